This is an optimization exercise on Yosys and OpenROAD, whose aim is small area, a short achievable clock period and few clock cycles per item, not a production implementation. RTL that was checked went through simulation tests only; none was proved equivalent to the original. Runs are listed by start time; runs that overlapped did not see each other's results, and the first one shown may already differ from the original design. Some runs may be left out. An edit can pass the tests and still lose a function that they never use. Only the layout flow was run in runs 3, 4, 9, 10, 12 and 21; the RTL was not checked for function there. Power and IR drop assume default switching activity.

==> design.v <==
`timescale 1ns / 1ps
module mul_ctrl
#(  parameter 					r = 10163,
	parameter					G_DAT_DEP = 159,
	parameter                   G_ADDR_W = 8,
    parameter                   G_DAT_W = 64,
    parameter                   H_ADDR_W = 7,
    parameter                   H_DAT_W = 14,
    parameter					H_DAT_DEP = 71)
(
	input						clk,
	input 						rst_b,
	input 						start,
	output reg 					done,
	output reg [G_ADDR_W-1:0]	g_addra,
	output reg 					g_wea,
	output reg [G_DAT_W-1:0]	g_douta,
	input      [G_DAT_W-1:0]	g_dina, 
	output reg [G_ADDR_W-1:0]	g_addrb,
	output reg 					g_web,
	output reg [G_DAT_W-1:0]	g_doutb,
	input      [G_DAT_W-1:0]	g_dinb,
	output reg [H_ADDR_W-1:0]	h_addra,
	output reg 					h_wea,
	output reg [H_DAT_W-1:0]	h_douta,
	input      [H_DAT_W-1:0]	h_dina, 
	output reg [G_ADDR_W-1:0]	f_addra,
	output reg 					f_wea,
	output reg [G_DAT_W-1:0]	f_douta,
	input      [G_DAT_W-1:0]	f_dina
    );
wire [H_DAT_W-1:0] h_dina_inv;
wire [5:0] offset, offset2;
wire [G_DAT_W-7:0] base;
reg [3:0] cnt;
reg h_flag;
reg [5:0] offset_reg,offset_reg2;
reg [2*G_DAT_W-1:0] rotate;
reg g_rd_done;
reg ld_done;
reg rot_done;
reg [1:0] f_wr_done;
parameter 		INIT = 3'd0,  
				READ_H = 3'd1,  
				READ_G = 3'd2,  
				LOAD = 3'd3,  
				ROTATE = 3'd4,
				ADD = 3'd5,
				WRITE_F = 3'd6;
reg    [2:0]   state, next_state;
always @ (posedge clk)
	  if (!rst_b)            
			state <= INIT;        
	  else                  
			state <= next_state; 
always @(*) begin
    case (state)
        INIT: 
            if (start)
                next_state = READ_H;
            else
                next_state = INIT;  
        READ_H:
        	if (cnt == 2)
                next_state = READ_G;  
            else 
            	next_state = READ_H;          
        READ_G:
        	if (g_rd_done)
        		next_state = LOAD;
        	else 
        		next_state = READ_G;	
        LOAD:	
        	if (ld_done)
        		next_state = ROTATE;
        	else 
        		next_state = LOAD;
        ROTATE:
        	if (rot_done)
        		next_state = ADD;
        	else 
        		next_state = ROTATE;
        ADD:
        	next_state = WRITE_F;
        WRITE_F:
        	if (done)
        		next_state = INIT;
        	else if (h_flag)
        		next_state = READ_H;	
        	else 
        		next_state = ROTATE;
        default:
            next_state = INIT;        
    endcase
end
always @(posedge clk) begin
	case (state)
		INIT: begin
			done <= 0;
			g_rd_done <= 0;
			ld_done <= 0;
			rot_done <= 0;
			f_wr_done <= 0;
			h_flag <= 0;
			cnt <= 0;
			offset_reg <= 0;
			offset_reg2 <= 0;
			rotate <= {2*G_DAT_W{1'b0}};
			g_addra <= 0;
			g_wea <= 0;
			g_douta <= {G_DAT_W{1'b0}};
			g_addrb <= 0;
			g_web <= 0;
			g_doutb <= {G_DAT_W{1'b0}};	
			h_addra <= 0;
			h_wea <= 0;
			h_douta <= {H_DAT_W{1'b0}};
			f_addra <= 0;
			f_wea <= 0;
			f_douta <= {G_DAT_W{1'b0}};
		end
		READ_H: begin
			done <= 0;
			g_rd_done <= 0;
			ld_done <= 0;
			rot_done <= 0;
			f_wr_done <= 0;
			h_flag <= 0;
			if (cnt != 2)
				cnt <= cnt + 1;
			else 
				cnt <= 0;	
			offset_reg <= offset_reg;
			offset_reg2 <= offset_reg2;
			rotate <= {2*G_DAT_W{1'b0}};
			g_addra <= 0;
			g_wea <= 0;
			g_douta <= {G_DAT_W{1'b0}};
			g_addrb <= 0;
			g_web <= 0;
			g_doutb <= {G_DAT_W{1'b0}};	
			h_addra <= h_addra;
			h_wea <= 0;
			h_douta <= {H_DAT_W{1'b0}};
			f_addra <= 0;
			f_wea <= 0;
			f_douta <= {G_DAT_W{1'b0}};			
		end
		READ_G: begin
			done <= 0;
			rot_done <= 0;
			f_wr_done <= 0;
			h_flag <= 0;
			if (!g_rd_done)
				cnt <= cnt + 1'd1;
			else 
				cnt <= 0;	
			offset_reg <= offset;
			offset_reg2 <= offset;
			rotate <= {2*G_DAT_W{1'b0}};
			if (base == G_DAT_DEP - 2 && cnt == 0 && offset_reg > 50) begin  
				g_addra <= base;
				g_addrb <= base + 1'd1;
				g_rd_done <= 0;
				ld_done <= 0;
			end
			else if (base == G_DAT_DEP - 2 && cnt == 1 && offset_reg > 50) begin  
				g_addra <= base + 1'd1;
				g_addrb <= 0;
				g_rd_done <= 1;
				ld_done <= 0;
			end
			else  if (cnt == 0) begin
				g_addra <= base;
				g_addrb <= base == G_DAT_DEP - 1 ? 0 : base + 1'd1;
				g_rd_done <= 0;
				ld_done <= 0;
			end
			else begin
				g_addra <= base;
				g_addrb <= base == G_DAT_DEP - 1 ? 0 : base + 1'd1;
				g_rd_done <= 1;
				ld_done <= 0;
			end
			g_wea <= 0;
			g_douta <= {G_DAT_W{1'b0}};
			g_web <= 0;
			g_doutb <= {G_DAT_W{1'b0}};	
			h_addra <= h_addra;
			h_wea <= 0;
			h_douta <= {H_DAT_W{1'b0}};
			f_addra <= 0;
			f_wea <= 0;
			f_douta <= {G_DAT_W{1'b0}};			
		end
		LOAD: begin
			done <= 0;
			g_rd_done <= 0;
			rot_done <= 0;
			f_wr_done <= 0;
			h_flag <= 0;
			if (ld_done)
				offset_reg <= g_addra == 0 ? offset2 : offset;
			else 
				offset_reg <= offset_reg;	
			offset_reg2 <= offset_reg2;
			if (ld_done)
				cnt <= 0;
			else 
				cnt <= cnt + 1'b1;	
			if (base == G_DAT_DEP - 2 && cnt == 0 && offset_reg > 50) begin
				rotate <= {g_dina,g_dinb[G_DAT_W-1:G_DAT_W-51],13'd0};
				ld_done <= 1;
			end
			else if (base == G_DAT_DEP - 2 && cnt == 1 && offset_reg > 50) begin
				rotate <= {rotate[2*G_DAT_W-1:2*G_DAT_W-115],g_dinb[G_DAT_W-1:G_DAT_W-13]};
				ld_done <= 0;	
			end	
			else if (base == G_DAT_DEP - 1) begin
				rotate <= {g_dina[G_DAT_W-1:G_DAT_W-51],g_dinb,13'b0};
				ld_done <= 1;
			end
			else begin
				rotate <= {g_dina,g_dinb};
				ld_done <= 1;
			end
			if (cnt == 0) begin
				h_addra <= h_addra;	
				g_addra <= g_addra != G_DAT_DEP - 1 ? g_addra + 1'd1 : 0;
				g_addrb <= g_addrb != G_DAT_DEP - 1 ? g_addrb + 1'd1 : 0;
			end
			else begin
				h_addra <= h_addra;
				g_addra <= g_addra;
				g_addrb <= g_addrb;
			end
			g_wea <= 0;
			g_douta <= {G_DAT_W{1'b0}};
			g_web <= 0;
			g_doutb <= {G_DAT_W{1'b0}};	
			h_wea <= 0;
			h_douta <= {H_DAT_W{1'b0}};
			f_addra <= 0;
			f_wea <= 0;
			f_douta <= {G_DAT_W{1'b0}};
		end
		ROTATE: begin
			done <= 0;
			g_rd_done <= 0;
			ld_done <= 0;
			f_wr_done <= 0;
			h_flag <= h_flag;
			if (cnt == 5)
				cnt <= 0;
			else	
				cnt <= cnt + 1;
			if (cnt == 4)
				rot_done <= 1;
			else 
				rot_done <= 0;	
			if (cnt == 0 && offset_reg2[0])
				rotate <= {rotate[2*G_DAT_W-2:0],1'b0};
			else if (cnt == 1 && offset_reg2[1])
				rotate <= {rotate[2*G_DAT_W-3:0],2'b0};
			else if (cnt == 2 && offset_reg2[2])
				rotate <= {rotate[2*G_DAT_W-5:0],4'b0};
			else if (cnt == 3 && offset_reg2[3])
				rotate <= {rotate[2*G_DAT_W-9:0],8'b0};
			else if (cnt == 4 && offset_reg2[4])
				rotate <= {rotate[2*G_DAT_W-17:0],16'b0};
			else if (cnt == 5 && offset_reg2[5])
				rotate <= {rotate[2*G_DAT_W-33:0],32'b0};
			else 
				rotate <= rotate;	
			g_wea <= 0;
			g_douta <= {G_DAT_W{1'b0}};			
			g_web <= 0;
			g_doutb <= {G_DAT_W{1'b0}};	
			if (cnt == 2 && h_flag) begin  
				h_addra <= h_addra;
				g_addra <= base;
				g_addrb <= base + 1'd1 == G_DAT_DEP ? 0 : base + 1'd1;
				offset_reg <= offset; 
				offset_reg2 <= offset_reg2;
			end
			else if (cnt == 3 && base == G_DAT_DEP - 2 && offset_reg > 50 && h_flag) begin  
				h_addra <= h_addra;
				g_addra <= base + 1'b1;
				g_addrb <= 0;
				offset_reg <= offset_reg;
				offset_reg2 <= offset_reg2;
			end
			else if (cnt == 3 && g_addra == G_DAT_DEP - 2 && offset_reg > 50) begin  
				h_addra <= h_addra;
				g_addra <= G_DAT_DEP - 1;
				g_addrb <= 0;
				offset_reg <= offset_reg;
				offset_reg2 <= offset_reg2;
			end
			else begin
				h_addra <= h_addra;
				g_addra <= g_addra;
				g_addrb <= g_addrb;
				offset_reg <= offset_reg;
				offset_reg2 <= offset_reg2;
			end
			h_wea <= 0;
			h_douta <= {H_DAT_W{1'b0}};
			f_addra <= f_addra;
			f_wea <= 0;
			f_douta <= {G_DAT_W{1'b0}};	
		end
		ADD: begin
			if (h_addra == H_DAT_DEP-1'b1 && f_addra == G_DAT_DEP-1'b1) 
				done <= 1;
			else
				done <= 0;	
			g_rd_done <= 0;
			ld_done <= 0;
			rot_done <= 0;
			f_wr_done <= 0;	
			offset_reg <= offset_reg;
			offset_reg2 <= offset_reg2;
			cnt <= 0;
			if (g_addra == G_DAT_DEP-1 && offset_reg > 50)  
				rotate <= {g_dina,g_dinb[G_DAT_W-1:G_DAT_W-51],13'd0};
			else if (g_addra == G_DAT_DEP-1 && (offset_reg < 50 || offset_reg == 50))
				rotate <= {g_dina[G_DAT_W-1:G_DAT_W-51],g_dinb,13'd0};
			else 	
				rotate <= {g_dina,g_dinb};	
			g_addra <= g_addra;
			g_wea <= 0;
			g_douta <= {G_DAT_W{1'b0}};
			g_addrb <= g_addrb;
			g_web <= 0;
			g_doutb <= {G_DAT_W{1'b0}};	
			h_wea <= 0;
			h_douta <= {H_DAT_W{1'b0}};
			if (f_addra == G_DAT_DEP-1) begin
				h_addra <= h_addra + 1;
				h_flag <= 1;  
			end				
			else begin
				h_addra <= h_addra;	
				h_flag <= 0;
			end
			f_addra <= f_addra;
			f_wea <= 1;
			f_douta <= f_addra != G_DAT_DEP-1 ? f_dina ^ rotate[2*G_DAT_W-1:2*G_DAT_W-G_DAT_W] : {f_dina[G_DAT_W-1:G_DAT_W-51] ^ rotate[2*G_DAT_W-1:2*G_DAT_W-51],13'b0};
		end
		WRITE_F: begin	
			done <= 0;	
			g_rd_done <= 0;
			ld_done <= 0;
			rot_done <= 0;
			f_wr_done <= 0;
			if (g_addra == G_DAT_DEP-1) begin
				offset_reg <= offset2;	
				offset_reg2 <= offset_reg;			
			end
			else begin
				offset_reg <= offset_reg;
				offset_reg2 <= offset_reg;
			end	
			cnt <= 0;			
			if (g_addra == G_DAT_DEP-1 && offset_reg > 50) 
				rotate <= {rotate[2*G_DAT_W-1:2*G_DAT_W-115],g_dinb[G_DAT_W-1:G_DAT_W-13]};
			else 
				rotate <= rotate;	
			g_addra <= g_addra != G_DAT_DEP - 1 ? g_addra + 1'd1 : 0;
			g_wea <= 0;
			g_douta <= {G_DAT_W{1'b0}};
			g_addrb <= g_addrb != G_DAT_DEP - 1 ? g_addrb + 1'd1 : 0;
			g_web <= 0;
			g_doutb <= {G_DAT_W{1'b0}};	
			h_wea <= 0;
			h_addra <= h_addra;	
			h_douta <= {H_DAT_W{1'b0}};
			h_flag <= h_flag;
			if (f_addra != G_DAT_DEP-1)
				f_addra <= f_addra + 1'b1;
			else 
				f_addra <= 0;	
			f_wea <= 0;
			f_douta <= {G_DAT_W{1'b0}};	
		end
	endcase
end
assign h_dina_inv = h_dina == 0 ? 0 : r - h_dina;
assign base = h_dina_inv[H_DAT_W-1:6];
assign offset = h_dina_inv[5:0];
assign offset2 = offset > 50 ? offset-51 : offset+13; 
endmodule
`timescale 1ns / 1ps
module bike_mul
#(  parameter               G_ADDR_W = 8,
    parameter               G_DAT_W = 64,
    parameter               H_ADDR_W = 7,
    parameter               H_DAT_W = 14
    )
(
    input                   clk,
    input                   rst_b,
    input                   start,
    output reg              done,
    output reg [G_ADDR_W-1:0] g_addra,
    input      [G_DAT_W-1:0]  g_douta,
    output reg [G_ADDR_W-1:0] g_addrb,
    input      [G_DAT_W-1:0]  g_doutb,
    output reg [H_ADDR_W-1:0] h_addra,
    input      [H_DAT_W-1:0]  h_douta,
    output reg                f_wea,
    output reg [G_ADDR_W-1:0] f_addra,
    output reg [G_DAT_W-1:0]  f_dina,
    input      [G_DAT_W-1:0]  f_douta
    );
wire                    mul_done;
wire                    mul_g_wea, mul_g_web;
wire [G_ADDR_W-1:0]     mul_g_addra, mul_g_addrb;
wire [G_DAT_W-1:0]      mul_g_douta, mul_g_doutb;
wire                    mul_h_wea;
wire [H_ADDR_W-1:0]     mul_h_addra;
wire [H_DAT_W-1:0]      mul_h_douta;
wire                    mul_f_wea;
wire [G_ADDR_W-1:0]     mul_f_addra;
wire [G_DAT_W-1:0]      mul_f_douta;
mul_ctrl mul0_ctrl (
    .clk                    (clk),
    .rst_b                  (rst_b),
    .start                  (start),
    .done                   (mul_done),
    .g_addra                (mul_g_addra),
    .g_wea                  (mul_g_wea),
    .g_douta                (mul_g_douta),
    .g_dina                 (g_douta),
    .g_addrb                (mul_g_addrb),
    .g_web                  (mul_g_web),
    .g_doutb                (mul_g_doutb),
    .g_dinb                 (g_doutb),
    .h_addra                (mul_h_addra),
    .h_wea                  (mul_h_wea),
    .h_douta                (mul_h_douta),
    .h_dina                 (h_douta),
    .f_addra                (mul_f_addra),
    .f_wea                  (mul_f_wea),
    .f_douta                (mul_f_douta),
    .f_dina                 (f_douta)
    );
always @(posedge clk) begin
    if (!rst_b) begin
        done    <= 1'b0;
        g_addra <= 0;
        g_addrb <= 0;
        h_addra <= 0;
        f_wea   <= 1'b0;
        f_addra <= 0;
        f_dina  <= 0;
    end
    else begin
        done    <= mul_done;
        g_addra <= mul_g_addra;
        g_addrb <= mul_g_addrb;
        h_addra <= mul_h_addra;
        f_wea   <= mul_f_wea;
        f_addra <= mul_f_addra;
        f_dina  <= mul_f_douta;
    end
end
endmodule
==> run.sh <==
#!/bin/bash
# synth_recipe.tcl (not shown) runs the flow's synth.tcl, then flattens the netlist and writes it again
# the make line also repeats each setting of config.mk as NAME=value (left out here)
make -C /OpenROAD-flow-scripts/flow DESIGN_CONFIG=/design/flow/config.mk WORK_HOME=/design/flow/orfs CLKGATE_MAP_FILE= SYNTH_SCRIPT=/design/flow/synth_recipe.tcl finish
==> config.mk <==
export PLATFORM = sky130hd
export DESIGN_NAME = bike_mul
export DESIGN_NICKNAME = bike_mul
export VERILOG_FILES = /design/flow/design.v
export SDC_FILE = /design/flow/constraint.sdc
export NUM_CORES = 4
export LEC_CHECK = 0
export CAP_MARGIN = 20
export CORE_MARGIN = 2
export CORE_UTILIZATION = 40
export PLACE_DENSITY = 0.6
export SLEW_MARGIN = 20
==> constraint.sdc <==
create_clock -name core_clock -period 8.0 [get_ports {clk}]
set_input_delay 1.6000 -clock core_clock [delete_from_list [all_inputs] [get_ports {clk}]]
set_output_delay 1.6000 -clock core_clock [all_outputs]
set_load 0.01 [all_outputs]
==> impl_metrics.ini, run 1 <==
[synthesis]
synth_xor_area_share_pct = 4.00
yosys.area_share.adder_pct = 1.18
ys_async_sr_fraction_pct = 0
synth_top_family_by_area = compound AO/OA/AOI/OAI gates
netlist_area_sq_um = 22300
avgSynthCellArea_sq_um = 8.71
ys_ff_latch = 345
synthMuxAreaShare_pct = 5.60
synth-edff-count = 245
synthFlopType = edfxtp_1
seq_area_frac_synth_pct = 42.0
synthSimpleGateAreaFrac_pct = 14.9
syn-num-nets = 2788
synth_cells = 2558
yosysWarnings = 2
synth_compound_area_share_pct = 26.9
ys_types = 76

[power]
p_leak_nw = 10.0
pwr-share-comb_pct = 11.9
p_per_area_nw_per_um2 = 159
clock_power_share_pct = 43.0
power_frac_seq_pct = 45.0
p_sw_share_pct = 25.3
p_int_w = 0.00321
p_switching_w = 0.00109
ir_worst_vdd_uv = 120

[setup_path]
critPathCaptureType = flip-flop
worstSetupStartpointType = primary input
cp_max_fo = 36
worstPathArrival_ns = 6.40
critPathKind = in2reg
worst_ep_required_time_ns = 8.31

[global_routing]
grt_max_degree = 114
grt-ovfl-total = 0
track_usage_pct = 28.7
grt_pass1_vias = 20060
grt_pass1_wl_um = 127000
antenna_found_initial = 5

[clock_network]
holdBufCountCts = 0
cts_tree = yes
clkTransAtPathRegs_ns = 0.06
clk_path_buf_depth = 3
h-tree-depth = 2
insertion_delay_ns = 0.57
cts-root-buf = clkbuf_16
clock-sinks = 345
cts_resized = 0
cts_setup_buffers = 0
cts_made_buffers = 41

[layout]
fillCellCount = 5286
largest_reg_flops = 128
nets = 2948
final_cell_mix = clkdlybuf4s50_1 (304), nor2_1 (294), a21oi_1 (286)
syn_to_final_growth_pct = 21.3
layout_commonest_cell = clkdlybuf4s50_1
reg_top3 = mul0_ctrl.rotate x128, f_dina x64, mul0_ctrl.f_douta x64
drive_gt1_share_pct = 6.37
largest-register = mul0_ctrl.rotate

[timing]
drv_slew = 0
period_share_pct = 76.1
finalHoldViolCount = 0
setup_viol = 0
finalCriticalPeriod_ns = 6.09
relSlewSlack_pct = 26.2
tns_ns = 0
rsz0062_at_grt = false
timing.hold.ws_ns = 0.444
worstMarginPinSlew_ns = 1.11
fmax_mhz = 164
finClkSkew_ns = 0.0213

[detailed_routing]
vias = 21649
drt_pass1_iterations = 6
routed_wirelength_um = 85200
ant_nets = 0
first_iter_violations = 2992
vias_per_cell = 6.19
drc = 0
wl_per_cell_um = 24.3

[die]
core-area_sq_um = 55100
die_w_um = 240
start_util_pct = 40.4
dieArea_sq_um = 57600
placementRows = 86
fp.dieH_um = 240
ioPinCount = 306

[worst_hold_path]
hp-class = reg2reg

[place]
gp_congestion = 0.942
io_buffer_count = 305
dpl.hpwl_um = 58300

[job]
maxCapViolCount = 0

[run_status]
status = complete, no violations
[metrics by stage]
stage,setup WS (ns),total power [W],utilization [%],cell area [sq um],cells
3_3_place_gp,1.66,0.00247,46.7,25700,3423
4_1_cts,2.01,0.00432,49.0,27000,3497
6_report,1.91,0.00430,49.1,27000,3500
3_5_place_dp,1.44,0.00248,46.7,25700,3423
5_1_grt,1.51,0.00444,49.1,27000,3498
2_1_floorplan,0.773,0.00224,-,22300,2558
[cell type report]
cell class | count | area [sq um] | share of cell area [%]
flip-flops and latches | 345 | 9360 | 34.6
well taps | 748 | 936 | 3.46
inverters | 76 | 285 | 1.06
diodes | 3 | 7.51 | 0.0278
clock buffers | 62 | 1180 | 4.36
multi-input cells | 1918 | 11900 | 43.9
clock inverters | 12 | 118 | 0.435
repair buffers | 336 | 3280 | 12.2
[power by group through the flow]
stage	registers [W]	clock network, W	logic [W]
2_1_floorplan	0.00197	0	0.000271
3_3_place_gp	0.00197	0	0.000499
3_5_place_dp	0.00197	0	0.000502
4_1_cts	0.00194	0.00188	0.000505
5_1_grt	0.00194	0.00194	0.000553
6_report	0.00194	0.00185	0.000513
[path summary, 6_finish.rpt]
path | slack [ns] | end | cells after the start | from
worst min-delay path | 0.44 | f_dina[34] | 1 | mul0_ctrl.f_douta[34]
worst min register to register | 0.44 | f_dina[34] | 1 | mul0_ctrl.f_douta[34]
worst max-delay path | 1.91 | mul0_ctrl.rotate[56] | 14 | h_douta[2]
worst max register to register | 3.98 | mul0_ctrl.rotate[18] | 7 | mul0_ctrl.cnt[0]
[synth_stat cells, drive strengths merged, types with 10 or more instances]
master / number / share of area [%]
o311ai: 16 / 0.63
o22a: 19 / 0.75
a22oi: 12 / 0.40
edfxtp: 245 / 33
nand2: 107 / 1.8
xnor2: 85 / 3.4
nor4: 10 / 0.28
and2: 148 / 4.2
mux2: 46 / 2.3
mux2i: 73 / 3.3
o21ai: 281 / 6.3
a22o: 13 / 0.51
a21oi: 290 / 6.5
a221oi: 31 / 1.2
nor2: 297 / 5.0
and3: 18 / 0.51
inv: 75 / 1.3
nor3: 22 / 0.60
dfxtp: 100 / 9.0
o211ai: 52 / 1.8
xor2: 16 / 0.63
a31oi: 12 / 0.34
a21o: 13 / 0.44
ha: 21 / 1.2
o22ai: 153 / 4.3
clkbuf: 158 / 2.7
a211oi: 56 / 1.9
buf: 61 / 1.5
nand3: 42 / 0.99
[metal layers]
metal	vias up	track usage, %	routed length [um]
li1	9803	-	-
met1	10313	39.8	35900
met2	1336	44.1	37300
met3	191	4.93	8140
met4	6	11.8	3770
met5	-	0	35
[critical path, stage by stage]
cell	delay, ns
clkdlybuf4s50_1	0.59
inv_1	0.16
ha_1	0.34
nor4bb_1	0.33
and4_1	0.46
a21oi_1	0.19
inv_1	0.13
ha_1	0.17
nand3_1	0.10
nor4bb_1	0.62
nand3_2	0.78
buf_4	0.55
a21oi_1	0.24
o211ai_1	0.12
[cell families after synthesis]
| kind of cell | count (synthesis) |
|---|---|
| AOI/OAI and AO/OA | 991 |
| xor gates and xnor gates | 101 |
| adders and majority gates | 21 |
| muxes | 119 |
| buffers and inverters | 295 |
| and+or+nand+nor | 686 |
| DFF | 345 |
Testbench counts, summed over its fixed seeds: cycles 1,635,858, mults 18.
==> inputs of run 2 (changes only) <==
==> design.v (replaced) <==
`timescale 1ns / 1ps
module mul_ctrl
(
    input               clk,
    input               rst_b,
    input               start,
    output reg          done,
    output reg [7:0]    g_addra,
    input      [63:0]   g_douta,
    output reg [7:0]    g_addrb,
    input      [63:0]   g_doutb,
    output reg [6:0]    h_addra,
    input      [13:0]   h_douta,
    output reg          f_wea,
    output reg [7:0]    f_addra,
    output     [63:0]   f_dina,
    input      [63:0]   f_douta
    );
localparam [2:0] IDLE  = 3'd0,
                 FILL1 = 3'd1,
                 FILL2 = 3'd2,
                 RUN1  = 3'd3,   
                 RUN2  = 3'd4,   
                 RUN3  = 3'd5,   
                 FIN   = 3'd6;   
reg  [2:0]  state;
reg  [7:0]  w;           
reg         type_b;      
reg         nowr;        
reg  [5:0]  off1, off2, off3;
reg         um1, um2, um3;
reg         first1, first2, first3;
reg  [63:0] acc;
wire [7:0]  ph  = h_douta[13:6];
wire [5:0]  pl  = h_douta[5:0];
wire        brw = |pl;
wire [5:0]  ol  = -pl;
wire [8:0]  ah  = {1'b0, w} - {1'b0, ph} - {8'd0, brw};
wire        neg = ah[8];
wire [5:0]  o   = neg ? ol + 6'd51 : ol;
wire [7:0]  a   = neg ? ah[7:0] + 8'd158 + {7'd0, ol >= 6'd13} : ah[7:0];
wire        sp_b = (a == 8'd158);
wire        sp_a = (a == 8'd157) && (o >= 6'd52);
wire        split = sp_a | sp_b;
wire [6:0]  h_inc = (h_addra == 7'd70) ? 7'd0 : h_addra + 7'd1;
wire [6:0]  h_dec = (h_addra == 7'd0) ? 7'd70 : h_addra - 7'd1;
wire        last_term = (h_addra == 7'd1);    
wire        first_term = (h_addra == 7'd2);   
always @(posedge clk) begin
    if (!rst_b) begin
        state   <= IDLE;
        first1  <= 1'b0;
        first2  <= 1'b0;
    end
    else begin
        first2  <= first1;
        case (state)
            IDLE: begin
                first1  <= 1'b0;
                if (start) begin
                    state   <= FILL1;
                    h_addra <= 7'd0;
                    w       <= 8'd0;
                end
            end
            FILL1: begin
                first1  <= 1'b0;
                h_addra <= 7'd1;
                state   <= FILL2;
            end
            FILL2: begin
                first1  <= 1'b0;
                h_addra <= 7'd2;
                state   <= RUN1;
            end
            RUN1: begin
                g_addra <= a;
                g_addrb <= sp_b ? 8'd0 : a + 8'd1;
                off1    <= o;
                um1     <= 1'b0;
                first1  <= first_term;
                type_b  <= sp_b;
                if (split) begin
                    h_addra <= h_dec;
                    state   <= RUN2;
                end
                else begin
                    h_addra <= h_inc;
                    if (last_term) begin
                        w <= w + 8'd1;
                        if (w == 8'd158)
                            state <= FIN;
                    end
                end
            end
            RUN2: begin
                g_addrb <= 8'd0;
                off1    <= off1 + 6'd13;
                um1     <= 1'b1;
                first1  <= 1'b0;
                h_addra <= h_inc;
                state   <= RUN3;
            end
            RUN3: begin
                g_addrb <= 8'd0;
                off1    <= type_b ? off1 + 6'd51 : 6'd0;
                um1     <= 1'b1;
                first1  <= 1'b0;
                h_addra <= h_inc;
                state   <= RUN1;
                if (last_term) begin
                    w <= w + 8'd1;
                    if (w == 8'd158)
                        state <= FIN;
                end
            end
            FIN: begin
                off1    <= 6'd0;
                um1     <= 1'b1;
                first1  <= 1'b1;
                state   <= IDLE;
            end
            default: begin
                first1  <= 1'b0;
                state   <= IDLE;
            end
        endcase
    end
end
always @(posedge clk) begin
    if (!rst_b) begin
        f_wea   <= 1'b0;
        done    <= 1'b0;
    end
    else begin
        f_wea   <= first2 & ~nowr;
        done    <= first2 & ~nowr & (state == IDLE);
        if (state == IDLE && start)
            nowr <= 1'b1;
        else if (first2)
            nowr <= 1'b0;
        if (first2 & ~nowr)
            f_addra <= f_addra - 8'd1;
        else if ((state == RUN1 && first_term) || state == FIN)
            f_addra <= w;
    end
end
wire [127:0] x  = {g_douta & {64{~um3}}, g_doutb};
wire [127:0] xs = x << off3;
always @(posedge clk) begin
    off2    <= off1;
    off3    <= off2;
    um2     <= um1;
    um3     <= um2;
    first3  <= first2;
    acc     <= (first3 ? f_douta : acc) ^ xs[127:64];
end
assign f_dina = {acc[63:13], acc[12:0] & {13{f_addra != 8'd158}}};
endmodule
`timescale 1ns / 1ps
module bike_mul
#(  parameter               G_ADDR_W = 8,
    parameter               G_DAT_W = 64,
    parameter               H_ADDR_W = 7,
    parameter               H_DAT_W = 14
    )
(
    input                   clk,
    input                   rst_b,
    input                   start,
    output                  done,
    output [G_ADDR_W-1:0]   g_addra,
    input  [G_DAT_W-1:0]    g_douta,
    output [G_ADDR_W-1:0]   g_addrb,
    input  [G_DAT_W-1:0]    g_doutb,
    output [H_ADDR_W-1:0]   h_addra,
    input  [H_DAT_W-1:0]    h_douta,
    output                  f_wea,
    output [G_ADDR_W-1:0]   f_addra,
    output [G_DAT_W-1:0]    f_dina,
    input  [G_DAT_W-1:0]    f_douta
    );
mul_ctrl mul0_ctrl (
    .clk        (clk),
    .rst_b      (rst_b),
    .start      (start),
    .done       (done),
    .g_addra    (g_addra),
    .g_douta    (g_douta),
    .g_addrb    (g_addrb),
    .g_doutb    (g_doutb),
    .h_addra    (h_addra),
    .h_douta    (h_douta),
    .f_wea      (f_wea),
    .f_addra    (f_addra),
    .f_dina     (f_dina),
    .f_douta    (f_douta)
    );
endmodule
==> impl_metrics.ini, run 2 <==
[setup_path]
worstRegToRegCells = 15
regToRegSetupSlack_ns = 2.77
critPathCaptureType = flip-flop
setup.worst_path.end = mul0_ctrl.w[3]
worstPathArrival_ns = 7.27
critPathKind = in2reg
cp-startpoint = h_douta[0]
cp_max_fo = 15
worstSetupStartpointType = primary input
rr_endpoint = mul0_ctrl.w[3]
r2r_start = mul0_ctrl.w[0]
worst_ep_required_time_ns = 8.19

[timing]
drv_slew = 0
period_share_pct = 88.4
finClkSkew_ns = 0.0130
fin_ws_ns = 0.925
rsz0062_at_grt = false
fmax_mhz = 141
relSlewSlack_pct = 25.5
finalHoldViolCount = 0
setup_viol = 0
worstMarginPinSlew_ns = 1.12
finalCriticalPeriod_ns = 7.08
tns_ns = 0

[synthesis]
syn-num-nets = 1838
synthTopCellsByArea = mux2i_1 (18%), mux4_2 (16%), dfxtp_1 (11%)
synth_top_area_share_pct = 18.0
synth-edff-count = 48
yosysWarnings = 1
synth_cells = 1596
ys_ff_latch = 134
synth.largest_area_cell = mux2i_1
synthFlopType = dfxtp_1
ys_async_sr_fraction_pct = 0
netlist_area_sq_um = 15000
seq_area_frac_synth_pct = 21.1
synth.most_common_cell = mux2i_1
avgSynthCellArea_sq_um = 9.39
ys_types = 82
synth_commonest_cells = mux2i_1 (270), nor2_1 (134), mux4_2 (106), nand2_1 (99), dfxtp_1 (86)

[place]
placed_area_sq_um = 17800
dpl.hpwl_um = 39000
io_buffer_count = 304
gp_congestion = 0.927
place_ws_ns = 0.532

[layout]
syn_to_final_growth_pct = 22.7
largest_reg_flops = 64
final_cell_mix = clkdlybuf4s50_1 (304), mux2i_1 (270), nor2_1 (134)
layout_commonest_cell = clkdlybuf4s50_1
fin_area_sq_um = 18400
drive_gt1_share_pct = 13.4
nets = 1996
largest-register = mul0_ctrl.acc
antenna_cells = 0

[die]
core-area_sq_um = 36800
placementRows = 70
die_w_um = 198
dieArea_sq_um = 39000
fp.dieH_um = 198
start_util_pct = 40.7
ioPinCount = 306

[clock_network]
cts_tree = yes
cts_setup_buffers = 0
cts_made_buffers = 17
clkTransAtPathRegs_ns = 0.06
clock-sinks = 134
clk_path_buf_depth = 2
cts-root-buf = clkbuf_16
insertion_delay_ns = 0.43
holdBufCountCts = 0
cts_resized = 0
h-tree-depth = 4

[global_routing]
grt-ovfl-total = 0
grt_pass1_vias = 12484
track_usage_pct = 24.7
grt_pass1_wl_um = 73300
grt_max_degree = 138
antenna_found_initial = 1

[detailed_routing]
routed_wirelength_um = 48700
drc = 0
wl_per_cell_um = 21.8
drt_pass1_iterations = 5
ant_nets = 0
first_iter_violations = 1057
vias_per_cell = 5.73
vias = 12816

[power]
ir_worst_vdd_uv = 140
p_leak_nw = 7.09
p_per_area_nw_per_um2 = 179

[run_status]
status = complete, no violations

[worst_hold_path]
hp-class = reg2reg

[job]
maxCapViolCount = 0
[run 2: critical path, cell delays in order]
cell and delay, ns:
clkdlybuf4s50_1 0.57, inv_1 0.10, ha_1 0.37, and3b_1 0.29, fa_1 0.52, inv_1 0.05, ha_1 0.18, or2_2 0.31
fa_1 0.46, nor3b_1 0.36, or3_1 0.21, nand4_2 0.37, a2111oi_2 0.54, a2bb2oi_1 0.19, and3b_1 0.37, o211ai_2 0.23
a221oi_1 0.30, nor2b_1 0.08, buf_4 0.17
[run 2: through the flow]
| step | power [W] | instances | utilization, % | hold slack (ns) |
|---|---|---|---|---|
| finish | 0.00329 | 2235 | 50.0 | 0.322 |
| global placement | 0.00250 | 2203 | 48.4 | 0.310 |
| CTS | 0.00332 | 2235 | 50.0 | 0.322 |
| global route | 0.00349 | 2235 | 50.0 | 0.326 |
| detailed placement | 0.00253 | 2203 | 48.4 | 0.312 |
| floorplan | 0.00202 | 1596 | - | 0.310 |
[run 2: worst min-delay path by stage]
| stage | from | endpoint | slack (ns) | depth (start not counted) |
|---|---|---|---|---|
| after floorplan | mul0_ctrl.off2[0] | mul0_ctrl.off3[0] | 0.31 | 0 |
| after global placement | mul0_ctrl.off2[3] | mul0_ctrl.off3[3] | 0.31 | 0 |
| after global routing | mul0_ctrl.off2[5] | mul0_ctrl.off3[5] | 0.33 | 0 |
| final | mul0_ctrl.off2[5] | mul0_ctrl.off3[5] | 0.32 | 0 |
| after detailed placement | mul0_ctrl.off2[5] | mul0_ctrl.off3[5] | 0.31 | 0 |
| after CTS | mul0_ctrl.off2[5] | mul0_ctrl.off3[5] | 0.32 | 0 |
[run 2: kinds of logic (layout without fill, tap and decap cells)]
logic type	count (synthesis)	count (layout)	synth area share, %
buffers and inverters	219	390	7.18
and+or+nand+nor	418	418	13.5
xor gates and xnor gates	108	108	6.31
adders and majority gates	33	33	2.86
muxes	431	431	38.1
DFF	134	134	21.1
AOI/OAI and AO/OA	253	253	10.9
[run 2: layer usage]
layer	share of wire [%]	GRT usage, %
met1	44	32.6
met2	46	40.3
met3	6.6	4.39
met4	3.6	9.50
met5	0.027	0
[run 2: report_power, final]
part	switching, W	total (W)	internal (W)
clock	0.000313	0.000780	0.000466
sequential	0.000115	0.00103	0.000913
combinational	0.000704	0.00149	0.000782
[run 2: final cells by class]
cell class              count  area (sq um)
clock inverters            12           128
multi-input cells        1243         10700
inverters                  45           169
flip-flops and latches    134          3190
fillers                  3459         18400
repair buffers            313          3120
clock buffers              20           447
well taps                 468           586
Testbench counts for the RTL of run 2, summed over its fixed seeds: cycles 205,832, mults 18.
==> inputs of run 3 (changes only) <==
--- a/design.v
+++ b/design.v
@@ -25,38 +25,27 @@
                  FIN   = 3'd6;   
 reg  [2:0]  state;
 reg  [7:0]  w;           
-reg         type_b;      
-reg         nowr;        
-reg  [5:0]  off1, off2, off3;
-reg         um1, um2, um3;
-reg         first1, first2, first3;
-reg  [63:0] acc;
 wire [7:0]  ph  = h_douta[13:6];
 wire [5:0]  pl  = h_douta[5:0];
-wire        brw = |pl;
-wire [5:0]  ol  = -pl;
-wire [8:0]  ah  = {1'b0, w} - {1'b0, ph} - {8'd0, brw};
-wire        neg = ah[8];
-wire [5:0]  o   = neg ? ol + 6'd51 : ol;
-wire [7:0]  a   = neg ? ah[7:0] + 8'd158 + {7'd0, ol >= 6'd13} : ah[7:0];
-wire        sp_b = (a == 8'd158);
-wire        sp_a = (a == 8'd157) && (o >= 6'd52);
-wire        split = sp_a | sp_b;
+wire        nzl = |pl;
+wire        split = ((ph == w) & nzl) | ((w == 8'd158) & (ph == 8'd0) & (pl <= 6'd12));
 wire [6:0]  h_inc = (h_addra == 7'd70) ? 7'd0 : h_addra + 7'd1;
 wire [6:0]  h_dec = (h_addra == 7'd0) ? 7'd70 : h_addra - 7'd1;
-wire        last_term = (h_addra == 7'd1);    
+wire        last_term  = (h_addra == 7'd1);   
 wire        first_term = (h_addra == 7'd2);   
+reg  [2:0]  kind;        
+reg  [8:0]  dq;          
+reg  [5:0]  plq;
+reg         firstq;
 always @(posedge clk) begin
     if (!rst_b) begin
         state   <= IDLE;
-        first1  <= 1'b0;
-        first2  <= 1'b0;
+        kind    <= IDLE;
     end
     else begin
-        first2  <= first1;
+        kind    <= state;
         case (state)
             IDLE: begin
-                first1  <= 1'b0;
                 if (start) begin
                     state   <= FILL1;
                     h_addra <= 7'd0;
@@ -64,22 +53,14 @@
                 end
             end
             FILL1: begin
-                first1  <= 1'b0;
                 h_addra <= 7'd1;
                 state   <= FILL2;
             end
             FILL2: begin
-                first1  <= 1'b0;
                 h_addra <= 7'd2;
                 state   <= RUN1;
             end
             RUN1: begin
-                g_addra <= a;
-                g_addrb <= sp_b ? 8'd0 : a + 8'd1;
-                off1    <= o;
-                um1     <= 1'b0;
-                first1  <= first_term;
-                type_b  <= sp_b;
                 if (split) begin
                     h_addra <= h_dec;
                     state   <= RUN2;
@@ -94,18 +75,10 @@
                 end
             end
             RUN2: begin
-                g_addrb <= 8'd0;
-                off1    <= off1 + 6'd13;
-                um1     <= 1'b1;
-                first1  <= 1'b0;
                 h_addra <= h_inc;
                 state   <= RUN3;
             end
             RUN3: begin
-                g_addrb <= 8'd0;
-                off1    <= type_b ? off1 + 6'd51 : 6'd0;
-                um1     <= 1'b1;
-                first1  <= 1'b0;
                 h_addra <= h_inc;
                 state   <= RUN1;
                 if (last_term) begin
@@ -115,45 +88,111 @@
                 end
             end
             FIN: begin
+                state   <= IDLE;
+            end
+            default: begin
+                state   <= IDLE;
+            end
+        endcase
+    end
+end
+always @(posedge clk) begin
+    dq      <= {1'b0, w} - {1'b0, ph} - {8'd0, nzl};
+    plq     <= pl;
+    firstq  <= first_term;
+end
+wire        neg = dq[8];
+wire        nzq = |plq;
+wire        cc  = nzq & (plq <= 6'd51);
+wire [7:0]  a_n = dq[7:0] + 8'd158 + {7'd0, cc};
+wire [7:0]  b_n = dq[7:0] + 8'd159 + {7'd0, cc};
+wire [7:0]  a   = neg ? a_n : dq[7:0];
+wire [7:0]  b   = neg ? b_n : dq[7:0] + 8'd1;
+wire        sp_b = neg ? (dq[7:0] + {7'd0, cc} == 8'd0) : (dq[7:0] == 8'd158);
+wire [5:0]  o   = neg ? 6'd51 - plq : 6'd0 - plq;
+reg         type_b;      
+reg         nowr;        
+reg  [5:0]  off1, off2, off3;
+reg  [3:0]  off4;
+reg         um1, um2, um3;
+reg         first1, first2, first3, first4;
+always @(posedge clk) begin
+    if (!rst_b) begin
+        first1  <= 1'b0;
+    end
+    else begin
+        case (kind)
+            RUN1: begin
+                g_addra <= a;
+                g_addrb <= sp_b ? 8'd0 : b;
+                off1    <= o;
+                um1     <= 1'b0;
+                first1  <= firstq;
+                type_b  <= sp_b;
+            end
+            RUN2: begin
+                g_addrb <= 8'd0;
+                off1    <= off1 + 6'd13;
+                um1     <= 1'b1;
+                first1  <= 1'b0;
+            end
+            RUN3: begin
+                g_addrb <= 8'd0;
+                off1    <= type_b ? off1 + 6'd51 : 6'd0;
+                um1     <= 1'b1;
+                first1  <= 1'b0;
+            end
+            FIN: begin
                 off1    <= 6'd0;
                 um1     <= 1'b1;
                 first1  <= 1'b1;
-                state   <= IDLE;
             end
             default: begin
                 first1  <= 1'b0;
-                state   <= IDLE;
             end
         endcase
     end
 end
 always @(posedge clk) begin
     if (!rst_b) begin
+        first2  <= 1'b0;
+        first3  <= 1'b0;
         f_wea   <= 1'b0;
         done    <= 1'b0;
     end
     else begin
-        f_wea   <= first2 & ~nowr;
-        done    <= first2 & ~nowr & (state == IDLE);
+        first2  <= first1;
+        first3  <= first2;
+        f_wea   <= first3 & ~nowr;
+        done    <= first3 & ~nowr & (state == IDLE);
         if (state == IDLE && start)
             nowr <= 1'b1;
-        else if (first2)
+        else if (first3)
             nowr <= 1'b0;
-        if (first2 & ~nowr)
+        if (first3 & ~nowr)
             f_addra <= f_addra - 8'd1;
-        else if ((state == RUN1 && first_term) || state == FIN)
+        else if ((kind == RUN1 && firstq) || kind == FIN)
             f_addra <= w;
     end
 end
-wire [127:0] x  = {g_douta & {64{~um3}}, g_doutb};
-wire [127:0] xs = x << off3;
+wire [127:0] x = {g_douta & {64{~um3}}, g_doutb};
+wire [94:0]  y5 = off3[5] ? x[95:1]  : x[127:33];
+wire [78:0]  y4 = off3[4] ? y5[78:0] : y5[94:16];
+reg  [78:0]  ya;
+wire [70:0]  y3 = off4[3] ? ya[70:0] : ya[78:8];
+wire [66:0]  y2 = off4[2] ? y3[66:0] : y3[70:4];
+wire [64:0]  y1 = off4[1] ? y2[64:0] : y2[66:2];
+wire [63:0]  y0 = off4[0] ? y1[63:0] : y1[64:1];
+reg  [63:0]  acc;
 always @(posedge clk) begin
     off2    <= off1;
     off3    <= off2;
+    off4    <= off3[3:0];
     um2     <= um1;
     um3     <= um2;
-    first3  <= first2;
-    acc     <= (first3 ? f_douta : acc) ^ xs[127:64];
+    first4  <= first3;
+    ya      <= y4;
+    acc     <= (first4 ? f_douta : acc) ^ y0;
 end
 assign f_dina = {acc[63:13], acc[12:0] & {13{f_addra != 8'd158}}};
 endmodule
==> impl_metrics.ini, run 3 <==
[synthesis]
synth_compound_area_share_pct = 7.94
ys_types = 65
synth-edff-count = 48
synth_cells = 1357
netlist_area_sq_um = 14600
synthFlopType = dfxtp_1
synthTopCellsByArea = dfxtp_1 (26%), mux4_2 (15%), mux2i_1 (15%)
yosysWarnings = 1
syn-num-nets = 1603
synth.most_common_cell = mux2i_1
ys_async_sr_fraction_pct = 0
synthSimpleGateAreaFrac_pct = 9.42
avgSynthCellArea_sq_um = 10.8
synth.largest_area_cell = dfxtp_1
synth_top_area_share_pct = 25.9
synth_xor_area_share_pct = 6.17
synthMuxAreaShare_pct = 31.2
seq_area_frac_synth_pct = 35.7
synth_top_family_by_area = multiplexers
yosys.area_share.adder_pct = 3.27
synth_commonest_cells = mux2i_1 (213), dfxtp_1 (189), mux4_2 (99), nand2_1 (87), nor2_1 (86)
ys_ff_latch = 237

[setup_path]
cp_max_fo = 13
regToRegSetupSlack_ns = 5.11
cp-startpoint = mul0_ctrl.f_addra[0]
critPathKind = reg2out
worstSetupStartpointType = flip-flop
r2r_start = mul0_ctrl.off4[2]
worstPathArrival_ns = 2.59
setup.worst_path.end = f_dina[11]
worst_ep_required_time_ns = 6.40
critPathCaptureType = output port
worstRegToRegCells = 6
rr_endpoint = mul0_ctrl.acc[51]

[clock_network]
insertion_delay_ns = 0.55
cts_setup_buffers = 0
cts_resized = 0
h-tree-depth = 1
clkTransAtPathRegs_ns = 0.06
holdBufCountCts = 0
cts_made_buffers = 29
cts_tree = yes
clock-sinks = 237
cts-root-buf = clkbuf_16
clk_path_buf_depth = 3

[timing]
finalHoldViolCount = 0
fmax_mhz = 238
tns_ns = 0
timing.hold.ws_ns = 0.314
drv_slew = 0
rsz0062_at_grt = false
relSlewSlack_pct = 30.1
finClkSkew_ns = 0.0113
period_share_pct = 52.4
setup_viol = 0
fin_ws_ns = 3.81
finalCriticalPeriod_ns = 4.19
worstMarginPinSlew_ns = 1.05

[layout]
largest-register = mul0_ctrl.ya
multi_input_area_sq_um = 8480
largest_reg_flops = 79
syn_to_final_growth_pct = 27.0
regArea_sq_um = 5250
final_cell_mix = clkdlybuf4s50_1 (304), mux2i_1 (213), dfxtp_1 (182)
fin_area_sq_um = 18600
fin_cells = 2066
reg_top3 = mul0_ctrl.ya x79, mul0_ctrl.acc x64, mul0_ctrl.dq x9
nets = 1805
layout_commonest_cell = clkdlybuf4s50_1
fillCellCount = 3333
drive_gt1_share_pct = 11.9

[place]
place_ws_ns = 3.75
dpl.hpwl_um = 34000
gp_congestion = 0.889
io_buffer_count = 304
dp.cells = 1996
placed_area_sq_um = 17600

[run_status]
status = complete, no violations

[detailed_routing]
drt_pass1_iterations = 6
ant_nets = 0
wl_per_cell_um = 21.2
first_iter_violations = 801
vias = 11260
vias_per_cell = 5.45
drc = 0
routed_wirelength_um = 43900

[die]
die_w_um = 195
start_util_pct = 40.3
core-area_sq_um = 36300
dieArea_sq_um = 38100
placementRows = 70
fp.dieH_um = 195
ioPinCount = 306

[global_routing]
antenna_found_initial = 24
track_usage_pct = 22.4
grt_pass1_wl_um = 65800
grt_max_degree = 83
grt-ovfl-total = 0
grt_pass1_vias = 11047

[worst_hold_path]
hp-class = reg2reg

[job]
maxCapViolCount = 0

[power]
p_leak_nw = 7.02
p_per_area_nw_per_um2 = 222
ir_worst_vdd_uv = 149
-- run 3: cell types whose count changed after synthesis, moves of 12 or more --
cell and change:
clkbuf_1 -24, mux2i_1 -57, nand2_1 -12, a211oi_1 -16, nand2b_1 -55, o211ai_1 -21
xnor2_1 +36, o21ai_0 -26, a22oi_1 +32, dfxtp_1 +103, xor2_1 -41, mux2_2 -38
nor2_1 -48
-- run 3: critical path, cell delays in order, from the launching register on --
cell and delay [ns]:
edfxtp_1 0.42, inv_1 0.13, ha_1 0.15, nand3_1 0.07, nor2_1 0.64, nor2b_1 0.12, clkdlybuf4s50_1 0.51
-- run 3: report_power, final --
| part | leakage, nW | switching [W] | internal (W) |
|---|---|---|---|
| Sequential | 2.03 | 0.000175 | 0.00145 |
| Clock | 0.466 | 0.000528 | 0.000785 |
| Combinational | 4.51 | 0.000477 | 0.000694 |
-- run 3: metrics by stage --
step	total power, W	utilization, %
6_report	0.00411	51.2
5_1_grt	0.00431	51.1
4_1_cts	0.00416	51.1
3_5_place_dp	0.00283	48.4
3_3_place_gp	0.00281	48.4
2_1_floorplan	0.00240	-
-- run 3: per-layer routing --
| metal | vias to the layer above | global-route usage (%) | wire length (um) |
|---|---|---|---|
| met4 | 18 | 6.39 | 1080 |
| met3 | 70 | 6.37 | 3570 |
| met2 | 383 | 38.9 | 21400 |
| met1 | 5426 | 27.1 | 17700 |
| li1 | 5363 | - | - |
| met5 | - | 0 | 118 |
-- run 3: cell type report --
type | count | share of cell area, %
Multi-Input combinational cell | 938 | 45.7
Clock buffer | 37 | 4.19
Clock inverter | 17 | 0.937
Sequential cell | 237 | 28.3
Antenna cell | 16 | 0.216
Timing Repair Buffer | 312 | 16.7
Tap cell | 468 | 3.16
Inverter | 41 | 0.829
-- run 3: worst min path at each step --
| stage | start | endpoint | slack [ns] | depth (start not counted) |
|---|---|---|---|---|
| final | mul0_ctrl.off3[1] | mul0_ctrl.off4[1] | 0.31 | 0 |
| after floorplan | mul0_ctrl.off2[0] | mul0_ctrl.off3[0] | 0.31 | 0 |
| after CTS | mul0_ctrl.off3[1] | mul0_ctrl.off4[1] | 0.31 | 0 |
| after detailed placement | mul0_ctrl.off2[0] | mul0_ctrl.off3[0] | 0.31 | 0 |
| after global routing | mul0_ctrl.off3[1] | mul0_ctrl.off4[1] | 0.31 | 0 |
| after global placement | mul0_ctrl.off2[5] | mul0_ctrl.off3[5] | 0.31 | 0 |
-- run 3: cells by family (layout without fill, tap and decap cells) --
| group | count (synthesis) | count (layout) |
|---|---|---|
| mux | 329 | 329 |
| xor+xnor | 103 | 103 |
| fa+ha+maj | 37 | 37 |
| compound gates | 186 | 186 |
| flops | 237 | 237 |
| buf+inv | 182 | 407 |
| other cells | 0 | 16 |
| simple gates | 283 | 283 |
==> inputs of run 4 (changes only) <==
--- a/config.mk
+++ b/config.mk
@@ -5,8 +5,10 @@
 export SDC_FILE = /design/flow/constraint.sdc
 export NUM_CORES = 4
 export LEC_CHECK = 0
+export ABC_CLOCK_PERIOD_IN_PS = 2500
 export CAP_MARGIN = 20
 export CORE_MARGIN = 2
 export CORE_UTILIZATION = 40
 export PLACE_DENSITY = 0.6
+export SETUP_SLACK_MARGIN = 5
 export SLEW_MARGIN = 20
==> impl_metrics.ini, run 4 <==
[layout]
fillCellCount = 3348
drive_gt1_share_pct = 18.6
largest-register = mul0_ctrl.ya
largest_reg_flops = 79
nets = 1851
layout_commonest_cell = mux2i_1
reg_top3 = mul0_ctrl.ya x79, mul0_ctrl.acc x64, mul0_ctrl.dq x9
fin_cells = 2099
final_cell_mix = mux2i_1 (213), clkdlybuf4s50_1 (193), dfxtp_1 (182)
syn_to_final_growth_pct = 30.2
fin_area_sq_um = 19000

[global_routing]
antenna_found_initial = 11
grt-ovfl-total = 0
grt_pass1_vias = 11484
grt_pass1_wl_um = 66400
grt_max_degree = 83
track_usage_pct = 22.6

[place]
dpl.hpwl_um = 33500
gp_congestion = 0.873
io_buffer_count = 304
dp.cells = 1997
placed_area_sq_um = 17700

[timing]
relSlewSlack_pct = 32.2
rsz0062_at_grt = true
tns_ns = 0
period_share_pct = 43.6
finalCriticalPeriod_ns = 3.49
setup_viol = 0
fmax_mhz = 287
worstMarginPinSlew_ns = 1.02
drv_slew = 0
finClkSkew_ns = 0.0152
finalHoldViolCount = 0

[detailed_routing]
drt_pass1_iterations = 4
ant_nets = 0
vias_per_cell = 5.39
drc = 0
wl_per_cell_um = 20.7
vias = 11322
routed_wirelength_um = 43500
first_iter_violations = 653

[synthesis]
ys_async_sr_fraction_pct = 0
ys_types = 65
synthFlopType = dfxtp_1
yosysWarnings = 1
synth_cells = 1357
synth_top_area_share_pct = 25.9
synth-edff-count = 48
synth.most_common_cell = mux2i_1
synth.largest_area_cell = dfxtp_1
ys_ff_latch = 237
seq_area_frac_synth_pct = 35.7
synth_commonest_cells = mux2i_1 (213), dfxtp_1 (189), mux4_2 (99), nand2_1 (87), nor2_1 (86)
synthTopCellsByArea = dfxtp_1 (26%), mux4_2 (15%), mux2i_1 (15%)
avgSynthCellArea_sq_um = 10.8
netlist_area_sq_um = 14600
syn-num-nets = 1603

[setup_path]
critPathCaptureType = output port
critPathKind = reg2out
worst_ep_required_time_ns = 6.40
cp_max_fo = 7
worstSetupStartpointType = flip-flop
r2r_start = mul0_ctrl.off4[2]
worstPathArrival_ns = 1.89
cp-startpoint = mul0_ctrl.f_addra[0]

[clock_network]
cts_tree = yes
cts_made_buffers = 28
clkTransAtPathRegs_ns = 0.06
clk_path_buf_depth = 3
cts-root-buf = clkbuf_16
clock-sinks = 237
h-tree-depth = 1
insertion_delay_ns = 0.56
holdBufCountCts = 0

[power]
p_leak_nw = 7.46
total_power_w = 0.00399
p_sw_share_pct = 29.0
ir_worst_vdd_uv = 133
p_int_w = 0.00283
p_switching_w = 0.00116
p_per_area_nw_per_um2 = 210
clock_power_share_pct = 32.7
power_frac_seq_pct = 40.3
pwr-share-comb_pct = 26.9

[die]
start_util_pct = 40.3
ioPinCount = 306
placementRows = 70
fp.dieH_um = 195
dieArea_sq_um = 38100
core-area_sq_um = 36300
die_w_um = 195

[run_status]
status = complete, no violations

[job]
maxCapViolCount = 0

[worst_hold_path]
hp-class = reg2reg
min-delay-start = mul0_ctrl.off2[4]
run 4: logic make-up (layout without fill, tap and decap cells):
kind of cell             after synthesis  count (layout)  synth area share (%)
AO/OA/AOI/OAI                        186             186                  7.94
other                                  0               4                     0
AND/OR/NAND/NOR                      283             283                  9.42
adder cells (fa/ha/maj)               37              37                  3.27
buffers and inverters                182             452                  6.31
XOR/XNOR                             103             103                  6.17
multiplexers                         329             329                  31.2
flip-flops                           237             237                  35.7
run 4: metrics by stage:
| step | utilization, % | worst slack [ns] | hold slack, ns |
|---|---|---|---|
| finish | 52.5 | 4.51 | 0.324 |
| global route | 52.5 | 4.44 | 0.328 |
| CTS | 52.1 | 4.50 | 0.325 |
| detailed placement | 48.9 | 3.74 | 0.312 |
| global placement | 48.9 | 3.82 | 0.310 |
| floorplan | - | 4.61 | 0.310 |
run 4: timing repair:
action                     4_1_cts  5_1_grt
gates resized for setup        218       23
pin swaps                       24       16
setup buffers                   37        9
setup endpoints to repair      137       29
run 4: power by group through the flow:
stage                     logic, W  clock network, W  registers [W]
after floorplan           0.000847                 0        0.00157
after global placement     0.00117                 0        0.00164
after detailed placement   0.00118                 0        0.00164
after CTS                  0.00108           0.00133        0.00161
after global routing       0.00118           0.00138        0.00164
final                      0.00107           0.00130        0.00161
run 4: worst paths after layout:
| kind | to | slack, ns | cells after the start |
|---|---|---|---|
| worst max-delay path | f_dina[12] | 4.51 | 8 |
| worst min-delay path | mul0_ctrl.off3[4] | 0.32 | 0 |
| worst max register to register | mul0_ctrl.acc[46] | 5.33 | 5 |
| worst min register to register | mul0_ctrl.off3[4] | 0.32 | 0 |
run 4: metal layers:
layer	share of wire, %	GRT usage [%]	up-vias
li1	-	-	5429
met2	47	37.9	352
met4	1.8	5.06	16
met3	7.3	5.30	62
met1	43	29.7	5463
met5	0.23	0	-
run 4: worst max-delay path: stages, from the launching register on:
cell,delay (ns)
edfxtp_1,0.42
inv_2,0.10
ha_4,0.13
nand3_4,0.07
nor2_4,0.16
buf_12,0.15
buf_6,0.11
nor2b_1,0.04
buf_2,0.14
run 4: area by class of cell:
type | instances | area [sq um] | area share, %
diodes | 4 | 10.0 | 0.0526
clock buffers | 38 | 831 | 4.37
clock inverters | 14 | 123 | 0.644
inverters | 41 | 154 | 0.809
multi-input cells | 938 | 8760 | 46.0
flip-flops and latches | 237 | 5250 | 27.6
well taps | 468 | 586 | 3.08
repair buffers | 359 | 3320 | 17.5
==> inputs of run 5 (changes only) <==
--- a/design.v
+++ b/design.v
@@ -61,17 +61,16 @@
                 state   <= RUN1;
             end
             RUN1: begin
+                if (last_term)
+                    w <= w + 8'd1;
                 if (split) begin
                     h_addra <= h_dec;
                     state   <= RUN2;
                 end
                 else begin
                     h_addra <= h_inc;
-                    if (last_term) begin
-                        w <= w + 8'd1;
-                        if (w == 8'd158)
-                            state <= FIN;
-                    end
+                    if (last_term && w == 8'd158)
+                        state <= FIN;
                 end
             end
             RUN2: begin
@@ -81,11 +80,8 @@
             RUN3: begin
                 h_addra <= h_inc;
                 state   <= RUN1;
-                if (last_term) begin
-                    w <= w + 8'd1;
-                    if (w == 8'd158)
-                        state <= FIN;
-                end
+                if (last_term && w == 8'd159)
+                    state <= FIN;
             end
             FIN: begin
                 state   <= IDLE;
@@ -113,7 +109,7 @@
 reg         type_b;      
 reg         nowr;        
 reg  [5:0]  off1, off2, off3;
-reg  [3:0]  off4;
+reg  [2:0]  off4;
 reg         um1, um2, um3;
 reg         first1, first2, first3, first4;
 always @(posedge clk) begin
@@ -178,23 +174,27 @@
 wire [127:0] x = {g_douta & {64{~um3}}, g_doutb};
 wire [94:0]  y5 = off3[5] ? x[95:1]  : x[127:33];
 wire [78:0]  y4 = off3[4] ? y5[78:0] : y5[94:16];
-reg  [78:0]  ya;
-wire [70:0]  y3 = off4[3] ? ya[70:0] : ya[78:8];
-wire [66:0]  y2 = off4[2] ? y3[66:0] : y3[70:4];
+wire [70:0]  y3 = off3[3] ? y4[70:0] : y4[78:8];
+reg  [70:0]  ya;
+wire [66:0]  y2 = off4[2] ? ya[66:0] : ya[70:4];
 wire [64:0]  y1 = off4[1] ? y2[64:0] : y2[66:2];
 wire [63:0]  y0 = off4[0] ? y1[63:0] : y1[64:1];
 reg  [63:0]  acc;
+reg          m158;
+wire [63:0]  acc_nx = (first4 ? f_douta : acc) ^ y0;
 always @(posedge clk) begin
     off2    <= off1;
     off3    <= off2;
-    off4    <= off3[3:0];
+    off4    <= off3[2:0];
     um2     <= um1;
     um3     <= um2;
     first4  <= first3;
-    ya      <= y4;
-    acc     <= (first4 ? f_douta : acc) ^ y0;
-end
-assign f_dina = {acc[63:13], acc[12:0] & {13{f_addra != 8'd158}}};
+    ya      <= y3;
+    acc     <= acc_nx & {51'h7_ffff_ffff_ffff, {13{~m158}}};
+    if (first3)
+        m158 <= (f_addra == 8'd158);
+end
+assign f_dina = acc;
 endmodule
 `timescale 1ns / 1ps
 module bike_mul
--- a/config.mk
+++ b/config.mk
@@ -5,7 +5,6 @@
 export SDC_FILE = /design/flow/constraint.sdc
 export NUM_CORES = 4
 export LEC_CHECK = 0
-export ABC_CLOCK_PERIOD_IN_PS = 2500
 export CAP_MARGIN = 20
 export CORE_MARGIN = 2
 export CORE_UTILIZATION = 40
==> impl_metrics.ini, run 5 <==
[global_routing]
track_usage_pct = 23.5
grt-ovfl-total = 0
antenna_found_initial = 16
grt_pass1_vias = 11270
grt_pass1_wl_um = 65600
grt_max_degree = 89

[synthesis]
seq_area_frac_synth_pct = 36.5
ys_ff_latch = 229
synth-edff-count = 49
yosysWarnings = 1
ys_types = 65
synth.largest_area_cell = dfxtp_1
syn-num-nets = 1565
synth_top_area_share_pct = 25.9
netlist_area_sq_um = 13900
synth_cells = 1319
avgSynthCellArea_sq_um = 10.6
synth.most_common_cell = mux2i_1
ys_async_sr_fraction_pct = 0
synthFlopType = dfxtp_1
synth_commonest_cells = mux2i_1 (230), dfxtp_1 (180), nor2_1 (91), nand2_1 (79), xor2_1 (69)
synthTopCellsByArea = dfxtp_1 (26%), mux2i_1 (17%), edfxtp_1 (11%)

[clock_network]
insertion_delay_ns = 0.55
clk_path_buf_depth = 3
clkTransAtPathRegs_ns = 0.06
cts-root-buf = clkbuf_16
clock-sinks = 229
holdBufCountCts = 0
h-tree-depth = 1
cts_made_buffers = 28
cts_tree = yes

[layout]
reg_top3 = mul0_ctrl.ya x71, mul0_ctrl.acc x64, mul0_ctrl.dq x9
layout_commonest_cell = mux2i_1
fillCellCount = 3087
largest-register = mul0_ctrl.ya
largest_reg_flops = 71
drive_gt1_share_pct = 16.7
multi_input_area_sq_um = 8510
final_cell_mix = mux2i_1 (230), clkdlybuf4s50_1 (193), dfxtp_1 (173)
nets = 1857
syn_to_final_growth_pct = 33.4
regArea_sq_um = 5100

[timing]
drv_slew = 0
finalCriticalPeriod_ns = 3.35
finClkSkew_ns = 0.00910
worstMarginPinSlew_ns = 1.10
fmax_mhz = 298
rsz0062_at_grt = true
period_share_pct = 41.9
fin_ws_ns = 4.65
setup_viol = 0
finalHoldViolCount = 0
tns_ns = 0
relSlewSlack_pct = 26.6

[detailed_routing]
drc = 0
vias = 11300
routed_wirelength_um = 43500
wl_per_cell_um = 20.8
drt_pass1_iterations = 5
met3_length_um = 3060
vias_per_cell = 5.39
wl_met2_um = 21300
drt-met1-wl_um = 18000
first_iter_violations = 658
ant_nets = 0
top_layer_used = met5

[setup_path]
critPathCaptureType = flip-flop
worstSetupStartpointType = primary input
critPathKind = in2reg
worst_ep_required_time_ns = 8.48
cp_max_fo = 2
worstPathArrival_ns = 3.83
worstRegToRegCells = 12

[place]
dpl.hpwl_um = 33000
place_ws_ns = 3.57
gp_congestion = 0.884
io_buffer_count = 304

[die]
ioPinCount = 306
fp.dieH_um = 191
core-area_sq_um = 34400
dieArea_sq_um = 36300
start_util_pct = 40.5
die_w_um = 191
placementRows = 68

[job]
maxCapViolCount = 0

[worst_hold_path]
holdPathStages = 0
hp-class = reg2reg

[power]
ir_worst_vdd_uv = 180
p_leak_nw = 7.44
p_per_area_nw_per_um2 = 197

[run_status]
status = complete, no violations
## run 5: cell types whose count changed after synthesis, moves of 10 or more
cell,change
buf_4,-51
mux2_2,+41
xor2_1,+40
mux4_2,-36
xnor2_1,-34
mux2i_1,+17
nor2b_1,-12
a21oi_1,-10
## run 5: final timing paths
| kind | from | endpoint | slack [ns] |
|---|---|---|---|
| worst max register to register | mul0_ctrl.plq[2] | mul0_ctrl.g_addrb[1] | 5.27 |
| worst min-delay path | mul0_ctrl.off3[1] | mul0_ctrl.off4[1] | 0.32 |
| worst min register to register | mul0_ctrl.off3[1] | mul0_ctrl.off4[1] | 0.32 |
| worst max-delay path | h_douta[1] | mul0_ctrl.dq[7] | 4.65 |
## run 5: cell families after synthesis
group | Yosys count | synth area share, %
AOI/OAI and AO/OA | 190 | 8.88
xor gates and xnor gates | 109 | 6.86
muxes | 351 | 31.4
buffers and inverters | 135 | 3.92
and+or+nand+nor | 268 | 9.04
DFF | 229 | 36.5
adders and majority gates | 37 | 3.43
## run 5: what timing repair did
action                                 4_1_cts  5_1_grt
setup buffers                               35        2
endpoints found under the hold margin        0        0
pin swaps                                   22        7
resized for setup                          166       17
setup endpoints to repair                  139       50
## run 5: report_power, final
group	internal [W]	switching [W]	leakage, nW
Clock	0.000756	0.000518	0.447
Sequential	0.00137	0.000128	1.96
Combinational	0.000479	0.000415	5.03
## run 5: routing by layer
layer  vias up  track usage [%]
met5         -                0
met4        16             6.38
met3        68             5.67
met2       337             41.2
met1      5449             28.5
li1       5430                -
## run 5: final cells by class
cell class | count | share of cell area, %
Inverter | 47 | 0.970
Multi-Input combinational cell | 955 | 45.8
Clock buffer | 36 | 4.22
Timing Repair Buffer | 350 | 17.6
Tap cell | 455 | 3.06
Sequential cell | 229 | 27.4
Antenna cell | 7 | 0.0943
Clock inverter | 16 | 0.761
## run 5: through the flow
stage / utilization (%) / power [W] / cells / hold slack [ns] / cell area (sq um)
finish: 54.0 / 0.00366 / 2095 / 0.321 / 18600
global route: 54.0 / 0.00384 / 2091 / 0.321 / 18600
CTS: 53.7 / 0.00369 / 2086 / 0.319 / 18500
detailed placement: 50.5 / 0.00249 / 1999 / 0.312 / 17400
global placement: 50.5 / 0.00247 / 1999 / 0.310 / 17400
floorplan: - / 0.00197 / 1319 / 0.310 / 14000
## run 5: worst max-delay path: stages
cell and delay (ns):
buf_8 0.10, nor4_4 0.27, nand2_1 0.12, fa_2 0.57, inv_2 0.05, ha_4 0.15
o21ai_2 0.12, nand3b_1 0.12, a21oi_2 0.17, o21ai_2 0.10, a2111oi_2 0.33, nand3b_1 0.14
Testbench counts for the RTL of run 5, summed over its fixed seeds: cycles 205,868, mults 18.
==> inputs of run 6 (changes only) <==
==> flow/run.sh (new file) <==
#!/bin/bash
# The standard layout, with the port buffers made of buf_1 cells instead of
# the clkdlybuf4s50_1 cells buffer_ports picks by default.
set -euo pipefail
bash standard.sh "BUFFER_PORTS_ARGS=-buffer_cell sky130_fd_sc_hd__buf_1" finish > standard_flow.log 2>&1
==> standard.sh (new file) <==
#!/bin/bash
# synth_recipe.tcl (not shown) runs the flow's synth.tcl, then flattens the netlist and writes it again
# the make line also repeats each setting of config.mk as NAME=value (left out here)
make -C /OpenROAD-flow-scripts/flow DESIGN_CONFIG=/design/flow/config.mk WORK_HOME=/design/flow/orfs CLKGATE_MAP_FILE= SYNTH_SCRIPT=/design/flow/synth_recipe.tcl "${@:-finish}"
removed: run.sh
==> impl_metrics.ini, run 6 <==
[layout]
layout_commonest_cell = buf_1
drive_gt1_share_pct = 14.7
syn_to_final_growth_pct = 19.6
largest_reg_flops = 71
largest-register = mul0_ctrl.ya
nets = 1834
reg_top3 = mul0_ctrl.ya x71, mul0_ctrl.acc x64, mul0_ctrl.dq x9
fin_area_sq_um = 16700
final_cell_mix = buf_1 (296), mux2i_1 (230), dfxtp_1 (173)

[die]
die_w_um = 191
placementRows = 68
ioPinCount = 306
start_util_pct = 40.5
core-area_sq_um = 34400
fp.dieH_um = 191
dieArea_sq_um = 36300

[synthesis]
syn-num-nets = 1565
netlist_area_sq_um = 13900
synthTopCellsByArea = dfxtp_1 (26%), mux2i_1 (17%), edfxtp_1 (11%)
seq_area_frac_synth_pct = 36.5
synth-edff-count = 49
yosysWarnings = 1
ys_async_sr_fraction_pct = 0
synthFlopType = dfxtp_1
synth_cells = 1319
ys_types = 65
ys_ff_latch = 229
synth_commonest_cells = mux2i_1 (230), dfxtp_1 (180), nor2_1 (91), nand2_1 (79), xor2_1 (69)
synth.most_common_cell = mux2i_1
synth_top_area_share_pct = 25.9
avgSynthCellArea_sq_um = 10.6
synth.largest_area_cell = dfxtp_1

[timing]
setup_viol = 0
finalCriticalPeriod_ns = 3.29
rsz0062_at_grt = true
fmax_mhz = 304
worstMarginPinSlew_ns = 0.969
finalHoldViolCount = 0
period_share_pct = 41.2
tns_ns = 0
finClkSkew_ns = 0.0114
drv_slew = 0
relSlewSlack_pct = 35.4

[setup_path]
worstPathArrival_ns = 3.77
critPathKind = in2reg
regToRegSetupSlack_ns = 5.23
worstSetupStartpointType = primary input
setup.worst_path.end = mul0_ctrl.dq[7]
r2r_start = mul0_ctrl.plq[2]
cp_max_fo = 3
worst_ep_required_time_ns = 8.48
cp-startpoint = h_douta[2]
worstRegToRegCells = 12
rr_endpoint = mul0_ctrl.g_addrb[1]
critPathCaptureType = flip-flop

[power]
power_frac_seq_pct = 42.5
p_per_area_nw_per_um2 = 212
p_int_w = 0.00251
clock_power_share_pct = 36.8
p_sw_share_pct = 28.9
pwr-share-comb_pct = 20.7
p_switching_w = 0.00102
ir_worst_vdd_uv = 138
p_leak_nw = 6.34

[detailed_routing]
routed_wirelength_um = 40600
first_iter_violations = 626
vias = 11168
wl_per_cell_um = 19.6
drc = 0
vias_per_cell = 5.39
ant_nets = 0
drt_pass1_iterations = 5

[clock_network]
h-tree-depth = 1
cts_tree = yes
cts_made_buffers = 27
clk_path_buf_depth = 3
clkTransAtPathRegs_ns = 0.06
cts-root-buf = clkbuf_16
clock-sinks = 229
insertion_delay_ns = 0.54
holdBufCountCts = 0

[global_routing]
grt_pass1_vias = 10785
grt_pass1_wl_um = 60400
grt-ovfl-total = 0
antenna_found_initial = 17
track_usage_pct = 21.5
grt_max_degree = 81

[run_status]
status = complete, no violations

[place]
gp_congestion = 0.878
io_buffer_count = 304
placed_area_sq_um = 15500
dpl.hpwl_um = 31500

[job]
maxCapViolCount = 0

[worst_hold_path]
hp-class = reg2reg
-- run 6: cell counts after synthesis --
No cell type changed its count.
-- run 6: final cells by class --
| type | count | area (sq um) |
|---|---|---|
| diodes | 9 | 22.5 |
| clock buffers | 41 | 800 |
| clock inverters | 8 | 146 |
| fillers | 3262 | 17700 |
| inverters | 47 | 176 |
| multi-input cells | 955 | 8470 |
| flip-flops and latches | 229 | 5100 |
| well taps | 455 | 569 |
| repair buffers | 328 | 1380 |
-- run 6: stage by stage --
stage	std cells	hold WS (ns)	utilization [%]	worst slack, ns	power, W
2_1_floorplan	1319	0.310	-	4.29	0.00197
3_3_place_gp	2000	0.310	45.0	4.01	0.00223
3_5_place_dp	2000	0.312	45.0	3.92	0.00225
4_1_cts	2059	0.324	48.1	4.68	0.00357
5_1_grt	2068	0.329	48.4	4.62	0.00371
6_report	2072	0.324	48.4	4.71	0.00354
-- run 6: routing by layer --
metal | wire (um) | vias up | share of wire (%) | global-route usage [%]
met5 | 84 | - | 0.21 | 0
met4 | 844 | 14 | 2.1 | 5.40
met3 | 3090 | 68 | 7.6 | 5.52
met2 | 20200 | 398 | 50 | 38.3
met1 | 16400 | 5301 | 40 | 25.8
li1 | - | 5387 | - | -
-- run 6: critical path, stage by stage --
cell and delay, ns:
buf_8 0.10, nor4_4 0.27, nand2_1 0.11, fa_2 0.56, inv_2 0.05, ha_4 0.15
o21ai_2 0.10, nand3b_1 0.12, a21oi_2 0.16, o21ai_2 0.09, a2111oi_2 0.30, nand3b_1 0.16
-- run 6: worst min-delay path by stage --
stage | cells past startpoint | slack, ns | end | start
2_1_floorplan | 0 | 0.31 | mul0_ctrl.off3[0] | mul0_ctrl.off2[0]
3_3_place_gp | 0 | 0.31 | mul0_ctrl.off4[2] | mul0_ctrl.off3[2]
3_5_place_dp | 0 | 0.31 | mul0_ctrl.off4[1] | mul0_ctrl.off3[1]
4_1_cts | 0 | 0.32 | mul0_ctrl.off4[1] | mul0_ctrl.off3[1]
5_1_grt | 0 | 0.33 | mul0_ctrl.off4[1] | mul0_ctrl.off3[1]
6_report | 0 | 0.32 | mul0_ctrl.off4[1] | mul0_ctrl.off3[1]
-- run 6: cells by family after synthesis --
group                    count (synthesis)  synth area share [%]
multiplexers                           351                  31.4
AND/OR/NAND/NOR                        268                  9.04
flip-flops                             229                  36.5
AO/OA/AOI/OAI                          190                  8.88
buffers and inverters                  135                  3.92
XOR/XNOR                               109                  6.86
adder cells (fa/ha/maj)                 37                  3.43
-- run 6: power by group through the flow --
stage	Clock, W	Sequential, W	Combinational, W
2_1_floorplan	0	0.00155	0.000425
3_3_place_gp	0	0.00152	0.000708
3_5_place_dp	0	0.00153	0.000721
4_1_cts	0.00134	0.00150	0.000735
5_1_grt	0.00138	0.00152	0.000813
6_report	0.00130	0.00150	0.000732
-- run 6: what timing repair did --
action	CTS	global route
setup endpoints to repair	11	24
pin swaps	9	20
resized for setup	16	21
buffers inserted	10	4
==> inputs of run 7 (changes only) <==
--- a/design.v
+++ b/design.v
@@ -16,26 +16,35 @@
     output     [63:0]   f_dina,
     input      [63:0]   f_douta
     );
-localparam [2:0] IDLE  = 3'd0,
-                 FILL1 = 3'd1,
-                 FILL2 = 3'd2,
-                 RUN1  = 3'd3,   
-                 RUN2  = 3'd4,   
-                 RUN3  = 3'd5,   
-                 FIN   = 3'd6;   
-reg  [2:0]  state;
+localparam [3:0] IDLE  = 4'd0,
+                 FILL1 = 4'd1,
+                 FILL2 = 4'd2,
+                 FILL3 = 4'd3,
+                 RUN1  = 4'd4,   
+                 RUN2  = 4'd5,   
+                 RUN3  = 4'd6,   
+                 RUN4  = 4'd7,   
+                 FIN   = 4'd8;   
+reg  [13:0] hq;
+reg  [3:0]  state;
 reg  [7:0]  w;           
-wire [7:0]  ph  = h_douta[13:6];
-wire [5:0]  pl  = h_douta[5:0];
+wire [7:0]  ph  = hq[13:6];
+wire [5:0]  pl  = hq[5:0];
 wire        nzl = |pl;
-wire        split = ((ph == w) & nzl) | ((w == 8'd158) & (ph == 8'd0) & (pl <= 6'd12));
+wire        eqw = (ph == w);
+wire        w158 = (w == 8'd158);
+wire        p0  = (ph == 8'd0);
+wire        split = (eqw & nzl) | (w158 & p0 & (pl <= 6'd12));
+wire        sp_b  = (eqw & nzl & (pl <= 6'd51)) | (w158 & p0 & ~nzl);
 wire [6:0]  h_inc = (h_addra == 7'd70) ? 7'd0 : h_addra + 7'd1;
-wire [6:0]  h_dec = (h_addra == 7'd0) ? 7'd70 : h_addra - 7'd1;
-wire        last_term  = (h_addra == 7'd1);   
-wire        first_term = (h_addra == 7'd2);   
-reg  [2:0]  kind;        
+wire [6:0]  h_rep = (h_addra < 7'd2) ? h_addra + 7'd69 : h_addra - 7'd2;
+wire        last_term  = (h_addra == 7'd2);   
+wire        first_term = (h_addra == 7'd3);   
+reg  [3:0]  kind;        
 reg  [8:0]  dq;          
 reg  [5:0]  plq;
+reg         ccq;         
+reg         spbq;        
 reg         firstq;
 always @(posedge clk) begin
     if (!rst_b) begin
@@ -58,18 +67,22 @@
             end
             FILL2: begin
                 h_addra <= 7'd2;
+                state   <= FILL3;
+            end
+            FILL3: begin
+                h_addra <= 7'd3;
                 state   <= RUN1;
             end
             RUN1: begin
                 if (last_term)
                     w <= w + 8'd1;
                 if (split) begin
-                    h_addra <= h_dec;
+                    h_addra <= h_rep;
                     state   <= RUN2;
                 end
                 else begin
                     h_addra <= h_inc;
-                    if (last_term && w == 8'd158)
+                    if (last_term && w158)
                         state <= FIN;
                 end
             end
@@ -79,9 +92,14 @@
             end
             RUN3: begin
                 h_addra <= h_inc;
-                state   <= RUN1;
+                state   <= RUN4;
+            end
+            RUN4: begin
+                h_addra <= h_inc;
                 if (last_term && w == 8'd159)
                     state <= FIN;
+                else
+                    state <= RUN1;
             end
             FIN: begin
                 state   <= IDLE;
@@ -93,18 +111,16 @@
     end
 end
 always @(posedge clk) begin
+    hq      <= h_douta;
     dq      <= {1'b0, w} - {1'b0, ph} - {8'd0, nzl};
     plq     <= pl;
+    ccq     <= nzl & (pl <= 6'd51);
+    spbq    <= sp_b;
     firstq  <= first_term;
 end
 wire        neg = dq[8];
-wire        nzq = |plq;
-wire        cc  = nzq & (plq <= 6'd51);
-wire [7:0]  a_n = dq[7:0] + 8'd158 + {7'd0, cc};
-wire [7:0]  b_n = dq[7:0] + 8'd159 + {7'd0, cc};
-wire [7:0]  a   = neg ? a_n : dq[7:0];
-wire [7:0]  b   = neg ? b_n : dq[7:0] + 8'd1;
-wire        sp_b = neg ? (dq[7:0] + {7'd0, cc} == 8'd0) : (dq[7:0] == 8'd158);
+wire [7:0]  a   = neg ? dq[7:0] + 8'd158 + {7'd0, ccq} : dq[7:0];
+wire [7:0]  b   = neg ? dq[7:0] + 8'd159 + {7'd0, ccq} : dq[7:0] + 8'd1;
 wire [5:0]  o   = neg ? 6'd51 - plq : 6'd0 - plq;
 reg         type_b;      
 reg         nowr;        
@@ -113,18 +129,19 @@
 reg         um1, um2, um3;
 reg         first1, first2, first3, first4;
 always @(posedge clk) begin
+    g_addra <= a;
+    if (kind == RUN1)
+        type_b  <= spbq;
     if (!rst_b) begin
         first1  <= 1'b0;
     end
     else begin
         case (kind)
             RUN1: begin
-                g_addra <= a;
-                g_addrb <= sp_b ? 8'd0 : b;
+                g_addrb <= spbq ? 8'd0 : b;
                 off1    <= o;
                 um1     <= 1'b0;
                 first1  <= firstq;
-                type_b  <= sp_b;
             end
             RUN2: begin
                 g_addrb <= 8'd0;
@@ -139,11 +156,15 @@
                 first1  <= 1'b0;
             end
             FIN: begin
+                g_addrb <= 8'd0;
                 off1    <= 6'd0;
                 um1     <= 1'b1;
                 first1  <= 1'b1;
             end
             default: begin
+                g_addrb <= 8'd0;
+                off1    <= 6'd0;
+                um1     <= 1'b1;
                 first1  <= 1'b0;
             end
         endcase
--- a/config.mk
+++ b/config.mk
@@ -7,7 +7,7 @@
 export LEC_CHECK = 0
 export CAP_MARGIN = 20
 export CORE_MARGIN = 2
-export CORE_UTILIZATION = 40
-export PLACE_DENSITY = 0.6
+export CORE_UTILIZATION = 60
+export PLACE_DENSITY = 0.75
 export SETUP_SLACK_MARGIN = 5
 export SLEW_MARGIN = 20
==> impl_metrics.ini, run 7 <==
[synthesis]
netlist_area_sq_um = 14100
ys_types = 63
ys_ff_latch = 247
ys_async_sr_fraction_pct = 0
yosysWarnings = 1
synth_commonest_cells = mux2i_1 (230), dfxtp_1 (206), nor2_1 (84), nand2_1 (74), mux4_2 (64)
avgSynthCellArea_sq_um = 10.8
synth-edff-count = 41
synth_top_area_share_pct = 29.3
seq_area_frac_synth_pct = 38.1
synth.largest_area_cell = dfxtp_1
synth_cells = 1306
syn-num-nets = 1549
synth.most_common_cell = mux2i_1
synthTopCellsByArea = dfxtp_1 (29%), mux2i_1 (16%), mux4_2 (10%)
synthFlopType = dfxtp_1

[timing]
fin_ws_ns = 5.15
drv_slew = 0
fmax_mhz = 350
tns_ns = 0
finalCriticalPeriod_ns = 2.85
relSlewSlack_pct = 25.8
period_share_pct = 35.7
worstMarginPinSlew_ns = 1.11
setup_viol = 0
finalHoldViolCount = 0
finClkSkew_ns = 0.0150
rsz0062_at_grt = false

[layout]
largest_reg_flops = 71
layout_commonest_cell = buf_1
reg_top3 = mul0_ctrl.ya x71, mul0_ctrl.acc x64, mul0_ctrl.hq x14
fin_cells = 1907
final_cell_mix = buf_1 (304), mux2i_1 (230), dfxtp_1 (199)
syn_to_final_growth_pct = 15.9
fin_area_sq_um = 16300
nets = 1805
drive_gt1_share_pct = 12.5
largest-register = mul0_ctrl.ya

[clock_network]
cts_tree = yes
clock-sinks = 247
cts_setup_buffers = 0
holdBufCountCts = 0
cts_resized = 0
h-tree-depth = 1
clkTransAtPathRegs_ns = 0.06
cts_made_buffers = 26
clk_path_buf_depth = 3
cts-root-buf = clkbuf_16
insertion_delay_ns = 0.54

[global_routing]
grt_max_degree = 89
antenna_found_initial = 12
grt_pass1_vias = 10753
grt-ovfl-total = 0
track_usage_pct = 29.1
grt_pass1_wl_um = 55900

[setup_path]
worstSetupStartpointType = flip-flop
crit_chain = inv_1 -> ha_1 -> nand4_1 -> or3_4 -> o32ai_4 -> a21o_1 -> o22ai_1 -> a211o_1
timing.critical_path.depth = 8
path_delay_family = compound AO/OA/AOI/OAI gates
cp.buffers_inverters = 1
cp_max_fo = 10
critPathKind = reg2reg
cpMaxStageDelayCell = edfxtp_1
critPathCaptureType = flip-flop
worstPathArrival_ns = 3.14
worstRegToRegCells = 8
critPathMaxStageDelay_ns = 0.45
worst_ep_required_time_ns = 8.28

[die]
placementRows = 56
start_util_pct = 60.4
core-area_sq_um = 23300
dieArea_sq_um = 24700
ioPinCount = 306
die_w_um = 157
fp.dieH_um = 157

[detailed_routing]
first_iter_violations = 612
vias = 11172
vias_per_cell = 5.86
drc = 0
ant_nets = 0
wl_per_cell_um = 19.6
routed_wirelength_um = 37400
drt_pass1_iterations = 5

[place]
dp.cells = 1853
place_ws_ns = 4.67
dpl.hpwl_um = 28300
io_buffer_count = 304
placed_area_sq_um = 15300
gp_congestion = 0.925

[worst_hold_path]
hp-class = reg2reg
holdPathStages = 0

[power]
p_per_area_nw_per_um2 = 235
power_frac_seq_pct = 43.2
p_int_w = 0.00268
p_sw_share_pct = 30.0
pwr-share-comb_pct = 23.0
p_leak_nw = 5.99
p_switching_w = 0.00115
clock_power_share_pct = 33.8
ir_worst_vdd_uv = 189

[run_status]
status = complete, no violations

[job]
maxCapViolCount = 0
==> run 7: cell count changes after synthesis, sizes merged, moves of 7 or more <==
| cell | before | now |
|---|---|---|
| a21oi | 37 | 29 |
| and3 | 4 | 15 |
| dfxtp | 180 | 206 |
| edfxtp | 49 | 41 |
| nand3 | 24 | 13 |
| nor2 | 92 | 84 |
| xor2 | 69 | 62 |
==> run 7: final cells by class <==
cell class              count  area, sq um
clock inverters            15          223
multi-input cells         926         8190
inverters                  48          180
diodes                      7         17.5
flip-flops and latches    247         5380
fillers                  1831         6960
well taps                 319          399
clock buffers              32          703
repair buffers            313         1210
==> run 7: path summary, 6_finish.rpt <==
| check | startpoint | endpoint | slack [ns] |
|---|---|---|---|
| worst min register to register | mul0_ctrl.off2[5] | mul0_ctrl.off3[5] | 0.32 |
| worst min-delay path | mul0_ctrl.off2[5] | mul0_ctrl.off3[5] | 0.32 |
| worst max register to register | mul0_ctrl.w[2] | mul0_ctrl.h_addra[6] | 5.15 |
| worst max-delay path | mul0_ctrl.w[2] | mul0_ctrl.h_addra[6] | 5.15 |
==> run 7: power by group through the flow <==
stage                     Clock [W]  Combinational, W  Sequential, W
final                       0.00129          0.000881        0.00166
after global routing        0.00136          0.000968        0.00168
after CTS                   0.00132          0.000884        0.00166
after detailed placement          0          0.000876        0.00168
after global placement            0          0.000860        0.00167
after floorplan                   0          0.000548        0.00170
==> run 7: routing by layer <==
metal	GRT usage [%]	routed length, um	part of all wire [%]	vias up
li1	-	-	-	5308
met1	32.5	14100	38	5328
met2	53.3	18900	50	409
met3	6.33	2540	6.8	117
met4	12.6	1780	4.7	10
met5	0	63	0.17	-
==> run 7: logic make-up (layout without fill, tap and decap cells) <==
family | count (synthesis) | after routing | synth area share, %
AO/OA/AOI/OAI | 185 | 185 | 8.85
buffers and inverters | 133 | 408 | 3.83
adder cells (fa/ha/maj) | 34 | 34 | 3.08
multiplexers | 352 | 352 | 31.3
other | 0 | 7 | 0
XOR/XNOR | 106 | 106 | 6.60
flip-flops | 247 | 247 | 38.1
AND/OR/NAND/NOR | 249 | 249 | 8.29
==> run 7: through the flow <==
stage | hold WS (ns) | total power, W | utilization [%]
floorplan | 0.310 | 0.00225 | -
global placement | 0.310 | 0.00253 | 65.9
detailed placement | 0.314 | 0.00256 | 65.9
CTS | 0.321 | 0.00386 | 69.9
global route | 0.328 | 0.00401 | 70.0
finish | 0.320 | 0.00383 | 70.1
Testbench counts for the RTL of run 7, summed over its fixed seeds: cycles 207,147, mults 18.
==> inputs of run 8 (changes only) <==
--- a/config.mk
+++ b/config.mk
@@ -7,7 +7,7 @@
 export LEC_CHECK = 0
 export CAP_MARGIN = 20
 export CORE_MARGIN = 2
-export CORE_UTILIZATION = 60
-export PLACE_DENSITY = 0.75
+export CORE_UTILIZATION = 40
+export PLACE_DENSITY = 0.6
 export SETUP_SLACK_MARGIN = 5
 export SLEW_MARGIN = 20
==> impl_metrics.ini, run 8 <==
[run_status]
status = complete, no violations

[setup_path]
critPathMaxStageDelay_ns = 0.54
worstSetupStartpointType = flip-flop
worst_ep_required_time_ns = 6.40
regToRegSetupSlack_ns = 5.20
crit_chain = buf_1
cpMaxStageDelayCell = edfxtp_1
worstRegToRegCells = 13
worstPathArrival_ns = 1.27
cp_max_fo = 10
r2r_start = mul0_ctrl.hq[1]
rr_endpoint = mul0_ctrl.dq[8]
critPathCaptureType = output port
path_delay_family = flip-flops
critPathKind = reg2out
cp.buffers_inverters = 1

[timing]
tns_ns = 0
relSlewSlack_pct = 26.2
finalCriticalPeriod_ns = 2.87
finClkSkew_ns = 0.0186
rsz0062_at_grt = true
period_share_pct = 35.9
worstMarginPinSlew_ns = 1.11
timing.hold.ws_ns = 0.323
drv_slew = 0
finalHoldViolCount = 0
fmax_mhz = 348
setup_viol = 0

[die]
ioPinCount = 306
placementRows = 68
dieArea_sq_um = 36700
start_util_pct = 40.7
fp.dieH_um = 191
die_w_um = 191
core-area_sq_um = 34500

[synthesis]
synth.largest_area_cell = dfxtp_1
synth_top_family_by_area = multiplexers
netlist_area_sq_um = 14100
synth_commonest_cells = mux2i_1 (230), dfxtp_1 (206), nor2_1 (84), nand2_1 (74), mux4_2 (64)
ys_types = 63
synthFlopType = dfxtp_1
synth.most_common_cell = mux2i_1
ys_async_sr_fraction_pct = 0
synth_top_area_share_pct = 29.3
synthSimpleGateAreaFrac_pct = 8.29
yosysWarnings = 1
synth_cells = 1306
syn-num-nets = 1549
synth_compound_area_share_pct = 8.85
synthMuxAreaShare_pct = 31.3
ys_ff_latch = 247
yosys.area_share.adder_pct = 3.08
seq_area_frac_synth_pct = 38.1
synthTopCellsByArea = dfxtp_1 (29%), mux2i_1 (16%), mux4_2 (10%)
synth_xor_area_share_pct = 6.60
synth-edff-count = 41
avgSynthCellArea_sq_um = 10.8

[place]
dpl.hpwl_um = 31500
gp_congestion = 0.858
io_buffer_count = 304
placed_area_sq_um = 15500

[detailed_routing]
vias_per_cell = 5.36
drt_pass1_iterations = 5
first_iter_violations = 596
routed_wirelength_um = 40700
wl_per_cell_um = 19.9
vias = 10956
ant_nets = 0
drc = 0

[worst_hold_path]
hp-class = reg2reg
min_to = mul0_ctrl.off3[4]
min-delay-start = mul0_ctrl.off2[4]
holdPathStages = 0

[clock_network]
cts_tree = yes
insertion_delay_ns = 0.55
h-tree-depth = 1
clkTransAtPathRegs_ns = 0.06
holdBufCountCts = 0
clk_path_buf_depth = 3
cts_setup_buffers = 0
clock-sinks = 247
cts-root-buf = clkbuf_16
cts_made_buffers = 29
cts_resized = 0

[power]
p_per_area_nw_per_um2 = 236
ir_worst_vdd_uv = 174
p_leak_nw = 6.04

[global_routing]
antenna_found_initial = 4
grt_pass1_wl_um = 59900
track_usage_pct = 21.3
grt-ovfl-total = 0
grt_pass1_vias = 10506
grt_max_degree = 89

[layout]
largest_reg_flops = 71
largest-register = mul0_ctrl.ya
nets = 1808
syn_to_final_growth_pct = 17.4
layout_commonest_cell = buf_1
drive_gt1_share_pct = 12.6
fin_area_sq_um = 16500
final_cell_mix = buf_1 (304), mux2i_1 (230), dfxtp_1 (199)
fillCellCount = 3360
reg_top3 = mul0_ctrl.ya x71, mul0_ctrl.acc x64, mul0_ctrl.hq x14

[job]
maxCapViolCount = 0
## run 8: cell counts after synthesis
Identical to the previous run, type by type.
## run 8: power by group
part / switching, W / internal, W
registers: 0.000179 / 0.00149
clock network: 0.000526 / 0.000825
logic: 0.000480 / 0.000400
total: 0.00118 / 0.00272
## run 8: final cells by class
type	count	area [sq um]	share of cell area [%]
timing repair buffer	313	1210	7.34
inverter	48	180	1.09
clock inverter	13	143	0.864
multi-input combinational	926	8190	49.6
tap	455	569	3.45
clock buffer	40	838	5.08
sequential	247	5380	32.6
antenna	1	2.50	0.0152
## run 8: logic make-up after synthesis
logic type / Yosys count
multiplexers: 352
adder cells (fa/ha/maj): 34
flip-flops: 247
XOR/XNOR: 106
buffers and inverters: 133
AND/OR/NAND/NOR: 249
AO/OA/AOI/OAI: 185
## run 8: how the worst max path moves through the flow
| stage | endpoint | startpoint | cells after the start | slack (ns) |
|---|---|---|---|---|
| 4_1_cts | mul0_ctrl.dq[8] | mul0_ctrl.hq[1] | 13 | 5.08 |
| 6_report | h_addra[3] | mul0_ctrl.h_addra[3] | 1 | 5.13 |
| 2_1_floorplan | mul0_ctrl.h_addra[1] | start | 2 | 5.04 |
| 5_1_grt | mul0_ctrl.dq[8] | mul0_ctrl.hq[1] | 14 | 4.97 |
| 3_5_place_dp | mul0_ctrl.w[5] | rst_b | 5 | 4.61 |
| 3_3_place_gp | mul0_ctrl.w[5] | rst_b | 5 | 4.62 |
## run 8: per-layer routing
layer	vias to the layer above	GRT usage [%]	wire length [um]
li1	5304	-	-
met5	-	0	42
met1	5220	24.8	16000
met2	361	39.9	20900
met3	65	3.64	2570
met4	6	6.07	1120
## run 8: worst reg2reg max path: stages (launching register included)
cell      delay, ns
dfxtp_1        0.32
nor2_1         0.21
and3_2         0.28
xnor2_1        0.15
ha_1           0.27
ha_1           0.21
nor2_1         0.14
fa_1           0.22
nand2_1        0.06
a21oi_1        0.21
o21bai_1       0.11
a21oi_2        0.22
nor3_1         0.07
a311oi_1       0.22
## run 8: through the flow
| step | std cells | setup WS, ns | total power, W | util [%] |
|---|---|---|---|---|
| floorplan | 1306 | 5.04 | 0.00225 | - |
| global placement | 1989 | 4.62 | 0.00257 | 44.9 |
| detailed placement | 1989 | 4.61 | 0.00258 | 44.9 |
| CTS | 2042 | 5.08 | 0.00394 | 47.8 |
| global route | 2042 | 4.97 | 0.00410 | 47.8 |
| finish | 2043 | 5.13 | 0.00390 | 47.8 |
==> inputs of run 9 (changes only) <==
--- a/design.v
+++ b/design.v
@@ -55,11 +55,10 @@
         kind    <= state;
         case (state)
             IDLE: begin
-                if (start) begin
+                h_addra <= 7'd0;
+                w       <= 8'd0;
+                if (start)
                     state   <= FILL1;
-                    h_addra <= 7'd0;
-                    w       <= 8'd0;
-                end
             end
             FILL1: begin
                 h_addra <= 7'd1;
@@ -101,10 +100,8 @@
                 else
                     state <= RUN1;
             end
-            FIN: begin
-                state   <= IDLE;
-            end
             default: begin
+                h_addra <= 7'd0;
                 state   <= IDLE;
             end
         endcase
@@ -119,9 +116,9 @@
     firstq  <= first_term;
 end
 wire        neg = dq[8];
-wire [7:0]  a   = neg ? dq[7:0] + 8'd158 + {7'd0, ccq} : dq[7:0];
-wire [7:0]  b   = neg ? dq[7:0] + 8'd159 + {7'd0, ccq} : dq[7:0] + 8'd1;
-wire [5:0]  o   = neg ? 6'd51 - plq : 6'd0 - plq;
+wire [7:0]  a   = dq[7:0] + ({8{neg}} & {7'b1001111, ccq});
+wire [7:0]  b   = a + 8'd1;
+wire [5:0]  o   = ({6{neg}} & 6'd51) - plq;
 reg         type_b;      
 reg         nowr;        
 reg  [5:0]  off1, off2, off3;
@@ -132,43 +129,18 @@
     g_addra <= a;
     if (kind == RUN1)
         type_b  <= spbq;
-    if (!rst_b) begin
+    g_addrb <= (kind == RUN1 && !spbq) ? b : 8'd0;
+    um1     <= (kind != RUN1);
+    case (kind)
+        RUN1:    off1 <= o;
+        RUN2:    off1 <= off1 + 6'd13;
+        RUN3:    off1 <= type_b ? off1 + 6'd51 : 6'd0;
+        default: off1 <= 6'd0;
+    endcase
+    if (!rst_b)
         first1  <= 1'b0;
-    end
-    else begin
-        case (kind)
-            RUN1: begin
-                g_addrb <= spbq ? 8'd0 : b;
-                off1    <= o;
-                um1     <= 1'b0;
-                first1  <= firstq;
-            end
-            RUN2: begin
-                g_addrb <= 8'd0;
-                off1    <= off1 + 6'd13;
-                um1     <= 1'b1;
-                first1  <= 1'b0;
-            end
-            RUN3: begin
-                g_addrb <= 8'd0;
-                off1    <= type_b ? off1 + 6'd51 : 6'd0;
-                um1     <= 1'b1;
-                first1  <= 1'b0;
-            end
-            FIN: begin
-                g_addrb <= 8'd0;
-                off1    <= 6'd0;
-                um1     <= 1'b1;
-                first1  <= 1'b1;
-            end
-            default: begin
-                g_addrb <= 8'd0;
-                off1    <= 6'd0;
-                um1     <= 1'b1;
-                first1  <= 1'b0;
-            end
-        endcase
-    end
+    else
+        first1  <= (kind == RUN1 && firstq) || kind == FIN;
 end
 always @(posedge clk) begin
     if (!rst_b) begin
==> impl_metrics.ini, run 9 <==
[run_status]
status = complete, no violations

[timing]
worstMarginPinSlew_ns = 1.12
setup_viol = 0
drv_slew = 0
fmax_mhz = 346
finalHoldViolCount = 0
timing.hold.ws_ns = 0.324
finClkSkew_ns = 0.0161
rsz0062_at_grt = false
tns_ns = 0
relSlewSlack_pct = 25.6
finalCriticalPeriod_ns = 2.89
period_share_pct = 36.1

[synthesis]
ys_async_sr_fraction_pct = 0
netlist_area_sq_um = 13900
synth.most_common_cell = mux2i_1
seq_area_frac_synth_pct = 37.4
syn-num-nets = 1546
ys_ff_latch = 247
synthFlopType = dfxtp_1
ys_types = 64
yosysWarnings = 1
synth_top_area_share_pct = 31.8
synth_commonest_cells = mux2i_1 (229), dfxtp_1 (221), nor2_1 (82), nand2_1 (66), mux4_2 (64)
synthTopCellsByArea = dfxtp_1 (32%), mux2i_1 (16%), mux4_2 (10%)
synth-edff-count = 26
synth.largest_area_cell = dfxtp_1
synth_cells = 1299
avgSynthCellArea_sq_um = 10.7

[power]
p_switching_w = 0.00121
total_power_w = 0.00386
p_leak_nw = 5.32
pwr-share-comb_pct = 24.7
clock_power_share_pct = 33.3
power_frac_seq_pct = 42.0
p_per_area_nw_per_um2 = 236
p_sw_share_pct = 31.3
ir_worst_vdd_uv = 158
p_int_w = 0.00265

[setup_path]
critPathKind = reg2out
cp_max_fo = 10
critPathCaptureType = output port
path_delay_family = flip-flops
worstSetupStartpointType = flip-flop
worstPathArrival_ns = 1.29
crit_chain = buf_1
worst_ep_required_time_ns = 6.40
critPathMaxStageDelay_ns = 0.52
cp.buffers_inverters = 1
cpMaxStageDelayCell = edfxtp_1

[clock_network]
cts_tree = yes
clkTransAtPathRegs_ns = 0.06
holdBufCountCts = 0
clk_path_buf_depth = 3
h-tree-depth = 1
insertion_delay_ns = 0.55
clock-sinks = 247
cts-root-buf = clkbuf_16
cts_made_buffers = 29
cts_setup_buffers = 0

[global_routing]
grt-ovfl-total = 0
track_usage_pct = 20.9
antenna_found_initial = 16
grt_max_degree = 89
grt_pass1_wl_um = 58800
grt_pass1_vias = 10566

[detailed_routing]
vias = 10892
wl_met2_um = 19500
ant_nets = 0
vias_per_cell = 5.33
routed_wirelength_um = 39400
met3_length_um = 2950
first_iter_violations = 628
drt_pass1_iterations = 4
wl_per_cell_um = 19.3
top_layer_used = met5
drt-met1-wl_um = 15900
drc = 0

[layout]
layout_commonest_cell = buf_1
largest_reg_flops = 71
fin_cells = 2042
final_cell_mix = buf_1 (304), mux2i_1 (229), dfxtp_1 (213)
drive_gt1_share_pct = 12.6
nets = 1806
utilization_pct = 47.5
syn_to_final_growth_pct = 17.4
reg_top3 = mul0_ctrl.ya x71, mul0_ctrl.acc x64, mul0_ctrl.hq x14
largest-register = mul0_ctrl.ya

[die]
fp.dieH_um = 191
core-area_sq_um = 34400
placementRows = 68
start_util_pct = 40.5
die_w_um = 191
ioPinCount = 306
dieArea_sq_um = 36300

[place]
dp.cells = 1983
dpl.hpwl_um = 30600
io_buffer_count = 304
gp_congestion = 0.887

[worst_hold_path]
hp-class = reg2reg

[job]
maxCapViolCount = 0
-- run 9: timing repair --
action / CTS / global route
hold endpoints to repair: 0 / 0
setup endpoints to repair: 0 / 10
resized for setup: 0 / 3
-- run 9: path summary, 6_finish.rpt --
check	start	endpoint	slack [ns]	depth (start not counted)
min reg2reg	mul0_ctrl.off2[3]	mul0_ctrl.off3[3]	0.32	0
max	mul0_ctrl.h_addra[3]	h_addra[3]	5.11	1
max reg2reg	mul0_ctrl.hq[3]	mul0_ctrl.dq[8]	5.20	10
min	mul0_ctrl.off2[3]	mul0_ctrl.off3[3]	0.32	0
-- run 9: power by group through the flow --
stage	clock network (W)	logic [W]	registers (W)
2_1_floorplan	0	0.000654	0.00164
3_3_place_gp	0	0.000938	0.00164
3_5_place_dp	0	0.000954	0.00164
4_1_cts	0.00132	0.000960	0.00162
5_1_grt	0.00137	0.00105	0.00165
6_report	0.00129	0.000951	0.00162
-- run 9: per-stage QoR --
step / cell area (sq um) / setup WS, ns
floorplan: 13900 / 5.39
global placement: 15400 / 4.55
detailed placement: 15400 / 4.51
CTS: 16300 / 5.07
global route: 16300 / 5.01
finish: 16300 / 5.11
-- run 9: routing by layer --
metal  GRT usage (%)  vias to the layer above
met4            6.38                       16
met5               0                        -
met3            5.21                       74
met2            37.0                      335
li1                -                     5289
met1            24.7                     5178
-- run 9: final cells by class --
| cell class | count | area [sq um] |
|---|---|---|
| multi-input combinational | 923 | 8210 |
| clock inverter | 14 | 110 |
| clock buffer | 39 | 833 |
| inverter | 46 | 173 |
| fill | 3244 | 18000 |
| tap | 455 | 569 |
| timing repair buffer | 312 | 1200 |
| antenna | 6 | 15.0 |
| sequential | 247 | 5230 |
-- run 9: cells by family (layout without fill, tap and decap cells) --
| family | after synthesis | count (layout) | synth area share [%] |
|---|---|---|---|
| AND/OR/NAND/NOR | 242 | 242 | 8.22 |
| multiplexers | 351 | 351 | 31.5 |
| flip-flops | 247 | 247 | 37.4 |
| other | 0 | 6 | 0 |
| adder cells (fa/ha/maj) | 38 | 38 | 3.63 |
| XOR/XNOR | 103 | 103 | 6.48 |
| AO/OA/AOI/OAI | 189 | 189 | 9.08 |
| buffers and inverters | 129 | 411 | 3.69 |
==> inputs of run 10 (changes only) <==
==> flow/run.sh (replaced) <==
#!/bin/bash
# The standard layout, with the port buffers made of buf_1 cells instead of
# the clkdlybuf4s50_1 cells buffer_ports picks by default, and a clock tree
# without dummy loads.
set -euo pipefail
bash standard.sh "BUFFER_PORTS_ARGS=-buffer_cell sky130_fd_sc_hd__buf_1" \
  "CTS_ARGS=-sink_clustering_enable -repair_clock_nets -dont_use_dummy_load" \
  finish > standard_flow.log 2>&1
==> impl_metrics.ini, run 10 <==
[worst_hold_path]
hp-class = reg2reg

[layout]
nets = 1806
utilization_pct = 46.9
largest-register = mul0_ctrl.ya
drive_gt1_share_pct = 11.4
syn_to_final_growth_pct = 15.8
reg_top3 = mul0_ctrl.ya x71, mul0_ctrl.acc x64, mul0_ctrl.hq x14
fillCellCount = 3271
final_cell_mix = buf_1 (304), mux2i_1 (229), dfxtp_1 (213)
layout_commonest_cell = buf_1
largest_reg_flops = 71

[power]
p_switching_w = 0.00115
p_int_w = 0.00252
clock_power_share_pct = 29.8
p_sw_share_pct = 31.3
ir_worst_vdd_uv = 136
pwr-share-comb_pct = 25.9
p_per_area_nw_per_um2 = 227
power_frac_seq_pct = 44.3
p_leak_nw = 5.21

[setup_path]
path_delay_family = flip-flops
regToRegSetupSlack_ns = 5.18
cp.buffers_inverters = 1
worstSetupStartpointType = flip-flop
cpMaxStageDelayCell = edfxtp_1
crit_chain = buf_1
critPathMaxStageDelay_ns = 0.51
worst_ep_required_time_ns = 6.40
critPathCaptureType = output port
cp_max_fo = 10
worstPathArrival_ns = 1.26
critPathKind = reg2out

[clock_network]
holdBufCountCts = 0
h-tree-depth = 1
cts-root-buf = clkbuf_16
cts_tree = yes
clkTransAtPathRegs_ns = 0.05
clock-sinks = 247
cts_made_buffers = 29
clk_path_buf_depth = 3
insertion_delay_ns = 0.55
cts_setup_buffers = 0

[timing]
relSlewSlack_pct = 26.5
worstMarginPinSlew_ns = 1.10
setup_viol = 0
fmax_mhz = 350
finClkSkew_ns = 0.0328
tns_ns = 0
rsz0062_at_grt = false
finalCriticalPeriod_ns = 2.86
drv_slew = 0
finalHoldViolCount = 0
period_share_pct = 35.8

[detailed_routing]
drc = 0
wl_per_cell_um = 19.5
vias = 10806
top_layer_used = met5
met3_length_um = 2990
wl_met2_um = 19400
vias_per_cell = 5.36
ant_nets = 0
routed_wirelength_um = 39300
first_iter_violations = 574
drt-met1-wl_um = 15800
drt_pass1_iterations = 5

[global_routing]
grt_pass1_wl_um = 58600
track_usage_pct = 20.8
grt-ovfl-total = 0
antenna_found_initial = 15
grt_max_degree = 89
grt_pass1_vias = 10513

[place]
gp_congestion = 0.887
io_buffer_count = 304
dpl.hpwl_um = 30600

[die]
core-area_sq_um = 34400
die_w_um = 191
fp.dieH_um = 191
ioPinCount = 306
placementRows = 68
start_util_pct = 40.5
dieArea_sq_um = 36300

[synthesis]
netlist_area_sq_um = 13900
synthTopCellsByArea = dfxtp_1 (32%), mux2i_1 (16%), mux4_2 (10%)
avgSynthCellArea_sq_um = 10.7
synth.most_common_cell = mux2i_1
synth.largest_area_cell = dfxtp_1
ys_async_sr_fraction_pct = 0
syn-num-nets = 1546
synth_top_area_share_pct = 31.8
synthFlopType = dfxtp_1
synth_cells = 1299
synth_commonest_cells = mux2i_1 (229), dfxtp_1 (221), nor2_1 (82), nand2_1 (66), mux4_2 (64)
synth-edff-count = 26
yosysWarnings = 1
seq_area_frac_synth_pct = 37.4
ys_ff_latch = 247
ys_types = 64

[run_status]
status = complete, no violations

[job]
maxCapViolCount = 0
-- run 10: cell count changes in the layout (fill, tap and decap cells not counted), sizes merged --
cell and change:
clkinvlp -3, clkinv -8, diode -1, bufinv -1, inv -2, clkbuf -10
-- run 10: path summary, 6_finish.rpt --
| check | cells after the start | from | end |
|---|---|---|---|
| setup / recovery | 1 | mul0_ctrl.h_addra[3] | h_addra[3] |
| hold / removal | 0 | mul0_ctrl.off2[3] | mul0_ctrl.off3[3] |
| setup reg to reg | 10 | mul0_ctrl.hq[2] | mul0_ctrl.dq[8] |
| hold reg to reg | 0 | mul0_ctrl.off2[3] | mul0_ctrl.off3[3] |
-- run 10: metal layers --
metal / vias to the layer above / global-route usage [%]
met1: 5104 / 24.6
met5: - / 0
met2: 348 / 37.0
met4: 16 / 6.02
met3: 75 / 5.30
li1: 5263 / -
-- run 10: stage by stage --
stage / hold WS [ns] / setup WS (ns) / power [W] / cell area [sq um] / std cells
final: 0.323 / 5.14 / 0.00366 / 16100 / 2017
after global routing: 0.335 / 5.00 / 0.00387 / 16100 / 2014
after CTS: 0.323 / 5.09 / 0.00370 / 16100 / 2012
after detailed placement: 0.312 / 4.51 / 0.00260 / 15400 / 1983
after global placement: 0.310 / 4.55 / 0.00258 / 15400 / 1983
after floorplan: 0.310 / 5.39 / 0.00229 / 13900 / 1299
-- run 10: what timing repair did --
item	in CTS	in global routing
endpoints found under the hold margin	0	0
resized for setup	0	3
endpoints found under the setup margin	0	10
-- run 10: area by class of cell --
class                      count  area [sq um]  share of cell area, %
timing repair buffer         312          1200                   7.47
tap                          455           569                   3.53
inverter                      46           173                   1.07
multi-input combinational    923          8210                   50.9
sequential                   247          5230                   32.4
clock buffer                  29           726                   4.50
antenna                        5          12.5                 0.0776
-- run 10: power by group through the flow --
stage	clock network (W)	logic (W)	registers, W
finish	0.00109	0.000950	0.00162
global route	0.00117	0.00105	0.00165
CTS	0.00112	0.000960	0.00162
detailed placement	0	0.000954	0.00164
global placement	0	0.000938	0.00164
floorplan	0	0.000654	0.00164
-- run 10: logic make-up after synthesis --
kind of cell / count (synthesis) / synth area share [%]
compound gates: 189 / 9.08
xor+xnor: 103 / 6.48
fa+ha+maj: 38 / 3.63
buf+inv: 129 / 3.69
flops: 247 / 37.4
mux: 351 / 31.5
simple gates: 242 / 8.22
==> inputs of run 11 (changes only) <==
--- a/design.v
+++ b/design.v
@@ -32,6 +32,8 @@
 wire [5:0]  pl  = hq[5:0];
 wire        nzl = |pl;
 wire        eqw = (ph == w);
+wire [8:0]  dm1 = {1'b0, w} + {1'b1, ~ph};           
+wire [8:0]  d0  = {1'b0, w} + {1'b1, ~ph} + 9'd1;   
 wire        w158 = (w == 8'd158);
 wire        p0  = (ph == 8'd0);
 wire        split = (eqw & nzl) | (w158 & p0 & (pl <= 6'd12));
@@ -54,62 +56,52 @@
     else begin
         kind    <= state;
         case (state)
-            IDLE: begin
-                h_addra <= 7'd0;
-                w       <= 8'd0;
+            IDLE:
                 if (start)
-                    state   <= FILL1;
-            end
-            FILL1: begin
-                h_addra <= 7'd1;
-                state   <= FILL2;
-            end
-            FILL2: begin
-                h_addra <= 7'd2;
-                state   <= FILL3;
-            end
-            FILL3: begin
-                h_addra <= 7'd3;
-                state   <= RUN1;
-            end
-            RUN1: begin
-                if (last_term)
-                    w <= w + 8'd1;
-                if (split) begin
-                    h_addra <= h_rep;
-                    state   <= RUN2;
-                end
-                else begin
-                    h_addra <= h_inc;
-                    if (last_term && w158)
-                        state <= FIN;
-                end
-            end
-            RUN2: begin
-                h_addra <= h_inc;
-                state   <= RUN3;
-            end
-            RUN3: begin
-                h_addra <= h_inc;
-                state   <= RUN4;
-            end
-            RUN4: begin
-                h_addra <= h_inc;
+                    state <= FILL1;
+            FILL1:
+                state <= FILL2;
+            FILL2:
+                state <= FILL3;
+            FILL3:
+                state <= RUN1;
+            RUN1:
+                if (split)
+                    state <= RUN2;
+                else if (last_term && w158)
+                    state <= FIN;
+            RUN2:
+                state <= RUN3;
+            RUN3:
+                state <= RUN4;
+            RUN4:
                 if (last_term && w == 8'd159)
                     state <= FIN;
                 else
                     state <= RUN1;
-            end
-            default: begin
-                h_addra <= 7'd0;
-                state   <= IDLE;
-            end
+            default:
+                state <= IDLE;
         endcase
     end
 end
 always @(posedge clk) begin
+    case (state)
+        FILL1:   h_addra <= 7'd1;
+        FILL2:   h_addra <= 7'd2;
+        FILL3:   h_addra <= 7'd3;
+        RUN1:    h_addra <= split ? h_rep : h_inc;
+        RUN2, RUN3, RUN4:
+                 h_addra <= h_inc;
+        default: h_addra <= 7'd0;
+    endcase
+    if (state == IDLE)
+        w <= 8'd0;
+    else if (state == RUN1 && last_term)
+        w <= w + 8'd1;
+end
+always @(posedge clk) begin
     hq      <= h_douta;
-    dq      <= {1'b0, w} - {1'b0, ph} - {8'd0, nzl};
+    dq      <= nzl ? dm1 : d0;
     plq     <= pl;
     ccq     <= nzl & (pl <= 6'd51);
     spbq    <= sp_b;
==> flow/run.sh (replaced) <==
#!/bin/bash
# The standard layout, with the port buffers made of buf_1 cells instead of
# the clkdlybuf4s50_1 cells buffer_ports picks by default.
set -euo pipefail
bash standard.sh "BUFFER_PORTS_ARGS=-buffer_cell sky130_fd_sc_hd__buf_1" finish > standard_flow.log 2>&1
==> impl_metrics.ini, run 11 <==
[power]
p_per_area_nw_per_um2 = 247
p_leak_nw = 5.34
ir_worst_vdd_uv = 248

[die]
dieArea_sq_um = 36000
core-area_sq_um = 34300
die_w_um = 190
placementRows = 68
ioPinCount = 306
start_util_pct = 40.3
fp.dieH_um = 190

[worst_hold_path]
hp-class = reg2reg

[global_routing]
grt_pass1_wl_um = 58900
antenna_found_initial = 20
grt-ovfl-total = 0
track_usage_pct = 20.9
grt_pass1_vias = 10721
grt_max_degree = 89

[timing]
finalCriticalPeriod_ns = 2.85
fmax_mhz = 351
worstMarginPinSlew_ns = 1.08
relSlewSlack_pct = 27.7
finalHoldViolCount = 0
drv_slew = 0
finClkSkew_ns = 0.0215
period_share_pct = 35.6
setup_viol = 0
tns_ns = 0
rsz0062_at_grt = false
fin_ws_ns = 5.15

[layout]
utilization_pct = 47.4
syn_to_final_growth_pct = 17.6
fillCellCount = 3297
nets = 1809
reg_top3 = mul0_ctrl.ya x71, mul0_ctrl.acc x64, mul0_ctrl.hq x14
largest-register = mul0_ctrl.ya
largest_reg_flops = 71
layout_commonest_cell = buf_1
fin_cells = 2056
fin_area_sq_um = 16200
final_cell_mix = buf_1 (304), mux2i_1 (229), dfxtp_1 (228)
drive_gt1_share_pct = 12.0

[synthesis]
ys_types = 65
synthTopCellsByArea = dfxtp_1 (34%), mux2i_1 (17%), mux4_2 (10%)
seq_area_frac_synth_pct = 36.7
synth-edff-count = 12
synth.largest_area_cell = dfxtp_1
syn-num-nets = 1549
synth_commonest_cells = dfxtp_1 (235), mux2i_1 (229), nor2_1 (83), nand2_1 (74), xor2_1 (69)
ys_ff_latch = 247
synth_cells = 1308
yosysWarnings = 1
netlist_area_sq_um = 13800
synth.most_common_cell = dfxtp_1
synthFlopType = dfxtp_1
synth_top_area_share_pct = 34.1
avgSynthCellArea_sq_um = 10.6
ys_async_sr_fraction_pct = 0

[clock_network]
insertion_delay_ns = 0.55
h-tree-depth = 1
clk_path_buf_depth = 3
cts-root-buf = clkbuf_16
cts_setup_buffers = 0
cts_tree = yes
holdBufCountCts = 0
clkTransAtPathRegs_ns = 0.06
cts_made_buffers = 28
clock-sinks = 247
cts_resized = 0

[run_status]
status = complete, no violations

[detailed_routing]
first_iter_violations = 596
wl_per_cell_um = 18.8
drc = 0
drt_pass1_iterations = 5
vias_per_cell = 5.29
routed_wirelength_um = 38600
ant_nets = 0
vias = 10886

[place]
dpl.hpwl_um = 29800
dp.cells = 1993
gp_congestion = 0.878
placed_area_sq_um = 15300
place_ws_ns = 4.94
io_buffer_count = 304

[setup_path]
critPathCaptureType = output port
worst_ep_required_time_ns = 6.40
path_delay_family = flip-flops
regToRegSetupSlack_ns = 5.31
cp_max_fo = 9
crit_chain = buf_1
cpMaxStageDelayCell = dfxtp_1
cp.buffers_inverters = 1
critPathMaxStageDelay_ns = 0.51
worstPathArrival_ns = 1.25
critPathKind = reg2out
worstSetupStartpointType = flip-flop

[job]
maxCapViolCount = 0
run 11: cell types whose count changed in the layout (fill, tap and decap cells not counted), sizes merged, moves of 8 or more:
cell    previous run  this run
xor2              59        69
nand2             66        74
inv               46        35
clkinv             0         8
dfxtp            221       235
edfxtp            26        12
clkbuf            29        37
diode              5        13
run 11: logic make-up after synthesis:
logic type / share of synthesized area (%)
adders and majority gates: 3.06
muxes: 31.8
DFF: 36.7
xor gates and xnor gates: 6.72
buffers and inverters: 3.39
AOI/OAI and AO/OA: 9.11
and+or+nand+nor: 9.27
run 11: final cells by class:
cell class / instances / area, sq um / area share (%)
multi-input combinational: 945 / 8280 / 51.0
sequential: 247 / 5090 / 31.3
clock inverter: 13 / 153 / 0.940
clock buffer: 37 / 786 / 4.84
tap: 455 / 569 / 3.51
inverter: 34 / 128 / 0.786
antenna: 13 / 32.5 / 0.200
timing repair buffer: 312 / 1200 / 7.42
run 11: where the power goes:
part,switching [W],internal (W)
clock network,0.000521,0.000784
logic,0.000533,0.000479
registers,0.000221,0.00148
run 11: worst paths after layout:
| check | to | cells past startpoint | from |
|---|---|---|---|
| max | h_addra[4] | 1 | mul0_ctrl.h_addra[4] |
| min | mul0_ctrl.off4[0] | 0 | mul0_ctrl.off3[0] |
| max reg2reg | mul0_ctrl.ya[68] | 5 | mul0_ctrl.off3[4] |
| min reg2reg | mul0_ctrl.off4[0] | 0 | mul0_ctrl.off3[0] |
run 11: stage by stage:
step	hold WS (ns)	power, W
floorplan	0.310	0.00240
global placement	0.309	0.00272
detailed placement	0.312	0.00274
CTS	0.324	0.00406
global route	0.331	0.00424
finish	0.325	0.00402
run 11: routing by layer:
metal	part of all wire (%)	vias up	global-route usage [%]	wire length [um]
met1	42	5130	25.7	16100
li1	-	5326	-	-
met3	8.0	73	5.48	3100
met2	47	343	35.7	18300
met5	0.25	-	0	96
met4	2.7	14	6.44	1040
Testbench counts for the RTL of run 11, summed over its fixed seeds: cycles 207,147, mults 18.
==> inputs of run 12 (changes only) <==
==> design.v: back to that of run 9 <==
==> flow/run.sh (replaced) <==
#!/bin/bash
# The standard layout, with the port buffers made of buf_1 cells instead of
# the clkdlybuf4s50_1 cells buffer_ports picks by default, and a clock tree
# of smaller buffers without dummy loads.
set -euo pipefail
bash standard.sh "BUFFER_PORTS_ARGS=-buffer_cell sky130_fd_sc_hd__buf_1" \
  "CTS_ARGS=-sink_clustering_enable -repair_clock_nets -dont_use_dummy_load -buf_list {sky130_fd_sc_hd__clkbuf_4 sky130_fd_sc_hd__clkbuf_8}" \
  finish > standard_flow.log 2>&1
==> impl_metrics.ini, run 12 <==
[synthesis]
synth.largest_area_cell = dfxtp_1
yosys.area_share.adder_pct = 3.63
synthSimpleGateAreaFrac_pct = 8.21
ys_types = 64
avgSynthCellArea_sq_um = 10.7
synth_top_family_by_area = multiplexers
ys_ff_latch = 247
synth_compound_area_share_pct = 9.08
netlist_area_sq_um = 13900
ys_async_sr_fraction_pct = 0
yosysWarnings = 1
synthMuxAreaShare_pct = 31.5
synth_xor_area_share_pct = 6.48
synth-edff-count = 26
seq_area_frac_synth_pct = 37.4
synth_commonest_cells = mux2i_1 (229), dfxtp_1 (221), nor2_1 (82), nand2_1 (66), mux4_2 (64)
syn-num-nets = 1546
synth_top_area_share_pct = 31.8
synthFlopType = dfxtp_1
synth.most_common_cell = mux2i_1
synthTopCellsByArea = dfxtp_1 (32%), mux2i_1 (16%), mux4_2 (10%)
synth_cells = 1299

[die]
placementRows = 68
fp.dieH_um = 191
start_util_pct = 40.5
core-area_sq_um = 34400
ioPinCount = 306
die_w_um = 191
dieArea_sq_um = 36300

[clock_network]
clkTransAtPathRegs_ns = 0.06
clock-sinks = 247
h-tree-depth = 2
cts_setup_buffers = 0
cts_made_buffers = 44
clk_path_buf_depth = 3
cts_tree = yes
insertion_delay_ns = 0.59
holdBufCountCts = 0
cts-root-buf = clkbuf_8

[worst_hold_path]
holdPathStages = 0
hp-class = reg2reg
min-delay-start = mul0_ctrl.off2[5]
min_to = mul0_ctrl.off3[5]

[setup_path]
cpMaxStageDelayCell = edfxtp_1
path_delay_family = flip-flops
worstPathArrival_ns = 1.32
worstRegToRegCells = 10
critPathKind = reg2out
worst_ep_required_time_ns = 6.40
critPathMaxStageDelay_ns = 0.52
critPathCaptureType = output port
cp.buffers_inverters = 1
worstSetupStartpointType = flip-flop
cp_max_fo = 10
rr_endpoint = mul0_ctrl.dq[8]
regToRegSetupSlack_ns = 5.19
crit_chain = buf_1
r2r_start = mul0_ctrl.hq[3]

[timing]
fmax_mhz = 342
tns_ns = 0
finClkSkew_ns = 0.0304
setup_viol = 0
timing.hold.ws_ns = 0.319
drv_slew = 0
worstMarginPinSlew_ns = 1.12
period_share_pct = 36.5
finalHoldViolCount = 0
relSlewSlack_pct = 25.7
rsz0062_at_grt = false
finalCriticalPeriod_ns = 2.92

[detailed_routing]
wl_per_cell_um = 19.5
routed_wirelength_um = 39600
drc = 0
vias = 10888
ant_nets = 0
first_iter_violations = 542
drt_pass1_iterations = 5
vias_per_cell = 5.36

[global_routing]
grt_pass1_vias = 10645
grt_pass1_wl_um = 59100
grt-ovfl-total = 0
antenna_found_initial = 11
grt_max_degree = 89
track_usage_pct = 21.3

[layout]
reg_top3 = mul0_ctrl.ya x71, mul0_ctrl.acc x64, mul0_ctrl.hq x14
largest_reg_flops = 71
final_cell_mix = buf_1 (304), mux2i_1 (229), dfxtp_1 (213)
fillCellCount = 3290
syn_to_final_growth_pct = 15.0
largest-register = mul0_ctrl.ya
drive_gt1_share_pct = 12.3
nets = 1821
layout_commonest_cell = buf_1

[place]
io_buffer_count = 304
gp_congestion = 0.887
dpl.hpwl_um = 30600

[power]
ir_worst_vdd_uv = 121
p_per_area_nw_per_um2 = 220
p_leak_nw = 5.17

[run_status]
status = complete, no violations

[job]
maxCapViolCount = 0
## run 12: changes by cell type after synthesis, sizes merged, moves of 4 or more
cell    change
o22ai       +4
xor2       -10
nand2       -8
dfxtp      -14
nor2        -4
nor3        -6
ha          +5
inv        +12
a211oi      -5
xnor2       +7
edfxtp     +14
## run 12: cell type report
class / instances / area [sq um] / share of cell area [%]
sequential: 247 / 5230 / 32.7
multi-input combinational: 923 / 8210 / 51.3
tap: 455 / 569 / 3.56
antenna: 6 / 15.0 / 0.0938
inverter: 46 / 173 / 1.08
clock buffer: 44 / 606 / 3.78
timing repair buffer: 312 / 1200 / 7.53
## run 12: worst max path at each step
stage                               startpoint              to  slack [ns]  cells after the start
after global placement                   rst_b  mul0_ctrl.w[3]        4.55                      4
final                     mul0_ctrl.h_addra[3]      h_addra[3]        5.08                      1
after CTS                 mul0_ctrl.h_addra[3]      h_addra[3]        5.02                      1
after detailed placement                 rst_b  mul0_ctrl.w[3]        4.51                      4
after floorplan                          rst_b  mul0_ctrl.w[0]        5.39                      3
after global routing      mul0_ctrl.h_addra[3]      h_addra[3]        5.00                      1
## run 12: metal layers
layer  track usage [%]  vias up  routed length [um]
met5                 0        -                  59
li1                  -     5283                   -
met4              7.16       10                1100
met3              5.78       80                3180
met2              37.0      361               19400
met1              25.3     5154               15900
## run 12: report_power, final
part / switching (W) / internal (W)
Clock: 0.000475 / 0.000483
Combinational: 0.000520 / 0.000431
Sequential: 0.000163 / 0.00146
## run 12: through the flow
| step | instances | utilization, % | instance area, sq um | setup slack (ns) | total power [W] |
|---|---|---|---|---|---|
| after global routing | 2027 | 46.5 | 16000 | 5.00 | 0.00375 |
| final | 2033 | 46.6 | 16000 | 5.08 | 0.00353 |
| after floorplan | 1299 | - | 13900 | 5.39 | 0.00229 |
| after CTS | 2027 | 46.5 | 16000 | 5.02 | 0.00357 |
| after detailed placement | 1983 | 44.7 | 15400 | 4.51 | 0.00260 |
| after global placement | 1983 | 44.7 | 15400 | 4.55 | 0.00258 |
## run 12: cells by family after synthesis
family                   after synthesis
multiplexers                         351
flip-flops                           247
AND/OR/NAND/NOR                      242
AO/OA/AOI/OAI                        189
buffers and inverters                129
XOR/XNOR                             103
adder cells (fa/ha/maj)               38
## run 12: repair_timing
item                                    CTS  global route
hold endpoints to repair                  0             0
gates resized for setup                   0             3
endpoints found under the setup margin    0            10
==> inputs of run 13 (changes only) <==
==> design.v: back to that of run 11 <==
==> flow/run.sh (replaced) <==
#!/bin/bash
# The standard layout, with the port buffers made of buf_1 cells instead of
# the clkdlybuf4s50_1 cells buffer_ports picks by default, a clock tree
# without dummy loads, and repair_timing aiming at a 2.7 ns cycle.
set -euo pipefail
bash standard.sh "BUFFER_PORTS_ARGS=-buffer_cell sky130_fd_sc_hd__buf_1" \
  "CTS_ARGS=-sink_clustering_enable -repair_clock_nets -dont_use_dummy_load" \
  "SETUP_SLACK_MARGIN=5.3" \
  finish > standard_flow.log 2>&1
==> impl_metrics.ini, run 13 <==
[timing]
timing.hold.ws_ns = 0.320
worstMarginPinSlew_ns = 1.10
rsz0062_at_grt = true
fmax_mhz = 364
drv_slew = 0
period_share_pct = 34.4
tns_ns = 0
setup_viol = 0
finClkSkew_ns = 0.0406
fin_ws_ns = 5.25
finalHoldViolCount = 0
finalCriticalPeriod_ns = 2.75
relSlewSlack_pct = 26.8

[setup_path]
cp_max_fo = 3
worstRegToRegCells = 9
worstPathArrival_ns = 1.15
rr_endpoint = mul0_ctrl.dq[8]
worstSetupStartpointType = flip-flop
worst_ep_required_time_ns = 6.40
cpMaxStageDelayCell = edfxtp_1
path_delay_family = flip-flops
cp-startpoint = mul0_ctrl.f_addra[4]
critPathCaptureType = output port
crit_chain = clkbuf_2
timing.critical_path.depth = 1
r2r_start = mul0_ctrl.w[0]
critPathMaxStageDelay_ns = 0.44
critPathKind = reg2out
regToRegSetupSlack_ns = 5.41
cp.buffers_inverters = 1

[power]
p_switching_w = 0.00122
pwr-share-comb_pct = 27.1
p_leak_nw = 5.40
clock_power_share_pct = 28.1
p_sw_share_pct = 32.1
ir_worst_vdd_uv = 142
p_per_area_nw_per_um2 = 234
power_frac_seq_pct = 44.8
p_int_w = 0.00257

[detailed_routing]
routed_wirelength_um = 38700
vias_per_cell = 5.30
vias = 10854
drc = 0
drt_pass1_iterations = 5
first_iter_violations = 610
ant_nets = 0
wl_per_cell_um = 18.9

[die]
die_w_um = 190
placementRows = 68
core-area_sq_um = 34300
fp.dieH_um = 190
dieArea_sq_um = 36000
ioPinCount = 306
start_util_pct = 40.3

[synthesis]
yosysWarnings = 1
synthFlopType = dfxtp_1
synth.largest_area_cell = dfxtp_1
synth_top_area_share_pct = 34.1
syn-num-nets = 1549
netlist_area_sq_um = 13800
synthTopCellsByArea = dfxtp_1 (34%), mux2i_1 (17%), mux4_2 (10%)
seq_area_frac_synth_pct = 36.7
synth_cells = 1308
ys_async_sr_fraction_pct = 0
synth-edff-count = 12
ys_types = 65
synth.most_common_cell = dfxtp_1
ys_ff_latch = 247
synth_commonest_cells = dfxtp_1 (235), mux2i_1 (229), nor2_1 (83), nand2_1 (74), xor2_1 (69)
avgSynthCellArea_sq_um = 10.6

[clock_network]
cts_tree = yes
cts-root-buf = clkbuf_16
h-tree-depth = 1
clock-sinks = 247
clkTransAtPathRegs_ns = 0.06
holdBufCountCts = 0
cts_made_buffers = 28
clk_path_buf_depth = 3
insertion_delay_ns = 0.56

[layout]
layout_commonest_cell = buf_1
reg_top3 = mul0_ctrl.ya x71, mul0_ctrl.acc x64, mul0_ctrl.hq x14
fillCellCount = 3266
fin_area_sq_um = 16200
final_cell_mix = buf_1 (284), mux2i_1 (229), dfxtp_1 (219)
nets = 1826
largest-register = mul0_ctrl.ya
largest_reg_flops = 71
syn_to_final_growth_pct = 17.2
drive_gt1_share_pct = 14.3

[global_routing]
antenna_found_initial = 12
track_usage_pct = 20.8
grt-ovfl-total = 0
grt_pass1_vias = 10557
grt_pass1_wl_um = 58400
grt_max_degree = 89

[place]
dpl.hpwl_um = 29900
io_buffer_count = 304
gp_congestion = 0.880
placed_area_sq_um = 15300
place_ws_ns = 4.96

[worst_hold_path]
min_to = mul0_ctrl.off3[3]
holdPathStages = 0
hp-class = reg2reg
min-delay-start = mul0_ctrl.off2[3]

[job]
maxCapViolCount = 0

[run_status]
status = complete, no violations
==> run 13: cell types whose count changed after synthesis, sizes merged, moves of 4 or more <==
cell and change:
dfxtp +14, edfxtp -14, inv -12, xor2 +10, nand2 +8, xnor2 -7, nor3 +6, a211oi +5
ha -5, nor2 +4, o22ai -4
==> run 13: cell families (layout without fill, tap and decap cells) <==
kind of cell	count (synthesis)	in the layout	share of synthesized area, %
buffers and inverters	116	391	3.39
muxes	352	352	31.8
and+or+nand+nor	264	264	9.27
adders and majority gates	32	32	3.06
AOI/OAI and AO/OA	191	191	9.11
other	0	10	0
xor gates and xnor gates	106	106	6.72
DFF	247	247	36.7
==> run 13: worst max-delay path by stage <==
stage	to	slack [ns]
floorplan	mul0_ctrl.f_addra[0]	5.31
global placement	mul0_ctrl.f_addra[7]	5.01
detailed placement	mul0_ctrl.f_addra[5]	4.96
CTS	f_addra[4]	5.20
global route	f_addra[4]	5.21
finish	f_addra[4]	5.25
==> run 13: power by group through the flow <==
stage                     registers (W)  clock network, W  logic [W]
after floorplan                 0.00167                 0   0.000735
after global placement          0.00172                 0    0.00101
after detailed placement        0.00173                 0    0.00102
after CTS                       0.00170           0.00110    0.00103
after global routing            0.00173           0.00115    0.00113
final                           0.00170           0.00107    0.00103
==> run 13: area by class of cell <==
| cell class | instances | area (sq um) | share of cell area (%) |
|---|---|---|---|
| multi-input combinational | 945 | 8290 | 51.2 |
| timing repair buffer | 329 | 1360 | 8.39 |
| clock buffer | 28 | 701 | 4.33 |
| sequential | 247 | 5110 | 31.6 |
| antenna | 10 | 25.0 | 0.155 |
| tap | 455 | 569 | 3.52 |
| inverter | 34 | 128 | 0.788 |
==> run 13: metrics by stage <==
| stage | cells | power (W) | util, % |
|---|---|---|---|
| after detailed placement | 1993 | 0.00274 | 44.5 |
| after floorplan | 1308 | 0.00240 | - |
| after global routing | 2042 | 0.00401 | 47.2 |
| after global placement | 1993 | 0.00272 | 44.5 |
| final | 2048 | 0.00379 | 47.2 |
| after CTS | 2028 | 0.00383 | 46.8 |
==> run 13: what timing repair did <==
item / CTS / global route
cloned: 0 / 0
endpoints found under the setup margin: 20 / 25
buffers inserted: 7 / 10
resized for setup: 20 / 18
==> run 13: layer usage <==
layer	share of wire, %	vias to the layer above	global-route usage, %
li1	-	5344	-
met1	41	5086	25.5
met2	48	357	36.1
met3	8.5	59	5.28
met4	2.2	8	5.64
met5	0.14	-	0
Testbench counts for the RTL of run 13, summed over its fixed seeds: cycles 207,147, mults 18.
==> inputs of run 14 (changes only) <==
==> flow/run.sh (replaced) <==
#!/bin/bash
# The standard layout, with the port buffers made of buf_1 cells instead of
# the clkdlybuf4s50_1 cells buffer_ports picks by default, and a clock tree
# without dummy loads.
set -euo pipefail
bash standard.sh "BUFFER_PORTS_ARGS=-buffer_cell sky130_fd_sc_hd__buf_1" \
  "CTS_ARGS=-sink_clustering_enable -repair_clock_nets -dont_use_dummy_load" \
  finish > standard_flow.log 2>&1
==> impl_metrics.ini, run 14 <==
[power]
total_power_w = 0.00378
ir_worst_vdd_uv = 184
p_sw_share_pct = 32.2
power_frac_seq_pct = 44.9
p_per_area_nw_per_um2 = 236
clock_power_share_pct = 28.3
pwr-share-comb_pct = 26.8
p_int_w = 0.00257
p_leak_nw = 5.23
p_switching_w = 0.00122

[synthesis]
synth_commonest_cells = dfxtp_1 (235), mux2i_1 (229), nor2_1 (83), nand2_1 (74), xor2_1 (69)
ys_async_sr_fraction_pct = 0
yosysWarnings = 1
synth.largest_area_cell = dfxtp_1
seq_area_frac_synth_pct = 36.7
synth_cells = 1308
synth_top_area_share_pct = 34.1
ys_ff_latch = 247
netlist_area_sq_um = 13800
synth-edff-count = 12
synthFlopType = dfxtp_1
avgSynthCellArea_sq_um = 10.6
synthTopCellsByArea = dfxtp_1 (34%), mux2i_1 (17%), mux4_2 (10%)
ys_types = 65
synth.most_common_cell = dfxtp_1
syn-num-nets = 1549

[detailed_routing]
vias_per_cell = 5.34
first_iter_violations = 549
ant_nets = 0
wl_per_cell_um = 18.9
routed_wirelength_um = 38500
drc = 0
drt_pass1_iterations = 5
vias = 10862

[layout]
largest-register = mul0_ctrl.ya
largest_reg_flops = 71
fillCellCount = 3315
final_cell_mix = buf_1 (304), mux2i_1 (229), dfxtp_1 (228)
syn_to_final_growth_pct = 15.9
drive_gt1_share_pct = 11.4
layout_commonest_cell = buf_1
fin_area_sq_um = 16000
fin_cells = 2034
reg_top3 = mul0_ctrl.ya x71, mul0_ctrl.acc x64, mul0_ctrl.hq x14
regArea_sq_um = 5090
nets = 1809
multi_input_area_sq_um = 8280

[setup_path]
critPathKind = reg2out
cpMaxStageDelayCell = dfxtp_1
critPathCaptureType = output port
cp.buffers_inverters = 1
worstSetupStartpointType = flip-flop
worst_ep_required_time_ns = 6.40
worstPathArrival_ns = 1.23
cp_max_fo = 9
path_delay_family = flip-flops
critPathMaxStageDelay_ns = 0.50
crit_chain = buf_1

[clock_network]
holdBufCountCts = 0
cts_resized = 0
cts_made_buffers = 28
clk_path_buf_depth = 3
h-tree-depth = 1
insertion_delay_ns = 0.54
clkTransAtPathRegs_ns = 0.05
cts-root-buf = clkbuf_16
cts_setup_buffers = 0
cts_tree = yes
clock-sinks = 247

[global_routing]
grt_pass1_vias = 10688
antenna_found_initial = 20
track_usage_pct = 20.8
grt-ovfl-total = 0
grt_max_degree = 89
grt_pass1_wl_um = 58700

[timing]
finalHoldViolCount = 0
tns_ns = 0
finClkSkew_ns = 0.0340
drv_slew = 0
rsz0062_at_grt = false
fmax_mhz = 353
timing.hold.ws_ns = 0.323
finalCriticalPeriod_ns = 2.83
worstMarginPinSlew_ns = 1.07
period_share_pct = 35.4
setup_viol = 0
relSlewSlack_pct = 28.6

[die]
start_util_pct = 40.3
core-area_sq_um = 34300
placementRows = 68
die_w_um = 190
fp.dieH_um = 190
ioPinCount = 306
dieArea_sq_um = 36000

[place]
dpl.hpwl_um = 29800
gp_congestion = 0.878
io_buffer_count = 304
dp.cells = 1993
placed_area_sq_um = 15300

[run_status]
status = complete, no violations

[job]
maxCapViolCount = 0

[worst_hold_path]
hp-class = reg2reg
-- run 14: changes by cell type in the layout (fill, tap and decap cells not counted), moves of 6 or more --
| cell | delta |
|---|---|
| buf_1 | +20 |
| buf_4 | -17 |
| clkbuf_2 | -12 |
| dfxtp_1 | +9 |
| buf_2 | -8 |
| dfxtp_4 | -6 |
-- run 14: cell type report --
class | count | area share [%]
Antenna cell | 13 | 0.203
Inverter | 34 | 0.797
Multi-Input combinational cell | 945 | 51.7
Tap cell | 455 | 3.56
Timing Repair Buffer | 312 | 7.53
Sequential cell | 247 | 31.8
Clock buffer | 28 | 4.38
-- run 14: cells by family after synthesis --
kind of cell	synth area share [%]
AO/OA/AOI/OAI	9.11
XOR/XNOR	6.72
adder cells (fa/ha/maj)	3.06
buffers and inverters	3.39
flip-flops	36.7
multiplexers	31.8
AND/OR/NAND/NOR	9.27
-- run 14: path summary, 6_finish.rpt --
check / to / slack (ns) / startpoint / cells past startpoint
setup / recovery: h_addra[4] / 5.17 / mul0_ctrl.h_addra[4] / 1
hold / removal: mul0_ctrl.off3[3] / 0.32 / mul0_ctrl.off2[3] / 0
setup reg to reg: mul0_ctrl.ya[68] / 5.29 / mul0_ctrl.off3[4] / 5
hold reg to reg: mul0_ctrl.off3[3] / 0.32 / mul0_ctrl.off2[3] / 0
-- run 14: per-layer routing --
metal	vias to the layer above	wire, um	global-route usage (%)
met5	-	96	0
met4	14	943	5.87
met3	70	3050	5.40
met2	364	18300	36.0
met1	5104	16100	25.6
li1	5310	-	-
-- run 14: stage by stage --
stage	worst slack, ns	util [%]
floorplan	5.09	-
global placement	4.66	44.5
detailed placement	4.94	44.5
CTS	5.14	46.6
global route	5.05	46.6
finish	5.17	46.7
-- run 14: power by group through the flow --
stage	Sequential, W	Combinational (W)	Clock [W]
2_1_floorplan	0.00167	0.000735	0
3_3_place_gp	0.00171	0.00101	0
3_5_place_dp	0.00172	0.00102	0
4_1_cts	0.00170	0.00102	0.00111
5_1_grt	0.00173	0.00111	0.00116
6_report	0.00170	0.00101	0.00107
==> inputs of run 15 (changes only) <==
==> flow/run.sh (replaced) <==
#!/bin/bash
# The standard layout, with the port buffers made of buf_1 cells instead of
# the clkdlybuf4s50_1 cells buffer_ports picks by default, a clock tree
# without dummy loads, and repair_timing aiming at a 2.55 ns cycle.
set -euo pipefail
bash standard.sh "BUFFER_PORTS_ARGS=-buffer_cell sky130_fd_sc_hd__buf_1" \
  "CTS_ARGS=-sink_clustering_enable -repair_clock_nets -dont_use_dummy_load" \
  "SETUP_SLACK_MARGIN=5.45" \
  finish > standard_flow.log 2>&1
==> impl_metrics.ini, run 15 <==
[detailed_routing]
ant_nets = 0
routed_wirelength_um = 40300
wl_per_cell_um = 19.6
drc = 0
vias_per_cell = 5.39
drt_pass1_iterations = 6
first_iter_violations = 572
vias = 11081

[layout]
final_cell_mix = mux2i_1 (229), buf_1 (213), dfxtp_1 (148)
fin_area_sq_um = 17000
largest_reg_flops = 71
drive_gt1_share_pct = 24.6
layout_commonest_cell = mux2i_1
fillCellCount = 3177
largest-register = mul0_ctrl.ya
syn_to_final_growth_pct = 23.4
reg_top3 = mul0_ctrl.ya x71, mul0_ctrl.acc x64, mul0_ctrl.hq x14
nets = 1842

[synthesis]
synthFlopType = dfxtp_1
synthTopCellsByArea = dfxtp_1 (34%), mux2i_1 (17%), mux4_2 (10%)
ys_async_sr_fraction_pct = 0
netlist_area_sq_um = 13800
ys_ff_latch = 247
synth.most_common_cell = dfxtp_1
ys_types = 65
avgSynthCellArea_sq_um = 10.6
synth.largest_area_cell = dfxtp_1
synth_commonest_cells = dfxtp_1 (235), mux2i_1 (229), nor2_1 (83), nand2_1 (74), xor2_1 (69)
yosysWarnings = 1
synth_cells = 1308
syn-num-nets = 1549
synth_top_area_share_pct = 34.1
seq_area_frac_synth_pct = 36.7
synth-edff-count = 12

[die]
dieArea_sq_um = 36000
die_w_um = 190
core-area_sq_um = 34300
ioPinCount = 306
fp.dieH_um = 190
start_util_pct = 40.3
placementRows = 68

[timing]
worstMarginPinSlew_ns = 1.08
rsz0062_at_grt = true
period_share_pct = 34.0
fin_ws_ns = 5.28
setup_viol = 0
finClkSkew_ns = 0.0451
fmax_mhz = 368
drv_slew = 0
timing.hold.ws_ns = 0.321
finalCriticalPeriod_ns = 2.72
finalHoldViolCount = 0
tns_ns = 0
relSlewSlack_pct = 28.1

[setup_path]
critPathKind = reg2out
path_delay_family = flip-flops
cpMaxStageDelayCell = edfxtp_1
critPathMaxStageDelay_ns = 0.42
critPathCaptureType = output port
worstSetupStartpointType = flip-flop
cp_max_fo = 2
cp.buffers_inverters = 1
crit_chain = buf_1
worst_ep_required_time_ns = 6.40
worstPathArrival_ns = 1.12

[power]
total_power_w = 0.00409
pwr-share-comb_pct = 30.9
clock_power_share_pct = 26.1
p_leak_nw = 5.85
p_per_area_nw_per_um2 = 240
p_sw_share_pct = 31.1
p_switching_w = 0.00127
ir_worst_vdd_uv = 229
p_int_w = 0.00282
power_frac_seq_pct = 42.9

[clock_network]
clock-sinks = 247
holdBufCountCts = 0
cts_made_buffers = 28
cts-root-buf = clkbuf_16
clk_path_buf_depth = 3
insertion_delay_ns = 0.55
clkTransAtPathRegs_ns = 0.06
h-tree-depth = 1
cts_tree = yes

[run_status]
status = complete, no violations

[job]
maxCapViolCount = 0

[place]
dpl.hpwl_um = 30400
place_ws_ns = 5.17
io_buffer_count = 304
gp_congestion = 0.893
placed_area_sq_um = 15300

[global_routing]
track_usage_pct = 21.7
grt-ovfl-total = 0
grt_pass1_vias = 10907
grt_pass1_wl_um = 61000
antenna_found_initial = 8
grt_max_degree = 89

[worst_hold_path]
hp-class = reg2reg
[run 15: cell counts after synthesis]
No cell type changed its count.
[run 15: through the flow]
stage | std cells | util (%)
global placement | 1993 | 44.5
CTS | 2043 | 49.2
global route | 2056 | 49.7
floorplan | 1308 | -
finish | 2056 | 49.7
detailed placement | 1993 | 44.5
[run 15: power groups by stage]
| stage | sequential (W) | combinational [W] | clock (W) |
|---|---|---|---|
| after floorplan | 0.00167 | 0.000735 | 0 |
| after global routing | 0.00179 | 0.00137 | 0.00115 |
| after detailed placement | 0.00173 | 0.00101 | 0 |
| after global placement | 0.00172 | 0.00100 | 0 |
| after CTS | 0.00176 | 0.00124 | 0.00110 |
| final | 0.00176 | 0.00126 | 0.00107 |
[run 15: routing by layer]
| layer | routed length (um) | part of all wire [%] | GRT usage [%] | up-vias |
|---|---|---|---|---|
| met1 | 16400 | 41 | 26.6 | 5212 |
| met3 | 3490 | 8.7 | 6.11 | 71 |
| met4 | 1140 | 2.8 | 6.86 | 12 |
| met2 | 19200 | 48 | 36.9 | 421 |
| li1 | - | - | - | 5365 |
| met5 | 81 | 0.20 | 0 | - |
[run 15: final timing paths]
path	startpoint	end	slack, ns	cells past startpoint
setup / recovery	mul0_ctrl.f_addra[2]	f_addra[2]	5.28	1
hold / removal	mul0_ctrl.off2[4]	mul0_ctrl.off3[4]	0.32	0
setup reg to reg	mul0_ctrl.w[5]	mul0_ctrl.h_addra[0]	5.58	8
hold reg to reg	mul0_ctrl.off2[4]	mul0_ctrl.off3[4]	0.32	0
[run 15: cell families (layout without fill, tap and decap cells)]
kind of cell / count (synthesis) / count (layout) / synth area share [%]
muxes: 352 / 352 / 31.8
and+or+nand+nor: 264 / 264 / 9.27
DFF: 247 / 247 / 36.7
AOI/OAI and AO/OA: 191 / 191 / 9.11
buffers and inverters: 116 / 407 / 3.39
xor gates and xnor gates: 106 / 106 / 6.72
adders and majority gates: 32 / 32 / 3.06
other: 0 / 2 / 0
[run 15: cell type report]
cell class / instances / area [sq um] / area share, %
repair buffers: 345 / 2080 / 12.2
clock buffers: 28 / 701 / 4.11
well taps: 455 / 569 / 3.34
inverters: 34 / 128 / 0.749
multi-input cells: 945 / 8350 / 49.0
diodes: 2 / 5.00 / 0.0294
flip-flops and latches: 247 / 5210 / 30.6
[run 15: timing repair]
item,CTS,global route
endpoints found under the setup margin,123,149
gates cloned,0,0
pin swaps,0,3
gates resized for setup,260,18
buffers inserted,22,11
==> inputs of run 16 (changes only) <==
--- a/design.v
+++ b/design.v
@@ -94,7 +94,7 @@
                  h_addra <= h_inc;
         default: h_addra <= 7'd0;
     endcase
-    if (state == IDLE)
+    if (state == IDLE && start)
         w <= 8'd0;
     else if (state == RUN1 && last_term)
         w <= w + 8'd1;
@@ -112,7 +112,6 @@
 wire [7:0]  b   = a + 8'd1;
 wire [5:0]  o   = ({6{neg}} & 6'd51) - plq;
 reg         type_b;      
-reg         nowr;        
 reg  [5:0]  off1, off2, off3;
 reg  [2:0]  off4;
 reg         um1, um2, um3;
@@ -134,6 +133,7 @@
     else
         first1  <= (kind == RUN1 && firstq) || kind == FIN;
 end
+wire        wr = first3 & (w != 8'd0);
 always @(posedge clk) begin
     if (!rst_b) begin
         first2  <= 1'b0;
@@ -144,17 +144,10 @@
     else begin
         first2  <= first1;
         first3  <= first2;
-        f_wea   <= first3 & ~nowr;
-        done    <= first3 & ~nowr & (state == IDLE);
-        if (state == IDLE && start)
-            nowr <= 1'b1;
-        else if (first3)
-            nowr <= 1'b0;
-        if (first3 & ~nowr)
-            f_addra <= f_addra - 8'd1;
-        else if ((kind == RUN1 && firstq) || kind == FIN)
-            f_addra <= w;
-    end
+        f_wea   <= wr;
+        done    <= wr & (state == IDLE);
+    end
+    f_addra <= wr ? w - 8'd1 : w;
 end
 wire [127:0] x = {g_douta & {64{~um3}}, g_doutb};
 wire [94:0]  y5 = off3[5] ? x[95:1]  : x[127:33];
@@ -177,7 +170,7 @@
     ya      <= y3;
     acc     <= acc_nx & {51'h7_ffff_ffff_ffff, {13{~m158}}};
     if (first3)
-        m158 <= (f_addra == 8'd158);
+        m158 <= w158;
 end
 assign f_dina = acc;
 endmodule
==> flow/run.sh (replaced) <==
#!/bin/bash
# The standard layout, with the port buffers made of buf_1 cells instead of
# the clkdlybuf4s50_1 cells buffer_ports picks by default, a clock tree
# without dummy loads, and repair_timing aiming at a 2.7 ns cycle.
set -euo pipefail
bash standard.sh "BUFFER_PORTS_ARGS=-buffer_cell sky130_fd_sc_hd__buf_1" \
  "CTS_ARGS=-sink_clustering_enable -repair_clock_nets -dont_use_dummy_load" \
  "SETUP_SLACK_MARGIN=5.3" \
  finish > standard_flow.log 2>&1
==> impl_metrics.ini, run 16 <==
[run_status]
status = complete, no violations

[setup_path]
path_delay_family = flip-flops
critPathKind = reg2out
worst_ep_required_time_ns = 6.40
critPathCaptureType = output port
cp.buffers_inverters = 1
worstPathArrival_ns = 1.12
cp_max_fo = 2
r2r_start = mul0_ctrl.dq[8]
worstSetupStartpointType = flip-flop
cpMaxStageDelayCell = edfxtp_1
critPathMaxStageDelay_ns = 0.42
regToRegSetupSlack_ns = 5.42
rr_endpoint = mul0_ctrl.g_addrb[6]
worstRegToRegCells = 9
crit_chain = buf_1

[timing]
finClkSkew_ns = 0.0423
rsz0062_at_grt = true
fin_ws_ns = 5.28
timing.hold.ws_ns = 0.318
finalHoldViolCount = 0
finalCriticalPeriod_ns = 2.72
drv_slew = 0
setup_viol = 0
tns_ns = 0
period_share_pct = 34.0
fmax_mhz = 368
relSlewSlack_pct = 27.6
worstMarginPinSlew_ns = 1.09

[global_routing]
grt_pass1_vias = 10405
antenna_found_initial = 12
track_usage_pct = 20.7
grt_max_degree = 89
grt_pass1_wl_um = 58100
grt-ovfl-total = 0

[power]
p_per_area_nw_per_um2 = 220
pwr-share-comb_pct = 23.7
p_leak_nw = 5.29
p_switching_w = 0.00108
clock_power_share_pct = 30.4
ir_worst_vdd_uv = 180
p_sw_share_pct = 30.7
power_frac_seq_pct = 46.0
p_int_w = 0.00243

[clock_network]
cts_tree = yes
h-tree-depth = 1
cts_made_buffers = 28
cts-root-buf = clkbuf_16
clock-sinks = 246
clk_path_buf_depth = 3
clkTransAtPathRegs_ns = 0.06
insertion_delay_ns = 0.55

[die]
fp.dieH_um = 189
ioPinCount = 306
core-area_sq_um = 33600
die_w_um = 189
placementRows = 67
start_util_pct = 40.7
dieArea_sq_um = 35700

[layout]
largest-register = mul0_ctrl.ya
syn_to_final_growth_pct = 16.8
final_cell_mix = buf_1 (296), mux2i_1 (230), dfxtp_1 (227)
largest_reg_flops = 71
drive_gt1_share_pct = 14.1
multi_input_area_sq_um = 8230
layout_commonest_cell = buf_1
utilization_pct = 47.5
fillCellCount = 3216
reg_top3 = mul0_ctrl.ya x71, mul0_ctrl.acc x64, mul0_ctrl.hq x14
nets = 1791
regArea_sq_um = 5010

[detailed_routing]
wl_per_cell_um = 19.1
ant_nets = 0
vias_per_cell = 5.34
drt_pass1_iterations = 5
drt-met1-wl_um = 16200
routed_wirelength_um = 38300
vias = 10697
wl_met2_um = 18100
met3_length_um = 2930
drc = 0
top_layer_used = met5
first_iter_violations = 685

[synthesis]
avgSynthCellArea_sq_um = 10.7
ys_types = 73
syn-num-nets = 1521
yosysWarnings = 1
synth_cells = 1280
ys_ff_latch = 246
synthFlopType = dfxtp_1
synthTopCellsByArea = dfxtp_1 (36%), mux2i_1 (17%), mux4_2 (11%)
synth.most_common_cell = dfxtp_1
synth.largest_area_cell = dfxtp_1
ys_async_sr_fraction_pct = 0
netlist_area_sq_um = 13700
seq_area_frac_synth_pct = 36.3
synth_commonest_cells = dfxtp_1 (243), mux2i_1 (230), nor2_1 (83), xor2_1 (69), mux4_2 (64)
synth-edff-count = 3
synth_top_area_share_pct = 35.6

[place]
io_buffer_count = 304
dpl.hpwl_um = 29500
gp_congestion = 0.924
place_ws_ns = 5.23

[worst_hold_path]
min_to = mul0_ctrl.off4[0]
hp-class = reg2reg
holdPathStages = 0
min-delay-start = mul0_ctrl.off3[0]

[job]
maxCapViolCount = 0
==> run 16: cell count changes in the layout (fill, tap and decap cells not counted), sizes merged, moves of 3 or more <==
cell    change
buf        -20
nand2      -13
o21ai      -12
nand3      -10
edfxtp      -9
dfxtp       +8
a21oi       -6
diode       +5
nand2b      -3
or2         +3
==> run 16: layout make-up <==
type	instances	area share [%]
multi-input cells	914	51.5
flip-flops and latches	246	31.4
repair buffers	324	8.22
clock buffers	28	4.39
well taps	448	3.51
inverters	36	0.847
diodes	7	0.110
==> run 16: how the worst max path moves through the flow <==
stage,startpoint,to,slack [ns],cells after the start
2_1_floorplan,mul0_ctrl.dq[8],mul0_ctrl.g_addrb[6],5.43,9
3_3_place_gp,mul0_ctrl.off3[5],mul0_ctrl.ya[36],5.23,5
3_5_place_dp,mul0_ctrl.off3[5],mul0_ctrl.ya[20],5.23,5
4_1_cts,mul0_ctrl.h_addra[6],h_addra[6],5.20,1
5_1_grt,mul0_ctrl.w[0],mul0_ctrl.dq[8],5.22,9
6_report,mul0_ctrl.h_addra[0],h_addra[0],5.28,1
==> run 16: cell families after synthesis <==
family,Yosys count,synth area share (%)
muxes,352,32.2
DFF,246,36.3
and+or+nand+nor,242,8.72
AOI/OAI and AO/OA,179,9.06
buffers and inverters,121,3.78
xor gates and xnor gates,108,6.92
adders and majority gates,32,3.09
==> run 16: what timing repair did <==
action | in CTS | in global routing
gates resized for setup | 21 | 11
gates cloned | 0 | 1
hold buffers | 0 | 0
setup endpoints to repair | 49 | 28
buffers inserted | 3 | 10
pin swaps | 0 | 1
==> run 16: stage by stage <==
step	cells	power (W)	instance area, sq um
after global placement	1954	0.00245	15100
after floorplan	1280	0.00218	13700
final	2003	0.00351	16000
after CTS	1985	0.00355	15800
after global routing	2000	0.00370	16000
after detailed placement	1954	0.00247	15100
==> run 16: metal layers <==
metal,vias to the layer above,global-route usage (%)
li1,5219,-
met1,5042,26.6
met2,361,35.1
met3,67,4.78
met4,8,5.53
met5,-,0
==> run 16: power groups by stage <==
stage / registers (W) / clock network (W) / logic [W]
final: 0.00161 / 0.00107 / 0.000832
after global routing: 0.00164 / 0.00114 / 0.000917
after global placement: 0.00163 / 0 / 0.000820
after CTS: 0.00161 / 0.00110 / 0.000835
after detailed placement: 0.00164 / 0 / 0.000827
after floorplan: 0.00163 / 0 / 0.000551
Testbench counts for the RTL of run 16, summed over its fixed seeds: cycles 207,147, mults 18.
==> inputs of run 17 (changes only) <==
==> flow/run.sh (replaced) <==
#!/bin/bash
# The standard layout, with the port buffers made of buf_1 cells instead of
# the clkdlybuf4s50_1 cells buffer_ports picks by default, a clock tree
# without dummy loads and with clusters of up to 30 sinks, and repair_timing aiming at a 2.7 ns cycle.
set -euo pipefail
bash standard.sh "BUFFER_PORTS_ARGS=-buffer_cell sky130_fd_sc_hd__buf_1" \
  "CTS_ARGS=-sink_clustering_enable -repair_clock_nets -dont_use_dummy_load -sink_clustering_size 30 -sink_clustering_max_diameter 100" \
  "SETUP_SLACK_MARGIN=5.3" \
  finish > standard_flow.log 2>&1
==> impl_metrics.ini, run 17 <==
[layout]
layout_commonest_cell = buf_1
largest-register = mul0_ctrl.ya
drive_gt1_share_pct = 12.7
utilization_pct = 46.3
syn_to_final_growth_pct = 13.9
final_cell_mix = buf_1 (302), mux2i_1 (230), dfxtp_1 (227)
largest_reg_flops = 71
reg_top3 = mul0_ctrl.ya x71, mul0_ctrl.acc x64, mul0_ctrl.hq x14
nets = 1774

[setup_path]
critPathCaptureType = output port
crit_chain = buf_1
critPathKind = reg2out
cp_max_fo = 2
path_delay_family = flip-flops
worstSetupStartpointType = flip-flop
r2r_start = mul0_ctrl.w[0]
cpMaxStageDelayCell = edfxtp_1
worstPathArrival_ns = 1.11
regToRegSetupSlack_ns = 5.44
critPathMaxStageDelay_ns = 0.45
cp.buffers_inverters = 1
worst_ep_required_time_ns = 6.40
rr_endpoint = mul0_ctrl.dq[8]
worstRegToRegCells = 9

[global_routing]
grt_pass1_wl_um = 57700
grt_max_degree = 89
grt_pass1_vias = 10297
grt-ovfl-total = 0
antenna_found_initial = 11
track_usage_pct = 20.6

[detailed_routing]
vias_per_cell = 5.38
drt_pass1_iterations = 5
drc = 0
ant_nets = 0
routed_wirelength_um = 38000
first_iter_violations = 646
wl_per_cell_um = 19.2
vias = 10676

[synthesis]
synth_commonest_cells = dfxtp_1 (243), mux2i_1 (230), nor2_1 (83), xor2_1 (69), mux4_2 (64)
yosysWarnings = 1
synth_top_area_share_pct = 35.6
synthTopCellsByArea = dfxtp_1 (36%), mux2i_1 (17%), mux4_2 (11%)
seq_area_frac_synth_pct = 36.3
ys_ff_latch = 246
synthFlopType = dfxtp_1
ys_async_sr_fraction_pct = 0
synth_cells = 1280
ys_types = 73
synth.largest_area_cell = dfxtp_1
synth-edff-count = 3
syn-num-nets = 1521
netlist_area_sq_um = 13700
avgSynthCellArea_sq_um = 10.7
synth.most_common_cell = dfxtp_1

[worst_hold_path]
min-delay-start = mul0_ctrl.off2[4]
min_to = mul0_ctrl.off3[4]
hp-class = reg2reg
holdPathStages = 0

[timing]
finalCriticalPeriod_ns = 2.71
finClkSkew_ns = 0.0479
drv_slew = 0
tns_ns = 0
setup_viol = 0
relSlewSlack_pct = 26.2
rsz0062_at_grt = true
fin_ws_ns = 5.29
finalHoldViolCount = 0
worstMarginPinSlew_ns = 1.11
timing.hold.ws_ns = 0.331
fmax_mhz = 370
period_share_pct = 33.8

[die]
dieArea_sq_um = 35700
die_w_um = 189
fp.dieH_um = 189
ioPinCount = 306
core-area_sq_um = 33600
placementRows = 67
start_util_pct = 40.7

[clock_network]
clkTransAtPathRegs_ns = 0.10
clk_path_buf_depth = 3
cts_made_buffers = 14
h-tree-depth = 1
cts-root-buf = clkbuf_16
insertion_delay_ns = 0.50
clock-sinks = 246
cts_tree = yes

[power]
p_leak_nw = 5.08
ir_worst_vdd_uv = 133
p_per_area_nw_per_um2 = 203

[job]
maxCapViolCount = 0

[run_status]
status = complete, no violations

[place]
dpl.hpwl_um = 29500
place_ws_ns = 5.23
gp_congestion = 0.924
io_buffer_count = 304
[run 17: area by class of cell]
| type | count | area (sq um) |
|---|---|---|
| Multi-Input combinational cell | 914 | 8230 |
| Fill cell | 3244 | 18000 |
| Inverter | 36 | 135 |
| Timing Repair Buffer | 321 | 1280 |
| Clock buffer | 14 | 350 |
| Tap cell | 448 | 561 |
| Sequential cell | 246 | 5000 |
| Antenna cell | 6 | 15.0 |
[run 17: through the flow]
step | instance area, sq um | std cells | power, W
after CTS | 15500 | 1971 | 0.00319
after global placement | 15100 | 1954 | 0.00245
final | 15600 | 1985 | 0.00316
after global routing | 15600 | 1982 | 0.00333
after floorplan | 13700 | 1280 | 0.00218
after detailed placement | 15100 | 1954 | 0.00247
[run 17: report_power, final]
part	internal, W	switching, W	leakage [nW]	total, W
clock	0.000315	0.000397	0.173	0.000712
combinational	0.000386	0.000444	2.87	0.000830
sequential	0.00144	0.000176	2.03	0.00161
total	0.00214	0.00102	5.08	0.00316
[run 17: logic make-up after synthesis]
kind of cell	synth area share (%)
adders and majority gates	3.09
buffers and inverters	3.78
and+or+nand+nor	8.72
DFF	36.3
muxes	32.2
xor gates and xnor gates	6.92
AOI/OAI and AO/OA	9.06
[run 17: timing repair]
action | in CTS | in global routing
endpoints found under the setup margin | 46 | 24
resized for setup | 13 | 8
hold buffers | 0 | 0
endpoints found under the hold margin | 0 | 0
setup buffers | 3 | 7
pin swaps | 0 | 1
cloned | 0 | 1
[run 17: worst reg2reg max path, delay by kind of cell (launching register included)]
family	cells	cell delay [ns]
compound gates	3	0.67
xor+xnor	1	0.17
fa+ha+maj	2	0.64
buf+inv	1	0.06
flops	1	0.45
simple gates	2	0.47
[run 17: worst max-delay path by stage]
| stage | start | endpoint | slack [ns] | depth (start not counted) |
|---|---|---|---|---|
| 4_1_cts | mul0_ctrl.h_addra[6] | h_addra[6] | 5.22 | 1 |
| 3_5_place_dp | mul0_ctrl.off3[5] | mul0_ctrl.ya[20] | 5.23 | 5 |
| 2_1_floorplan | mul0_ctrl.dq[8] | mul0_ctrl.g_addrb[6] | 5.43 | 9 |
| 5_1_grt | mul0_ctrl.w[0] | mul0_ctrl.dq[8] | 5.20 | 9 |
| 3_3_place_gp | mul0_ctrl.off3[5] | mul0_ctrl.ya[36] | 5.23 | 5 |
| 6_report | mul0_ctrl.h_addra[0] | h_addra[0] | 5.29 | 1 |
[run 17: metal layers]
| metal | GRT usage, % | vias to the layer above | share of wire [%] |
|---|---|---|---|
| li1 | - | 5187 | - |
| met1 | 26.6 | 5088 | 43 |
| met2 | 35.3 | 342 | 48 |
| met3 | 4.65 | 51 | 7.3 |
| met4 | 4.27 | 8 | 1.9 |
| met5 | 0 | - | 0.14 |
==> inputs of run 18 (changes only) <==
==> flow/run.sh (replaced) <==
#!/bin/bash
# The standard layout, with the port buffers made of buf_1 cells instead of
# the clkdlybuf4s50_1 cells buffer_ports picks by default, a clock tree
# without dummy loads and with clusters of up to 24 sinks, and repair_timing aiming at a 2.7 ns cycle.
set -euo pipefail
bash standard.sh "BUFFER_PORTS_ARGS=-buffer_cell sky130_fd_sc_hd__buf_1" \
  "CTS_ARGS=-sink_clustering_enable -repair_clock_nets -dont_use_dummy_load -sink_clustering_size 24 -sink_clustering_max_diameter 80" \
  "SETUP_SLACK_MARGIN=5.3" \
  finish > standard_flow.log 2>&1
==> impl_metrics.ini, run 18 <==
[synthesis]
synth_xor_area_share_pct = 6.92
ys_ff_latch = 246
synth_cells = 1280
synth.largest_area_cell = dfxtp_1
synth_commonest_cells = dfxtp_1 (243), mux2i_1 (230), nor2_1 (83), xor2_1 (69), mux4_2 (64)
ys_async_sr_fraction_pct = 0
synth_top_family_by_area = multiplexers
yosys.area_share.adder_pct = 3.09
synth.most_common_cell = dfxtp_1
synthTopCellsByArea = dfxtp_1 (36%), mux2i_1 (17%), mux4_2 (11%)
ys_types = 73
netlist_area_sq_um = 13700
syn-num-nets = 1521
synthFlopType = dfxtp_1
synthSimpleGateAreaFrac_pct = 8.72
yosysWarnings = 1
synth-edff-count = 3
seq_area_frac_synth_pct = 36.3
synth_top_area_share_pct = 35.6
avgSynthCellArea_sq_um = 10.7
synthMuxAreaShare_pct = 32.2
synth_compound_area_share_pct = 9.06

[power]
ir_worst_vdd_uv = 124
p_per_area_nw_per_um2 = 207
p_leak_nw = 5.09
total_power_w = 0.00323

[setup_path]
path_delay_family = flip-flops
worstSetupStartpointType = flip-flop
cp.buffers_inverters = 1
critPathCaptureType = output port
worstPathArrival_ns = 1.07
crit_chain = buf_1
worst_ep_required_time_ns = 6.40
critPathKind = reg2out
critPathMaxStageDelay_ns = 0.44
cp_max_fo = 3
cpMaxStageDelayCell = edfxtp_1

[timing]
worstMarginPinSlew_ns = 1.10
period_share_pct = 33.4
tns_ns = 0
finalHoldViolCount = 0
finClkSkew_ns = 0.0358
relSlewSlack_pct = 26.8
finalCriticalPeriod_ns = 2.67
rsz0062_at_grt = true
timing.hold.ws_ns = 0.307
drv_slew = 0
fmax_mhz = 374
setup_viol = 0

[die]
placementRows = 67
dieArea_sq_um = 35700
die_w_um = 189
fp.dieH_um = 189
ioPinCount = 306
start_util_pct = 40.7
core-area_sq_um = 33600

[clock_network]
cts-root-buf = clkbuf_16
clkTransAtPathRegs_ns = 0.09
cts_made_buffers = 17
clock-sinks = 246
h-tree-depth = 1
cts_tree = yes
clk_path_buf_depth = 3
insertion_delay_ns = 0.50

[worst_hold_path]
hp-class = reg2reg

[detailed_routing]
vias_per_cell = 5.33
first_iter_violations = 556
vias = 10583
wl_per_cell_um = 19.1
ant_nets = 0
routed_wirelength_um = 37900
drc = 0
drt_pass1_iterations = 6

[layout]
reg_top3 = mul0_ctrl.ya x71, mul0_ctrl.acc x64, mul0_ctrl.hq x14
layout_commonest_cell = buf_1
utilization_pct = 46.5
largest-register = mul0_ctrl.ya
largest_reg_flops = 71
nets = 1773
final_cell_mix = buf_1 (303), mux2i_1 (230), dfxtp_1 (227)
syn_to_final_growth_pct = 14.3
drive_gt1_share_pct = 12.7

[job]
maxCapViolCount = 0

[global_routing]
grt_max_degree = 89
grt_pass1_wl_um = 57700
track_usage_pct = 20.6
antenna_found_initial = 12
grt-ovfl-total = 0
grt_pass1_vias = 10315

[place]
io_buffer_count = 304
gp_congestion = 0.924
dpl.hpwl_um = 29500

[run_status]
status = complete, no violations
## run 18: cell counts after synthesis
Identical to the previous run, type by type.
## run 18: metal layers
layer | vias to the layer above | share of wire (%) | GRT usage, %
li1 | 5180 | - | -
met1 | 4990 | 43 | 26.5
met2 | 351 | 47 | 35.1
met3 | 54 | 7.9 | 4.82
met4 | 8 | 1.9 | 4.57
met5 | - | 0.14 | 0
## run 18: kinds of logic after synthesis
kind of cell               count (synthesis)
AOI/OAI and AO/OA                        179
buffers and inverters                    121
adders and majority gates                 32
muxes                                    352
xor gates and xnor gates                 108
DFF                                      246
and+or+nand+nor                          242
## run 18: repair_timing
item                                    in CTS  in global routing
endpoints found under the setup margin      28                  9
buffers inserted                             1                  5
resized for setup                           13                  7
cloned                                       0                  1
pin swaps                                    0                  1
hold buffers                                 0                  0
## run 18: final cells by class
| cell class | count | area, sq um |
|---|---|---|
| Sequential cell | 246 | 5000 |
| Fill cell | 3237 | 18000 |
| Tap cell | 448 | 561 |
| Timing Repair Buffer | 317 | 1250 |
| Inverter | 36 | 135 |
| Multi-Input combinational cell | 914 | 8230 |
| Clock buffer | 17 | 425 |
| Antenna cell | 7 | 17.5 |
## run 18: stage by stage
step / area, sq um / cells / setup WS [ns]
6_report: 15600 / 1985 / 5.33
5_1_grt: 15600 / 1982 / 5.28
4_1_cts: 15500 / 1972 / 5.27
3_5_place_dp: 15100 / 1954 / 5.23
3_3_place_gp: 15100 / 1954 / 5.23
2_1_floorplan: 13700 / 1280 / 5.43
## run 18: power by group
part | internal, W | leakage [nW] | total (W) | switching [W]
sequential | 0.00144 | 2.03 | 0.00161 | 0.000175
clock | 0.000378 | 0.210 | 0.000788 | 0.000409
combinational | 0.000385 | 2.84 | 0.000827 | 0.000442
## run 18: final timing paths
| path | from | to | slack, ns | depth (start not counted) |
|---|---|---|---|---|
| max | mul0_ctrl.h_addra[0] | h_addra[0] | 5.33 | 1 |
| max reg2reg | mul0_ctrl.dq[8] | mul0_ctrl.g_addrb[6] | 5.43 | 9 |
| min reg2reg | mul0_ctrl.off2[0] | mul0_ctrl.off3[0] | 0.31 | 0 |
| min | mul0_ctrl.off2[0] | mul0_ctrl.off3[0] | 0.31 | 0 |
==> inputs of run 19 (changes only) <==
--- a/design.v
+++ b/design.v
@@ -38,10 +38,13 @@
 wire        p0  = (ph == 8'd0);
 wire        split = (eqw & nzl) | (w158 & p0 & (pl <= 6'd12));
 wire        sp_b  = (eqw & nzl & (pl <= 6'd51)) | (w158 & p0 & ~nzl);
-wire [6:0]  h_inc = (h_addra == 7'd70) ? 7'd0 : h_addra + 7'd1;
-wire [6:0]  h_rep = (h_addra < 7'd2) ? h_addra + 7'd69 : h_addra - 7'd2;
-wire        last_term  = (h_addra == 7'd2);   
-wire        first_term = (h_addra == 7'd3);   
+reg  [6:0]  hn;
+reg  [6:0]  h_nx;
+wire [6:0]  hc    = ~hn;
+wire [6:0]  h_inc = (hc == 7'd70) ? 7'd0 : hc + 7'd1;
+wire [6:0]  h_rep = (hc < 7'd2) ? hc + 7'd69 : hc - 7'd2;
+wire        last_term  = (hc == 7'd2);   
+wire        first_term = (hc == 7'd3);   
 reg  [3:0]  kind;        
 reg  [8:0]  dq;          
 reg  [5:0]  plq;
@@ -84,16 +87,20 @@
         endcase
     end
 end
-always @(posedge clk) begin
+always @(*) begin
     case (state)
-        FILL1:   h_addra <= 7'd1;
-        FILL2:   h_addra <= 7'd2;
-        FILL3:   h_addra <= 7'd3;
-        RUN1:    h_addra <= split ? h_rep : h_inc;
+        FILL1:   h_nx = 7'd1;
+        FILL2:   h_nx = 7'd2;
+        FILL3:   h_nx = 7'd3;
+        RUN1:    h_nx = split ? h_rep : h_inc;
         RUN2, RUN3, RUN4:
-                 h_addra <= h_inc;
-        default: h_addra <= 7'd0;
+                 h_nx = h_inc;
+        default: h_nx = 7'd0;
     endcase
+end
+always @(posedge clk) begin
+    h_addra <= h_nx;
+    hn      <= ~h_nx;
     if (state == IDLE && start)
         w <= 8'd0;
     else if (state == RUN1 && last_term)
==> flow/run.sh (replaced) <==
#!/bin/bash
# The standard layout, with the port buffers made of buf_1 cells instead of
# the clkdlybuf4s50_1 cells buffer_ports picks by default, a clock tree
# without dummy loads and with clusters of up to 30 sinks, and repair_timing aiming at a 2.7 ns cycle.
set -euo pipefail
bash standard.sh "BUFFER_PORTS_ARGS=-buffer_cell sky130_fd_sc_hd__buf_1" \
  "CTS_ARGS=-sink_clustering_enable -repair_clock_nets -dont_use_dummy_load -sink_clustering_size 30 -sink_clustering_max_diameter 100" \
  "SETUP_SLACK_MARGIN=5.3" \
  finish > standard_flow.log 2>&1
==> impl_metrics.ini, run 19 <==
[synthesis]
synth.largest_area_cell = dfxtp_1
ys_types = 63
yosysWarnings = 1
synthFlopType = dfxtp_1
synth_cells = 1293
synth_top_area_share_pct = 36.5
synth-edff-count = 2
synthSimpleGateAreaFrac_pct = 8.57
synth_xor_area_share_pct = 6.99
syn-num-nets = 1534
synthTopCellsByArea = dfxtp_1 (36%), mux2i_1 (17%), mux4_2 (10%)
synth_commonest_cells = dfxtp_1 (251), mux2i_1 (230), nor2_1 (78), xor2_1 (72), mux4_2 (64)
avgSynthCellArea_sq_um = 10.7
ys_async_sr_fraction_pct = 0
synth.most_common_cell = dfxtp_1
synth_top_family_by_area = multiplexers
netlist_area_sq_um = 13800
yosys.area_share.adder_pct = 3.07
ys_ff_latch = 253
seq_area_frac_synth_pct = 36.9
synthMuxAreaShare_pct = 32.0
synth_compound_area_share_pct = 8.97

[timing]
worstMarginPinSlew_ns = 1.08
rsz0062_at_grt = true
setup_viol = 0
fmax_mhz = 378
drv_slew = 0
fin_ws_ns = 5.35
finClkSkew_ns = 0.0587
tns_ns = 0
finalCriticalPeriod_ns = 2.65
relSlewSlack_pct = 28.2
finalHoldViolCount = 0
period_share_pct = 33.1

[place]
dpl.hpwl_um = 30500
io_buffer_count = 304
gp_congestion = 0.879
place_ws_ns = 5.22

[setup_path]
worstSetupStartpointType = flip-flop
cp.buffers_inverters = 1
r2r_start = mul0_ctrl.dq[8]
worstRegToRegCells = 9
path_delay_family = flip-flops
regToRegSetupSlack_ns = 5.39
critPathMaxStageDelay_ns = 0.39
cp_max_fo = 2
rr_endpoint = mul0_ctrl.g_addrb[7]
worst_ep_required_time_ns = 6.40
worstPathArrival_ns = 1.05
crit_chain = buf_1
critPathCaptureType = output port
critPathKind = reg2out
cpMaxStageDelayCell = dfxtp_1

[power]
p_leak_nw = 5.12
p_per_area_nw_per_um2 = 207
ir_worst_vdd_uv = 157

[detailed_routing]
vias = 10654
routed_wirelength_um = 38600
drt_pass1_iterations = 5
drc = 0
wl_per_cell_um = 19.4
vias_per_cell = 5.37
ant_nets = 0
first_iter_violations = 581

[die]
fp.dieH_um = 190
core-area_sq_um = 33700
die_w_um = 190
placementRows = 67
ioPinCount = 306
dieArea_sq_um = 35900
start_util_pct = 40.9

[layout]
layout_commonest_cell = buf_1
reg_top3 = mul0_ctrl.ya x71, mul0_ctrl.acc x64, mul0_ctrl.hq x14
largest-register = mul0_ctrl.ya
syn_to_final_growth_pct = 13.3
regArea_sq_um = 5110
multi_input_area_sq_um = 8240
fillCellCount = 3296
drive_gt1_share_pct = 10.8
largest_reg_flops = 71
final_cell_mix = buf_1 (304), dfxtp_1 (242), mux2i_1 (230)
nets = 1777

[clock_network]
clk_path_buf_depth = 3
insertion_delay_ns = 0.51
cts_tree = yes
clock-sinks = 253
h-tree-depth = 1
cts_made_buffers = 14
cts-root-buf = clkbuf_16
clkTransAtPathRegs_ns = 0.10

[worst_hold_path]
holdPathStages = 0
min-delay-start = mul0_ctrl.off3[1]
min_to = mul0_ctrl.off4[1]
hp-class = reg2reg

[run_status]
status = complete, no violations

[global_routing]
grt_pass1_vias = 10386
track_usage_pct = 20.8
grt_max_degree = 89
antenna_found_initial = 2
grt_pass1_wl_um = 58400
grt-ovfl-total = 0

[job]
maxCapViolCount = 0
run 19: cell types whose count changed in the layout (fill, tap and decap cells not counted), moves of 5 or more:
| cell | previous run | this run |
|---|---|---|
| or4_1 | 0 | 5 |
| nand3_1 | 6 | 14 |
| dfxtp_1 | 227 | 242 |
| a21oi_1 | 26 | 33 |
| buf_4 | 11 | 5 |
| diode_2 | 7 | 2 |
| nor2_1 | 82 | 76 |
run 19: how the worst max path moves through the flow:
stage | start | to | slack [ns] | cells past startpoint
2_1_floorplan | mul0_ctrl.dq[8] | mul0_ctrl.g_addrb[7] | 5.53 | 9
3_3_place_gp | g_doutb[9] | mul0_ctrl.ya[0] | 5.20 | 3
3_5_place_dp | g_doutb[9] | mul0_ctrl.ya[0] | 5.22 | 3
4_1_cts | mul0_ctrl.acc[29] | f_dina[29] | 5.33 | 1
5_1_grt | mul0_ctrl.dq[8] | mul0_ctrl.g_addrb[7] | 5.24 | 9
6_report | mul0_ctrl.acc[31] | f_dina[31] | 5.35 | 1
run 19: through the flow:
| step | area [sq um] | util [%] | instances | hold slack, ns | power, W |
|---|---|---|---|---|---|
| 3_5_place_dp | 15200 | 45.1 | 1967 | 0.312 | 0.00253 |
| 6_report | 15600 | 46.3 | 1984 | 0.331 | 0.00323 |
| 4_1_cts | 15600 | 46.2 | 1981 | 0.334 | 0.00326 |
| 3_3_place_gp | 15200 | 45.1 | 1967 | 0.310 | 0.00251 |
| 5_1_grt | 15600 | 46.3 | 1982 | 0.337 | 0.00340 |
| 2_1_floorplan | 13800 | - | 1293 | 0.310 | 0.00223 |
run 19: area by class of cell:
type | count | area share, %
Timing Repair Buffer | 311 | 7.70
Sequential cell | 253 | 32.8
Tap cell | 448 | 3.59
Inverter | 36 | 0.866
Multi-Input combinational cell | 920 | 52.8
Clock buffer | 14 | 2.25
Antenna cell | 2 | 0.0321
run 19: where the power goes:
part / switching [W] / internal [W] / leakage (nW)
sequential: 0.000189 / 0.00147 / 2.08
combinational: 0.000444 / 0.000396 / 2.86
clock: 0.000413 / 0.000315 / 0.173
run 19: kinds of logic after synthesis:
group / count (synthesis)
muxes: 353
AOI/OAI and AO/OA: 183
buffers and inverters: 120
and+or+nand+nor: 242
xor gates and xnor gates: 110
adders and majority gates: 32
DFF: 253
run 19: metal layers:
layer | GRT usage [%] | vias up | wire, um | part of all wire (%)
met5 | 0 | - | 0 | 0
met4 | 6.32 | 0 | 1170 | 3.0
met3 | 3.58 | 53 | 2560 | 6.6
met2 | 34.7 | 379 | 17900 | 46
met1 | 27.7 | 5026 | 16900 | 44
li1 | - | 5196 | - | -
run 19: repair_timing:
| action | 4_1_cts | 5_1_grt |
|---|---|---|
| setup endpoints to repair | 3 | 15 |
| hold endpoints to repair | 0 | 0 |
| buffers inserted | 0 | 1 |
| hold buffers | 0 | 0 |
| resized for setup | 3 | 5 |
| pin swaps | 0 | 4 |
Testbench counts for the RTL of run 19, summed over its fixed seeds: cycles 207,147, mults 18.
==> inputs of run 20 (changes only) <==
==> flow/run.sh (replaced) <==
#!/bin/bash
# The standard layout, with the port buffers made of buf_1 cells instead of
# the clkdlybuf4s50_1 cells buffer_ports picks by default, a clock tree
# without dummy loads and with clusters of up to 24 sinks, and repair_timing aiming at a 2.7 ns cycle.
set -euo pipefail
bash standard.sh "BUFFER_PORTS_ARGS=-buffer_cell sky130_fd_sc_hd__buf_1" \
  "CTS_ARGS=-sink_clustering_enable -repair_clock_nets -dont_use_dummy_load -sink_clustering_size 24 -sink_clustering_max_diameter 80" \
  "SETUP_SLACK_MARGIN=5.3" \
  finish > standard_flow.log 2>&1
==> impl_metrics.ini, run 20 <==
[run_status]
status = complete, no violations

[detailed_routing]
met3_length_um = 2740
drc = 0
wl_per_cell_um = 19.4
drt_pass1_iterations = 5
vias_per_cell = 5.38
drt-met1-wl_um = 16800
routed_wirelength_um = 38500
first_iter_violations = 547
wl_met2_um = 18000
ant_nets = 0
vias = 10678
top_layer_used = met4

[timing]
fin_ws_ns = 5.36
relSlewSlack_pct = 28.2
worstMarginPinSlew_ns = 1.08
drv_slew = 0
finClkSkew_ns = 0.0441
timing.hold.ws_ns = 0.327
finalCriticalPeriod_ns = 2.64
fmax_mhz = 379
setup_viol = 0
tns_ns = 0
finalHoldViolCount = 0
period_share_pct = 33.0
rsz0062_at_grt = true

[setup_path]
critPathCaptureType = output port
worstSetupStartpointType = flip-flop
worstPathArrival_ns = 1.04
path_delay_family = flip-flops
cpMaxStageDelayCell = dfxtp_1
critPathKind = reg2out
critPathMaxStageDelay_ns = 0.38
crit_chain = buf_1
worst_ep_required_time_ns = 6.40
cp_max_fo = 2
cp.buffers_inverters = 1

[power]
clock_power_share_pct = 24.2
ir_worst_vdd_uv = 141
p_sw_share_pct = 31.9
p_leak_nw = 5.15
p_per_area_nw_per_um2 = 210
power_frac_seq_pct = 50.3
p_switching_w = 0.00105
pwr-share-comb_pct = 25.5
p_int_w = 0.00224

[place]
dpl.hpwl_um = 30500
place_ws_ns = 5.22
dp.cells = 1967
io_buffer_count = 304
gp_congestion = 0.879

[die]
die_w_um = 190
placementRows = 67
dieArea_sq_um = 35900
start_util_pct = 40.9
ioPinCount = 306
fp.dieH_um = 190
core-area_sq_um = 33700

[synthesis]
synthSimpleGateAreaFrac_pct = 8.57
synthFlopType = dfxtp_1
synth_cells = 1293
synthMuxAreaShare_pct = 32.0
ys_ff_latch = 253
netlist_area_sq_um = 13800
syn-num-nets = 1534
yosysWarnings = 1
synth_commonest_cells = dfxtp_1 (251), mux2i_1 (230), nor2_1 (78), xor2_1 (72), mux4_2 (64)
synthTopCellsByArea = dfxtp_1 (36%), mux2i_1 (17%), mux4_2 (10%)
synth.largest_area_cell = dfxtp_1
synth.most_common_cell = dfxtp_1
avgSynthCellArea_sq_um = 10.7
synth_top_area_share_pct = 36.5
synth_compound_area_share_pct = 8.97
seq_area_frac_synth_pct = 36.9
ys_async_sr_fraction_pct = 0
yosys.area_share.adder_pct = 3.07
synth-edff-count = 2
ys_types = 63
synth_top_family_by_area = multiplexers
synth_xor_area_share_pct = 6.99

[layout]
final_cell_mix = buf_1 (303), dfxtp_1 (242), mux2i_1 (230)
drive_gt1_share_pct = 11.1
fillCellCount = 3292
syn_to_final_growth_pct = 13.8
layout_commonest_cell = buf_1
largest-register = mul0_ctrl.ya
nets = 1779
reg_top3 = mul0_ctrl.ya x71, mul0_ctrl.acc x64, mul0_ctrl.hq x14
largest_reg_flops = 71
fin_cells = 1986

[global_routing]
track_usage_pct = 20.9
grt-ovfl-total = 0
grt_pass1_vias = 10407
grt_pass1_wl_um = 58400
grt_max_degree = 89
antenna_found_initial = 2

[worst_hold_path]
hp-class = reg2reg

[clock_network]
clkTransAtPathRegs_ns = 0.08
clk_path_buf_depth = 3
cts_tree = yes
insertion_delay_ns = 0.50
clock-sinks = 253
cts_setup_buffers = 0
h-tree-depth = 1
cts-root-buf = clkbuf_16
cts_made_buffers = 17

[job]
maxCapViolCount = 0
-- run 20: layer usage --
layer / global-route usage, % / vias up
met1: 27.5 / 5055
met5: 0 / -
met4: 5.87 / 0
li1: - / 5201
met3: 3.80 / 51
met2: 35.1 / 371
-- run 20: worst paths after layout --
path                     start              endpoint  slack, ns  cells past startpoint
max          mul0_ctrl.acc[31]            f_dina[31]       5.36                      1
min          mul0_ctrl.off3[1]     mul0_ctrl.off4[1]       0.33                      0
min reg2reg  mul0_ctrl.off3[1]     mul0_ctrl.off4[1]       0.33                      0
max reg2reg    mul0_ctrl.dq[8]  mul0_ctrl.g_addrb[7]       5.46                      9
-- run 20: area by class of cell --
class,count,area (sq um),area share (%)
Tap cell,448,561,3.58
Timing Repair Buffer,310,1190,7.62
Inverter,36,135,0.862
Antenna cell,2,5.00,0.0319
Clock buffer,17,425,2.71
Sequential cell,253,5110,32.6
Multi-Input combinational cell,920,8250,52.6
-- run 20: cells by family (layout without fill, tap and decap cells) --
| kind of cell | Yosys count | after routing |
|---|---|---|
| AOI/OAI and AO/OA | 183 | 183 |
| DFF | 253 | 253 |
| buffers and inverters | 120 | 363 |
| xor gates and xnor gates | 110 | 110 |
| and+or+nand+nor | 242 | 242 |
| other | 0 | 2 |
| adders and majority gates | 32 | 32 |
| muxes | 353 | 353 |
-- run 20: power groups by stage --
stage	clock, W	combinational [W]	sequential (W)
final	0.000796	0.000841	0.00166
after global routing	0.000869	0.000921	0.00169
after CTS	0.000823	0.000845	0.00166
after detailed placement	0	0.000841	0.00169
after global placement	0	0.000831	0.00168
after floorplan	0	0.000588	0.00165
-- run 20: timing repair --
item / in CTS / in global routing
gates resized for setup: 1 / 9
hold buffers: 0 / 0
endpoints found under the hold margin: 0 / 0
pin swaps: 0 / 2
cloned: 0 / 0
setup endpoints to repair: 1 / 23
-- run 20: stage by stage --
stage | instance area, sq um | power [W] | util (%)
floorplan | 13800 | 0.00223 | -
global placement | 15200 | 0.00251 | 45.1
detailed placement | 15200 | 0.00253 | 45.1
CTS | 15600 | 0.00333 | 46.4
global route | 15700 | 0.00348 | 46.5
finish | 15700 | 0.00330 | 46.5
==> inputs of run 21 (changes only) <==
--- a/design.v
+++ b/design.v
@@ -32,8 +32,6 @@
 wire [5:0]  pl  = hq[5:0];
 wire        nzl = |pl;
 wire        eqw = (ph == w);
-wire [8:0]  dm1 = {1'b0, w} + {1'b1, ~ph};           
-wire [8:0]  d0  = {1'b0, w} + {1'b1, ~ph} + 9'd1;   
 wire        w158 = (w == 8'd158);
 wire        p0  = (ph == 8'd0);
 wire        split = (eqw & nzl) | (w158 & p0 & (pl <= 6'd12));
@@ -108,7 +106,7 @@
 end
 always @(posedge clk) begin
     hq      <= h_douta;
-    dq      <= nzl ? dm1 : d0;
+    dq      <= {1'b0, w} - {1'b0, ph} - {8'd0, nzl};
     plq     <= pl;
     ccq     <= nzl & (pl <= 6'd51);
     spbq    <= sp_b;
==> impl_metrics.ini, run 21 <==
[run_status]
status = complete, no violations

[synthesis]
synthSimpleGateAreaFrac_pct = 8.43
synth.largest_area_cell = dfxtp_1
synth.most_common_cell = dfxtp_1
ys_types = 72
synth_top_family_by_area = multiplexers
ys_ff_latch = 253
synth_compound_area_share_pct = 9.05
seq_area_frac_synth_pct = 36.7
synth_top_area_share_pct = 36.2
synthMuxAreaShare_pct = 31.8
synth_cells = 1305
synth_commonest_cells = dfxtp_1 (251), mux2i_1 (229), nor2_1 (80), mux4_2 (64), nand2_1 (61)
synth_xor_area_share_pct = 6.63
ys_async_sr_fraction_pct = 0
synthTopCellsByArea = dfxtp_1 (36%), mux2i_1 (17%), mux4_2 (10%)
synthFlopType = dfxtp_1
yosysWarnings = 1
yosys.area_share.adder_pct = 3.64
syn-num-nets = 1552
netlist_area_sq_um = 13900
synth-edff-count = 2
avgSynthCellArea_sq_um = 10.6

[place]
gp_congestion = 0.886
io_buffer_count = 304
dpl.hpwl_um = 30700
dp.cells = 1988
place_ws_ns = 4.97
placed_area_sq_um = 15300

[die]
placementRows = 68
ioPinCount = 306
dieArea_sq_um = 36200
core-area_sq_um = 34400
fp.dieH_um = 190
die_w_um = 190
start_util_pct = 40.4

[setup_path]
cp.buffers_inverters = 2
worst_ep_required_time_ns = 8.41
worstPathArrival_ns = 3.17
critPathMaxStageDelay_ns = 0.54
cpMaxStageDelayCell = or4_4
critPathCaptureType = flip-flop
crit_chain = or4_4 -> nor3_4 -> fa_2 -> inv_1 -> ha_1 -> o21ai_2 -> nand3b_1 -> a21o_1 -> a21oi_2 -> buf_4 -> a211o_1
critPathKind = reg2reg
cp_max_fo = 4
path_delay_family = simple AND/OR/NAND/NOR gates
worstSetupStartpointType = flip-flop

[layout]
layout_commonest_cell = buf_1
largest_reg_flops = 71
largest-register = mul0_ctrl.ya
fillCellCount = 3345
reg_top3 = mul0_ctrl.ya x71, mul0_ctrl.acc x64, mul0_ctrl.hq x14
fin_cells = 2025
final_cell_mix = buf_1 (303), dfxtp_1 (237), mux2i_1 (229)
drive_gt1_share_pct = 12.8
fin_area_sq_um = 16000
syn_to_final_growth_pct = 15.1
nets = 1807

[power]
ir_worst_vdd_uv = 144
total_power_w = 0.00346
p_leak_nw = 5.21
p_per_area_nw_per_um2 = 217

[global_routing]
grt-ovfl-total = 0
grt_pass1_vias = 10498
track_usage_pct = 21.1
grt_max_degree = 89
grt_pass1_wl_um = 59200
antenna_found_initial = 14

[timing]
finalCriticalPeriod_ns = 2.77
setup_viol = 0
relSlewSlack_pct = 28.3
period_share_pct = 34.6
finClkSkew_ns = 0.0466
finalHoldViolCount = 0
fin_ws_ns = 5.23
tns_ns = 0
worstMarginPinSlew_ns = 1.07
fmax_mhz = 362
drv_slew = 0
rsz0062_at_grt = true

[detailed_routing]
vias = 10838
drc = 0
wl_per_cell_um = 19.5
first_iter_violations = 579
ant_nets = 0
routed_wirelength_um = 39400
drt_pass1_iterations = 5
vias_per_cell = 5.35

[worst_hold_path]
hp-class = reg2reg

[clock_network]
clk_path_buf_depth = 3
h-tree-depth = 1
clkTransAtPathRegs_ns = 0.09
cts_made_buffers = 17
cts_tree = yes
cts-root-buf = clkbuf_16
insertion_delay_ns = 0.51
clock-sinks = 253

[job]
maxCapViolCount = 0
[run 21: cell count changes after synthesis, moves of 4 or more]
cell / before / now
inv_1: 36 / 50
xor2_1: 72 / 55
xnor2_1: 38 / 50
and2_1: 13 / 6
buf_1: 12 / 20
and3_1: 11 / 4
clkbuf_1: 54 / 46
or4_1: 5 / 1
nor4_1: 4 / 8
ha_1: 29 / 34
[run 21: path summary, 6_finish.rpt]
| check | startpoint | endpoint | slack [ns] | cells after the start |
|---|---|---|---|---|
| worst min register to register | mul0_ctrl.off2[3] | mul0_ctrl.off3[3] | 0.33 | 0 |
| worst max-delay path | mul0_ctrl.hq[3] | mul0_ctrl.dq[7] | 5.23 | 11 |
| worst min-delay path | mul0_ctrl.off2[3] | mul0_ctrl.off3[3] | 0.33 | 0 |
| worst max register to register | mul0_ctrl.hq[3] | mul0_ctrl.dq[7] | 5.23 | 11 |
[run 21: per-stage QoR]
| stage | hold WS [ns] | utilization, % |
|---|---|---|
| after floorplan | 0.310 | - |
| after global placement | 0.310 | 44.6 |
| after detailed placement | 0.312 | 44.6 |
| after CTS | 0.327 | 45.9 |
| after global routing | 0.332 | 46.4 |
| final | 0.326 | 46.4 |
[run 21: cell families after synthesis]
group | count (synthesis)
muxes | 353
AOI/OAI and AO/OA | 183
xor gates and xnor gates | 105
adders and majority gates | 38
buffers and inverters | 134
DFF | 253
and+or+nand+nor | 239
[run 21: area by class of cell]
| cell class | count | area [sq um] | share of cell area (%) |
|---|---|---|---|
| Antenna cell | 12 | 30.0 | 0.188 |
| Clock buffer | 17 | 425 | 2.67 |
| Inverter | 50 | 188 | 1.18 |
| Multi-Input combinational cell | 918 | 8360 | 52.4 |
| Sequential cell | 253 | 5120 | 32.1 |
| Tap cell | 455 | 569 | 3.57 |
| Timing Repair Buffer | 320 | 1270 | 7.96 |
[run 21: per-layer routing]
layer  vias to the layer above  GRT usage [%]  wire length [um]
li1                       5273              -                 -
met1                      5173           26.1             16200
met2                       340           37.1             19300
met3                        46           5.02              3030
met4                         6           4.98               825
met5                         -              0                44
[run 21: worst reg2reg max path, stage by stage, from the launching register on]
cell	delay, ns
dfxtp_2	0.34
or4_4	0.54
nor3_4	0.22
fa_2	0.50
inv_1	0.08
ha_1	0.18
o21ai_2	0.07
nand3b_1	0.11
a21o_1	0.16
a21oi_2	0.07
buf_4	0.15
a211o_1	0.24
[run 21: repair_timing]
item,4_1_cts,5_1_grt
pin swaps,2,7
hold buffers,0,0
buffers inserted,2,6
endpoints found under the hold margin,0,0
setup endpoints to repair,13,19
resized for setup,7,19
[run 21: power by group]
group | internal (W) | total [W] | switching [W] | leakage [nW]
Sequential | 0.00149 | 0.00167 | 0.000186 | 2.08
Combinational | 0.000453 | 0.000987 | 0.000534 | 2.92
Clock | 0.000379 | 0.000796 | 0.000417 | 0.210
Total | 0.00232 | 0.00346 | 0.00114 | 5.21
==> inputs of run 22 (changes only) <==
--- a/design.v
+++ b/design.v
@@ -32,6 +32,8 @@
 wire [5:0]  pl  = hq[5:0];
 wire        nzl = |pl;
 wire        eqw = (ph == w);
+wire [8:0]  dm1 = {1'b0, w} + {1'b1, ~ph};           
+wire [8:0]  d0  = {1'b0, w} + {1'b1, ~ph} + 9'd1;   
 wire        w158 = (w == 8'd158);
 wire        p0  = (ph == 8'd0);
 wire        split = (eqw & nzl) | (w158 & p0 & (pl <= 6'd12));
@@ -106,7 +108,7 @@
 end
 always @(posedge clk) begin
     hq      <= h_douta;
-    dq      <= {1'b0, w} - {1'b0, ph} - {8'd0, nzl};
+    dq      <= nzl ? dm1 : d0;
     plq     <= pl;
     ccq     <= nzl & (pl <= 6'd51);
     spbq    <= sp_b;
==> flow/run.sh (replaced) <==
#!/bin/bash
# The standard layout, with the port buffers made of buf_1 cells instead of
# the clkdlybuf4s50_1 cells buffer_ports picks by default, a clock tree
# without dummy loads and with clusters of up to 24 sinks, and repair_timing aiming at a 2.8 ns cycle.
set -euo pipefail
bash standard.sh "BUFFER_PORTS_ARGS=-buffer_cell sky130_fd_sc_hd__buf_1" \
  "CTS_ARGS=-sink_clustering_enable -repair_clock_nets -dont_use_dummy_load -sink_clustering_size 24 -sink_clustering_max_diameter 80" \
  "SETUP_SLACK_MARGIN=5.2" \
  finish > standard_flow.log 2>&1
==> impl_metrics.ini, run 22 <==
[run_status]
status = complete, no violations

[setup_path]
critPathKind = reg2reg
critPathCaptureType = flip-flop
cp.buffers_inverters = 1
worstRegToRegCells = 5
rr_endpoint = mul0_ctrl.ya[19]
regToRegSetupSlack_ns = 5.35
cpMaxStageDelayCell = nor2_2
worstSetupStartpointType = flip-flop
timing.critical_path.depth = 5
crit_chain = nor2_2 -> buf_4 -> a22oi_1 -> mux2i_1 -> mux2_2
cp_max_fo = 20
worst_ep_required_time_ns = 8.44
setup.worst_path.end = mul0_ctrl.ya[19]
worstPathArrival_ns = 3.09
critPathMaxStageDelay_ns = 0.74
r2r_start = mul0_ctrl.um3
cp-startpoint = mul0_ctrl.um3
path_delay_family = simple AND/OR/NAND/NOR gates

[synthesis]
ys_ff_latch = 253
synth_commonest_cells = dfxtp_1 (251), mux2i_1 (230), nor2_1 (78), xor2_1 (72), mux4_2 (64)
synth.largest_area_cell = dfxtp_1
netlist_area_sq_um = 13800
seq_area_frac_synth_pct = 36.9
ys_types = 63
ys_async_sr_fraction_pct = 0
synth-edff-count = 2
synthTopCellsByArea = dfxtp_1 (36%), mux2i_1 (17%), mux4_2 (10%)
yosysWarnings = 1
syn-num-nets = 1534
synth.most_common_cell = dfxtp_1
synthFlopType = dfxtp_1
synth_top_area_share_pct = 36.5
synth_cells = 1293
avgSynthCellArea_sq_um = 10.7

[power]
ir_worst_vdd_uv = 141
p_per_area_nw_per_um2 = 210
p_sw_share_pct = 31.9
p_int_w = 0.00224
power_frac_seq_pct = 50.4
p_leak_nw = 5.14
clock_power_share_pct = 24.2
p_switching_w = 0.00105
pwr-share-comb_pct = 25.5

[detailed_routing]
drc = 0
first_iter_violations = 585
ant_nets = 0
drt_pass1_iterations = 4
wl_per_cell_um = 19.4
vias_per_cell = 5.37
vias = 10662
routed_wirelength_um = 38600

[place]
io_buffer_count = 304
dp.cells = 1967
gp_congestion = 0.879
dpl.hpwl_um = 30500

[layout]
nets = 1779
syn_to_final_growth_pct = 13.6
layout_commonest_cell = buf_1
reg_top3 = mul0_ctrl.ya x71, mul0_ctrl.acc x64, mul0_ctrl.hq x14
largest_reg_flops = 71
multi_input_area_sq_um = 8220
fillCellCount = 3299
drive_gt1_share_pct = 10.8
largest-register = mul0_ctrl.ya
final_cell_mix = buf_1 (304), dfxtp_1 (243), mux2i_1 (230)
regArea_sq_um = 5110
fin_cells = 1986

[global_routing]
grt_max_degree = 89
track_usage_pct = 20.9
grt_pass1_wl_um = 58400
grt_pass1_vias = 10407
grt-ovfl-total = 0
antenna_found_initial = 2

[die]
ioPinCount = 306
dieArea_sq_um = 35900
fp.dieH_um = 190
core-area_sq_um = 33700
die_w_um = 190
start_util_pct = 40.9
placementRows = 67

[clock_network]
insertion_delay_ns = 0.50
clk_path_buf_depth = 3
cts_tree = yes
h-tree-depth = 1
cts_setup_buffers = 0
clkTransAtPathRegs_ns = 0.09
holdBufCountCts = 0
cts_made_buffers = 17
clock-sinks = 253
cts-root-buf = clkbuf_16

[timing]
drv_slew = 0
worstMarginPinSlew_ns = 1.08
relSlewSlack_pct = 28.2
rsz0062_at_grt = true
setup_viol = 0
finClkSkew_ns = 0.0460
period_share_pct = 33.1
finalHoldViolCount = 0
fmax_mhz = 377
finalCriticalPeriod_ns = 2.65
tns_ns = 0

[job]
maxCapViolCount = 0

[worst_hold_path]
hp-class = reg2reg
-- run 22: cell types whose count changed in the layout (fill, tap and decap cells not counted), moves of 4 or more --
cell	previous run	this run
a21oi_1	29	33
dfxtp_1	237	243
buf_4	14	6
xnor2_1	48	38
or4_1	1	5
diode_2	12	2
inv_1	50	36
xor2_1	55	72
and2_1	6	13
nor4_1	8	4
dfxtp_2	7	2
and3_1	4	11
-- run 22: worst register-to-register path: stages, from the launching register on --
cell and delay, ns:
dfxtp_1 0.62, nor2_2 0.74, buf_4 0.38, a22oi_1 0.12, mux2i_1 0.47, mux2_2 0.25
-- run 22: cell type report --
| class | instances | area share [%] |
|---|---|---|
| multi-input cells | 920 | 52.6 |
| flip-flops and latches | 253 | 32.7 |
| repair buffers | 310 | 7.58 |
| well taps | 448 | 3.58 |
| clock buffers | 17 | 2.72 |
| inverters | 36 | 0.864 |
| diodes | 2 | 0.0320 |
-- run 22: metrics by stage --
stage / util, % / total power, W / worst slack [ns] / instance area [sq um] / hold slack (ns)
after floorplan: - / 0.00223 / 5.53 / 13800 / 0.310
after global placement: 45.1 / 0.00251 / 5.20 / 15200 / 0.310
after detailed placement: 45.1 / 0.00253 / 5.22 / 15200 / 0.312
after CTS: 46.4 / 0.00333 / 5.25 / 15600 / 0.329
after global routing: 46.4 / 0.00348 / 5.19 / 15600 / 0.333
final: 46.4 / 0.00329 / 5.35 / 15600 / 0.327
-- run 22: power by group through the flow --
stage	sequential, W	clock [W]	combinational, W
6_report	0.00166	0.000795	0.000839
2_1_floorplan	0.00165	0	0.000588
4_1_cts	0.00166	0.000823	0.000845
5_1_grt	0.00169	0.000869	0.000919
3_5_place_dp	0.00169	0	0.000841
3_3_place_gp	0.00168	0	0.000831
-- run 22: cells by family (layout without fill, tap and decap cells) --
logic type	Yosys count	count (layout)	share of synthesized area, %
flip-flops	253	253	36.9
adder cells (fa/ha/maj)	32	32	3.07
XOR/XNOR	110	110	6.99
multiplexers	353	353	32.0
other	0	2	0
AND/OR/NAND/NOR	242	242	8.57
AO/OA/AOI/OAI	183	183	8.97
buffers and inverters	120	363	3.48
-- run 22: worst min path at each step --
stage / from / end / slack [ns] / cells past startpoint
5_1_grt: mul0_ctrl.off2[5] / mul0_ctrl.off3[5] / 0.33 / 0
2_1_floorplan: mul0_ctrl.off2[0] / mul0_ctrl.off3[0] / 0.31 / 0
3_5_place_dp: mul0_ctrl.um2 / mul0_ctrl.um3 / 0.31 / 0
3_3_place_gp: mul0_ctrl.off2[3] / mul0_ctrl.off3[3] / 0.31 / 0
4_1_cts: mul0_ctrl.off3[1] / mul0_ctrl.off4[1] / 0.33 / 0
6_report: mul0_ctrl.off3[1] / mul0_ctrl.off4[1] / 0.33 / 0
-- run 22: metal layers --
metal  vias up  wire, um  global-route usage, %
li1       5199         -                      -
met1      5055     16800                   27.5
met2       357     18000                   35.1
met3        51      2760                   3.80
met4         0       994                   5.87
met5         -         0                      0
-- run 22: what timing repair did --
action | CTS | global route
resized for setup | 0 | 2
endpoints found under the setup margin | 0 | 2
hold endpoints to repair | 0 | 0
Testbench counts for the RTL of run 22, summed over its fixed seeds: cycles 207,147, mults 18.
==> inputs of run 23 (changes only) <==
==> flow/run.sh (replaced) <==
#!/bin/bash
# The standard layout, with the port buffers made of buf_1 cells instead of
# the clkdlybuf4s50_1 cells buffer_ports picks by default, a clock tree
# without dummy loads and with clusters of up to 24 sinks, and repair_timing aiming at a 2.6 ns cycle.
set -euo pipefail
bash standard.sh "BUFFER_PORTS_ARGS=-buffer_cell sky130_fd_sc_hd__buf_1" \
  "CTS_ARGS=-sink_clustering_enable -repair_clock_nets -dont_use_dummy_load -sink_clustering_size 24 -sink_clustering_max_diameter 80" \
  "SETUP_SLACK_MARGIN=5.4" \
  finish > standard_flow.log 2>&1
==> impl_metrics.ini, run 23 <==
[layout]
drive_gt1_share_pct = 19.5
syn_to_final_growth_pct = 15.6
fillCellCount = 3266
nets = 1779
multi_input_area_sq_um = 8260
fin_area_sq_um = 15900
regArea_sq_um = 5160
layout_commonest_cell = mux2i_1
largest_reg_flops = 71
largest-register = mul0_ctrl.ya
final_cell_mix = mux2i_1 (230), buf_1 (220), dfxtp_1 (199)
utilization_pct = 47.2
reg_top3 = mul0_ctrl.ya x71, mul0_ctrl.acc x64, mul0_ctrl.hq x14

[detailed_routing]
vias = 10743
first_iter_violations = 620
drt_pass1_iterations = 5
vias_per_cell = 5.41
drc = 0
routed_wirelength_um = 38700
ant_nets = 0
wl_per_cell_um = 19.5

[setup_path]
r2r_start = mul0_ctrl.dq[8]
rr_endpoint = mul0_ctrl.g_addrb[7]
cp.buffers_inverters = 1
cpMaxStageDelayCell = dfxtp_1
crit_chain = buf_2
worstPathArrival_ns = 0.97
regToRegSetupSlack_ns = 5.47
worst_ep_required_time_ns = 6.40
critPathKind = reg2out
timing.critical_path.depth = 1
critPathMaxStageDelay_ns = 0.34
path_delay_family = flip-flops
worstSetupStartpointType = flip-flop
worstRegToRegCells = 9
critPathCaptureType = output port
cp_max_fo = 2

[power]
p_leak_nw = 5.43
total_power_w = 0.00336
ir_worst_vdd_uv = 141
p_per_area_nw_per_um2 = 211

[place]
dpl.hpwl_um = 30500
gp_congestion = 0.879
io_buffer_count = 304
placed_area_sq_um = 15200

[die]
start_util_pct = 40.9
fp.dieH_um = 190
placementRows = 67
core-area_sq_um = 33700
die_w_um = 190
dieArea_sq_um = 35900
ioPinCount = 306

[clock_network]
h-tree-depth = 1
clock-sinks = 253
cts-root-buf = clkbuf_16
cts_made_buffers = 17
cts_setup_buffers = 0
insertion_delay_ns = 0.50
clk_path_buf_depth = 3
clkTransAtPathRegs_ns = 0.08
holdBufCountCts = 0
cts_tree = yes

[synthesis]
netlist_area_sq_um = 13800
ys_ff_latch = 253
syn-num-nets = 1534
yosysWarnings = 1
synth_cells = 1293
synthFlopType = dfxtp_1
synthTopCellsByArea = dfxtp_1 (36%), mux2i_1 (17%), mux4_2 (10%)
ys_types = 63
synth_commonest_cells = dfxtp_1 (251), mux2i_1 (230), nor2_1 (78), xor2_1 (72), mux4_2 (64)
ys_async_sr_fraction_pct = 0
synth.most_common_cell = dfxtp_1
seq_area_frac_synth_pct = 36.9
synth-edff-count = 2
synth_top_area_share_pct = 36.5
avgSynthCellArea_sq_um = 10.7
synth.largest_area_cell = dfxtp_1

[global_routing]
grt_pass1_vias = 10411
grt_pass1_wl_um = 58400
track_usage_pct = 20.9
grt-ovfl-total = 0
grt_max_degree = 89
antenna_found_initial = 2

[run_status]
status = complete, no violations

[timing]
finClkSkew_ns = 0.0446
finalCriticalPeriod_ns = 2.57
setup_viol = 0
worstMarginPinSlew_ns = 1.07
tns_ns = 0
period_share_pct = 32.1
drv_slew = 0
rsz0062_at_grt = true
fmax_mhz = 390
relSlewSlack_pct = 28.6
finalHoldViolCount = 0

[worst_hold_path]
min_to = mul0_ctrl.off4[1]
hp-class = reg2reg
holdPathStages = 0
min-delay-start = mul0_ctrl.off3[1]

[job]
maxCapViolCount = 0
## run 23: cell counts after synthesis
No cell type changed its count.
## run 23: report_power, final
part,switching (W),leakage [nW],internal (W)
registers,0.000191,2.08,0.00148
logic,0.000445,3.14,0.000444
clock network,0.000418,0.210,0.000379
## run 23: worst reg2reg max path, delay by kind of cell, from the launching register on
| kind | cells | cell delay (ns) |
|---|---|---|
| XOR/XNOR | 1 | 0.17 |
| flip-flops | 1 | 0.40 |
| adder cells (fa/ha/maj) | 2 | 0.62 |
| AO/OA/AOI/OAI | 3 | 0.50 |
| AND/OR/NAND/NOR | 3 | 0.79 |
## run 23: per-stage QoR
stage                     hold WS (ns)  instances  setup slack (ns)
final                            0.327       1986              5.43
after detailed placement         0.312       1967              5.22
after global placement           0.310       1967              5.20
after global routing             0.333       1984              5.33
after floorplan                  0.310       1293              5.53
after CTS                        0.329       1984              5.36
## run 23: area by class of cell
cell class,instances,area share (%)
well taps,448,3.52
multi-input cells,920,51.9
flip-flops and latches,253,32.4
clock buffers,17,2.67
repair buffers,310,8.57
diodes,2,0.0314
inverters,36,0.849
## run 23: how the worst max path moves through the flow
stage          slack [ns]                   end               from
6_report             5.43            f_dina[35]  mul0_ctrl.acc[35]
4_1_cts              5.36  mul0_ctrl.g_addrb[7]    mul0_ctrl.dq[8]
5_1_grt              5.33  mul0_ctrl.g_addrb[7]    mul0_ctrl.dq[8]
3_5_place_dp         5.22       mul0_ctrl.ya[0]         g_doutb[9]
2_1_floorplan        5.53  mul0_ctrl.g_addrb[7]    mul0_ctrl.dq[8]
3_3_place_gp         5.20       mul0_ctrl.ya[0]         g_doutb[9]
## run 23: timing repair
| action | 4_1_cts | 5_1_grt |
|---|---|---|
| gates resized for setup | 65 | 89 |
| setup endpoints to repair | 53 | 101 |
| pin swaps | 0 | 3 |
## run 23: cells by family after synthesis
kind of cell	after synthesis	share of synthesized area, %
multiplexers	353	32.0
flip-flops	253	36.9
AND/OR/NAND/NOR	242	8.57
AO/OA/AOI/OAI	183	8.97
buffers and inverters	120	3.48
XOR/XNOR	110	6.99
adder cells (fa/ha/maj)	32	3.07
## run 23: routing by layer
layer | global-route usage [%] | share of wire [%] | up-vias
li1 | - | - | 5206
met1 | 27.5 | 43 | 5107
met2 | 35.2 | 47 | 380
met3 | 3.80 | 7.2 | 50
met4 | 5.87 | 2.5 | 0
met5 | 0 | 0 | -
==> inputs of run 24 (changes only) <==
==> flow/run.sh (replaced) <==
#!/bin/bash
# The standard layout, with the port buffers made of buf_1 cells instead of
# the clkdlybuf4s50_1 cells buffer_ports picks by default, a clock tree
# without dummy loads and with clusters of up to 24 sinks, and repair_timing aiming at a 2.5 ns cycle.
set -euo pipefail
bash standard.sh "BUFFER_PORTS_ARGS=-buffer_cell sky130_fd_sc_hd__buf_1" \
  "CTS_ARGS=-sink_clustering_enable -repair_clock_nets -dont_use_dummy_load -sink_clustering_size 24 -sink_clustering_max_diameter 80" \
  "SETUP_SLACK_MARGIN=5.5" \
  finish > standard_flow.log 2>&1
==> impl_metrics.ini, run 24 <==
[layout]
layout_commonest_cell = mux2i_1
largest-register = mul0_ctrl.ya
nets = 1786
fin_area_sq_um = 16600
largest_reg_flops = 71
syn_to_final_growth_pct = 20.3
drive_gt1_share_pct = 24.2
final_cell_mix = mux2i_1 (230), buf_1 (207), dfxtp_1 (152)
reg_top3 = mul0_ctrl.ya x71, mul0_ctrl.acc x64, mul0_ctrl.hq x14
utilization_pct = 49.2

[setup_path]
critPathMaxStageDelay_ns = 0.36
cp.buffers_inverters = 1
cp_max_fo = 2
critPathCaptureType = output port
path_delay_family = flip-flops
worstSetupStartpointType = flip-flop
cpMaxStageDelayCell = dfxtp_2
crit_chain = buf_6
worstPathArrival_ns = 0.96
critPathKind = reg2out
worst_ep_required_time_ns = 6.40

[place]
gp_congestion = 0.879
io_buffer_count = 304
placed_area_sq_um = 15200
dpl.hpwl_um = 30500

[detailed_routing]
drt_pass1_iterations = 5
routed_wirelength_um = 39300
vias = 10760
vias_per_cell = 5.40
wl_met2_um = 18700
first_iter_violations = 504
wl_per_cell_um = 19.7
ant_nets = 0
drc = 0
met3_length_um = 2590
drt-met1-wl_um = 16900
top_layer_used = met4

[synthesis]
yosysWarnings = 1
seq_area_frac_synth_pct = 36.9
ys_ff_latch = 253
synth_top_area_share_pct = 36.5
synth.largest_area_cell = dfxtp_1
syn-num-nets = 1534
ys_async_sr_fraction_pct = 0
synth_commonest_cells = dfxtp_1 (251), mux2i_1 (230), nor2_1 (78), xor2_1 (72), mux4_2 (64)
netlist_area_sq_um = 13800
synth.most_common_cell = dfxtp_1
synth-edff-count = 2
synth_cells = 1293
ys_types = 63
synthFlopType = dfxtp_1
avgSynthCellArea_sq_um = 10.7
synthTopCellsByArea = dfxtp_1 (36%), mux2i_1 (17%), mux4_2 (10%)

[clock_network]
cts_tree = yes
clkTransAtPathRegs_ns = 0.09
h-tree-depth = 1
cts_made_buffers = 17
clock-sinks = 253
clk_path_buf_depth = 3
cts-root-buf = clkbuf_16
insertion_delay_ns = 0.50

[worst_hold_path]
hp-class = reg2reg

[die]
core-area_sq_um = 33700
dieArea_sq_um = 35900
placementRows = 67
die_w_um = 190
fp.dieH_um = 190
ioPinCount = 306
start_util_pct = 40.9

[timing]
timing.hold.ws_ns = 0.327
relSlewSlack_pct = 28.3
finalHoldViolCount = 0
finalCriticalPeriod_ns = 2.56
worstMarginPinSlew_ns = 1.07
rsz0062_at_grt = true
tns_ns = 0
finClkSkew_ns = 0.0479
drv_slew = 0
fmax_mhz = 390
period_share_pct = 32.0
setup_viol = 0

[global_routing]
grt_max_degree = 89
grt_pass1_vias = 10627
grt-ovfl-total = 0
grt_pass1_wl_um = 59400
track_usage_pct = 21.2
antenna_found_initial = 2

[run_status]
status = complete, no violations

[power]
p_leak_nw = 5.66
ir_worst_vdd_uv = 141
p_per_area_nw_per_um2 = 214

[job]
maxCapViolCount = 0
## run 24: cell count changes in the layout (fill, tap and decap cells not counted), moves of 4 or more
cell and change:
buf_1 -13, dfxtp_1 -47, ha_4 +4, buf_4 +5, dfxtp_2 +46, clkbuf_2 -33
buf_6 +71, buf_2 -25
## run 24: cell type report
class | instances | area [sq um]
Fill cell | 3171 | 17100
Inverter | 36 | 135
Timing Repair Buffer | 317 | 1890
Tap cell | 448 | 561
Multi-Input combinational cell | 920 | 8330
Sequential cell | 253 | 5230
Antenna cell | 2 | 5.00
Clock buffer | 17 | 425
## run 24: logic make-up (layout without fill, tap and decap cells)
kind of cell	after synthesis	in the layout	synth area share, %
AOI/OAI and AO/OA	183	183	8.97
xor gates and xnor gates	110	110	6.99
adders and majority gates	32	32	3.07
buffers and inverters	120	370	3.48
DFF	253	253	36.9
muxes	353	353	32.0
other	0	2	0
and+or+nand+nor	242	242	8.57
## run 24: final timing paths
kind                          start              endpoint  slack [ns]  cells past startpoint
setup / recovery  mul0_ctrl.acc[31]            f_dina[31]        5.44                      1
setup reg to reg    mul0_ctrl.dq[8]  mul0_ctrl.g_addrb[7]        5.52                      9
hold reg to reg   mul0_ctrl.off3[1]     mul0_ctrl.off4[1]        0.33                      0
hold / removal    mul0_ctrl.off3[1]     mul0_ctrl.off4[1]        0.33                      0
## run 24: report_power, final
part	switching, W	total (W)	internal (W)
clock network	0.000419	0.000798	0.000379
registers	0.000218	0.00171	0.00150
logic	0.000452	0.00104	0.000585
total	0.00109	0.00355	0.00246
## run 24: metrics by stage
stage          power [W]  instances  setup slack, ns
2_1_floorplan    0.00223       1293             5.53
3_3_place_gp     0.00251       1967             5.20
3_5_place_dp     0.00253       1967             5.22
4_1_cts          0.00356       1987             5.36
5_1_grt          0.00374       1991             5.39
6_report         0.00355       1993             5.44
## run 24: routing by layer
layer,vias up,track usage [%]
met5,-,0
met4,0,5.90
met3,54,3.60
met2,354,36.1
met1,5136,27.8
li1,5216,-
## run 24: repair_timing
action,in CTS,in global routing
pin swaps,2,5
setup endpoints to repair,128,132
hold buffers,0,0
resized for setup,256,42
gates cloned,0,0
setup buffers,3,4

==> separate check: timing with driven ports <==
How much do the figures lean on ideal ports? The routed layouts below were timed once more, with nothing changed but the port constraints.
Step 1, drivers: a clkbuf_16 drives clk and a buf_2 each remaining input, both assumed.
Step 2 also shifts input and output timing later by t, the mid clock arrival at the registers, as if the neighbouring blocks saw the same clock.
a / b / c = ideal / step 1 / step 2; a / b = the first two.
| run | t (ns) | slack for setup (ns) | worst setup path after step 2 | clock arrival spread, ns | worst data-port slew with drivers (ns) |
|---|---|---|---|---|---|
| run 1 | 0.617 | 1.913 / 1.949 / 1.332 | input to register | 0.025 / 0.025 | 0.13 |
| run 2 | 0.475 | 0.925 / 0.953 / 0.478 | input to register | 0.018 / 0.018 | 0.07 |
| run 3 | 0.591 | 3.806 / 3.754 / 3.734 | input to register | 0.017 / 0.016 | 0.11 |
| run 4 | 0.601 | 4.512 / 4.459 / 4.322 | input to register | 0.018 / 0.018 | 0.10 |
| run 5 | 0.592 | 4.650 / 4.662 / 4.070 | input to register | 0.009 / 0.010 | 0.10 |
| run 6 | 0.583 | 4.705 / 4.716 / 4.133 | input to register | 0.013 / 0.013 | 0.10 |
| run 7 | 0.585 | 5.145 / 5.104 / 4.647 | input to register | 0.017 / 0.017 | 0.08 |
| run 8 | 0.587 | 5.130 / 5.080 / 4.610 | input to register | 0.019 / 0.020 | 0.09 |
| run 9 | 0.593 | 5.112 / 5.063 / 4.787 | input to register | 0.017 / 0.017 | 0.10 |
| run 10 | 0.583 | 5.139 / 5.090 / 4.773 | input to register | 0.035 / 0.035 | 0.10 |
| run 11 | 0.591 | 5.150 / 5.101 / 4.960 | input to register | 0.023 / 0.022 | 0.10 |
| run 12 | 0.617 | 5.080 / 5.033 / 4.772 | input to register | 0.042 / 0.043 | 0.11 |
| run 13 | 0.585 | 5.250 / 5.201 / 4.950 | input to register | 0.040 / 0.041 | 0.11 |
| run 14 | 0.576 | 5.167 / 5.117 / 4.974 | input to register | 0.034 / 0.034 | 0.10 |
| run 15 | 0.579 | 5.280 / 5.231 / 5.178 | input to register | 0.045 / 0.045 | 0.10 |
| run 16 | 0.578 | 5.281 / 5.230 / 5.240 | input to register | 0.044 / 0.044 | 0.09 |
| run 17 | 0.527 | 5.295 / 5.242 / 5.259 | input to register | 0.048 / 0.048 | 0.09 |
| run 18 | 0.532 | 5.329 / 5.277 / 5.271 | input to register | 0.037 / 0.038 | 0.09 |
| run 19 | 0.533 | 5.354 / 5.305 / 5.226 | input to register | 0.059 / 0.058 | 0.10 |
| run 20 | 0.532 | 5.364 / 5.315 / 5.245 | input to register | 0.052 / 0.052 | 0.10 |
| run 21 | 0.533 | 5.234 / 5.234 / 5.191 | input to register | 0.051 / 0.052 | 0.10 |
| run 22 | 0.530 | 5.349 / 5.313 / 5.248 | input to register | 0.052 / 0.052 | 0.09 |
| run 23 | 0.532 | 5.433 / 5.384 / 5.252 | input to register | 0.052 / 0.053 | 0.10 |
| run 24 | 0.530 | 5.438 / 5.389 / 5.249 | input to register | 0.054 / 0.053 | 0.10 |
After both steps every run listed still meets setup and hold. The setup slack of run 1, which loses most, moves by +0.036 ns with the drivers and by -0.581 ns with both steps.
